Source: an optimization exercise on an open RTL-to-GDS flow (aim: a short achievable clock period and few clock cycles). Production flows keep margins and buffers that such runs may drop. Where RTL was checked, it was by simulation tests only, not by an equivalence proof against the original. Order is by start time. A run may have started before the one above it ended, and the first run may already hold edits. Some runs may be left out. An edit can pass the tests and still lose a function that they never use. Function not checked in runs 4 and 5: the RTL went through the layout flow alone. Power and IR drop assume default switching activity.

File: flow/config.mk
export PLATFORM = sky130hd
export DESIGN_NAME = mini_mips_test_design
export DESIGN_NICKNAME = mini_mips_test_design
export VERILOG_FILES = /design/flow/design.v
export SDC_FILE = /design/flow/constraint.sdc
export NUM_CORES = 4
export LEC_CHECK = 0
export CAP_MARGIN = 20
export CORE_MARGIN = 2
export CORE_UTILIZATION = 40
export SLEW_MARGIN = 20
File: flow/constraint.sdc
create_clock -name core_clock -period 5.0 [get_ports {clk}]
set_input_delay 1.0000 -clock core_clock [delete_from_list [all_inputs] [get_ports {clk}]]
set_output_delay 1.0000 -clock core_clock [all_outputs]
set_load 0.01 [all_outputs]
File: flow/design.v
`timescale 1ns/10ps
module flop(
    input wire clk,
    input wire reset,
    input wire [7:0] d,
    output reg [7:0] q
);
    always @(posedge clk ) begin
        if (reset)
            q <= 8'b0;
        else
            q <= d;
    end
endmodule
`timescale 1ns/10ps
module flop_en(
    input wire clk,
    input wire reset,
    input wire en,
    input wire [7:0] d,
    output reg [7:0] q
);
    always @(posedge clk) begin
        if (reset) begin
            q <= 8'b0;
        end else begin
            if (en) begin
                q <= d;
            end
        end
    end
endmodule
`timescale 1ns/10ps
module mux2 #(parameter DATA_WIDTH=8) (
    input wire [DATA_WIDTH-1:0] a,
    input wire [DATA_WIDTH-1:0] b,
    input wire sel,
    output reg [DATA_WIDTH-1:0] y
);
    always @(*) begin
        case (sel)
            1'b0: y <= a;
            1'b1: y <= b;
        endcase
    end
endmodule
`timescale 1ns/10ps
module mux3(
    input wire [7:0] a,
    input wire [7:0] b,
    input wire [7:0] c,
    input wire [1:0] sel,
    output reg [7:0] y
);
    always @(*) begin
        case (sel)
            2'b00: y <= a;
            2'b01: y <= b;
            2'b10: y <= c;
            default: y <= a;
        endcase
    end
endmodule
`timescale 1ns/10ps
module mux4(
    input wire [7:0] a,
    input wire [7:0] b,
    input wire [7:0] c,
    input wire [7:0] d,
    input wire [1:0] sel,
    output reg [7:0] y
);
    always @(*) begin
        case (sel)
            2'b00: y <= a;
            2'b01: y <= b;
            2'b10: y <= c;
            2'b11: y <= d;
        endcase
    end
endmodule
`timescale 1ns/10ps
module alu(
    input wire [7:0] a,
    input wire [7:0] b,
    input wire [2:0] alucont,        
    output reg [7:0] aluout,         
    output reg zero                  
);
    reg [7:0] b2;
    reg [7:0] sum;
    reg [7:0] slt;
    always @(*) begin
        b2 = alucont[2] ? ~b : b;
        sum = a + b2 + alucont[2];
        slt = (sum[7]) ? 8'b1 : 8'b0;
        case (alucont[1:0])
            2'b00: aluout = a & b;        
            2'b01: aluout = a | b;        
            2'b10: aluout = sum;          
            2'b11: aluout = slt;          
        endcase
        zero = (aluout == 8'b0);
    end
endmodule
`timescale 1ns/10ps
module alucontrol(
    input wire [1:0] aluop,
    input wire [5:0] funct,
    output reg [2:0] alucont
);
    always @(*) begin
        case (aluop)
            2'b00: alucont <= 3'b010;  
            2'b01: alucont <= 3'b110;  
            default: begin
                case (funct)
                    6'b100000: alucont <= 3'b010;  
                    6'b100010: alucont <= 3'b110;  
                    6'b100100: alucont <= 3'b000;  
                    6'b100101: alucont <= 3'b001;  
                    6'b101010: alucont <= 3'b111;  
                    default:   alucont <= 3'b010;  
                endcase
            end
        endcase
    end
endmodule
`timescale 1ns/10ps
module register_file(
    input wire clk,
    input wire reset,               
    input wire regwrite,            
    input wire [4:0] ra1,           
    input wire [4:0] ra2,           
    input wire [4:0] wa,            
    input wire [7:0] wd,            
    output reg [7:0] rd1,          
    output reg [7:0] rd2           
);
    reg [7:0] REGS [7:0];           
    always @ (*) begin
        rd1 = (ra1[2:0] == 3'b0) ? 8'b0 : REGS[ra1[2:0]];
        rd2 = (ra2[2:0] == 3'b0) ? 8'b0 : REGS[ra2[2:0]];
    end
    always @(posedge clk) begin
        if (reset) begin
            REGS[0] <= 8'b0;
            REGS[1] <= 8'b0;
            REGS[2] <= 8'b0;
            REGS[3] <= 8'b0;
            REGS[4] <= 8'b0;
            REGS[5] <= 8'b0;
            REGS[6] <= 8'b0;
            REGS[7] <= 8'b0;
        end else begin
            if (regwrite && wa[2:0] != 3'b0) begin
                REGS[wa[2:0]] <= wd;
            end
        end
    end
endmodule
`timescale 1ns/10ps
module controller(
    input clk, reset,
    input [5:0] op,
    input [5:0] funct,
    output reg alusrca, 
    output reg [1:0] alusrcb,
    output reg branch,
    output reg iord,
    output reg [3:0] irwrite,
    output reg memwrite,
    output reg memtoreg,
    output reg pcwrite,
    output reg [1:0] pcsource,
    output reg regwrite,
    output reg regdst,
    output wire [2:0] alucont
);
parameter FETCH1 = 4'b0001;       
parameter FETCH2 = 4'b0010;       
parameter FETCH3 = 4'b0011;       
parameter FETCH4 = 4'b0100;       
parameter DECODE = 4'b0101;       
parameter MEMADR = 4'b0110;       
parameter LBRD = 4'b0111;         
parameter LBWR = 4'b1000;         
parameter SBWR = 4'b1001;         
parameter RTYPEEX = 4'b1010;      
parameter RTYPEWR = 4'b1011;      
parameter BEQEX = 4'b1100;        
parameter JEX = 4'b1101;          
parameter LB = 6'b100000;         
parameter SB = 6'b101000;         
parameter RTYPE = 6'b000000;      
parameter BEQ = 6'b000010;        
parameter J = 6'b001000;          
reg [3:0] state, nextstate;
reg [1:0] aluop;
alucontrol alucontt(
    .aluop(aluop),
    .funct(funct),
    .alucont(alucont)
);
always @(posedge clk) begin
    if (reset) begin
        state <= FETCH1;
    end 
    else begin
        state <= nextstate;
    end
end
always @(*) begin
    nextstate = state;
    case (state)
        FETCH1: nextstate = FETCH2;
        FETCH2: nextstate = FETCH3;
        FETCH3: nextstate = FETCH4;
        FETCH4: nextstate = DECODE;
        DECODE: begin
            case (op)
                LB: nextstate = MEMADR;
                SB: nextstate = MEMADR;
                RTYPE: nextstate = RTYPEEX;
                BEQ: nextstate = BEQEX;
                J: nextstate = JEX;
                default: nextstate = FETCH1;  
            endcase
        end
        MEMADR: begin
            case (op)
                LB: nextstate = LBRD;
                SB: nextstate = SBWR;
                default: nextstate = FETCH1;  
            endcase
        end
        LBRD: nextstate = LBWR;
        LBWR: nextstate = FETCH1;
        SBWR: nextstate = FETCH1;
        RTYPEEX: nextstate = RTYPEWR;
        RTYPEWR: nextstate = FETCH1;
        BEQEX: nextstate = FETCH1;
        JEX: nextstate = FETCH1;
        default: nextstate = FETCH1;  
    endcase
end
always @(*) begin
    irwrite = 4'b0000;
    pcwrite = 1'b0;
    regwrite = 1'b0;
    regdst = 1'b0;
    memwrite = 1'b0;
    alusrca = 1'b0;
    alusrcb = 2'b00;
    aluop = 2'b00;
    pcsource = 2'b00;
    iord = 1'b0;
    memtoreg = 1'b0;
    branch = 1'b0;
    case (state)
        FETCH1: begin
            alusrca = 1'b0;
            iord = 1'b0;
            irwrite = 4'b0001;  
            alusrcb = 2'b01;
            aluop = 2'b00;
            pcwrite = 1'b1;
            pcsource = 2'b00;
        end
        FETCH2: begin
            alusrca = 1'b0;
            iord = 1'b0;
            irwrite = 4'b0010;  
            alusrcb = 2'b01;
            aluop = 2'b00;
            pcwrite = 1'b1;
            pcsource = 2'b00;
        end
        FETCH3: begin
            alusrca = 1'b0;
            iord = 1'b0;
            irwrite = 4'b0100;  
            alusrcb = 2'b01;
            aluop = 2'b00;
            pcwrite = 1'b1;
            pcsource = 2'b00;
        end
        FETCH4: begin
            alusrca = 1'b0;
            iord = 1'b0;
            irwrite = 4'b1000;  
            alusrcb = 2'b01;
            aluop = 2'b00;
            pcwrite = 1'b1;
            pcsource = 2'b00;
        end
        DECODE: begin
            alusrca = 1'b0;
            alusrcb = 2'b11;
            aluop = 2'b00;
        end
        MEMADR: begin
            alusrca = 1'b1;
            alusrcb = 2'b10;
            aluop = 2'b00;
        end
        LBRD: begin
            iord = 1'b1;
        end
        LBWR: begin
            regdst = 1'b0;
            regwrite = 1'b1;
            memtoreg = 1'b1;
        end
        SBWR: begin
            memwrite = 1'b1;
            iord = 1'b1;
        end
        RTYPEEX: begin
            alusrca = 1'b1;
            alusrcb = 2'b00;
            aluop = 2'b10;
        end
        RTYPEWR: begin
            regdst = 1'b1;
            regwrite = 1'b1;
            memtoreg = 1'b0;
        end
        BEQEX: begin
            alusrca = 1'b1;
            alusrcb = 2'b00;
            aluop = 2'b01;
            branch = 1'b1;
            pcsource = 2'b01;
        end
        JEX: begin
            pcwrite = 1'b1;
            pcsource = 2'b10;
        end
    endcase
end
endmodule
`timescale 1ns/10ps
module datapath_test_design(
    input wire clk,
    input wire reset,
    input wire pcen,
    input wire iord,
    input wire [3:0] irwrite,
    input wire regdst,
    input wire memtoreg,
    input wire regwrite,
    input wire alusrca,
    input wire [1:0] alusrcb,
    input wire [2:0] alucont,
    input wire [1:0] pcsource,
    input wire [7:0] memdata,
    output reg [5:0] op,
    output reg [5:0] funct,
    output wire zero,
    output wire [7:0] addr,
    output wire [7:0] wdata
);
    wire [7:0] pc, pcnext, data, a;
    wire [7:0] aluout, aluout_flop, aluin1, aluin2, wd, rd1, rd2;
    wire [4:0] wa;
    reg  [31:0] instr;
    wire [7:0] imm = instr[7:0];
    wire [7:0] immx4 = {instr[5:0], 2'b00};
    flop_en pc_flop(.clk(clk), .reset(reset), .en(pcen), .d(pcnext), .q(pc));
    mux2 mux2_pc(.a(pc), .b(aluout_flop), .sel(iord), .y(addr));
    always @(posedge clk) begin
        if (irwrite[0]) instr[7:0]   <= memdata;
        if (irwrite[1]) instr[15:8]  <= memdata;
        if (irwrite[2]) instr[23:16] <= memdata;
        if (irwrite[3]) instr[31:24] <= memdata;
    end
    flop memdata_flop(.clk(clk), .reset(reset), .d(memdata), .q(data));
    mux2 #(.DATA_WIDTH(5)) mux2_a3(
        .a(instr[20:16]), 
        .b(instr[15:11]), 
        .sel(regdst), 
        .y(wa)
    );
    mux2 mux2_w3(.a(aluout_flop), .b(data), .sel(memtoreg), .y(wd));
    register_file regfile(
        .clk(clk),
        .reset(reset),
        .regwrite(regwrite),
        .ra1(instr[25:21]),
        .ra2(instr[20:16]),
        .wa(wa),
        .wd(wd),
        .rd1(rd1),
        .rd2(rd2)
    );
    flop rdata1_flop(.clk(clk), .reset(reset), .d(rd1), .q(a));
    flop rdata2_flop(.clk(clk), .reset(reset), .d(rd2), .q(wdata));
    mux2 mux2_a(.a(pc), .b(a), .sel(alusrca), .y(aluin1));
    mux4 mux4_b(
        .a(wdata), 
        .b(8'b00000001), 
        .c(imm), 
        .d(immx4[7:0]), 
        .sel(alusrcb), 
        .y(aluin2)
    );
    alu alu(.alucont(alucont), .a(aluin1), .b(aluin2), .aluout(aluout), .zero(zero));
    flop aluout_ff(.clk(clk), .reset(reset), .d(aluout), .q(aluout_flop));
    mux3 mux3_pc(.a(aluout), .b(aluout_flop), .c(immx4), .sel(pcsource), .y(pcnext));
    always @(*) begin
        op    = instr[31:26];
        funct = instr[5:0];
    end
endmodule
module mini_mips_test_design(
    input clk,
    input reset,
    input [7:0] memdata,
    output memwrite,
    output [7:0] adr,
    output [7:0] writedata
);
    wire zero, branch, pcwrite, alusrca, iord, regdst, memtoreg, regwrite;
    wire [1:0] alusrcb, pcsource;
    wire [2:0] alucont;
    wire [3:0] irwrite;
    wire [5:0] op, funct;
    datapath_test_design dp (
        .clk(clk),
        .reset(reset),
        .pcen((zero & branch) | pcwrite),
        .iord(iord),
        .irwrite(irwrite),
        .regdst(regdst),
        .memtoreg(memtoreg),
        .regwrite(regwrite),
        .alusrca(alusrca),
        .alusrcb(alusrcb),
        .alucont(alucont),
        .pcsource(pcsource),
        .memdata(memdata),
        .op(op),
        .funct(funct),
        .zero(zero),
        .addr(adr),
        .wdata(writedata)
    );
    controller cont (
        .clk(clk),
        .reset(reset),
        .op(op),
        .funct(funct),
        .alusrca(alusrca),
        .alusrcb(alusrcb),
        .branch(branch),
        .iord(iord),
        .irwrite(irwrite),
        .memwrite(memwrite),
        .memtoreg(memtoreg),
        .pcwrite(pcwrite),
        .pcsource(pcsource),
        .regwrite(regwrite),
        .regdst(regdst),
        .alucont(alucont)
    );
endmodule
File: flow/run.sh
#!/bin/bash
# synth_recipe.tcl (not shown) runs the flow's synth.tcl, then flattens the netlist and writes it again
# the make line also repeats each setting of config.mk as NAME=value (left out here)
make -C /OpenROAD-flow-scripts/flow DESIGN_CONFIG=/design/flow/config.mk WORK_HOME=/design/flow/orfs CLKGATE_MAP_FILE= SYNTH_SCRIPT=/design/flow/synth_recipe.tcl finish
==> parameters.txt, run 1 <==
Parameter                              Value

Drt
  Final routed DRC violation total ... 0
  Routed length per placed instance ... 21.0 um
  Post-detailed-routing wire length ... 18.5 mm
  Routed vias ... 5085
  First-pass detailed-route iteration total ... 5
  Number of DRC markers after the initial detailed-route iteration ... around 420
  Routed vias/inst ... 5.76
  Detail Route Antenna Nets ... 0

Timing
  Number of endpoints failing setup at the final stage ... 0
  Hold Vio Cnt, Final ... 0
  Worst-margin pin slew ... 979 ps
  Max transition margin ... 0.347
  Number of pins exceeding their max-slew limit in the final report ... 0
  Setup TNS ... 0 ps
  Post-route fraction of the period consumed by the critical path ... 0.821
  Fin Clk Skew ... between 9 and 10 ps
  Unrepaired setup endpoints after global routing ... no
  Post-layout minimum cycle time ... 4100 ps
  Peak clock frequency supported by timing ... 244 MHz
  Min setup slack post-route ... 896 ps

Setup path
  Startpoint type of the worst setup path ... flip-flop
  Critical-path maximum fanout ... 10
  Slowest stage cell, crit path ... sky130_fd_sc_hd__edfxtp_1
  Type of the worst setup path ... flip-flop to flip-flop
  Launch point of the critical path ... dp.instr[5]
  CP Capture Type ... flip-flop
  Maximum single-stage delay on the critical path ... 480 ps
  Series of cell instances along the critical path ... and3b_4, a32oi_4, xnor2_1, inv_1, fa_1, nor2b_1, o21ai_0, a311oi_1, nand2_1, a31o_2, nor3b_1, a41oi_4, mux2_4
  Data required, critical path ... 5310 ps
  Critical path arrival ... about 4400 ps
  FF-to-FF Start ... dp.instr[5]

Logic synthesis
  Most used flip-flop cell after synthesis ... sky130_fd_sc_hd__edfxtp_1
  Synth area leaders ... sky130_fd_sc_hd__edfxtp_1 (35%), sky130_fd_sc_hd__dfxtp_1 (16%), sky130_fd_sc_hd__mux4_2 (9.8%), sky130_fd_sc_hd__mux2i_1 (5.0%), sky130_fd_sc_hd__nor2_1 (5.0%)
  Cell type with the largest total area after synthesis ... sky130_fd_sc_hd__edfxtp_1
  Yosys top cell area share ... 0.354
  Seq/Total Area, Yosys ... 0.517
  Leading cell types by count after synthesis ... sky130_fd_sc_hd__nor2_1 (98), sky130_fd_sc_hd__edfxtp_1 (87), sky130_fd_sc_hd__dfxtp_1 (60)
  Yosys warns ... 11
  Most common cell in the netlist ... sky130_fd_sc_hd__nor2_1
  Count of different cell masters after synthesis ... 68
  Post-Syn Instances ... roughly 620
  Async set-reset flop share out of synthesis ... 0
  Summed instance area of the synthesized netlist ... 0.00737 sq mm
  Post-synthesis area per instance ... 12.0 sq um
  Synth Register Bits ... 147
  Number of flops mapped to enable cells by yosys ... 87

Clocking
  Setup fix buffers added after clock tree synthesis ... 0
  Maximum root-to-sink buffer count ... 2
  Post-CTS Resized ... 0
  Reg clk slew, reported paths ... 60 ps
  Num Clock Sinks ... 147
  Number of H-tree levels ... 4
  Clk Tree Root Cell ... sky130_fd_sc_hd__clkbuf_16
  CTS tree ... built
  Cts bufs inserted ... 17
  Later-pin clock latency in the skew report ... 430 ps
  Count of hold-fix buffers inserted at cts ... 0

Global routing
  Remaining global-route overflow ... 0
  Wire length of the first global-routing pass ... 29.3 mm
  Antenna violations before repair ... 0
  Via count of the first global-routing pass ... 5063
  Maximum number of pins on one net before global-route repair ... 55
  Global-route total usage across every layer ... 0.197

Layout
  Final nets ... approximately 670
  Final cell area excluding filler cells ... 0.00848 sq mm
  Ratio of cells with drive above 1 in the final layout ... 0.142
  Layout area overhead ... 15.0%
  Antenna cell count ... 0

Place
  Setup WS pre-CTS ... 956 ps
  Half-perimeter wire length after detailed placement ... 13.4 mm
  Global placer's final weighted congestion ... 0.871
  Quantity of I/O buffers inserted on ports ... 26
  Placed cell area ... a little under 0.008 sq mm

Die
  Total core area ... roughly 0.018 sq mm
  Number of rows in the core area ... 49
  Area of the die ... 0.0195 sq mm
  # IOs ... 27
  Overall die width ... 140 um
  Die Y-Extent ... around 140 um
  Initial cell density of the core ... 0.409

Run status
  Status ... no timing/DRC/antenna violations

Run
  Max-cap violations ... 0

Pwr
  Worst IR drop on VDD ... 0.256 mV
  Power Dens Cells ... 408 mW/mm^2
  Static power due to leakage ... between 3 and 4 nW

Worst hold path
  Type of the tightest min-delay check ... flip-flop to flip-flop
  Hold Path Origin ... dp.pc_flop.q[2]
worst paths after layout:
kind              slack (ps)  cells after the start               to
setup reg to reg         900                     13  dp.pc_flop.q[6]
setup / recovery         900                     13  dp.pc_flop.q[6]
hold reg to reg          500                      2  dp.pc_flop.q[2]
hold / removal           500                      2  dp.pc_flop.q[2]
area by class of cell:
cell class                 count  area [sq um]
clock inverter                 9           124
multi-input combinational    427          3400
timing repair buffer          29           285
sequential                   147          3810
clock buffer                  23           500
inverter                      19          71.3
fill                        1631          9540
tap                          229           287
metrics by stage:
stage	hold WS, ps	total power [mW]	cells	utilization
floorplan	460	1.91	623	-
global placement	480	2.13	850	0.435
detailed placement	484	2.14	850	0.435
CTS	499	3.48	882	0.470
global route	518	3.61	883	0.471
finish	500	3.46	883	0.471
registers in the layout, summed over array words and instances, names as in the netlist, 2 cells and up:
signal	count
dp.pc_flop.q	8
dp.rdata2_flop.q	8
cont.alucontt.aluop	2
dp.instr	23
dp.mux4_b.sel	2
dp.rdata1_flop.q	8
cont.state	4
dp.aluout_ff.q	8
dp.regfile.REGS	64
cont.irwrite	4
dp.memdata_flop.q	8
layer usage:
metal / vias to the layer above / track usage / wire length, um / share of wire
met5: - / 0 / 0 / 0
met4: 0 / 0.0632 / 330 / 0.018
met3: 23 / 0.0475 / 1250 / 0.067
met2: 154 / 0.315 / 8980 / 0.48
met1: 2578 / 0.267 / 7980 / 0.43
li1: 2330 / - / - / -
critical path: cells and delay by family, from the launching register on:
kind | cells | cell delay (ps)
muxes | 1 | 380
and+or+nand+nor | 4 | 900
adders and majority gates | 1 | 430
xor gates and xnor gates | 1 | 200
DFF | 1 | 480
AOI/OAI and AO/OA | 5 | 1530
buffers and inverters | 1 | 90
placed cells by master (no fill, tap or decap), types with 8 or more instances in the layout:
cell type                         instances
sky130_fd_sc_hd__nor2_1                  98
sky130_fd_sc_hd__edfxtp_1                87
sky130_fd_sc_hd__dfxtp_1                 60
sky130_fd_sc_hd__mux2i_1                 37
sky130_fd_sc_hd__mux4_2                  32
sky130_fd_sc_hd__clkdlybuf4s50_1         25
sky130_fd_sc_hd__nand2_1                 24
sky130_fd_sc_hd__nand2b_1                21
sky130_fd_sc_hd__inv_1                   19
sky130_fd_sc_hd__clkbuf_16               19
sky130_fd_sc_hd__mux2_2                  16
sky130_fd_sc_hd__a21oi_1                 16
sky130_fd_sc_hd__nor2b_1                 15
sky130_fd_sc_hd__ha_1                    13
sky130_fd_sc_hd__nand3_1                 12
sky130_fd_sc_hd__o21ai_0                 11
sky130_fd_sc_hd__nor3_1                   9
sky130_fd_sc_hd__conb_1                   8
cells by family (layout without fill, tap and decap cells):
family / Yosys count / count (layout) / synth area share
compound gates: 85 / 85 / 0.0889
xor+xnor: 9 / 9 / 0.0127
fa+ha+maj: 17 / 17 / 0.0288
buf+inv: 49 / 80 / 0.0251
flops: 147 / 147 / 0.517
mux: 88 / 88 / 0.178
other cells: 1 / 8 / 0.000509
simple gates: 220 / 220 / 0.148
report_power, final:
part / switching [mW] / internal [mW]
sequential: 0.117 / 1.38
clock: 0.483 / 0.855
combinational: 0.331 / 0.295
total: 0.931 / 2.53
Testbench counts, summed over its fixed seeds: cycles 77,306.
==> run 2, diff against run 1 <==
--- a/flow/design.v
+++ b/flow/design.v
@@ -423,46 +423,196 @@
     output [7:0] writedata
 );
-    wire zero, branch, pcwrite, alusrca, iord, regdst, memtoreg, regwrite;
-    wire [1:0] alusrcb, pcsource;
-    wire [2:0] alucont;
-    wire [3:0] irwrite;
-    wire [5:0] op, funct;
-    datapath_test_design dp (
-        .clk(clk),
-        .reset(reset),
-        .pcen((zero & branch) | pcwrite),
-        .iord(iord),
-        .irwrite(irwrite),
-        .regdst(regdst),
-        .memtoreg(memtoreg),
-        .regwrite(regwrite),
-        .alusrca(alusrca),
-        .alusrcb(alusrcb),
-        .alucont(alucont),
-        .pcsource(pcsource),
-        .memdata(memdata),
-        .op(op),
-        .funct(funct),
-        .zero(zero),
-        .addr(adr),
-        .wdata(writedata)
-    );
-    controller cont (
-        .clk(clk),
-        .reset(reset),
-        .op(op),
-        .funct(funct),
-        .alusrca(alusrca),
-        .alusrcb(alusrcb),
-        .branch(branch),
-        .iord(iord),
-        .irwrite(irwrite),
-        .memwrite(memwrite),
-        .memtoreg(memtoreg),
-        .pcwrite(pcwrite),
-        .pcsource(pcsource),
-        .regwrite(regwrite),
-        .regdst(regdst),
-        .alucont(alucont)
-    );
+    localparam E_R = 0, E_LB = 1, E_SB = 2, E_BEQ = 3, E_J = 4;
+    localparam EW = 26;
+    localparam S_ST = 0, S_B2 = 1, S_B1 = 2, S_B0 = 3, S_MEM = 4;
+    reg  [4:0]    st;
+    reg  [5:0]    pcw;           
+    reg           la_ok;         
+    reg           hit_q;
+    reg  [EW-1:0] cur;           
+    reg  [4:0]    mk;            
+    reg  [7:0]    adr_q, wdata_q;
+    reg           mw_q;
+    reg           mem_lb;
+    reg  [2:0]    mem_dest;
+    assign adr = adr_q;
+    assign writedata = wdata_q;
+    assign memwrite = mw_q;
+    wire       c_isR   = cur[0];
+    wire       c_isLB  = cur[1];
+    wire       c_isSB  = cur[2];
+    wire       c_isBEQ = cur[3];
+    wire       c_isJ   = cur[4];
+    wire [2:0] c_rs    = cur[7:5];
+    wire [2:0] c_rt    = cur[10:8];
+    wire [2:0] c_dest  = cur[13:11];
+    wire [2:0] c_aluop = cur[16:14];
+    wire [7:0] c_imm   = cur[24:17];
+    wire [5:0] c_tgt   = cur[22:17];
+    wire       c_we    = cur[25];
+    reg [7:0] rf [1:7];
+    wire [7:0] ra = (c_rs == 3'd0) ? 8'd0 : rf[c_rs];
+    wire [7:0] rb = (c_rt == 3'd0) ? 8'd0 : rf[c_rt];
+    reg [EW-1:0] cdata [0:31];
+    reg [31:0]   cvalid;
+    reg [31:0]   ctag;
+    wire [5:0]    pcw1 = pcw + 6'd1;
+    wire [5:0]    addrB = la_ok ? c_tgt : pcw;
+    wire [EW-1:0] entA = cdata[pcw1[4:0]];
+    wire          hitA = cvalid[pcw1[4:0]] & (ctag[pcw1[4:0]] == pcw1[5]);
+    wire [EW-1:0] entB = cdata[addrB[4:0]];
+    wire          hitB = cvalid[addrB[4:0]] & (ctag[addrB[4:0]] == addrB[5]);
+    function [2:0] dec_funct(input [5:0] f);
+        case (f)
+            6'b100010: dec_funct = 3'd1;   
+            6'b100100: dec_funct = 3'd2;   
+            6'b100101: dec_funct = 3'd3;   
+            6'b101010: dec_funct = 3'd4;   
+            default:   dec_funct = 3'd0;   
+        endcase
+    endfunction
+    wire [2:0] aluop = st[S_B0] ? dec_funct(memdata[5:0]) : c_aluop;
+    wire [7:0] sum  = ra + rb;
+    wire [7:0] diff = ra - rb;
+    reg  [7:0] alu;
+    always @(*) begin
+        case (aluop)
+            3'd1:    alu = diff;
+            3'd2:    alu = ra & rb;
+            3'd3:    alu = ra | rb;
+            3'd4:    alu = {7'd0, diff[7]};
+            default: alu = sum;
+        endcase
+    end
+    wire eq = (ra == rb);
+    wire X   = st[S_ST] & la_ok & hit_q;           
+    wire LK  = st[S_ST] & ~la_ok & hitB;           
+    wire DEC = st[S_ST] & ~(la_ok & hit_q) & ~LK;  
+    wire [5:0] op = memdata[7:2];
+    wire op_R   = (op == 6'b000000);
+    wire op_LB  = (op == 6'b100000);
+    wire op_SB  = (op == 6'b101000);
+    wire op_BEQ = (op == 6'b000010);
+    wire op_J   = (op == 6'b001000);
+    wire wr_alu = (X & c_isR & c_we) | (st[S_B0] & mk[E_R] & (c_dest != 3'd0));
+    wire wr_mem = st[S_MEM] & mem_lb & (mem_dest != 3'd0);
+    wire [7:0] b0_imm = mk[E_BEQ] ? {2'b00, pcw1 + memdata[5:0]} :
+                        mk[E_J]   ? {2'b00, memdata[5:0]} : memdata;
+    wire       b0_we  = (mk[E_R] | mk[E_LB]) & (c_dest != 3'd0);
+    wire [EW-1:0] b0_ent = {b0_we, b0_imm, dec_funct(memdata[5:0]), c_dest, c_rt, c_rs, mk};
+    integer i;
+    always @(posedge clk) begin
+        if (reset) begin
+            for (i = 1; i < 8; i = i + 1) rf[i] <= 8'd0;
+        end else if (wr_mem) begin
+            rf[mem_dest] <= memdata;
+        end else if (wr_alu) begin
+            rf[c_dest] <= alu;
+        end
+    end
+    always @(posedge clk) begin
+        if (reset) begin
+            cvalid <= 32'd0;
+        end else if (st[S_B0]) begin
+            cvalid[pcw[4:0]] <= 1'b1;
+            ctag[pcw[4:0]]   <= pcw[5];
+            cdata[pcw[4:0]]  <= b0_ent;
+        end
+    end
+    reg       take;
+    reg [5:0] npc;
+    always @(posedge clk) begin
+        if (reset) begin
+            st     <= 5'b00001;
+            pcw    <= 6'd0;
+            la_ok  <= 1'b0;
+            hit_q  <= 1'b0;
+            adr_q  <= 8'h03;
+            mw_q   <= 1'b0;
+            mem_lb <= 1'b0;
+        end else begin
+            mw_q <= 1'b0;
+            if (X) begin
+                if (c_isLB | c_isSB) begin
+                    adr_q    <= ra + c_imm;
+                    wdata_q  <= rb;
+                    mw_q     <= c_isSB;
+                    mem_lb   <= c_isLB;
+                    mem_dest <= c_dest;
+                    st       <= 5'b10000;
+                    pcw      <= pcw1;
+                    cur      <= entA;
+                    hit_q    <= hitA;
+                    la_ok    <= 1'b1;
+                end else begin
+                    take = c_isJ | (c_isBEQ & eq);
+                    npc  = take ? c_tgt : pcw1;
+                    pcw   <= npc;
+                    adr_q <= {npc, 2'b11};
+                    cur   <= take ? entB : entA;
+                    hit_q <= take ? hitB : hitA;
+                    la_ok <= 1'b1;
+                end
+            end else if (LK) begin
+                cur   <= entB;
+                hit_q <= 1'b1;
+                la_ok <= 1'b1;
+            end else if (DEC) begin
+                mk <= {op_J, op_BEQ, op_SB, op_LB, op_R};
+                if (op_J) begin
+                    st    <= 5'b01000;
+                    adr_q <= {pcw, 2'b00};
+                end else if (op_R | op_LB | op_SB | op_BEQ) begin
+                    st    <= 5'b00010;
+                    adr_q <= {pcw, 2'b10};
+                end else begin
+                    pcw   <= pcw1;
+                    adr_q <= {pcw1, 2'b11};
+                    cur   <= entA;
+                    hit_q <= hitA;
+                    la_ok <= 1'b1;
+                end
+            end else if (st[S_B2]) begin
+                cur[7:5]   <= memdata[7:5];
+                cur[10:8]  <= memdata[2:0];
+                cur[13:11] <= memdata[2:0];
+                if (mk[E_R]) begin
+                    st    <= 5'b00100;
+                    adr_q <= {pcw, 2'b01};
+                end else begin
+                    st    <= 5'b01000;
+                    adr_q <= {pcw, 2'b00};
+                end
+            end else if (st[S_B1]) begin
+                cur[13:11] <= memdata[5:3];
+                st    <= 5'b01000;
+                adr_q <= {pcw, 2'b00};
+            end else if (st[S_B0]) begin
+                if (mk[E_LB] | mk[E_SB]) begin
+                    adr_q    <= ra + memdata;
+                    wdata_q  <= rb;
+                    mw_q     <= mk[E_SB];
+                    mem_lb   <= mk[E_LB];
+                    mem_dest <= c_dest;
+                    st       <= 5'b10000;
+                    pcw      <= pcw1;
+                    cur      <= entA;
+                    hit_q    <= hitA;
+                    la_ok    <= 1'b1;
+                end else begin
+                    take = mk[E_J] | (mk[E_BEQ] & eq);
+                    npc  = mk[E_J] ? memdata[5:0] : (take ? b0_imm[5:0] : pcw1);
+                    st    <= 5'b00001;
+                    pcw   <= npc;
+                    adr_q <= {npc, 2'b11};
+                    cur   <= entA;
+                    hit_q <= hitA;
+                    la_ok <= ~take;
+                end
+            end else begin  
+                st    <= 5'b00001;
+                adr_q <= {pcw, 2'b11};
+            end
+        end
+    end
 endmodule
==> run 2 against run 1 <==
Against the previous run: power grew to 11 times the previous value; first-iteration DRC count grew to 11 times the previous value; sequential power grew to 7.5 times the previous value; still clean; synthesized area grew to 7.2 times the previous value; highest routed layer is now met5; wire length grew to 9.5 times the previous value; largest cell class unchanged; worst hold slack worse by 7.3 ps; global-route usage is 5.8 points higher; combinational power grew to 29 times the previous value; sequential share of layout area is 5.4 points higher.
==> parameters.txt, run 2 <==
Parameter                              Value

Setup path
  Crit path buf inv count ... 2 (+1)
  Slowest stage cell, crit path ... sky130_fd_sc_hd__mux4_2
  Series of cell instances along the critical path ... buf_4, mux4_2, nand2_1, a21o_1, ha_1, or4_1, nor2_1, buf_4, nand2_1, nor2_1, a21oi_1, mux2i_1, a2111oi_0, a2111oi_0, a221oi_1
  Maximum single-stage delay on the critical path ... 550 ps (+70 ps)
  Data required, critical path ... 5600 ps (+290 ps)
  Type of the worst setup path ... flip-flop to flip-flop
  Reg-to-reg endpoint ... adr_q[2]
  Critical-path maximum fanout ... 18 (+8)
  Depth of the most critical reg-to-reg path ... 15 (+2)
  End point of the critical path ... adr_q[2]
  CP Capture Type ... flip-flop
  Startpoint type of the worst setup path ... flip-flop
  Critical path arrival ... 5210 ps (+790 ps)
  Slack of the worst reg-to-reg path ... 390 ps (-510 ps)
  Depth of the critical timing path with buffers and inverters included ... 15 (+2)
  Kind of cell with the highest combined delay on the critical path ... simple AND/OR/NAND/NOR gates

Clocking
  Number of H-tree levels ... 3 (-1)
  Reg clk slew, reported paths ... 80 ps (+20 ps)
  Count of hold-fix buffers inserted at cts ... 0 (unchanged)
  Post-CTS Resized ... 0 (unchanged)
  Clk Tree Root Cell ... sky130_fd_sc_hd__clkbuf_16
  Later-pin clock latency in the skew report ... 730 ps (+300 ps)
  Cts bufs inserted ... 111 (+94)
  Maximum root-to-sink buffer count ... 3 (+1)
  CTS tree ... built
  Num Clock Sinks ... 1031 (+600%)
  Setup fix buffers added after clock tree synthesis ... 0 (unchanged)

Logic synthesis
  Seq/Total Area, Yosys ... 0.570 (+0.0524)
  Most used flip-flop cell after synthesis ... sky130_fd_sc_hd__edfxtp_1
  Count of different cell masters after synthesis ... 80 (+18%)
  Post-synthesis area per instance ... 12.2 sq um (+1.6%)
  Async set-reset flop share out of synthesis ... 0 (unchanged)
  Cell type with the largest total area after synthesis ... sky130_fd_sc_hd__edfxtp_1
  Leading cell types by count after synthesis ... sky130_fd_sc_hd__nand2_1 (1013), sky130_fd_sc_hd__edfxtp_1 (970), sky130_fd_sc_hd__nand3_1 (423)
  Yosys top cell area share ... 0.547 (+0.192)
  Yosys warns ... 1 (-10)
  Synth Register Bits ... 1031 (+600%)
  Post-Syn Instances ... 4381 (+610%)
  Summed instance area of the synthesized netlist ... 0.0533 sq mm (+620%)
  Most common cell in the netlist ... sky130_fd_sc_hd__nand2_1
  Synth area leaders ... sky130_fd_sc_hd__edfxtp_1 (55%), sky130_fd_sc_hd__mux4_2 (12%), sky130_fd_sc_hd__nand2_1 (7.1%), sky130_fd_sc_hd__nand3_1 (4.0%), sky130_fd_sc_hd__a311oi_1 (2.6%)
  Number of flops mapped to enable cells by yosys ... 970 (+1000%)

Layout
  Leading cell types in the layout, fill and taps excluded ... sky130_fd_sc_hd__nand2_1 (1013), sky130_fd_sc_hd__edfxtp_1 (970), sky130_fd_sc_hd__nand3_1 (423)
  Reg area ... 0.0304 sq mm (+700%)
  Area of the multi-input gates ... 0.0217 sq mm (+540%)
  Filler cells ... 11729 (+620%)
  Layout area overhead ... 13.1%
  Most common cell after layout, fill and taps aside ... sky130_fd_sc_hd__nand2_1
  Ratio of cells with drive above 1 in the final layout ... 0.166 (+0.0241)
  Number of flip-flops under the largest register name ... 832 (+1200%)
  Final nets ... 4437 (+570%)

Run
  Max-cap violations ... 0 (unchanged)

Die
  Overall die width ... 369 um (+160%)
  Area of the die ... 0.136 sq mm (+600%)
  Initial cell density of the core ... 0.404 (-0.00484)
  Total core area ... 0.132 sq mm (+630%)
  # IOs ... 27 (unchanged)
  Number of rows in the core area ... 133 (+170%)
  Die Y-Extent ... 369 um (+160%)

Drt
  Number of DRC markers after the initial detailed-route iteration ... 4691 (+1000%)
  Routed vias ... 38742 (+660%)
  Routed length per placed instance ... 28.3 um (+35%)
  Detail Route Antenna Nets ... 0 (unchanged)
  Post-detailed-routing wire length ... 176 mm (+850%)
  Final routed DRC violation total ... 0 (unchanged)
  First-pass detailed-route iteration total ... 6 (+1)
  Routed vias/inst ... 6.22 (+7.9%)

Pwr
  Power Dens Cells ... 625 mW/mm^2 (+53%)
  Worst IR drop on VDD ... 0.557 mV (+120%)
  Static power due to leakage ... 20.4 nW (+560%)

Global routing
  Via count of the first global-routing pass ... 37443 (+640%)
  Wire length of the first global-routing pass ... 256 mm (+780%)
  Antenna violations before repair ... 3 (+3)
  Global-route total usage across every layer ... 0.255 (+0.0579)
  Maximum number of pins on one net before global-route repair ... 146 (+170%)
  Remaining global-route overflow ... 0 (unchanged)

Worst hold path
  Hold Path Origin ... cvalid[21]
  Type of the tightest min-delay check ... flip-flop to flip-flop

Timing
  Worst-margin pin slew ... 1190 ps (+212 ps)
  Final worst hold slack ... 493 ps (-7.29 ps)
  Max transition margin ... 0.200 (-0.147)
  Unrepaired setup endpoints after global routing ... no
  Setup TNS ... 0 ps (unchanged)
  Hold Vio Cnt, Final ... 0 (unchanged)
  Post-route fraction of the period consumed by the critical path ... 0.923 (+0.102)
  Fin Clk Skew ... 33.5 ps (+23.9 ps)
  Number of endpoints failing setup at the final stage ... 0 (unchanged)
  Number of pins exceeding their max-slew limit in the final report ... 0 (unchanged)
  Post-layout minimum cycle time ... 4610 ps (+510 ps)
  Peak clock frequency supported by timing ... 217 MHz (-11%)

Place
  Quantity of I/O buffers inserted on ports ... 26 (unchanged)
  Global placer's final weighted congestion ... 0.947 (+8.7%)
  Half-perimeter wire length after detailed placement ... 104 mm (+680%)

Run status
  Status ... no timing/DRC/antenna violations
[run 2: cell count changes in the layout (fill, tap and decap cells not counted), sizes merged, moves of 62 or more]
cell,before,now
nand2,24,1013
edfxtp,87,970
nand3,12,424
mux4,32,280
buf,4,198
a311oi,2,156
clkbuf,23,135
mux2i,37,135
nor2,98,195
a21oi,16,95
and3,7,69
[run 2: worst min-delay path by stage]
| stage | endpoint | slack (ps) | cells after the start |
|---|---|---|---|
| after CTS | cvalid[21] | 490 | 1 |
| after floorplan | mem_lb | 430 | 2 |
| final | cvalid[21] | 490 | 1 |
| after global routing | cvalid[21] | 500 | 1 |
| after global placement | cvalid[29] | 480 | 1 |
| after detailed placement | cvalid[21] | 480 | 1 |
[run 2: final cells by class]
cell class,count,area share
antenna,4,0.000166
clock buffer,135,0.0493
clock inverter,76,0.0132
inverter,58,0.00374
multi-input combinational,2950,0.360
sequential,1031,0.504
tap,1755,0.0364
timing repair buffer,224,0.0336
[run 2: where the power goes]
group / switching, mW / internal (mW) / leakage [nW] / total, mW
combinational: 11.3 / 6.58 / 9.22 / 17.9
clock: 3.61 / 4.92 / 1.82 / 8.53
sequential: 0.569 / 10.6 / 9.34 / 11.2
total: 15.5 / 22.1 / 20.4 / 37.6
[run 2: metal layers]
layer,share of wire,track usage,vias to the layer above,wire (um)
met5,0.000074,0,-,13
met4,0.047,0.115,2,8250
met3,0.093,0.0462,457,16300
met2,0.46,0.403,2146,81800
met1,0.40,0.344,19426,69900
li1,-,-,16711,-
[run 2: cells by family (layout without fill, tap and decap cells)]
kind of cell,count (synthesis),in the layout,share of synthesized area
and+or+nand+nor,1841,1841,0.149
DFF,1031,1031,0.570
AOI/OAI and AO/OA,579,579,0.0808
muxes,432,432,0.148
buffers and inverters,400,493,0.0321
adders and majority gates,55,55,0.0134
xor gates and xnor gates,43,43,0.00707
other,0,4,0
[run 2: metrics by stage]
stage	std cells	util	setup WS (ps)	instance area [sq um]	power, mW
floorplan	4381	-	136	53300	23.3
global placement	6018	0.428	402	56500	28.9
detailed placement	6018	0.428	447	56500	29.0
CTS	6229	0.457	408	60200	37.4
global route	6231	0.457	123	60200	39.3
finish	6233	0.457	385	60300	37.6
Testbench counts for the RTL of run 2, summed over its fixed seeds: cycles 26,275.
==> run 3, diff against run 2 <==
--- a/flow/config.mk
+++ b/flow/config.mk
@@ -6,6 +6,8 @@
 export NUM_CORES = 4
 export LEC_CHECK = 0
+export ABC_CLOCK_PERIOD_IN_PS = 2500
 export CAP_MARGIN = 20
 export CORE_MARGIN = 2
 export CORE_UTILIZATION = 40
+export SETUP_SLACK_MARGIN = 2.2
 export SLEW_MARGIN = 20
==> run 3 against run 2 <==
Against the previous run: flip-flop and latch count stayed put; critical path depth rose by 1; sequential power about the same; cell area up 7.3%; setup slack gained 750 ps; largest power group unchanged.
==> parameters.txt, run 3 <==
Parameter                              Value

Run status
  Status ... no timing/DRC/antenna violations

Setup path
  Critical-path maximum fanout ... 8 (-10)
  Startpoint type of the worst setup path ... flip-flop
  Series of cell instances along the critical path ... buf_12, mux4_2, nand2_1, a21o_1, ha_4, or4_4, nor2_4, buf_12, a21oi_4, nand2b_4, nor2_4, nor2_4, buf_12, nor3_4, a21oi_4, buf_4
  Reg-to-reg endpoint ... cur[24]
  Data required, critical path ... 5460 ps (-140 ps)
  Slowest stage cell, crit path ... sky130_fd_sc_hd__or4_4
  Type of the worst setup path ... flip-flop to flip-flop
  Maximum single-stage delay on the critical path ... 560 ps (about the same)
  Slack of the worst reg-to-reg path ... 1130 ps (+750 ps)
  Critical path arrival ... 4330 ps (-880 ps)
  Depth of the most critical reg-to-reg path ... 16 (+1)
  CP Capture Type ... flip-flop

Drt
  First-pass detailed-route iteration total ... 6 (unchanged)
  Detail Route Antenna Nets ... 0 (unchanged)
  Final routed DRC violation total ... 0 (unchanged)
  Number of DRC markers after the initial detailed-route iteration ... 5652 (+20%)
  Routed vias ... 40213 (+3.8%)
  Routed length per placed instance ... 28.8 um (+1.8%)
  Routed vias/inst ... 6.28 (+0.98%)
  Post-detailed-routing wire length ... 184 mm (+4.6%)

Run
  Max-cap violations ... 0 (unchanged)

Logic synthesis
  Synth area leaders ... sky130_fd_sc_hd__edfxtp_1 (55%), sky130_fd_sc_hd__mux4_2 (12%), sky130_fd_sc_hd__nand2_1 (7.1%), sky130_fd_sc_hd__nand3_1 (4.0%), sky130_fd_sc_hd__a311oi_1 (2.6%)
  Yosys top cell area share ... 0.547 (unchanged)
  Leading cell types by count after synthesis ... sky130_fd_sc_hd__nand2_1 (1013), sky130_fd_sc_hd__edfxtp_1 (970), sky130_fd_sc_hd__nand3_1 (423)
  Synth Register Bits ... 1031 (unchanged)
  Cell type with the largest total area after synthesis ... sky130_fd_sc_hd__edfxtp_1
  Async set-reset flop share out of synthesis ... 0 (unchanged)
  Yosys warns ... 1 (unchanged)
  Post-synthesis area per instance ... 12.2 sq um (unchanged)
  Seq/Total Area, Yosys ... 0.570 (unchanged)
  Summed instance area of the synthesized netlist ... 0.0533 sq mm (unchanged)
  Most used flip-flop cell after synthesis ... sky130_fd_sc_hd__edfxtp_1
  Number of flops mapped to enable cells by yosys ... 970 (unchanged)
  Count of different cell masters after synthesis ... 80 (unchanged)
  Most common cell in the netlist ... sky130_fd_sc_hd__nand2_1
  Post-Syn Instances ... 4381 (unchanged)

Clocking
  CTS tree ... built
  Num Clock Sinks ... 1031 (unchanged)
  Maximum root-to-sink buffer count ... 3 (unchanged)
  Cts bufs inserted ... 110 (-0.90%)
  Number of H-tree levels ... 3 (unchanged)
  Clk Tree Root Cell ... sky130_fd_sc_hd__clkbuf_16
  Reg clk slew, reported paths ... 60 ps (-20 ps)
  Count of hold-fix buffers inserted at cts ... 0 (unchanged)
  Later-pin clock latency in the skew report ... 730 ps (about the same)

Timing
  Final worst hold slack ... 461 ps (-31.0 ps)
  Number of endpoints failing setup at the final stage ... 0 (unchanged)
  Post-route fraction of the period consumed by the critical path ... 0.774 (-0.149)
  Setup TNS ... 0 ps (unchanged)
  Max transition margin ... 0.292 (+0.0916)
  Unrepaired setup endpoints after global routing ... yes
  Min setup slack post-route ... 1130 ps (+746 ps)
  Post-layout minimum cycle time ... 3870 ps (-746 ps)
  Fin Clk Skew ... 43.9 ps (+10.4 ps)
  Hold Vio Cnt, Final ... 0 (unchanged)
  Worst-margin pin slew ... 1060 ps (-129 ps)
  Number of pins exceeding their max-slew limit in the final report ... 0 (unchanged)
  Peak clock frequency supported by timing ... 258 MHz (+19%)

Die
  Initial cell density of the core ... 0.404 (unchanged)
  Area of the die ... 0.136 sq mm (unchanged)
  # IOs ... 27 (unchanged)
  Number of rows in the core area ... 133 (unchanged)
  Overall die width ... 369 um (unchanged)
  Die Y-Extent ... 369 um (unchanged)
  Total core area ... 0.132 sq mm (unchanged)

Worst hold path
  Hold Path Origin ... adr_q[6]
  Worst hold path stage count ... 2 (+1)
  Type of the tightest min-delay check ... flip-flop to flip-flop
  Capture endpoint of the worst hold path ... adr_q[6]

Layout
  Final nets ... 4619 (+4.1%)
  Layout area overhead ... 21.3%
  Final instance count without filler cells ... 6407 (+2.8%)
  Leading cell types in the layout, fill and taps excluded ... sky130_fd_sc_hd__nand2_1 (989), sky130_fd_sc_hd__edfxtp_1 (970), sky130_fd_sc_hd__nand3_1 (419)
  Ratio of cells with drive above 1 in the final layout ... 0.257 (+0.0904)
  End-of-flow core utilization ... 0.491 (+0.0333)
  Most common cell after layout, fill and taps aside ... sky130_fd_sc_hd__nand2_1
  Number of flip-flops under the largest register name ... 832 (unchanged)

Global routing
  Global-route total usage across every layer ... 0.264 (+0.00917)
  Remaining global-route overflow ... 0 (unchanged)
  Maximum number of pins on one net before global-route repair ... 147 (+0.68%)
  Wire length of the first global-routing pass ... 265 mm (+3.4%)
  Antenna violations before repair ... 4 (+1)
  Via count of the first global-routing pass ... 38686 (+3.3%)

Place
  Half-perimeter wire length after detailed placement ... 99.5 mm (-4.8%)
  Setup WS pre-CTS ... 574 ps (+127 ps)
  Quantity of I/O buffers inserted on ports ... 26 (unchanged)
  Number of placed cells counting well taps ... 5987 (-0.52%)
  Global placer's final weighted congestion ... 0.912 (-3.6%)

Pwr
  Worst IR drop on VDD ... 0.507 mV (-9.0%)
  Static power due to leakage ... 21.9 nW (+7.2%)
  Power Dens Cells ... 644 mW/mm^2 (+3.2%)
[run 3: cell counts after synthesis]
Identical to the previous run, type by type.
[run 3: worst max-delay path by stage]
stage | slack (ps) | from | to
2_1_floorplan | 1430 | flip-flop | rf[2][7]
3_3_place_gp | 580 | flip-flop | cur[24]
3_5_place_dp | 570 | flip-flop | cur[24]
4_1_cts | 1240 | flip-flop | cur[24]
5_1_grt | 1060 | flip-flop | rf[4][7]
6_report | 1130 | flip-flop | cur[24]
[run 3: cells by family (layout without fill, tap and decap cells)]
logic type / count (synthesis) / after routing / share of synthesized area
XOR/XNOR: 43 / 44 / 0.00707
adder cells (fa/ha/maj): 55 / 55 / 0.0134
AND/OR/NAND/NOR: 1841 / 1841 / 0.149
flip-flops: 1031 / 1031 / 0.570
AO/OA/AOI/OAI: 579 / 582 / 0.0808
buffers and inverters: 400 / 663 / 0.0321
multiplexers: 432 / 435 / 0.148
other: 0 / 1 / 0
[run 3: layout make-up]
class	instances	area, sq um
fill	11341	67100
sequential	1031	30400
multi-input combinational	2957	23800
timing repair buffer	400	4480
clock buffer	140	2970
tap	1755	2200
clock inverter	65	569
inverter	58	253
antenna	1	2.50
[run 3: layer usage]
layer  vias up  track usage  share of wire
met5         -            0        0.00015
met4         4        0.121          0.047
met3       505       0.0562           0.11
met2      2398        0.416           0.46
met1     20175        0.351           0.38
li1      17131            -              -
[run 3: timing repair]
action | CTS | global route
gates cloned | 18 | 2
pin swaps | 120 | 67
buffers inserted | 160 | 34
endpoints found under the setup margin | 1140 | 425
gates resized for setup | 294 | 161
[run 3: worst max-delay path, delay by kind of cell (launching register included)]
kind / cells / cell delay [ps]
AO/OA/AOI/OAI: 3 / 390
AND/OR/NAND/NOR: 7 / 1440
adder cells (fa/ha/maj): 1 / 250
multiplexers: 1 / 510
flip-flops: 1 / 390
buffers and inverters: 4 / 610
[run 3: power breakdown]
part	switching, mW	internal, mW	leakage, nW
registers	0.450	10.6	9.34
clock network	3.56	4.61	1.73
logic	13.3	9.13	10.8
[run 3: metrics by stage]
step / cell area [sq um] / power, mW
after floorplan: 54000 / 23.8
after global placement: 56900 / 29.2
after detailed placement: 56900 / 29.3
after CTS: 63600 / 40.3
after global routing: 64600 / 43.3
final: 64600 / 41.7
==> run 4, diff against run 3 <==
--- a/flow/design.v
+++ b/flow/design.v
@@ -423,9 +423,13 @@
     output [7:0] writedata
 );
+    localparam IB = 4;               
+    localparam NE = 1 << IB;         
+    localparam TB = 6 - IB;          
     localparam E_R = 0, E_LB = 1, E_SB = 2, E_BEQ = 3, E_J = 4;
-    localparam EW = 26;
+    localparam EW = 30;
     localparam S_ST = 0, S_B2 = 1, S_B1 = 2, S_B0 = 3, S_MEM = 4;
     reg  [4:0]    st;
     reg  [5:0]    pcw;           
+    reg  [5:0]    pcw1;          
     reg           la_ok;         
     reg           hit_q;
@@ -436,4 +440,8 @@
     reg           mem_lb;
     reg  [2:0]    mem_dest;
+    reg           mis_q;         
+    reg  [EW-1:0] alt_ent;       
+    reg           alt_hit;
+    reg  [5:0]    alt_pc, alt_pc1;
     assign adr = adr_q;
     assign writedata = wdata_q;
@@ -447,46 +455,56 @@
     wire [2:0] c_rt    = cur[10:8];
     wire [2:0] c_dest  = cur[13:11];
-    wire [2:0] c_aluop = cur[16:14];
-    wire [7:0] c_imm   = cur[24:17];
-    wire [5:0] c_tgt   = cur[22:17];
-    wire       c_we    = cur[25];
+    wire [4:0] c_aluop = cur[18:14];     
+    wire [7:0] c_imm   = cur[26:19];
+    wire [5:0] c_tgt   = cur[24:19];
+    wire       c_we    = cur[27];
+    wire       c_ptk   = cur[28];        
+    wire       c_mem   = cur[29];        
     reg [7:0] rf [1:7];
     wire [7:0] ra = (c_rs == 3'd0) ? 8'd0 : rf[c_rs];
     wire [7:0] rb = (c_rt == 3'd0) ? 8'd0 : rf[c_rt];
-    reg [EW-1:0] cdata [0:31];
-    reg [31:0]   cvalid;
-    reg [31:0]   ctag;
-    wire [5:0]    pcw1 = pcw + 6'd1;
-    wire [5:0]    addrB = la_ok ? c_tgt : pcw;
-    wire [EW-1:0] entA = cdata[pcw1[4:0]];
-    wire          hitA = cvalid[pcw1[4:0]] & (ctag[pcw1[4:0]] == pcw1[5]);
-    wire [EW-1:0] entB = cdata[addrB[4:0]];
-    wire          hitB = cvalid[addrB[4:0]] & (ctag[addrB[4:0]] == addrB[5]);
-    function [2:0] dec_funct(input [5:0] f);
+    reg [EW-1:0] cdata [0:NE-1];
+    reg [NE-1:0] cvalid;
+    reg [TB-1:0] ctag [0:NE-1];
+    wire [5:0] pcw2 = pcw1 + 6'd1;
+    wire [5:0] tgt1 = c_tgt + 6'd1;
+    wire [5:0] addrB = c_tgt;            
+    reg  [EW-1:0] entA, entB;
+    reg           hitA, hitB;
+    integer k;
+    always @(*) begin
+        entA = {EW{1'b0}};
+        entB = {EW{1'b0}};
+        hitA = 1'b0;
+        hitB = 1'b0;
+        for (k = 0; k < NE; k = k + 1) begin
+            entA = entA | (cdata[k] & {EW{pcw1[IB-1:0] == k}});
+            entB = entB | (cdata[k] & {EW{addrB[IB-1:0] == k}});
+            hitA = hitA | (cvalid[k] & (ctag[k] == pcw1[5:IB]) & (pcw1[IB-1:0] == k));
+            hitB = hitB | (cvalid[k] & (ctag[k] == addrB[5:IB]) & (addrB[IB-1:0] == k));
+        end
+    end
+    function [4:0] dec_funct(input [5:0] f);
         case (f)
-            6'b100010: dec_funct = 3'd1;   
-            6'b100100: dec_funct = 3'd2;   
-            6'b100101: dec_funct = 3'd3;   
-            6'b101010: dec_funct = 3'd4;   
-            default:   dec_funct = 3'd0;   
+            6'b100010: dec_funct = 5'b00010;   
+            6'b100100: dec_funct = 5'b00100;   
+            6'b100101: dec_funct = 5'b01000;   
+            6'b101010: dec_funct = 5'b10000;   
+            default:   dec_funct = 5'b00001;   
         endcase
     endfunction
-    wire [2:0] aluop = st[S_B0] ? dec_funct(memdata[5:0]) : c_aluop;
+    wire [4:0] aluop = st[S_B0] ? dec_funct(memdata[5:0]) : c_aluop;
     wire [7:0] sum  = ra + rb;
     wire [7:0] diff = ra - rb;
-    reg  [7:0] alu;
-    always @(*) begin
-        case (aluop)
-            3'd1:    alu = diff;
-            3'd2:    alu = ra & rb;
-            3'd3:    alu = ra | rb;
-            3'd4:    alu = {7'd0, diff[7]};
-            default: alu = sum;
-        endcase
-    end
+    wire [7:0] alu  = ({8{aluop[0]}} & sum)
+                    | ({8{aluop[1]}} & diff)
+                    | ({8{aluop[2]}} & (ra & rb))
+                    | ({8{aluop[3]}} & (ra | rb))
+                    | ({8{aluop[4]}} & {7'd0, diff[7]});
     wire eq = (ra == rb);
-    wire X   = st[S_ST] & la_ok & hit_q;           
-    wire LK  = st[S_ST] & ~la_ok & hitB;           
-    wire DEC = st[S_ST] & ~(la_ok & hit_q) & ~LK;  
+    wire ST  = st[S_ST] & ~mis_q;
+    wire X   = ST & la_ok & hit_q;               
+    wire LK  = ST & ~la_ok & hitB;               
+    wire DEC = ST & ~(la_ok & hit_q) & ~LK;      
     wire [5:0] op = memdata[7:2];
     wire op_R   = (op == 6'b000000);
@@ -497,8 +515,13 @@
     wire wr_alu = (X & c_isR & c_we) | (st[S_B0] & mk[E_R] & (c_dest != 3'd0));
     wire wr_mem = st[S_MEM] & mem_lb & (mem_dest != 3'd0);
-    wire [7:0] b0_imm = mk[E_BEQ] ? {2'b00, pcw1 + memdata[5:0]} :
+    wire [5:0] b0_bt  = pcw1 + memdata[5:0];
+    wire [5:0] b0_bt1 = pcw2 + memdata[5:0];
+    wire [5:0] b0_jt1 = memdata[5:0] + 6'd1;
+    wire [7:0] b0_imm = mk[E_BEQ] ? {2'b00, b0_bt} :
                         mk[E_J]   ? {2'b00, memdata[5:0]} : memdata;
     wire       b0_we  = (mk[E_R] | mk[E_LB]) & (c_dest != 3'd0);
-    wire [EW-1:0] b0_ent = {b0_we, b0_imm, dec_funct(memdata[5:0]), c_dest, c_rt, c_rs, mk};
+    wire       b0_ptk = mk[E_J] | (mk[E_BEQ] & (c_rs == c_rt));
+    wire [EW-1:0] b0_ent = {mk[E_LB] | mk[E_SB], b0_ptk, b0_we, b0_imm,
+                            dec_funct(memdata[5:0]), c_dest, c_rt, c_rs, mk};
     integer i;
     always @(posedge clk) begin
@@ -513,11 +536,17 @@
     always @(posedge clk) begin
         if (reset) begin
-            cvalid <= 32'd0;
+            cvalid <= {NE{1'b0}};
         end else if (st[S_B0]) begin
-            cvalid[pcw[4:0]] <= 1'b1;
-            ctag[pcw[4:0]]   <= pcw[5];
-            cdata[pcw[4:0]]  <= b0_ent;
+            cvalid[pcw[IB-1:0]] <= 1'b1;
+            ctag[pcw[IB-1:0]]   <= pcw[5:IB];
+            cdata[pcw[IB-1:0]]  <= b0_ent;
         end
     end
+    always @(posedge clk) begin
+        alt_ent <= entB;
+        alt_hit <= hitB;
+        alt_pc  <= c_tgt;
+        alt_pc1 <= tgt1;
+    end
     reg       take;
     reg [5:0] npc;
@@ -526,4 +555,6 @@
             st     <= 5'b00001;
             pcw    <= 6'd0;
+            pcw1   <= 6'd1;
+            cur[24:19] <= 6'd0;
             la_ok  <= 1'b0;
             hit_q  <= 1'b0;
@@ -531,8 +562,17 @@
             mw_q   <= 1'b0;
             mem_lb <= 1'b0;
+            mis_q  <= 1'b0;
         end else begin
-            mw_q <= 1'b0;
-            if (X) begin
-                if (c_isLB | c_isSB) begin
+            mw_q  <= 1'b0;
+            mis_q <= 1'b0;
+            if (mis_q) begin
+                pcw   <= alt_pc;
+                pcw1  <= alt_pc1;
+                adr_q <= {alt_pc, 2'b11};
+                cur   <= alt_ent;
+                hit_q <= alt_hit;
+                la_ok <= 1'b1;
+            end else if (X) begin
+                if (c_mem) begin
                     adr_q    <= ra + c_imm;
                     wdata_q  <= rb;
@@ -542,14 +582,16 @@
                     st       <= 5'b10000;
                     pcw      <= pcw1;
+                    pcw1     <= pcw2;
                     cur      <= entA;
                     hit_q    <= hitA;
                     la_ok    <= 1'b1;
                 end else begin
-                    take = c_isJ | (c_isBEQ & eq);
-                    npc  = take ? c_tgt : pcw1;
+                    mis_q <= c_isBEQ & ~c_ptk & eq;
+                    npc   = c_ptk ? c_tgt : pcw1;
                     pcw   <= npc;
+                    pcw1  <= c_ptk ? tgt1 : pcw2;
                     adr_q <= {npc, 2'b11};
-                    cur   <= take ? entB : entA;
-                    hit_q <= take ? hitB : hitA;
+                    cur   <= c_ptk ? entB : entA;
+                    hit_q <= c_ptk ? hitB : hitA;
                     la_ok <= 1'b1;
                 end
@@ -568,4 +610,5 @@
                 end else begin
                     pcw   <= pcw1;
+                    pcw1  <= pcw2;
                     adr_q <= {pcw1, 2'b11};
                     cur   <= entA;
@@ -597,4 +640,5 @@
                     st       <= 5'b10000;
                     pcw      <= pcw1;
+                    pcw1     <= pcw2;
                     cur      <= entA;
                     hit_q    <= hitA;
@@ -602,13 +646,18 @@
                 end else begin
                     take = mk[E_J] | (mk[E_BEQ] & eq);
-                    npc  = mk[E_J] ? memdata[5:0] : (take ? b0_imm[5:0] : pcw1);
+                    npc  = mk[E_J] ? memdata[5:0] : (take ? b0_bt : pcw1);
                     st    <= 5'b00001;
                     pcw   <= npc;
+                    pcw1  <= mk[E_J] ? b0_jt1 : (take ? b0_bt1 : pcw2);
                     adr_q <= {npc, 2'b11};
-                    cur   <= entA;
-                    hit_q <= hitA;
+                    if (take) begin
+                        cur[24:19] <= npc;
+                    end else begin
+                        cur   <= entA;
+                        hit_q <= hitA;
+                    end
                     la_ok <= ~take;
                 end
-            end else begin  
+            end else if (st[S_MEM]) begin
                 st    <= 5'b00001;
                 adr_q <= {pcw, 2'b11};
--- a/flow/config.mk
+++ b/flow/config.mk
@@ -6,8 +6,8 @@
 export NUM_CORES = 4
 export LEC_CHECK = 0
-export ABC_CLOCK_PERIOD_IN_PS = 2500
+export ABC_CLOCK_PERIOD_IN_PS = 2000
 export CAP_MARGIN = 20
 export CORE_MARGIN = 2
-export CORE_UTILIZATION = 40
-export SETUP_SLACK_MARGIN = 2.2
+export CORE_UTILIZATION = 50
+export SETUP_SLACK_MARGIN = 2.6
 export SLEW_MARGIN = 20
==> run 4 against run 3 <==
Against the previous run: synthesized area is 36% lower; fmax is 7.1% higher; combinational power is 44% lower; clock skew is 9.8 ps lower; wire length is 17% lower; highest routed layer unchanged; non-clock buffer count is 48 higher; worst hold slack better by 52 ps; largest cell class unchanged; final cell count is 38% lower; sequential power is about 30% lower; core utilization is 17 points higher; power is 38% lower; clock-buffer cell count is 32 lower.
==> parameters.txt, run 4 <==
Parameter                              Value

Logic synthesis
  Leading cell types by count after synthesis ... sky130_fd_sc_hd__edfxtp_1 (599), sky130_fd_sc_hd__nor2_1 (182), sky130_fd_sc_hd__a221oi_1 (168)
  Count of different cell masters after synthesis ... 88 (+10%)
  Yosys top cell area share ... 0.530 (-0.0170)
  Most common cell in the netlist ... sky130_fd_sc_hd__edfxtp_1
  Synth area leaders ... sky130_fd_sc_hd__edfxtp_1 (53%), sky130_fd_sc_hd__dfxtp_1 (5.9%), sky130_fd_sc_hd__a221oi_1 (4.3%), sky130_fd_sc_hd__a22o_1 (4.1%), sky130_fd_sc_hd__xnor2_1 (2.5%)
  Synth Register Bits ... 699 (-32%)
  Number of flops mapped to enable cells by yosys ... 599 (-38%)
  Async set-reset flop share out of synthesis ... 0 (unchanged)
  Yosys warns ... 1 (unchanged)
  Post-synthesis area per instance ... 12.5 sq um (+3.0%)
  Cell type with the largest total area after synthesis ... sky130_fd_sc_hd__edfxtp_1
  Seq/Total Area, Yosys ... 0.589 (+0.0190)
  Post-Syn Instances ... 2711 (-38%)
  Most used flip-flop cell after synthesis ... sky130_fd_sc_hd__edfxtp_1
  Summed instance area of the synthesized netlist ... 0.0340 sq mm (-36%)

Drt
  Post-detailed-routing wire length ... 154 mm (-17%)
  Number of DRC markers after the initial detailed-route iteration ... 5318 (-5.9%)
  Routed vias ... 29850 (-26%)
  Detail Route Antenna Nets ... 0 (unchanged)
  Routed length per placed instance ... 38.4 um (+34%)
  Final routed DRC violation total ... 0 (unchanged)
  Routed vias/inst ... 7.46 (+19%)
  First-pass detailed-route iteration total ... 11 (+5)

Clocking
  Number of H-tree levels ... 3 (unchanged)
  CTS tree ... built
  Num Clock Sinks ... 699 (-32%)
  Later-pin clock latency in the skew report ... 650 ps (-80 ps)
  Maximum root-to-sink buffer count ... 3 (unchanged)
  Clk Tree Root Cell ... sky130_fd_sc_hd__clkbuf_16
  Cts bufs inserted ... 76 (-31%)
  Reg clk slew, reported paths ... 60 ps (about the same)

Place
  Half-perimeter wire length after detailed placement ... 80.8 mm (-19%)
  Setup WS pre-CTS ... 886 ps (+312 ps)
  Placed cell area ... 0.0359 sq mm (-37%)
  Global placer's final weighted congestion ... 0.977 (+7.1%)
  Quantity of I/O buffers inserted on ports ... 26 (unchanged)

Timing
  Number of pins exceeding their max-slew limit in the final report ... 0 (unchanged)
  Peak clock frequency supported by timing ... 277 MHz (+7.1%)
  Fin Clk Skew ... 34.2 ps (-9.76 ps)
  Setup TNS ... 0 ps (unchanged)
  Number of endpoints failing setup at the final stage ... 0 (unchanged)
  Max transition margin ... 0.0750 (-0.217)
  Post-route fraction of the period consumed by the critical path ... 0.723 (-0.0512)
  Hold Vio Cnt, Final ... 0 (unchanged)
  Worst-margin pin slew ... 1380 ps (+320 ps)
  Post-layout minimum cycle time ... 3610 ps (-256 ps)
  Final worst hold slack ... 513 ps (+52.0 ps)
  Unrepaired setup endpoints after global routing ... yes
  Min setup slack post-route ... 1390 ps (+256 ps)

Die
  # IOs ... 27 (unchanged)
  Number of rows in the core area ... 95 (-29%)
  Overall die width ... 265 um (-28%)
  Area of the die ... 0.0700 sq mm (-49%)
  Initial cell density of the core ... 0.506 (+0.101)
  Total core area ... 0.0672 sq mm (-49%)
  Die Y-Extent ... 265 um (-28%)

Setup path
  CP Capture Type ... flip-flop
  Depth of the most critical reg-to-reg path ... 13 (-3)
  Critical path arrival ... 4110 ps (-220 ps)
  Data required, critical path ... 5500 ps (+40 ps)
  Reg-to-reg endpoint ... pcw1[0]
  Critical-path maximum fanout ... 8 (unchanged)
  Type of the worst setup path ... flip-flop to flip-flop
  Startpoint type of the worst setup path ... flip-flop
  Slack of the worst reg-to-reg path ... 1390 ps (+260 ps)

Layout
  Final nets ... 3139 (-32%)
  Ratio of cells with drive above 1 in the final layout ... 0.318 (+0.0617)
  Layout area overhead ... 30.4%
  Filler cells ... 4869 (-57%)
  Most common cell after layout, fill and taps aside ... sky130_fd_sc_hd__edfxtp_1
  Number of flip-flops under the largest register name ... 464 (-44%)
  Final cell area excluding filler cells ... 0.0443 sq mm (-31%)
  Leading cell types in the layout, fill and taps excluded ... sky130_fd_sc_hd__edfxtp_1 (599), sky130_fd_sc_hd__buf_4 (269), sky130_fd_sc_hd__a22o_1 (160)
  End-of-flow core utilization ... 0.659 (+0.169)

Pwr
  Worst IR drop on VDD ... 0.337 mV (-33%)
  Power Dens Cells ... 587 mW/mm^2 (-9.0%)
  Static power due to leakage ... 15.5 nW (-29%)

Worst hold path
  Capture endpoint of the worst hold path ... cvalid[11]
  Type of the tightest min-delay check ... flip-flop to flip-flop
  Hold Path Origin ... cvalid[11]
  Worst hold path stage count ... 2 (unchanged)

Run status
  Status ... no timing/DRC/antenna violations

Run
  Max-cap violations ... 0 (unchanged)

Global routing
  Maximum number of pins on one net before global-route repair ... 52 (-65%)
  Antenna violations before repair ... 7 (+3)
  Via count of the first global-routing pass ... 28317 (-27%)
  Remaining global-route overflow ... 0 (unchanged)
  Global-route total usage across every layer ... 0.428 (+0.164)
  Wire length of the first global-routing pass ... 211 mm (-20%)
[run 4: cell types whose count changed in the layout (fill, tap and decap cells not counted), moves of 39 or more]
cell and change:
sky130_fd_sc_hd__nand2_1 -863, sky130_fd_sc_hd__nand3_1 -381, sky130_fd_sc_hd__edfxtp_1 -371, sky130_fd_sc_hd__mux4_2 -247, sky130_fd_sc_hd__a311oi_1 -155, sky130_fd_sc_hd__a22o_1 +134
sky130_fd_sc_hd__a221oi_1 +128, sky130_fd_sc_hd__nand4_1 +93, sky130_fd_sc_hd__a22oi_1 +91, sky130_fd_sc_hd__mux2i_1 -89, sky130_fd_sc_hd__xnor2_1 +67, sky130_fd_sc_hd__and3_1 -52
sky130_fd_sc_hd__nor2_4 -44, sky130_fd_sc_hd__nor2_1 +39
[run 4: per-stage QoR]
step / cells / total power [mW]
6_report: 4000 / 26.0
5_1_grt: 3995 / 26.6
4_1_cts: 3907 / 24.2
3_5_place_dp: 3522 / 16.5
3_3_place_gp: 3522 / 16.4
2_1_floorplan: 2711 / 13.4
[run 4: repair_timing]
action                                  CTS  global route
pin swaps                               132           185
hold buffers                              0             0
endpoints found under the setup margin  892           698
endpoints found under the hold margin     0             0
setup buffers                           218            87
cloned                                   27             1
gates resized for setup                 453           230
[run 4: area by class of cell]
type / instances / area (sq um) / share of cell area
Clock buffer: 108 / 2150 / 0.0485
Antenna cell: 5 / 12.5 / 0.000283
Multi-Input combinational cell: 1771 / 15500 / 0.351
Tap cell: 873 / 1090 / 0.0247
Inverter: 63 / 274 / 0.00619
Sequential cell: 699 / 20100 / 0.453
Clock inverter: 32 / 327 / 0.00737
Timing Repair Buffer: 448 / 4840 / 0.109
Timing Repair inverter: 1 / 5.00 / 0.000113
[run 4: power breakdown]
group          switching [mW]  internal, mW
registers               0.537          7.21
logic                    7.31          5.25
clock network            2.44          3.23
total                    10.3          15.7
[run 4: critical path, cell delays in order, from the launching register on]
cell and delay [ps]:
sky130_fd_sc_hd__dfxtp_4 390, sky130_fd_sc_hd__buf_12 150, sky130_fd_sc_hd__mux4_2 510, sky130_fd_sc_hd__nand2_2 80, sky130_fd_sc_hd__a21o_1 210, sky130_fd_sc_hd__buf_6 120
sky130_fd_sc_hd__ha_4 200, sky130_fd_sc_hd__nor4_4 340, sky130_fd_sc_hd__and3_4 320, sky130_fd_sc_hd__mux2i_1 230, sky130_fd_sc_hd__mux2_4 270, sky130_fd_sc_hd__a21bo_1 220
sky130_fd_sc_hd__a311o_1 290, sky130_fd_sc_hd__a21boi_1 140
[run 4: cell families (layout without fill, tap and decap cells)]
| kind of cell | Yosys count | in the layout | synth area share |
|---|---|---|---|
| AND/OR/NAND/NOR | 673 | 684 | 0.101 |
| multiplexers | 91 | 92 | 0.0394 |
| flip-flops | 699 | 699 | 0.589 |
| XOR/XNOR | 106 | 106 | 0.0273 |
| buffers and inverters | 253 | 652 | 0.0316 |
| AO/OA/AOI/OAI | 820 | 820 | 0.186 |
| adder cells (fa/ha/maj) | 69 | 69 | 0.0267 |
| other | 0 | 5 | 0 |
[run 4: how the worst max path moves through the flow]
stage | start | to | slack, ps
global route | flip-flop | adr_q[6] | 1270
detailed placement | memdata[1] | rf[6][3] | 890
floorplan | flip-flop | flip-flop | 1750
CTS | flip-flop | rf[6][7] | 1470
finish | flip-flop | pcw1[0] | 1390
global placement | memdata[0] | adr_q[6] | 960
[run 4: routing by layer]
| metal | up-vias | part of all wire | wire [um] | GRT usage |
|---|---|---|---|---|
| met5 | - | 0.00079 | 121 | 0.00832 |
| met4 | 8 | 0.081 | 12500 | 0.262 |
| met3 | 822 | 0.15 | 22500 | 0.145 |
| met2 | 2759 | 0.42 | 65200 | 0.628 |
| met1 | 14635 | 0.35 | 53500 | 0.549 |
| li1 | 11626 | - | - | - |
==> run 5, diff against run 4 <==
--- a/flow/design.v
+++ b/flow/design.v
@@ -423,9 +423,9 @@
     output [7:0] writedata
 );
-    localparam IB = 4;               
+    localparam IB = 5;               
     localparam NE = 1 << IB;         
     localparam TB = 6 - IB;          
     localparam E_R = 0, E_LB = 1, E_SB = 2, E_BEQ = 3, E_J = 4;
-    localparam EW = 30;
+    localparam EW = 41;
     localparam S_ST = 0, S_B2 = 1, S_B1 = 2, S_B0 = 3, S_MEM = 4;
     reg  [4:0]    st;
@@ -439,9 +439,15 @@
     reg           mw_q;
     reg           mem_lb;
-    reg  [2:0]    mem_dest;
+    reg  [7:1]    mem_dest;
     reg           mis_q;         
     reg  [EW-1:0] alt_ent;       
     reg           alt_hit;
     reg  [5:0]    alt_pc, alt_pc1;
+    reg  [5:0]    pf;            
+    reg  [3:0]    pf_st;         
+    reg  [4:0]    pf_mk;
+    reg  [7:1]    pf_rs, pf_rt, pf_dest;
+    reg  [4:0]    pf_alu;
+    reg           pf_own;        
     assign adr = adr_q;
     assign writedata = wdata_q;
@@ -452,16 +458,36 @@
     wire       c_isBEQ = cur[3];
     wire       c_isJ   = cur[4];
-    wire [2:0] c_rs    = cur[7:5];
-    wire [2:0] c_rt    = cur[10:8];
-    wire [2:0] c_dest  = cur[13:11];
-    wire [4:0] c_aluop = cur[18:14];     
-    wire [7:0] c_imm   = cur[26:19];
-    wire [5:0] c_tgt   = cur[24:19];
-    wire       c_we    = cur[27];
-    wire       c_ptk   = cur[28];        
-    wire       c_mem   = cur[29];        
+    wire [7:1] c_rs    = cur[11:5];
+    wire [7:1] c_rt    = cur[18:12];
+    wire [7:1] c_dest  = cur[25:19];
+    wire [4:0] c_aluop = cur[30:26];     
+    wire [7:0] c_imm   = cur[38:31];
+    wire [5:0] c_tgt   = cur[36:31];
+    wire       c_ptk   = cur[39];        
+    wire       c_mem   = cur[40];        
+    function [7:1] dec_reg(input [2:0] r);
+        integer j;
+        for (j = 1; j < 8; j = j + 1) dec_reg[j] = (r == j);
+    endfunction
+    function [4:0] dec_funct(input [5:0] f);
+        case (f)
+            6'b100010: dec_funct = 5'b00010;   
+            6'b100100: dec_funct = 5'b00100;   
+            6'b100101: dec_funct = 5'b01000;   
+            6'b101010: dec_funct = 5'b10000;   
+            default:   dec_funct = 5'b00001;   
+        endcase
+    endfunction
     reg [7:0] rf [1:7];
-    wire [7:0] ra = (c_rs == 3'd0) ? 8'd0 : rf[c_rs];
-    wire [7:0] rb = (c_rt == 3'd0) ? 8'd0 : rf[c_rt];
+    reg [7:0] ra, rb;
+    integer m;
+    always @(*) begin
+        ra = 8'd0;
+        rb = 8'd0;
+        for (m = 1; m < 8; m = m + 1) begin
+            ra = ra | (rf[m] & {8{c_rs[m]}});
+            rb = rb | (rf[m] & {8{c_rt[m]}});
+        end
+    end
     reg [EW-1:0] cdata [0:NE-1];
     reg [NE-1:0] cvalid;
@@ -485,14 +511,6 @@
         end
     end
-    function [4:0] dec_funct(input [5:0] f);
-        case (f)
-            6'b100010: dec_funct = 5'b00010;   
-            6'b100100: dec_funct = 5'b00100;   
-            6'b100101: dec_funct = 5'b01000;   
-            6'b101010: dec_funct = 5'b10000;   
-            default:   dec_funct = 5'b00001;   
-        endcase
-    endfunction
-    wire [4:0] aluop = st[S_B0] ? dec_funct(memdata[5:0]) : c_aluop;
+    wire pf_busy = cvalid[pf[IB-1:0]];    
+    wire [4:0] aluop = c_aluop;
     wire [7:0] sum  = ra + rb;
     wire [7:0] diff = ra - rb;
@@ -513,6 +531,8 @@
     wire op_BEQ = (op == 6'b000010);
     wire op_J   = (op == 6'b001000);
-    wire wr_alu = (X & c_isR & c_we) | (st[S_B0] & mk[E_R] & (c_dest != 3'd0));
-    wire wr_mem = st[S_MEM] & mem_lb & (mem_dest != 3'd0);
+    wire op_4   = op_R | op_LB | op_SB | op_BEQ;    
+    wire [7:1] md_dest = dec_reg(memdata[5:3]);    
+    wire [7:1] wr_alu = ({7{X & c_isR}} & c_dest) | ({7{st[S_B1]}} & md_dest);
+    wire wr_mem = st[S_MEM] & mem_lb;
     wire [5:0] b0_bt  = pcw1 + memdata[5:0];
     wire [5:0] b0_bt1 = pcw2 + memdata[5:0];
@@ -520,16 +540,92 @@
     wire [7:0] b0_imm = mk[E_BEQ] ? {2'b00, b0_bt} :
                         mk[E_J]   ? {2'b00, memdata[5:0]} : memdata;
-    wire       b0_we  = (mk[E_R] | mk[E_LB]) & (c_dest != 3'd0);
     wire       b0_ptk = mk[E_J] | (mk[E_BEQ] & (c_rs == c_rt));
-    wire [EW-1:0] b0_ent = {mk[E_LB] | mk[E_SB], b0_ptk, b0_we, b0_imm,
-                            dec_funct(memdata[5:0]), c_dest, c_rt, c_rs, mk};
-    integer i;
+    wire [EW-1:0] b0_ent = {mk[E_LB] | mk[E_SB], b0_ptk, b0_imm, c_aluop,
+                            st[S_B1] ? md_dest : (c_dest & {7{mk[E_LB]}}), c_rt, c_rs, mk};
+    wire b0_wr = (st[S_B0] & ~mk[E_R]) | st[S_B1];
+    wire [5:0] pf1   = pf + 6'd1;
+    wire [5:0] pf_bt = pf1 + memdata[5:0];
+    wire [7:0] pf_imm = pf_mk[E_BEQ] ? {2'b00, pf_bt} :
+                        pf_mk[E_J]   ? {2'b00, memdata[5:0]} : memdata;
+    wire [4:0] pf_k   = pf_mk;
+    wire       pf_ptk = pf_k[E_J] | (pf_k[E_BEQ] & (pf_rs == pf_rt));
+    wire [EW-1:0] pf_ent = {pf_k[E_LB] | pf_k[E_SB], pf_ptk, pf_imm, pf_alu,
+                            pf_st[2] ? md_dest : (pf_dest & {7{pf_k[E_LB]}}), pf_rt, pf_rs, pf_k};
+    wire pf_wr = pf_own & ((pf_st[3] & ~pf_mk[E_R]) | pf_st[2]);
+    reg next_free, main_done;
+    always @(*) begin
+        next_free = 1'b0;
+        main_done = 1'b0;
+        if (mis_q)          next_free = alt_hit;
+        else if (X)         next_free = ~c_mem & (c_ptk ? hitB : hitA);
+        else if (LK)        next_free = 1'b1;
+        else if (DEC) begin
+            next_free = ~(op_4 | op_J) & hitA;
+            main_done = ~(op_4 | op_J);
+        end else if (st[S_B0]) begin
+            next_free = ~(mk[E_LB] | mk[E_SB] | mk[E_R]) & ~(mk[E_J] | (mk[E_BEQ] & eq)) & hitA;
+            main_done = ~mk[E_R];
+        end else if (st[S_B1]) begin
+            next_free = hitA;
+            main_done = 1'b1;
+        end else if (st[S_MEM]) next_free = la_ok & hit_q;
+    end
+    reg [5:0] pf_n;
+    reg [3:0] pf_st_n;
+    reg [4:0] pf_mk_n;
+    reg [1:0] pf_b_n;
+    always @(*) begin
+        pf_n    = pf;
+        pf_st_n = pf_st;
+        pf_mk_n = pf_mk;
+        if (main_done) begin
+            pf_n    = pcw1;
+            pf_st_n = 4'b0001;
+        end else if (pf_st[0] & pf_busy) begin
+            pf_n    = pf1;
+        end else if (pf_own) begin
+            if (pf_st[0]) begin
+                pf_mk_n = {op_J, op_BEQ, op_SB, op_LB, op_R};
+                if (op_J)      pf_st_n = 4'b1000;
+                else if (op_4) pf_st_n = 4'b0010;
+                else           pf_n    = pf1;
+            end else if (pf_st[1]) begin
+                pf_st_n = 4'b1000;
+            end else if (pf_st[3] & pf_mk[E_R]) begin
+                pf_st_n = 4'b0100;
+            end else begin
+                pf_n    = pf1;
+                pf_st_n = 4'b0001;
+            end
+        end
+        pf_b_n = pf_st_n[0] ? 2'b11 : pf_st_n[1] ? 2'b10 : pf_st_n[2] ? 2'b01 : 2'b00;
+    end
     always @(posedge clk) begin
         if (reset) begin
-            for (i = 1; i < 8; i = i + 1) rf[i] <= 8'd0;
-        end else if (wr_mem) begin
-            rf[mem_dest] <= memdata;
-        end else if (wr_alu) begin
-            rf[c_dest] <= alu;
+            pf     <= 6'd1;
+            pf_st  <= 4'b0001;
+            pf_own <= 1'b0;
+        end else begin
+            pf     <= pf_n;
+            pf_st  <= pf_st_n;
+            pf_mk  <= pf_mk_n;
+            pf_own <= next_free;
+            if (pf_own & pf_st[1]) begin
+                pf_rs   <= dec_reg(memdata[7:5]);
+                pf_rt   <= dec_reg(memdata[2:0]);
+                pf_dest <= dec_reg(memdata[2:0]);
+            end
+            if (pf_own & pf_st[3]) pf_alu <= dec_funct(memdata[5:0]);
+        end
+    end
+    integer i;
+    always @(posedge clk) begin
+        for (i = 1; i < 8; i = i + 1) begin
+            if (reset)
+                rf[i] <= 8'd0;
+            else if (wr_mem & mem_dest[i])
+                rf[i] <= memdata;
+            else if (wr_alu[i])
+                rf[i] <= alu;
         end
     end
@@ -537,8 +633,12 @@
         if (reset) begin
             cvalid <= {NE{1'b0}};
-        end else if (st[S_B0]) begin
+        end else if (b0_wr) begin
             cvalid[pcw[IB-1:0]] <= 1'b1;
             ctag[pcw[IB-1:0]]   <= pcw[5:IB];
             cdata[pcw[IB-1:0]]  <= b0_ent;
+        end else if (pf_wr) begin
+            cvalid[pf[IB-1:0]] <= 1'b1;
+            ctag[pf[IB-1:0]]   <= pf[5:IB];
+            cdata[pf[IB-1:0]]  <= pf_ent;
         end
     end
@@ -556,5 +656,5 @@
             pcw    <= 6'd0;
             pcw1   <= 6'd1;
-            cur[24:19] <= 6'd0;
+            cur[36:31] <= 6'd0;
             la_ok  <= 1'b0;
             hit_q  <= 1'b0;
@@ -605,5 +705,5 @@
                     st    <= 5'b01000;
                     adr_q <= {pcw, 2'b00};
-                end else if (op_R | op_LB | op_SB | op_BEQ) begin
+                end else if (op_4) begin
                     st    <= 5'b00010;
                     adr_q <= {pcw, 2'b10};
@@ -617,18 +717,23 @@
                 end
             end else if (st[S_B2]) begin
-                cur[7:5]   <= memdata[7:5];
-                cur[10:8]  <= memdata[2:0];
-                cur[13:11] <= memdata[2:0];
-                if (mk[E_R]) begin
+                cur[11:5]  <= dec_reg(memdata[7:5]);
+                cur[18:12] <= dec_reg(memdata[2:0]);
+                cur[25:19] <= dec_reg(memdata[2:0]);
+                st    <= 5'b01000;
+                adr_q <= {pcw, 2'b00};
+            end else if (st[S_B1] | (st[S_B0] & mk[E_R])) begin
+                if (st[S_B0]) begin
+                    cur[30:26] <= dec_funct(memdata[5:0]);
                     st    <= 5'b00100;
                     adr_q <= {pcw, 2'b01};
                 end else begin
-                    st    <= 5'b01000;
-                    adr_q <= {pcw, 2'b00};
+                    st    <= 5'b00001;
+                    pcw   <= pcw1;
+                    pcw1  <= pcw2;
+                    adr_q <= {pcw1, 2'b11};
+                    cur   <= entA;
+                    hit_q <= hitA;
+                    la_ok <= 1'b1;
                 end
-            end else if (st[S_B1]) begin
-                cur[13:11] <= memdata[5:3];
-                st    <= 5'b01000;
-                adr_q <= {pcw, 2'b00};
             end else if (st[S_B0]) begin
                 if (mk[E_LB] | mk[E_SB]) begin
@@ -652,5 +757,5 @@
                     adr_q <= {npc, 2'b11};
                     if (take) begin
-                        cur[24:19] <= npc;
+                        cur[36:31] <= npc;
                     end else begin
                         cur   <= entA;
@@ -663,4 +768,5 @@
                 adr_q <= {pcw, 2'b11};
             end
+            if (next_free) adr_q <= {pf_n, pf_b_n};
         end
     end
==> run 5 against run 4 <==
Against the previous run: the run now fails in global routing (5_1_grt); synthesized cell count is 100% higher; synthesized area grew 110%.
==> parameters.txt, run 5 <==
Parameter                              Value

Global routing
  Remaining global-route overflow ... 1
  Global-route total usage across every layer ... 0.720
  Maximum number of pins on one net before global-route repair ... around 70

Die
  Die Y-Extent ... 382 um (+44%)
  # IOs ... 27 (unchanged)
  Overall die width ... 382 um (+44%)
  Initial cell density of the core ... 0.503 (-0.00234)
  Number of rows in the core area ... 138 (+45%)

Place
  Quantity of I/O buffers inserted on ports ... 26 (unchanged)
  Half-perimeter wire length after detailed placement ... 188 mm (+130%)
  Placed cell area ... 0.0766 sq mm (+110%)
  Global placer's final weighted congestion ... 0.983 (+0.62%)
  Number of placed cells counting well taps ... 7162 (+100%)

Run status
  Error message ... [ERROR GRT-0232] Routing congestion too high. Check the congestion heatmap in the GUI.
  Exit stage ... global routing (5_1_grt)
  Status ... aborted with a tool error

Logic synthesis
  Multiplexer area fraction after synthesis ... 0.00964 (-0.0297)
  Async set-reset flop share out of synthesis ... 0 (unchanged)
  Most used flip-flop cell after synthesis ... sky130_fd_sc_hd__edfxtp_1
  Post-synthesis area per instance ... 13.0 sq um (+3.9%)
  Summed instance area of the synthesized netlist ... 0.0713 sq mm (+110%)
  Xor-xnor portion of the synthesized cell area ... 0.0157 (-0.0116)
  Yosys top cell area share ... 0.586 (+0.0560)
  Cell type with the largest total area after synthesis ... sky130_fd_sc_hd__edfxtp_1
  Count of different cell masters after synthesis ... 94 (+6.8%)
  Seq/Total Area, Yosys ... 0.638 (+0.0499)
  Post-synthesis share of cell area spent on full adders, half adders and majority gates ... 0.0158 (-0.0109)
  Yosys warns ... 2 (+1)
  Largest family of logic cells by synthesized area ... compound AO/OA/AOI/OAI gates
  Synth area leaders ... sky130_fd_sc_hd__edfxtp_1 (59%), sky130_fd_sc_hd__a22oi_1 (9.2%), sky130_fd_sc_hd__dfxtp_1 (5.3%), sky130_fd_sc_hd__a222oi_1 (2.3%), sky130_fd_sc_hd__nand4_1 (2.2%)
  Post-Syn Instances ... 5475 (+100%)
  Leading cell types by count after synthesis ... sky130_fd_sc_hd__edfxtp_1 (1390), sky130_fd_sc_hd__a22oi_1 (877), sky130_fd_sc_hd__clkbuf_1 (360)
  Area fraction in and, or, nand and nor cells after synthesis ... 0.0914 (-0.00918)
  Synth Area in Compound Gates ... 0.199 (+0.0128)
  Number of flops mapped to enable cells by yosys ... 1390 (+130%)
  Synth Register Bits ... 1578 (+130%)
  Most common cell in the netlist ... sky130_fd_sc_hd__edfxtp_1

Clocking
  Cts bufs inserted ... 164 (+120%)
  Count of hold-fix buffers inserted at cts ... 0 (unchanged)
  Maximum root-to-sink buffer count ... 3 (unchanged)
  Clk Tree Root Cell ... sky130_fd_sc_hd__clkbuf_16
  Num Clock Sinks ... 1578 (+130%)
  Number of H-tree levels ... 4 (+1)
run 5: cell types whose count changed after synthesis, moves of 44 or more:
cell,change
sky130_fd_sc_hd__edfxtp_1,+791
sky130_fd_sc_hd__a22oi_1,+770
sky130_fd_sc_hd__clkbuf_1,+253
sky130_fd_sc_hd__nand4_1,+155
sky130_fd_sc_hd__a222oi_1,+149
sky130_fd_sc_hd__a21oi_1,+108
sky130_fd_sc_hd__dfxtp_1,+88
sky130_fd_sc_hd__nor2_1,+75
sky130_fd_sc_hd__nand3_1,+71
sky130_fd_sc_hd__nand2_1,+70
sky130_fd_sc_hd__a22o_1,-44
sky130_fd_sc_hd__a31oi_1,+44
run 5: repair_timing:
| action | 4_1_cts |
|---|---|
| pin swaps | 311 |
| gates resized for setup | 1320 |
| setup endpoints to repair | 2907 |
| buffers inserted | 612 |
| cloned | 297 |
run 5: metal layers:
| layer | overflow | GRT usage |
|---|---|---|
| met1 | 1 | 0.718 |
| met2 | 0 | 0.824 |
| met3 | 0 | 0.635 |
| met4 | 0 | 0.687 |
| met5 | 0 | 0.500 |
run 5: power groups by stage:
stage	Sequential [mW]	Clock, mW	Combinational [mW]
after floorplan	16.9	0	7.82
after global placement	17.9	0	12.5
after CTS	17.3	13.2	18.1
after detailed placement	17.9	0	12.5
run 5: cells by family after synthesis:
logic type / after synthesis
multiplexers: 60
flip-flops: 1578
adder cells (fa/ha/maj): 86
AND/OR/NAND/NOR: 1216
AO/OA/AOI/OAI: 1869
buffers and inverters: 538
XOR/XNOR: 128
run 5: how the worst max path moves through the flow:
stage | endpoint | depth (start not counted) | start
after floorplan | pcw1[5] | 14 | cur[5]
after global placement | adr_q[5] | 11 | cur[17]
after detailed placement | adr_q[5] | 11 | cur[17]
after CTS | adr_q[7] | 12 | cur[16]
run 5: per-stage QoR:
stage	hold slack [ps]	setup WS, ps	util
3_3_place_gp	460	402	0.541
2_1_floorplan	355	1620	-
4_1_cts	473	1270	0.714
3_5_place_dp	460	370	0.541
==> run 6, diff against run 5 <==
--- a/flow/design.v
+++ b/flow/design.v
@@ -427,26 +427,29 @@
     localparam TB = 6 - IB;          
     localparam E_R = 0, E_LB = 1, E_SB = 2, E_BEQ = 3, E_J = 4;
-    localparam EW = 41;
+    localparam EW = 40;
     localparam S_ST = 0, S_B2 = 1, S_B1 = 2, S_B0 = 3, S_MEM = 4;
+    localparam M_X = 0, M_DEC = 3, M_R = 4;
     reg  [4:0]    st;
+    reg  [4:0]    mode;
     reg  [5:0]    pcw;           
     reg  [5:0]    pcw1;          
-    reg           la_ok;         
-    reg           hit_q;
     reg  [EW-1:0] cur;           
+    reg  [7:0]    opa, opb;      
+    reg  [EW-1:0] nxt;           
+    reg           nxt_hit;
+    reg  [5:0]    nxt_pc, nxt_pc1;
+    reg  [5:0]    la_q;          
     reg  [4:0]    mk;            
     reg  [7:0]    adr_q, wdata_q;
     reg           mw_q;
-    reg           mem_lb;
+    reg           ldw;           
     reg  [7:1]    mem_dest;
-    reg           mis_q;         
-    reg  [EW-1:0] alt_ent;       
-    reg           alt_hit;
-    reg  [5:0]    alt_pc, alt_pc1;
     reg  [5:0]    pf;            
+    reg  [5:0]    pf1;           
     reg  [3:0]    pf_st;         
     reg  [4:0]    pf_mk;
-    reg  [7:1]    pf_rs, pf_rt, pf_dest;
-    reg  [4:0]    pf_alu;
+    reg  [7:1]    pf_rs, pf_rt;
+    reg  [2:0]    pf_dest;
+    reg  [2:0]    pf_alu;
     reg           pf_own;        
     assign adr = adr_q;
@@ -460,34 +463,55 @@
     wire [7:1] c_rs    = cur[11:5];
     wire [7:1] c_rt    = cur[18:12];
-    wire [7:1] c_dest  = cur[25:19];
-    wire [4:0] c_aluop = cur[30:26];     
-    wire [7:0] c_imm   = cur[38:31];
-    wire [5:0] c_tgt   = cur[36:31];
-    wire       c_ptk   = cur[39];        
-    wire       c_mem   = cur[40];        
+    wire [2:0] c_destb = cur[21:19];     
+    wire [2:0] c_alub  = cur[24:22];     
+    wire [7:0] c_imm   = cur[32:25];
+    wire [5:0] c_tgt   = cur[30:25];
+    wire       c_ptk   = cur[33];        
+    wire       c_mem   = c_isLB | c_isSB;
+    wire [7:1] n_rs    = nxt[11:5];
+    wire [7:1] n_rt    = nxt[18:12];
     function [7:1] dec_reg(input [2:0] r);
         integer j;
         for (j = 1; j < 8; j = j + 1) dec_reg[j] = (r == j);
     endfunction
-    function [4:0] dec_funct(input [5:0] f);
+    function [2:0] dec_funct(input [5:0] f);
         case (f)
-            6'b100010: dec_funct = 5'b00010;   
-            6'b100100: dec_funct = 5'b00100;   
-            6'b100101: dec_funct = 5'b01000;   
-            6'b101010: dec_funct = 5'b10000;   
-            default:   dec_funct = 5'b00001;   
+            6'b100010: dec_funct = 3'd1;   
+            6'b100100: dec_funct = 3'd2;   
+            6'b100101: dec_funct = 3'd3;   
+            6'b101010: dec_funct = 3'd4;   
+            default:   dec_funct = 3'd0;   
         endcase
     endfunction
+    function [7:0] ks_add(input [7:0] a, input [7:0] b, input cin);
+        reg [7:0] p, g, gg, pp, gn, pn;
+        integer d, j;
+        begin
+            p  = a ^ b;
+            g  = a & b;
+            gg = g;
+            gg[0] = g[0] | (p[0] & cin);
+            pp = p;
+            for (d = 1; d < 8; d = d * 2) begin
+                gn = gg;
+                pn = pp;
+                for (j = d; j < 8; j = j + 1) begin
+                    gn[j] = gg[j] | (pp[j] & gg[j-d]);
+                    pn[j] = pp[j] & pp[j-d];
+                end
+                gg = gn;
+                pp = pn;
+            end
+            ks_add = p ^ {gg[6:0], cin};
+        end
+    endfunction
     reg [7:0] rf [1:7];
-    reg [7:0] ra, rb;
-    integer m;
-    always @(*) begin
-        ra = 8'd0;
-        rb = 8'd0;
-        for (m = 1; m < 8; m = m + 1) begin
-            ra = ra | (rf[m] & {8{c_rs[m]}});
-            rb = rb | (rf[m] & {8{c_rt[m]}});
+    function [7:0] rd_reg(input [7:1] sel);
+        integer j;
+        begin
+            rd_reg = 8'd0;
+            for (j = 1; j < 8; j = j + 1) rd_reg = rd_reg | (rf[j] & {8{sel[j]}});
         end
-    end
+    endfunction
     reg [EW-1:0] cdata [0:NE-1];
     reg [NE-1:0] cvalid;
@@ -495,34 +519,33 @@
     wire [5:0] pcw2 = pcw1 + 6'd1;
     wire [5:0] tgt1 = c_tgt + 6'd1;
-    wire [5:0] addrB = c_tgt;            
-    reg  [EW-1:0] entA, entB;
-    reg           hitA, hitB;
+    wire [5:0] addrA  = la_q;
+    wire [5:0] addrA1 = addrA + 6'd1;
+    reg  [EW-1:0] entA;
+    reg           hitA;
     integer k;
     always @(*) begin
         entA = {EW{1'b0}};
-        entB = {EW{1'b0}};
         hitA = 1'b0;
-        hitB = 1'b0;
         for (k = 0; k < NE; k = k + 1) begin
-            entA = entA | (cdata[k] & {EW{pcw1[IB-1:0] == k}});
-            entB = entB | (cdata[k] & {EW{addrB[IB-1:0] == k}});
-            hitA = hitA | (cvalid[k] & (ctag[k] == pcw1[5:IB]) & (pcw1[IB-1:0] == k));
-            hitB = hitB | (cvalid[k] & (ctag[k] == addrB[5:IB]) & (addrB[IB-1:0] == k));
+            entA = entA | (cdata[k] & {EW{addrA[IB-1:0] == k}});
+            hitA = hitA | (cvalid[k] & (ctag[k] == addrA[5:IB]) & (addrA[IB-1:0] == k));
         end
     end
+    wire [5:0] a_pn  = entA[39:34];
     wire pf_busy = cvalid[pf[IB-1:0]];    
-    wire [4:0] aluop = c_aluop;
-    wire [7:0] sum  = ra + rb;
-    wire [7:0] diff = ra - rb;
-    wire [7:0] alu  = ({8{aluop[0]}} & sum)
-                    | ({8{aluop[1]}} & diff)
-                    | ({8{aluop[2]}} & (ra & rb))
-                    | ({8{aluop[3]}} & (ra | rb))
-                    | ({8{aluop[4]}} & {7'd0, diff[7]});
-    wire eq = (ra == rb);
-    wire ST  = st[S_ST] & ~mis_q;
-    wire X   = ST & la_ok & hit_q;               
-    wire LK  = ST & ~la_ok & hitB;               
-    wire DEC = ST & ~(la_ok & hit_q) & ~LK;      
+    wire [7:0] sum  = ks_add(opa, opb, 1'b0);
+    wire [7:0] diff = ks_add(opa, ~opb, 1'b1);
+    wire [7:1] c_dest  = dec_reg(c_destb);
+    wire [4:0] c_aluop = {c_alub == 3'd4, c_alub == 3'd3, c_alub == 3'd2, c_alub == 3'd1, c_alub == 3'd0};
+    wire [7:0] alu  = ({8{c_aluop[0]}} & sum)
+                    | ({8{c_aluop[1]}} & diff)
+                    | ({8{c_aluop[2]}} & (opa & opb))
+                    | ({8{c_aluop[3]}} & (opa | opb))
+                    | ({8{c_aluop[4]}} & {7'd0, diff[7]});
+    wire eq = (opa == opb);
+    wire X   = st[S_ST] & mode[M_X];
+    wire DEC = st[S_ST] & mode[M_DEC];                   
+    wire RD  = st[S_ST] & mode[M_R];                     
+    wire mis = c_isBEQ & ~c_ptk & eq;                    
     wire [5:0] op = memdata[7:2];
     wire op_R   = (op == 6'b000000);
@@ -533,6 +556,6 @@
     wire op_4   = op_R | op_LB | op_SB | op_BEQ;    
     wire [7:1] md_dest = dec_reg(memdata[5:3]);    
-    wire [7:1] wr_alu = ({7{X & c_isR}} & c_dest) | ({7{st[S_B1]}} & md_dest);
-    wire wr_mem = st[S_MEM] & mem_lb;
+    wire [7:1] wr_alu  = ({7{X & c_isR}} & c_dest) | ({7{st[S_B1]}} & md_dest);
+    wire       wr_mem  = ldw;
     wire [5:0] b0_bt  = pcw1 + memdata[5:0];
     wire [5:0] b0_bt1 = pcw2 + memdata[5:0];
@@ -541,15 +564,17 @@
                         mk[E_J]   ? {2'b00, memdata[5:0]} : memdata;
     wire       b0_ptk = mk[E_J] | (mk[E_BEQ] & (c_rs == c_rt));
-    wire [EW-1:0] b0_ent = {mk[E_LB] | mk[E_SB], b0_ptk, b0_imm, c_aluop,
-                            st[S_B1] ? md_dest : (c_dest & {7{mk[E_LB]}}), c_rt, c_rs, mk};
+    wire [5:0] b0_pn  = b0_ptk ? b0_imm[5:0] : pcw1;
+    wire [EW-1:0] b0_ent = {b0_pn, b0_ptk, b0_imm, c_alub,
+                            st[S_B1] ? memdata[5:3] : (c_destb & {3{mk[E_LB]}}), c_rt, c_rs, mk};
     wire b0_wr = (st[S_B0] & ~mk[E_R]) | st[S_B1];
-    wire [5:0] pf1   = pf + 6'd1;
+    wire b0_take = mk[E_J] | (mk[E_BEQ] & eq);
+    wire [5:0] pf2   = pf1 + 6'd1;
     wire [5:0] pf_bt = pf1 + memdata[5:0];
     wire [7:0] pf_imm = pf_mk[E_BEQ] ? {2'b00, pf_bt} :
                         pf_mk[E_J]   ? {2'b00, memdata[5:0]} : memdata;
-    wire [4:0] pf_k   = pf_mk;
-    wire       pf_ptk = pf_k[E_J] | (pf_k[E_BEQ] & (pf_rs == pf_rt));
-    wire [EW-1:0] pf_ent = {pf_k[E_LB] | pf_k[E_SB], pf_ptk, pf_imm, pf_alu,
-                            pf_st[2] ? md_dest : (pf_dest & {7{pf_k[E_LB]}}), pf_rt, pf_rs, pf_k};
+    wire       pf_ptk = pf_mk[E_J] | (pf_mk[E_BEQ] & (pf_rs == pf_rt));
+    wire [5:0] pf_pn  = pf_ptk ? pf_imm[5:0] : pf1;
+    wire [EW-1:0] pf_ent = {pf_pn, pf_ptk, pf_imm, pf_alu,
+                            pf_st[2] ? memdata[5:3] : (pf_dest & {3{pf_mk[E_LB]}}), pf_rt, pf_rs, pf_mk};
     wire pf_wr = pf_own & ((pf_st[3] & ~pf_mk[E_R]) | pf_st[2]);
     reg next_free, main_done;
@@ -557,19 +582,11 @@
         next_free = 1'b0;
         main_done = 1'b0;
-        if (mis_q)          next_free = alt_hit;
-        else if (X)         next_free = ~c_mem & (c_ptk ? hitB : hitA);
-        else if (LK)        next_free = 1'b1;
-        else if (DEC) begin
-            next_free = ~(op_4 | op_J) & hitA;
-            main_done = ~(op_4 | op_J);
-        end else if (st[S_B0]) begin
-            next_free = ~(mk[E_LB] | mk[E_SB] | mk[E_R]) & ~(mk[E_J] | (mk[E_BEQ] & eq)) & hitA;
-            main_done = ~mk[E_R];
-        end else if (st[S_B1]) begin
-            next_free = hitA;
-            main_done = 1'b1;
-        end else if (st[S_MEM]) next_free = la_ok & hit_q;
+        if (X)              next_free = ~c_mem & ~mis & nxt_hit;
+        else if (DEC)       main_done = ~(op_4 | op_J);
+        else if (st[S_B0])  main_done = ~mk[E_R];
+        else if (st[S_B1])  main_done = 1'b1;
+        else if (st[S_MEM]) next_free = ~mode[M_DEC];
     end
-    reg [5:0] pf_n;
+    reg [5:0] pf_n, pf_n1;
     reg [3:0] pf_st_n;
     reg [4:0] pf_mk_n;
@@ -577,17 +594,18 @@
     always @(*) begin
         pf_n    = pf;
+        pf_n1   = pf1;
         pf_st_n = pf_st;
         pf_mk_n = pf_mk;
         if (main_done) begin
             pf_n    = pcw1;
+            pf_n1   = pcw2;
             pf_st_n = 4'b0001;
         end else if (pf_st[0] & pf_busy) begin
             pf_n    = pf1;
+            pf_n1   = pf2;
         end else if (pf_own) begin
             if (pf_st[0]) begin
                 pf_mk_n = {op_J, op_BEQ, op_SB, op_LB, op_R};
-                if (op_J)      pf_st_n = 4'b1000;
-                else if (op_4) pf_st_n = 4'b0010;
-                else           pf_n    = pf1;
+                pf_st_n = 4'b0010;
             end else if (pf_st[1]) begin
                 pf_st_n = 4'b1000;
@@ -596,4 +614,5 @@
             end else begin
                 pf_n    = pf1;
+                pf_n1   = pf2;
                 pf_st_n = 4'b0001;
             end
@@ -604,8 +623,10 @@
         if (reset) begin
             pf     <= 6'd1;
+            pf1    <= 6'd2;
             pf_st  <= 4'b0001;
             pf_own <= 1'b0;
         end else begin
             pf     <= pf_n;
+            pf1    <= pf_n1;
             pf_st  <= pf_st_n;
             pf_mk  <= pf_mk_n;
@@ -614,5 +635,5 @@
                 pf_rs   <= dec_reg(memdata[7:5]);
                 pf_rt   <= dec_reg(memdata[2:0]);
-                pf_dest <= dec_reg(memdata[2:0]);
+                pf_dest <= memdata[2:0];
             end
             if (pf_own & pf_st[3]) pf_alu <= dec_funct(memdata[5:0]);
@@ -624,82 +645,105 @@
             if (reset)
                 rf[i] <= 8'd0;
+            else if (wr_alu[i])          
+                rf[i] <= alu;
             else if (wr_mem & mem_dest[i])
                 rf[i] <= memdata;
-            else if (wr_alu[i])
-                rf[i] <= alu;
         end
     end
+    reg          wq_v;
+    reg [5:0]    wq_pc;
+    reg [EW-1:0] wq_ent;
     always @(posedge clk) begin
-        if (reset) begin
+        wq_v   <= ~reset & (b0_wr | pf_wr);
+        wq_pc  <= b0_wr ? pcw : pf;
+        wq_ent <= b0_wr ? b0_ent : pf_ent;
+    end
+    always @(posedge clk) begin
+        if (reset)
             cvalid <= {NE{1'b0}};
-        end else if (b0_wr) begin
-            cvalid[pcw[IB-1:0]] <= 1'b1;
-            ctag[pcw[IB-1:0]]   <= pcw[5:IB];
-            cdata[pcw[IB-1:0]]  <= b0_ent;
-        end else if (pf_wr) begin
-            cvalid[pf[IB-1:0]] <= 1'b1;
-            ctag[pf[IB-1:0]]   <= pf[5:IB];
-            cdata[pf[IB-1:0]]  <= pf_ent;
-        end
+        else if (wq_v)
+            cvalid[wq_pc[IB-1:0]] <= 1'b1;
     end
     always @(posedge clk) begin
-        alt_ent <= entB;
-        alt_hit <= hitB;
-        alt_pc  <= c_tgt;
-        alt_pc1 <= tgt1;
+        if (wq_v) begin
+            ctag[wq_pc[IB-1:0]]  <= wq_pc[5:IB];
+            cdata[wq_pc[IB-1:0]] <= wq_ent;
+        end
     end
-    reg       take;
-    reg [5:0] npc;
+    wire fwd_a = c_isR & |(c_dest & n_rs);
+    wire fwd_b = c_isR & |(c_dest & n_rt);
+    wire [7:0] nxt_a = fwd_a ? alu : (ldw & |(mem_dest & n_rs)) ? memdata : rd_reg(n_rs);
+    wire [7:0] nxt_b = fwd_b ? alu : (ldw & |(mem_dest & n_rt)) ? memdata : rd_reg(n_rt);
+    wire ovl = nxt_hit & ~(c_isLB & |(c_dest & (n_rs | n_rt)));
+    task seq_next(input set_adr);
+        begin
+            pcw     <= pcw1;
+            pcw1    <= pcw2;
+            cur[4:0] <= 5'd0;
+            nxt     <= entA;
+            nxt_hit <= hitA;
+            nxt_pc  <= pcw1;
+            nxt_pc1 <= pcw2;
+            mode    <= hitA ? 5'b00001 : 5'b01000;   
+            la_q    <= hitA ? a_pn : pcw2;
+            if (set_adr) adr_q <= {pcw1, 2'b11};
+        end
+    endtask
     always @(posedge clk) begin
         if (reset) begin
             st     <= 5'b00001;
+            mode   <= 5'b01000;              
             pcw    <= 6'd0;
             pcw1   <= 6'd1;
-            cur[36:31] <= 6'd0;
-            la_ok  <= 1'b0;
-            hit_q  <= 1'b0;
+            la_q   <= 6'd1;
             adr_q  <= 8'h03;
             mw_q   <= 1'b0;
-            mem_lb <= 1'b0;
-            mis_q  <= 1'b0;
+            ldw    <= 1'b0;
         end else begin
-            mw_q  <= 1'b0;
-            mis_q <= 1'b0;
-            if (mis_q) begin
-                pcw   <= alt_pc;
-                pcw1  <= alt_pc1;
-                adr_q <= {alt_pc, 2'b11};
-                cur   <= alt_ent;
-                hit_q <= alt_hit;
-                la_ok <= 1'b1;
-            end else if (X) begin
+            mw_q <= 1'b0;
+            ldw  <= 1'b0;
+            if (X) begin
                 if (c_mem) begin
-                    adr_q    <= ra + c_imm;
-                    wdata_q  <= rb;
+                    adr_q    <= ks_add(opa, c_imm, 1'b0);
+                    wdata_q  <= opb;
                     mw_q     <= c_isSB;
-                    mem_lb   <= c_isLB;
+                    ldw      <= c_isLB;
                     mem_dest <= c_dest;
-                    st       <= 5'b10000;
-                    pcw      <= pcw1;
-                    pcw1     <= pcw2;
-                    cur      <= entA;
-                    hit_q    <= hitA;
-                    la_ok    <= 1'b1;
+                    if (~ovl) st <= 5'b10000;
+                end
+                if (mis) begin
+                    pcw  <= c_tgt;
+                    pcw1 <= tgt1;
+                    mode  <= 5'b10000;   
+                    la_q  <= c_tgt;
+                    adr_q <= {c_tgt, 2'b11};
                 end else begin
-                    mis_q <= c_isBEQ & ~c_ptk & eq;
-                    npc   = c_ptk ? c_tgt : pcw1;
-                    pcw   <= npc;
-                    pcw1  <= c_ptk ? tgt1 : pcw2;
-                    adr_q <= {npc, 2'b11};
-                    cur   <= c_ptk ? entB : entA;
-                    hit_q <= c_ptk ? hitB : hitA;
-                    la_ok <= 1'b1;
+                    pcw  <= nxt_pc;
+                    pcw1 <= nxt_pc1;
+                    if (nxt_hit) begin
+                        cur     <= nxt;
+                        opa     <= nxt_a;
+                        opb     <= nxt_b;
+                        nxt     <= entA;
+                        nxt_hit <= hitA;
+                        nxt_pc  <= addrA;
+                        nxt_pc1 <= addrA1;
+                        la_q    <= a_pn;
+                    end else begin
+                        mode <= 5'b01000;    
+                        la_q <= nxt_pc1;
+                        if (~c_mem) adr_q <= {nxt_pc, 2'b11};
+                    end
                 end
-            end else if (LK) begin
-                cur   <= entB;
-                hit_q <= 1'b1;
-                la_ok <= 1'b1;
+            end else if (RD) begin
+                cur[4:0] <= 5'd0;
+                    nxt     <= entA;
+                nxt_hit <= hitA;
+                nxt_pc  <= pcw;
+                nxt_pc1 <= pcw1;
+                la_q    <= hitA ? a_pn : pcw1;
+                mode    <= hitA ? 5'b00001 : 5'b01000;   
             end else if (DEC) begin
-                mk <= {op_J, op_BEQ, op_SB, op_LB, op_R};
+                mk   <= {op_J, op_BEQ, op_SB, op_LB, op_R};
                 if (op_J) begin
                     st    <= 5'b01000;
@@ -709,62 +753,47 @@
                     adr_q <= {pcw, 2'b10};
                 end else begin
-                    pcw   <= pcw1;
-                    pcw1  <= pcw2;
-                    adr_q <= {pcw1, 2'b11};
-                    cur   <= entA;
-                    hit_q <= hitA;
-                    la_ok <= 1'b1;
+                    seq_next(1'b1);
                 end
             end else if (st[S_B2]) begin
                 cur[11:5]  <= dec_reg(memdata[7:5]);
                 cur[18:12] <= dec_reg(memdata[2:0]);
-                cur[25:19] <= dec_reg(memdata[2:0]);
+                cur[21:19] <= memdata[2:0];
+                opa   <= rd_reg(dec_reg(memdata[7:5]));
+                opb   <= rd_reg(dec_reg(memdata[2:0]));
                 st    <= 5'b01000;
                 adr_q <= {pcw, 2'b00};
-            end else if (st[S_B1] | (st[S_B0] & mk[E_R])) begin
-                if (st[S_B0]) begin
-                    cur[30:26] <= dec_funct(memdata[5:0]);
-                    st    <= 5'b00100;
-                    adr_q <= {pcw, 2'b01};
-                end else begin
-                    st    <= 5'b00001;
-                    pcw   <= pcw1;
-                    pcw1  <= pcw2;
-                    adr_q <= {pcw1, 2'b11};
-                    cur   <= entA;
-                    hit_q <= hitA;
-                    la_ok <= 1'b1;
-                end
+            end else if (st[S_B0] & mk[E_R]) begin
+                cur[24:22] <= dec_funct(memdata[5:0]);
+                st    <= 5'b00100;
+                adr_q <= {pcw, 2'b01};
+            end else if (st[S_B1]) begin
+                st <= 5'b00001;
+                seq_next(1'b1);
             end else if (st[S_B0]) begin
                 if (mk[E_LB] | mk[E_SB]) begin
-                    adr_q    <= ra + memdata;
-                    wdata_q  <= rb;
+                    adr_q    <= ks_add(opa, memdata, 1'b0);
+                    wdata_q  <= opb;
                     mw_q     <= mk[E_SB];
-                    mem_lb   <= mk[E_LB];
+                    ldw      <= mk[E_LB];
                     mem_dest <= c_dest;
                     st       <= 5'b10000;
-                    pcw      <= pcw1;
-                    pcw1     <= pcw2;
-                    cur      <= entA;
-                    hit_q    <= hitA;
-                    la_ok    <= 1'b1;
+                    seq_next(1'b0);
                 end else begin
-                    take = mk[E_J] | (mk[E_BEQ] & eq);
-                    npc  = mk[E_J] ? memdata[5:0] : (take ? b0_bt : pcw1);
-                    st    <= 5'b00001;
-                    pcw   <= npc;
-                    pcw1  <= mk[E_J] ? b0_jt1 : (take ? b0_bt1 : pcw2);
-                    adr_q <= {npc, 2'b11};
-                    if (take) begin
-                        cur[36:31] <= npc;
+                    st <= 5'b00001;
+                    if (b0_take) begin
+                        pcw  <= mk[E_J] ? memdata[5:0] : b0_bt;
+                        pcw1 <= mk[E_J] ? b0_jt1 : b0_bt1;
+                        la_q <= mk[E_J] ? memdata[5:0] : b0_bt;
+                        mode  <= 5'b10000;   
+                        adr_q <= {mk[E_J] ? memdata[5:0] : b0_bt, 2'b11};
                     end else begin
-                        cur   <= entA;
-                        hit_q <= hitA;
+                        seq_next(1'b1);
                     end
-                    la_ok <= ~take;
                 end
             end else if (st[S_MEM]) begin
-                st    <= 5'b00001;
-                adr_q <= {pcw, 2'b11};
+                st <= 5'b00001;
+                if (mode[M_DEC]) adr_q <= {pcw, 2'b11};
+                if (mode[M_X] & ldw & |(mem_dest & c_rs)) opa <= memdata;
+                if (mode[M_X] & ldw & |(mem_dest & c_rt)) opb <= memdata;
             end
             if (next_free) adr_q <= {pf_n, pf_b_n};
--- a/flow/config.mk
+++ b/flow/config.mk
@@ -8,6 +8,9 @@
 export ABC_CLOCK_PERIOD_IN_PS = 2000
 export CAP_MARGIN = 20
+export CELL_PAD_IN_SITES_DETAIL_PLACEMENT = 1
+export CELL_PAD_IN_SITES_GLOBAL_PLACEMENT = 1
 export CORE_MARGIN = 2
-export CORE_UTILIZATION = 50
+export CORE_UTILIZATION = 33
+export PLACE_DENSITY = 0.45
 export SETUP_SLACK_MARGIN = 2.6
 export SLEW_MARGIN = 20
==> run 6 against run 5 <==
Against the previous run: now clean on timing, DRC and antenna; synthesized area fell by 7.6%; synthesized cell count decreased by 16%.
==> parameters.txt, run 6 <==
Parameter                              Value

Logic synthesis
  Summed instance area of the synthesized netlist ... 0.0659 sq mm (-7.6%)
  Count of different cell masters after synthesis ... 91 (-3.2%)
  Cell type with the largest total area after synthesis ... sky130_fd_sc_hd__edfxtp_1
  Yosys warns ... 2 (unchanged)
  Synth area leaders ... sky130_fd_sc_hd__edfxtp_1 (65%), sky130_fd_sc_hd__dfxtp_1 (5.7%), sky130_fd_sc_hd__a22oi_1 (4.3%), sky130_fd_sc_hd__nand2_1 (1.5%), sky130_fd_sc_hd__clkbuf_1 (1.5%)
  Post-Syn Instances ... 4596 (-16%)
  Yosys top cell area share ... 0.647 (+0.0616)
  Leading cell types by count after synthesis ... sky130_fd_sc_hd__edfxtp_1 (1420), sky130_fd_sc_hd__a22oi_1 (381), sky130_fd_sc_hd__nand2_1 (271)
  Most used flip-flop cell after synthesis ... sky130_fd_sc_hd__edfxtp_1
  Async set-reset flop share out of synthesis ... 0 (unchanged)
  Number of flops mapped to enable cells by yosys ... 1420 (+2.2%)
  Post-synthesis area per instance ... 14.3 sq um (+10%)
  Seq/Total Area, Yosys ... 0.704 (+0.0656)
  Most common cell in the netlist ... sky130_fd_sc_hd__edfxtp_1
  Synth Register Bits ... 1607 (+1.8%)

Setup path
  Series of cell instances along the critical path ... ha_4, and3_4, ha_4, buf_12, a222oi_1, nand4b_1, or4_4, mux2_4, a221oi_2, a311oi_1
  Critical path arrival ... approximately 3700 ps
  Slowest stage cell, crit path ... sky130_fd_sc_hd__or4_4
  Critical-path maximum fanout ... 8
  Reg-to-reg endpoint ... la_q[1]
  Depth of the most critical reg-to-reg path ... 10
  Cell type with the highest occurrence count on the critical path ... sky130_fd_sc_hd__ha_4
  Maximum single-stage delay on the critical path ... 630 ps
  Startpoint type of the worst setup path ... flip-flop
  FF-to-FF Start ... la_q[1]
  Kind of cell with the highest combined delay on the critical path ... simple AND/OR/NAND/NOR gates
  Type of the worst setup path ... flip-flop to flip-flop
  Data required, critical path ... roughly 5700 ps
  Depth of the critical timing path with buffers and inverters included ... 10
  Crit path buf inv count ... 1
  End point of the critical path ... la_q[1]
  CP Capture Type ... flip-flop
  Launch point of the critical path ... la_q[1]
  Slack of the worst reg-to-reg path ... 1980 ps

Run
  Max-cap violations ... 0

Drt
  Final routed DRC violation total ... 0
  Routed vias ... 48811
  Routed vias/inst ... 6.09
  First-pass detailed-route iteration total ... 6
  Number of DRC markers after the initial detailed-route iteration ... roughly 6300
  Routed length per placed instance ... 40.7 um
  Detail Route Antenna Nets ... 0
  Post-detailed-routing wire length ... 326 mm

Pwr
  Post-layout power ... 41.6 mW
  Static power due to leakage ... about 29 nW
  Worst IR drop on VDD ... 0.377 mV
  Power Dens Cells ... 483 mW/mm^2

Layout
  Layout area overhead ... 30.8%
  End-of-flow core utilization ... 0.436
  Filler cells ... 19511
  Leading cell types in the layout, fill and taps excluded ... sky130_fd_sc_hd__edfxtp_1 (1420), sky130_fd_sc_hd__buf_4 (395), sky130_fd_sc_hd__a22oi_1 (352)
  Final nets ... 5294
  Ratio of cells with drive above 1 in the final layout ... 0.310
  Number of flip-flops under the largest register name ... 1248
  Most common cell after layout, fill and taps aside ... sky130_fd_sc_hd__edfxtp_1

Die
  Overall die width ... 451 um (+18%)
  # IOs ... 27 (unchanged)
  Number of rows in the core area ... 163 (+18%)
  Initial cell density of the core ... 0.333 (-0.170)
  Die Y-Extent ... 451 um (+18%)
  Area of the die ... 0.203 sq mm
  Total core area ... 0.198 sq mm

Place
  Global placer's final weighted congestion ... 0.845 (-14%)
  Half-perimeter wire length after detailed placement ... 170 mm (-9.7%)
  Quantity of I/O buffers inserted on ports ... 26 (unchanged)

Timing
  Final worst hold slack ... 418 ps
  Unrepaired setup endpoints after global routing ... yes
  Setup TNS ... 0 ps
  Peak clock frequency supported by timing ... 331 MHz
  Hold Vio Cnt, Final ... 0
  Post-route fraction of the period consumed by the critical path ... 0.605
  Post-layout minimum cycle time ... 3020 ps
  Fin Clk Skew ... around 40 ps
  Max transition margin ... 0.184
  Worst-margin pin slew ... 1220 ps
  Number of endpoints failing setup at the final stage ... 0
  Number of pins exceeding their max-slew limit in the final report ... 0

Clocking
  CTS tree ... built
  Number of H-tree levels ... 4 (unchanged)
  Cts bufs inserted ... 182 (+11%)
  Maximum root-to-sink buffer count ... 3 (unchanged)
  Clk Tree Root Cell ... sky130_fd_sc_hd__clkbuf_16
  Num Clock Sinks ... 1607 (+1.8%)
  Later-pin clock latency in the skew report ... 860 ps
  Reg clk slew, reported paths ... 60 ps

Global routing
  Antenna violations before repair ... 19
  Wire length of the first global-routing pass ... 437 mm
  Remaining global-route overflow ... 0
  Maximum number of pins on one net before global-route repair ... 64
  Via count of the first global-routing pass ... 48266
  Global-route total usage across every layer ... 0.314

Run status
  Status ... no timing/DRC/antenna violations

Worst hold path
  Type of the tightest min-delay check ... flip-flop to flip-flop
## run 6: changes by cell type after synthesis, moves of 33 or more
cell,before,now
sky130_fd_sc_hd__a222oi_1,166,97
sky130_fd_sc_hd__nand4_1,252,119
sky130_fd_sc_hd__nand2_1,222,271
sky130_fd_sc_hd__nand3_1,116,83
sky130_fd_sc_hd__a22oi_1,877,381
sky130_fd_sc_hd__clkbuf_1,360,260
sky130_fd_sc_hd__a211oi_1,40,103
## run 6: per-stage QoR
stage,std cells,worst slack (ps),area [sq um]
finish,8009,1980,86200
global route,8005,1900,86200
CTS,7917,2010,84300
detailed placement,7133,669,70800
global placement,7131,731,70700
floorplan,4596,1240,66400
## run 6: timing repair
action,4_1_cts,5_1_grt
endpoints found under the hold margin,0,0
gates cloned,43,5
hold buffers,0,0
gates resized for setup,764,246
endpoints found under the setup margin,1516,610
pin swaps,259,173
buffers inserted,404,82
## run 6: cell type report
cell class / instances / area (sq um) / area share
Tap cell: 2640 / 3300 / 0.0383
Clock buffer: 249 / 5070 / 0.0589
Multi-Input combinational cell: 2614 / 21300 / 0.248
Timing Repair Buffer: 742 / 8800 / 0.102
Antenna cell: 4 / 10.0 / 0.000116
Clock inverter: 88 / 917 / 0.0106
Sequential cell: 1607 / 46500 / 0.539
Inverter: 65 / 265 / 0.00308
## run 6: metal layers
metal  vias up  GRT usage  share of wire
li1      19866          -              -
met1     26336      0.414           0.41
met2      2062      0.523           0.48
met3       539     0.0455          0.065
met4         8      0.118          0.046
met5         -          0        0.00015
## run 6: logic make-up (layout without fill, tap and decap cells)
group	after synthesis	after routing	synth area share
compound gates	1277	1277	0.144
xor+xnor	96	96	0.0128
fa+ha+maj	72	72	0.0145
buf+inv	390	1144	0.0241
flops	1607	1607	0.704
mux	125	125	0.0224
other cells	0	4	0
simple gates	1029	1044	0.0782
## run 6: worst min path at each step
stage               startpoint        to  slack [ps]  cells after the start
floorplan              nxt[25]  c_imm[0]         400                      0
global placement       nxt[32]  c_imm[7]         400                      0
detailed placement     nxt[32]  c_imm[7]         410                      0
CTS                    nxt[32]  c_imm[7]         410                      0
global route           nxt[28]  c_imm[3]         420                      0
finish                 nxt[28]  c_imm[3]         420                      0
## run 6: power breakdown
part | internal (mW) | switching (mW)
Combinational | 4.51 | 7.02
Clock | 7.74 | 5.82
Sequential | 15.5 | 0.958
Total | 27.8 | 13.8
Testbench counts for the RTL of run 6, summed over its fixed seeds: cycles 24,133.
==> run 7, diff against run 6 <==
--- a/flow/config.mk
+++ b/flow/config.mk
@@ -8,9 +8,9 @@
 export ABC_CLOCK_PERIOD_IN_PS = 2000
 export CAP_MARGIN = 20
-export CELL_PAD_IN_SITES_DETAIL_PLACEMENT = 1
-export CELL_PAD_IN_SITES_GLOBAL_PLACEMENT = 1
+export CELL_PAD_IN_SITES_DETAIL_PLACEMENT = 2
+export CELL_PAD_IN_SITES_GLOBAL_PLACEMENT = 2
 export CORE_MARGIN = 2
-export CORE_UTILIZATION = 33
-export PLACE_DENSITY = 0.45
+export CORE_UTILIZATION = 30
+export PLACE_DENSITY = 0.4
 export SETUP_SLACK_MARGIN = 2.6
 export SLEW_MARGIN = 20
==> run 7 against run 6 <==
Against the previous run: critical path depth did not move; synthesized area unchanged; largest power group unchanged; fmax decreased by 0.36%; first-iteration DRC count fell by 17%; clock skew increased by 36 ps.
==> parameters.txt, run 7 <==
Parameter                              Value

Layout
  Number of flip-flops under the largest register name ... 1248 (unchanged)
  Final nets ... 5271 (-0.43%)
  Filler cells ... 21436 (+9.9%)
  Final instance count without filler cells ... 8229 (+2.7%)
  Layout area overhead ... 30.5%
  Most common cell after layout, fill and taps aside ... sky130_fd_sc_hd__edfxtp_1
  Ratio of cells with drive above 1 in the final layout ... 0.307 (-0.00285)
  Area of the multi-input gates ... 0.0214 sq mm (+0.43%)
  Leading cell types in the layout, fill and taps excluded ... sky130_fd_sc_hd__edfxtp_1 (1420), sky130_fd_sc_hd__buf_4 (417), sky130_fd_sc_hd__a22oi_1 (369)
  Reg area ... 0.0465 sq mm (about the same)

Logic synthesis
  Yosys warns ... 2 (unchanged)
  Synth area leaders ... sky130_fd_sc_hd__edfxtp_1 (65%), sky130_fd_sc_hd__dfxtp_1 (5.7%), sky130_fd_sc_hd__a22oi_1 (4.3%), sky130_fd_sc_hd__nand2_1 (1.5%), sky130_fd_sc_hd__clkbuf_1 (1.5%)
  Post-Syn Instances ... 4596 (unchanged)
  Seq/Total Area, Yosys ... 0.704 (unchanged)
  Most used flip-flop cell after synthesis ... sky130_fd_sc_hd__edfxtp_1
  Count of different cell masters after synthesis ... 91 (unchanged)
  Async set-reset flop share out of synthesis ... 0 (unchanged)
  Most common cell in the netlist ... sky130_fd_sc_hd__edfxtp_1
  Yosys top cell area share ... 0.647 (unchanged)
  Number of flops mapped to enable cells by yosys ... 1420 (unchanged)
  Post-synthesis area per instance ... 14.3 sq um (unchanged)
  Synth Register Bits ... 1607 (unchanged)
  Leading cell types by count after synthesis ... sky130_fd_sc_hd__edfxtp_1 (1420), sky130_fd_sc_hd__a22oi_1 (381), sky130_fd_sc_hd__nand2_1 (271)
  Summed instance area of the synthesized netlist ... 0.0659 sq mm (unchanged)
  Cell type with the largest total area after synthesis ... sky130_fd_sc_hd__edfxtp_1

Die
  Die Y-Extent ... 473 um (+4.8%)
  Initial cell density of the core ... 0.301 (-0.0323)
  # IOs ... 27 (unchanged)
  Number of rows in the core area ... 172 (+5.5%)
  Overall die width ... 473 um (+4.8%)
  Total core area ... 0.219 sq mm (+11%)
  Area of the die ... 0.223 sq mm (+9.9%)

Timing
  Number of pins exceeding their max-slew limit in the final report ... 0 (unchanged)
  Unrepaired setup endpoints after global routing ... yes
  Setup TNS ... 0 ps (unchanged)
  Number of endpoints failing setup at the final stage ... 0 (unchanged)
  Fin Clk Skew ... 76.7 ps (+36.3 ps)
  Worst-margin pin slew ... 1120 ps (-102 ps)
  Hold Vio Cnt, Final ... 0 (unchanged)
  Post-layout minimum cycle time ... 3030 ps (+10.8 ps)
  Post-route fraction of the period consumed by the critical path ... 0.607 (+0.00216)
  Max transition margin ... 0.252 (+0.0679)
  Peak clock frequency supported by timing ... 330 MHz (-0.36%)

Clocking
  Maximum root-to-sink buffer count ... 3 (unchanged)
  CTS tree ... built
  Clk Tree Root Cell ... sky130_fd_sc_hd__clkbuf_16
  Count of hold-fix buffers inserted at cts ... 0 (unchanged)
  Later-pin clock latency in the skew report ... 860 ps (about the same)
  Reg clk slew, reported paths ... 50 ps (about the same)
  Cts bufs inserted ... 189 (+3.8%)
  Number of H-tree levels ... 4 (unchanged)
  Num Clock Sinks ... 1607 (unchanged)

Setup path
  Depth of the most critical reg-to-reg path ... 10 (unchanged)
  Slack of the worst reg-to-reg path ... 1970 ps (about the same)
  Maximum single-stage delay on the critical path ... 550 ps (-80 ps)
  Slowest stage cell, crit path ... sky130_fd_sc_hd__or4_4
  Startpoint type of the worst setup path ... flip-flop
  Critical-path maximum fanout ... 7 (-1)
  Critical path arrival ... 3680 ps (-40 ps)
  Series of cell instances along the critical path ... buf_16, and3_4, ha_4, buf_12, a222oi_1, nand4b_1, or4_4, mux2_4, a221oi_2, a311oi_2
  Data required, critical path ... 5640 ps (-50 ps)
  Type of the worst setup path ... flip-flop to flip-flop
  CP Capture Type ... flip-flop

Global routing
  Via count of the first global-routing pass ... 49609 (+2.8%)
  Remaining global-route overflow ... 0 (unchanged)
  Maximum number of pins on one net before global-route repair ... 76 (+19%)
  Wire length of the first global-routing pass ... 461 mm (+5.4%)
  Antenna violations before repair ... 23 (+4)
  Global-route total usage across every layer ... 0.304 (-0.0102)

Pwr
  Static power due to leakage ... 28.6 nW (-1.0%)
  Worst IR drop on VDD ... 0.326 mV (-14%)
  Power Dens Cells ... 482 mW/mm^2 (about the same)
  Post-layout power ... 41.5 mW (-0.29%)

Place
  Global placer's final weighted congestion ... 0.806 (-4.7%)
  Number of placed cells counting well taps ... 7380 (+3.5%)
  Quantity of I/O buffers inserted on ports ... 26 (unchanged)
  Half-perimeter wire length after detailed placement ... 187 mm (+10%)

Drt
  Routed vias/inst ... 5.88 (-3.6%)
  First-pass detailed-route iteration total ... 9 (+3)
  Post-detailed-routing wire length ... 348 mm (+6.7%)
  Final routed DRC violation total ... 0 (unchanged)
  Routed vias ... 48368 (-0.91%)
  Number of DRC markers after the initial detailed-route iteration ... 5249 (-17%)
  Routed length per placed instance ... 42.3 um (+3.9%)
  Detail Route Antenna Nets ... 0 (unchanged)

Run status
  Status ... no timing/DRC/antenna violations

Worst hold path
  Type of the tightest min-delay check ... flip-flop to flip-flop
  Worst hold path stage count ... 0 (unchanged)

Run
  Max-cap violations ... 0 (unchanged)
==> run 7: worst paths after layout <==
kind / startpoint / to
max: la_q[2] / la_q[1]
max reg2reg: la_q[2] / la_q[1]
min: nxt[31] / c_imm[6]
min reg2reg: nxt[31] / c_imm[6]
==> run 7: per-stage QoR <==
stage	cell area, sq um	worst slack [ps]	hold slack, ps	util
3_3_place_gp	71200	605	404	0.325
4_1_cts	83800	1990	432	0.382
3_5_place_dp	71200	601	406	0.325
6_report	86000	1970	430	0.392
2_1_floorplan	66400	1240	400	-
5_1_grt	86000	1930	438	0.392
==> run 7: layout make-up <==
class | instances | area share
sequential | 1607 | 0.541
multi-input combinational | 2611 | 0.249
timing repair buffer | 715 | 0.0937
clock buffer | 268 | 0.0615
tap | 2871 | 0.0418
clock inverter | 87 | 0.00923
inverter | 65 | 0.00319
antenna | 5 | 0.000146
==> run 7: kinds of logic (layout without fill, tap and decap cells) <==
family | after synthesis | count (layout) | share of synthesized area
AND/OR/NAND/NOR | 1029 | 1041 | 0.0782
XOR/XNOR | 96 | 96 | 0.0128
adder cells (fa/ha/maj) | 72 | 72 | 0.0145
other | 0 | 5 | 0
multiplexers | 125 | 125 | 0.0224
flip-flops | 1607 | 1607 | 0.704
buffers and inverters | 390 | 1135 | 0.0241
AO/OA/AOI/OAI | 1277 | 1277 | 0.144
==> run 7: power by group <==
group | leakage [nW] | internal, mW | switching, mW
Clock | 2.95 | 7.71 | 6.06
Sequential | 14.4 | 15.5 | 1.01
Combinational | 11.3 | 4.13 | 7.03
Total | 28.6 | 27.4 | 14.1
==> run 7: critical path: cells and delay by family (launching register included) <==
family                     cells  cell delay (ps)
muxes                          1              290
adders and majority gates      1              210
buffers and inverters          2              320
DFF                            1              390
and+or+nand+nor                3              890
AOI/OAI and AO/OA              3              770
==> run 7: per-layer routing <==
layer	GRT usage	up-vias	wire length, um
met5	0	-	36
met4	0.0820	6	10600
met3	0.0320	431	16000
met2	0.515	1444	169000
met1	0.412	26689	152000
li1	-	19798	-
==> run 7: timing repair <==
item                                    in CTS  in global routing
resized for setup                          698                252
endpoints found under the hold margin        0                  0
gates cloned                                30                  9
pin swaps                                  235                202
endpoints found under the setup margin    1447                315
buffers inserted                           365                 85
==> run 8, diff against run 7 <==
--- a/flow/design.v
+++ b/flow/design.v
@@ -440,4 +440,5 @@
     reg  [5:0]    nxt_pc, nxt_pc1;
     reg  [5:0]    la_q;          
+    reg  [NE-1:0] la_oh;         
     reg  [4:0]    mk;            
     reg  [7:0]    adr_q, wdata_q;
@@ -528,8 +529,12 @@
         hitA = 1'b0;
         for (k = 0; k < NE; k = k + 1) begin
-            entA = entA | (cdata[k] & {EW{addrA[IB-1:0] == k}});
-            hitA = hitA | (cvalid[k] & (ctag[k] == addrA[5:IB]) & (addrA[IB-1:0] == k));
+            entA = entA | (cdata[k] & {EW{la_oh[k]}});
+            hitA = hitA | (cvalid[k] & (ctag[k] == addrA[5:IB]) & la_oh[k]);
         end
     end
+    function [NE-1:0] dec_idx(input [IB-1:0] a);
+        integer j;
+        for (j = 0; j < NE; j = j + 1) dec_idx[j] = (a == j);
+    endfunction
     wire [5:0] a_pn  = entA[39:34];
     wire pf_busy = cvalid[pf[IB-1:0]];    
@@ -676,4 +681,10 @@
     wire [7:0] nxt_b = fwd_b ? alu : (ldw & |(mem_dest & n_rt)) ? memdata : rd_reg(n_rt);
     wire ovl = nxt_hit & ~(c_isLB & |(c_dest & (n_rs | n_rt)));
+    task set_la(input [5:0] v);
+        begin
+            la_q  <= v;
+            la_oh <= dec_idx(v[IB-1:0]);
+        end
+    endtask
     task seq_next(input set_adr);
         begin
@@ -686,5 +697,5 @@
             nxt_pc1 <= pcw2;
             mode    <= hitA ? 5'b00001 : 5'b01000;   
-            la_q    <= hitA ? a_pn : pcw2;
+            set_la(hitA ? a_pn : pcw2);
             if (set_adr) adr_q <= {pcw1, 2'b11};
         end
@@ -696,5 +707,5 @@
             pcw    <= 6'd0;
             pcw1   <= 6'd1;
-            la_q   <= 6'd1;
+            set_la(6'd1);
             adr_q  <= 8'h03;
             mw_q   <= 1'b0;
@@ -716,5 +727,5 @@
                     pcw1 <= tgt1;
                     mode  <= 5'b10000;   
-                    la_q  <= c_tgt;
+                    set_la(c_tgt);
                     adr_q <= {c_tgt, 2'b11};
                 end else begin
@@ -729,8 +740,8 @@
                         nxt_pc  <= addrA;
                         nxt_pc1 <= addrA1;
-                        la_q    <= a_pn;
+                        set_la(a_pn);
                     end else begin
                         mode <= 5'b01000;    
-                        la_q <= nxt_pc1;
+                        set_la(nxt_pc1);
                         if (~c_mem) adr_q <= {nxt_pc, 2'b11};
                     end
@@ -742,5 +753,5 @@
                 nxt_pc  <= pcw;
                 nxt_pc1 <= pcw1;
-                la_q    <= hitA ? a_pn : pcw1;
+                set_la(hitA ? a_pn : pcw1);
                 mode    <= hitA ? 5'b00001 : 5'b01000;   
             end else if (DEC) begin
@@ -784,5 +795,5 @@
                         pcw  <= mk[E_J] ? memdata[5:0] : b0_bt;
                         pcw1 <= mk[E_J] ? b0_jt1 : b0_bt1;
-                        la_q <= mk[E_J] ? memdata[5:0] : b0_bt;
+                        set_la(mk[E_J] ? memdata[5:0] : b0_bt);
                         mode  <= 5'b10000;   
                         adr_q <= {mk[E_J] ? memdata[5:0] : b0_bt, 2'b11};
--- a/flow/config.mk
+++ b/flow/config.mk
@@ -8,9 +8,9 @@
 export ABC_CLOCK_PERIOD_IN_PS = 2000
 export CAP_MARGIN = 20
-export CELL_PAD_IN_SITES_DETAIL_PLACEMENT = 2
-export CELL_PAD_IN_SITES_GLOBAL_PLACEMENT = 2
+export CELL_PAD_IN_SITES_DETAIL_PLACEMENT = 1
+export CELL_PAD_IN_SITES_GLOBAL_PLACEMENT = 1
 export CORE_MARGIN = 2
-export CORE_UTILIZATION = 30
-export PLACE_DENSITY = 0.4
+export CORE_UTILIZATION = 33
+export PLACE_DENSITY = 0.45
 export SETUP_SLACK_MARGIN = 2.6
 export SLEW_MARGIN = 20
==> run 8 against run 7 <==
Against the previous run: still clean on timing, DRC and antenna; via count grew 3.9%; setup slack got worse by 51 ps; sequential power up 12%; core utilization grew 3.0 points; wire length is 6.6% lower; cell area grew 0.24%; critical endpoint is now nxt[28]; largest power group unchanged.
==> parameters.txt, run 8 <==
Parameter                              Value

Run status
  Status ... no timing/DRC/antenna violations

Timing
  Post-route fraction of the period consumed by the critical path ... 0.617 (+0.0103)
  Setup TNS ... 0 ps (unchanged)
  Post-layout minimum cycle time ... 3090 ps (+51.3 ps)
  Number of endpoints failing setup at the final stage ... 0 (unchanged)
  Unrepaired setup endpoints after global routing ... yes
  Hold Vio Cnt, Final ... 0 (unchanged)
  Peak clock frequency supported by timing ... 324 MHz (-1.7%)
  Fin Clk Skew ... 54.2 ps (-22.5 ps)
  Number of pins exceeding their max-slew limit in the final report ... 0 (unchanged)
  Worst-margin pin slew ... 1200 ps (+76.8 ps)
  Max transition margin ... 0.201 (-0.0513)

Logic synthesis
  Most used flip-flop cell after synthesis ... sky130_fd_sc_hd__edfxtp_1
  Count of different cell masters after synthesis ... 92 (+1.1%)
  Post-Syn Instances ... 4897 (+6.5%)
  Xor-xnor portion of the synthesized cell area ... 0.0122 (-0.000580)
  Async set-reset flop share out of synthesis ... 0 (unchanged)
  Leading cell types by count after synthesis ... sky130_fd_sc_hd__edfxtp_1 (1420), sky130_fd_sc_hd__a22oi_1 (562), sky130_fd_sc_hd__nand2_1 (374)
  Most common cell in the netlist ... sky130_fd_sc_hd__edfxtp_1
  Cell type with the largest total area after synthesis ... sky130_fd_sc_hd__edfxtp_1
  Area fraction in and, or, nand and nor cells after synthesis ... 0.0857 (+0.00747)
  Summed instance area of the synthesized netlist ... 0.0676 sq mm (+2.6%)
  Synth Register Bits ... 1639 (+2.0%)
  Multiplexer area fraction after synthesis ... 0.0200 (-0.00240)
  Yosys warns ... 2 (unchanged)
  Post-synthesis area per instance ... 13.8 sq um (-3.7%)
  Synth Area in Compound Gates ... 0.150 (+0.00643)
  Synth area leaders ... sky130_fd_sc_hd__edfxtp_1 (63%), sky130_fd_sc_hd__dfxtp_1 (6.5%), sky130_fd_sc_hd__a22oi_1 (6.2%), sky130_fd_sc_hd__nand2_1 (2.1%), sky130_fd_sc_hd__clkbuf_1 (1.6%)
  Number of flops mapped to enable cells by yosys ... 1420 (unchanged)
  Seq/Total Area, Yosys ... 0.696 (-0.00824)
  Largest family of logic cells by synthesized area ... compound AO/OA/AOI/OAI gates
  Yosys top cell area share ... 0.631 (-0.0163)
  Post-synthesis share of cell area spent on full adders, half adders and majority gates ... 0.0134 (-0.00110)

Pwr
  Post-layout power ... 48.0 mW (+16%)
  Worst IR drop on VDD ... 0.370 mV (+13%)
  Power Dens Cells ... 557 mW/mm^2 (+15%)
  Static power due to leakage ... 28.7 nW (about the same)

Global routing
  Wire length of the first global-routing pass ... 438 mm (-5.0%)
  Maximum number of pins on one net before global-route repair ... 71 (-6.6%)
  Via count of the first global-routing pass ... 49384 (-0.45%)
  Global-route total usage across every layer ... 0.304 (about the same)
  Antenna violations before repair ... 24 (+4.3%)
  Remaining global-route overflow ... 0 (unchanged)

Clocking
  Later-pin clock latency in the skew report ... 870 ps (about the same)
  Maximum root-to-sink buffer count ... 3 (unchanged)
  Cts bufs inserted ... 187 (-1.1%)
  Clk Tree Root Cell ... sky130_fd_sc_hd__clkbuf_16
  Reg clk slew, reported paths ... 60 ps (about the same)
  Number of H-tree levels ... 4 (unchanged)
  Num Clock Sinks ... 1639 (+2.0%)
  CTS tree ... built

Drt
  Routed vias/inst ... 6.10 (+3.7%)
  Final routed DRC violation total ... 0 (unchanged)
  Number of DRC markers after the initial detailed-route iteration ... 5959 (+14%)
  Post-detailed-routing wire length ... 325 mm (-6.6%)
  Routed vias ... 50278 (+3.9%)
  First-pass detailed-route iteration total ... 6 (-3)
  Routed length per placed instance ... 39.4 um (-6.8%)
  Detail Route Antenna Nets ... 0 (unchanged)

Setup path
  Critical-path maximum fanout ... 9 (+2)
  Data required, critical path ... 5590 ps (-50 ps)
  Critical path arrival ... 3670 ps (about the same)
  Reg-to-reg endpoint ... nxt[28]
  Startpoint type of the worst setup path ... flip-flop
  Type of the worst setup path ... flip-flop to flip-flop
  FF-to-FF Start ... opa[0]
  Depth of the most critical reg-to-reg path ... 13 (+3)
  Slack of the worst reg-to-reg path ... 1910 ps (-50 ps)
  CP Capture Type ... flip-flop

Die
  Number of rows in the core area ... 166 (-3.5%)
  # IOs ... 27 (unchanged)
  Area of the die ... 0.208 sq mm (-6.7%)
  Total core area ... 0.204 sq mm (-6.8%)
  Die Y-Extent ... 457 um (-3.4%)
  Initial cell density of the core ... 0.331 (+0.0303)
  Overall die width ... 457 um (-3.4%)

Layout
  Filler cells ... 20529 (-4.2%)
  Leading cell types in the layout, fill and taps excluded ... sky130_fd_sc_hd__edfxtp_1 (1420), sky130_fd_sc_hd__a22oi_1 (556), sky130_fd_sc_hd__buf_4 (344)
  Final cell area excluding filler cells ... 0.0862 sq mm (+0.24%)
  End-of-flow core utilization ... 0.422 (+0.0297)
  Most common cell after layout, fill and taps aside ... sky130_fd_sc_hd__edfxtp_1
  Number of flip-flops under the largest register name ... 1248 (unchanged)
  Layout area overhead ... 27.5%
  Ratio of cells with drive above 1 in the final layout ... 0.276 (-0.0308)
  Final instance count without filler cells ... 8245 (+0.19%)
  Final nets ... 5470 (+3.8%)

Place
  Half-perimeter wire length after detailed placement ... 181 mm (-3.2%)
  Global placer's final weighted congestion ... 0.858 (+6.5%)
  Number of placed cells counting well taps ... 7493 (+1.5%)
  Placed cell area ... 0.0722 sq mm (+1.4%)
  Quantity of I/O buffers inserted on ports ... 26 (unchanged)

Worst hold path
  Capture endpoint of the worst hold path ... c_imm[4]
  Worst hold path stage count ... 0 (unchanged)
  Hold Path Origin ... nxt[29]
  Type of the tightest min-delay check ... flip-flop to flip-flop

Run
  Max-cap violations ... 0 (unchanged)
[run 8: worst max-delay path, cell delays in order, from the launching register on]
cell	delay, ps
sky130_fd_sc_hd__edfxtp_1	420
sky130_fd_sc_hd__inv_2	110
sky130_fd_sc_hd__ha_4	210
sky130_fd_sc_hd__nor4_4	290
sky130_fd_sc_hd__buf_6	170
sky130_fd_sc_hd__a31oi_4	160
sky130_fd_sc_hd__nor4b_4	310
sky130_fd_sc_hd__buf_6	140
sky130_fd_sc_hd__buf_4	140
sky130_fd_sc_hd__a21oi_4	70
sky130_fd_sc_hd__and2_4	170
sky130_fd_sc_hd__a21boi_4	140
sky130_fd_sc_hd__buf_12	170
sky130_fd_sc_hd__bufbuf_16	300
[run 8: what timing repair did]
| action | CTS | global route |
|---|---|---|
| hold buffers | 0 | 0 |
| endpoints found under the setup margin | 1579 | 492 |
| cloned | 13 | 7 |
| pin swaps | 189 | 153 |
| gates resized for setup | 751 | 261 |
| hold endpoints to repair | 0 | 0 |
| setup buffers | 309 | 69 |
[run 8: worst max path at each step]
stage | startpoint | to | depth (start not counted)
final | opa[0] | nxt[28] | 13
after global routing | opa[0] | la_oh[11] | 13
after CTS | la_q[5] | la_oh[0] | 11
after detailed placement | memdata[0] | la_oh[28] | 9
after global placement | memdata[3] | nxt[17] | 10
after floorplan | memdata[5] | c_isBEQ | 9
[run 8: cell families (layout without fill, tap and decap cells)]
| family | Yosys count | in the layout |
|---|---|---|
| AOI/OAI and AO/OA | 1399 | 1399 |
| xor gates and xnor gates | 94 | 94 |
| adders and majority gates | 68 | 68 |
| buffers and inverters | 395 | 1049 |
| DFF | 1639 | 1639 |
| muxes | 109 | 109 |
| other | 0 | 6 |
| and+or+nand+nor | 1193 | 1193 |
[run 8: layer usage]
metal / track usage / vias to the layer above / wire length (um)
met5: 0 / - / 13
met4: 0.0829 / 2 / 9930
met3: 0.0407 / 463 / 19500
met2: 0.494 / 2008 / 153000
met1: 0.426 / 27228 / 143000
li1: - / 20577 / -
[run 8: stage by stage]
stage	setup slack, ps	hold slack (ps)
after floorplan	1780	400
after global routing	1870	428
after detailed placement	919	410
final	1910	420
after CTS	2080	423
after global placement	1000	409
[run 8: cell type report]
class | instances | area [sq um] | share of cell area
clock buffers | 250 | 5020 | 0.0583
clock inverters | 98 | 998 | 0.0116
repair buffers | 633 | 7080 | 0.0821
multi-input cells | 2863 | 22200 | 0.258
inverters | 68 | 270 | 0.00314
diodes | 6 | 15.0 | 0.000174
well taps | 2688 | 3360 | 0.0390
flip-flops and latches | 1639 | 47200 | 0.548
[run 8: power by group]
group          internal, mW  switching, mW
Sequential             16.3           2.18
Combinational          5.63           10.2
Clock                  7.72           6.01
Total                  29.6           18.4
Testbench counts for the RTL of run 8, summed over its fixed seeds: cycles 24,133.
==> run 9, diff against run 8 <==
--- a/flow/design.v
+++ b/flow/design.v
@@ -440,5 +440,4 @@
     reg  [5:0]    nxt_pc, nxt_pc1;
     reg  [5:0]    la_q;          
-    reg  [NE-1:0] la_oh;         
     reg  [4:0]    mk;            
     reg  [7:0]    adr_q, wdata_q;
@@ -508,9 +507,10 @@
     endfunction
     reg [7:0] rf [1:7];
-    function [7:0] rd_reg(input [7:1] sel);
+    wire [63:8] rfv = {rf[7], rf[6], rf[5], rf[4], rf[3], rf[2], rf[1]};
+    function [7:0] rd_reg(input [7:1] sel, input [63:8] regs);
         integer j;
         begin
             rd_reg = 8'd0;
-            for (j = 1; j < 8; j = j + 1) rd_reg = rd_reg | (rf[j] & {8{sel[j]}});
+            for (j = 1; j < 8; j = j + 1) rd_reg = rd_reg | (regs[8*j +: 8] & {8{sel[j]}});
         end
     endfunction
@@ -529,12 +529,8 @@
         hitA = 1'b0;
         for (k = 0; k < NE; k = k + 1) begin
-            entA = entA | (cdata[k] & {EW{la_oh[k]}});
-            hitA = hitA | (cvalid[k] & (ctag[k] == addrA[5:IB]) & la_oh[k]);
+            entA = entA | (cdata[k] & {EW{addrA[IB-1:0] == k}});
+            hitA = hitA | (cvalid[k] & (ctag[k] == addrA[5:IB]) & (addrA[IB-1:0] == k));
         end
     end
-    function [NE-1:0] dec_idx(input [IB-1:0] a);
-        integer j;
-        for (j = 0; j < NE; j = j + 1) dec_idx[j] = (a == j);
-    endfunction
     wire [5:0] a_pn  = entA[39:34];
     wire pf_busy = cvalid[pf[IB-1:0]];    
@@ -678,13 +674,7 @@
     wire fwd_a = c_isR & |(c_dest & n_rs);
     wire fwd_b = c_isR & |(c_dest & n_rt);
-    wire [7:0] nxt_a = fwd_a ? alu : (ldw & |(mem_dest & n_rs)) ? memdata : rd_reg(n_rs);
-    wire [7:0] nxt_b = fwd_b ? alu : (ldw & |(mem_dest & n_rt)) ? memdata : rd_reg(n_rt);
+    wire [7:0] nxt_a = fwd_a ? alu : (ldw & |(mem_dest & n_rs)) ? memdata : rd_reg(n_rs, rfv);
+    wire [7:0] nxt_b = fwd_b ? alu : (ldw & |(mem_dest & n_rt)) ? memdata : rd_reg(n_rt, rfv);
     wire ovl = nxt_hit & ~(c_isLB & |(c_dest & (n_rs | n_rt)));
-    task set_la(input [5:0] v);
-        begin
-            la_q  <= v;
-            la_oh <= dec_idx(v[IB-1:0]);
-        end
-    endtask
     task seq_next(input set_adr);
         begin
@@ -697,5 +687,5 @@
             nxt_pc1 <= pcw2;
             mode    <= hitA ? 5'b00001 : 5'b01000;   
-            set_la(hitA ? a_pn : pcw2);
+            la_q    <= hitA ? a_pn : pcw2;
             if (set_adr) adr_q <= {pcw1, 2'b11};
         end
@@ -707,5 +697,5 @@
             pcw    <= 6'd0;
             pcw1   <= 6'd1;
-            set_la(6'd1);
+            la_q   <= 6'd1;
             adr_q  <= 8'h03;
             mw_q   <= 1'b0;
@@ -727,5 +717,5 @@
                     pcw1 <= tgt1;
                     mode  <= 5'b10000;   
-                    set_la(c_tgt);
+                    la_q  <= c_tgt;
                     adr_q <= {c_tgt, 2'b11};
                 end else begin
@@ -740,8 +730,8 @@
                         nxt_pc  <= addrA;
                         nxt_pc1 <= addrA1;
-                        set_la(a_pn);
+                        la_q    <= a_pn;
                     end else begin
                         mode <= 5'b01000;    
-                        set_la(nxt_pc1);
+                        la_q <= nxt_pc1;
                         if (~c_mem) adr_q <= {nxt_pc, 2'b11};
                     end
@@ -753,5 +743,5 @@
                 nxt_pc  <= pcw;
                 nxt_pc1 <= pcw1;
-                set_la(hitA ? a_pn : pcw1);
+                la_q    <= hitA ? a_pn : pcw1;
                 mode    <= hitA ? 5'b00001 : 5'b01000;   
             end else if (DEC) begin
@@ -770,6 +760,6 @@
                 cur[18:12] <= dec_reg(memdata[2:0]);
                 cur[21:19] <= memdata[2:0];
-                opa   <= rd_reg(dec_reg(memdata[7:5]));
-                opb   <= rd_reg(dec_reg(memdata[2:0]));
+                opa   <= rd_reg(dec_reg(memdata[7:5]), rfv);
+                opb   <= rd_reg(dec_reg(memdata[2:0]), rfv);
                 st    <= 5'b01000;
                 adr_q <= {pcw, 2'b00};
@@ -795,5 +785,5 @@
                         pcw  <= mk[E_J] ? memdata[5:0] : b0_bt;
                         pcw1 <= mk[E_J] ? b0_jt1 : b0_bt1;
-                        set_la(mk[E_J] ? memdata[5:0] : b0_bt);
+                        la_q <= mk[E_J] ? memdata[5:0] : b0_bt;
                         mode  <= 5'b10000;   
                         adr_q <= {mk[E_J] ? memdata[5:0] : b0_bt, 2'b11};
--- a/flow/config.mk
+++ b/flow/config.mk
@@ -8,9 +8,9 @@
 export ABC_CLOCK_PERIOD_IN_PS = 2000
 export CAP_MARGIN = 20
-export CELL_PAD_IN_SITES_DETAIL_PLACEMENT = 1
-export CELL_PAD_IN_SITES_GLOBAL_PLACEMENT = 1
+export CELL_PAD_IN_SITES_DETAIL_PLACEMENT = 2
+export CELL_PAD_IN_SITES_GLOBAL_PLACEMENT = 2
 export CORE_MARGIN = 2
-export CORE_UTILIZATION = 33
-export PLACE_DENSITY = 0.45
+export CORE_UTILIZATION = 30
+export PLACE_DENSITY = 0.4
 export SETUP_SLACK_MARGIN = 2.6
 export SLEW_MARGIN = 20
==> run 9 against run 8 <==
Against the previous run: still clean; cell area is 0.24% lower; flip-flop and latch count is 32 lower; sequential power is about 10% lower; combinational power is 29% lower; power is 14% lower; clock-buffer cell count is 18 higher; critical endpoint is now la_q[1]; largest cell class unchanged.
==> parameters.txt, run 9 <==
Parameter                              Value

Pwr
  Post-layout power ... 41.5 mW (-14%)
  Share of power burned in combinational logic ... 0.269 (-0.061)
  Switching share of total power ... 0.340 (-0.0432)
  Static power due to leakage ... 28.6 nW (about the same)
  Net switching power figure ... 14.1 mW (-23%)
  Worst IR drop on VDD ... 0.326 mV (-12%)
  Internal power contribution ... 27.4 mW (-7.5%)
  Share of total power in sequential cells ... 0.399 (+0.015)
  Clock network power share ... 0.332 (+0.046)
  Power Dens Cells ... 482 mW/mm^2 (-13%)

Die
  Number of rows in the core area ... 172 (+3.6%)
  Initial cell density of the core ... 0.301 (-0.0303)
  Area of the die ... 0.223 sq mm (+7.2%)
  Total core area ... 0.219 sq mm (+7.3%)
  # IOs ... 27 (unchanged)
  Die Y-Extent ... 473 um (+3.5%)
  Overall die width ... 473 um (+3.5%)

Place
  Quantity of I/O buffers inserted on ports ... 26 (unchanged)
  Global placer's final weighted congestion ... 0.806 (-6.1%)
  Half-perimeter wire length after detailed placement ... 187 mm (+3.4%)

Clocking
  Count of hold-fix buffers inserted at cts ... 0 (unchanged)
  Number of H-tree levels ... 4 (unchanged)
  Reg clk slew, reported paths ... 50 ps (about the same)
  Later-pin clock latency in the skew report ... 860 ps (about the same)
  CTS tree ... built
  Clk Tree Root Cell ... sky130_fd_sc_hd__clkbuf_16
  Maximum root-to-sink buffer count ... 3 (unchanged)
  Cts bufs inserted ... 189 (+1.1%)
  Num Clock Sinks ... 1607 (-2.0%)

Worst hold path
  Capture endpoint of the worst hold path ... c_imm[6]
  Type of the tightest min-delay check ... flip-flop to flip-flop
  Hold Path Origin ... nxt[31]
  Worst hold path stage count ... 0 (unchanged)

Global routing
  Via count of the first global-routing pass ... 49609 (+0.46%)
  Global-route total usage across every layer ... 0.304 (about the same)
  Wire length of the first global-routing pass ... 461 mm (+5.3%)
  Antenna violations before repair ... 23 (-4.2%)
  Remaining global-route overflow ... 0 (unchanged)
  Maximum number of pins on one net before global-route repair ... 76 (+7.0%)

Drt
  Detail Route Antenna Nets ... 0 (unchanged)
  First-pass detailed-route iteration total ... 9 (+3)
  Final routed DRC violation total ... 0 (unchanged)
  Routed length per placed instance ... 42.3 um (+7.3%)
  Post-detailed-routing wire length ... 348 mm (+7.1%)
  Routed vias ... 48368 (-3.8%)
  Number of DRC markers after the initial detailed-route iteration ... 5249 (-12%)
  Routed vias/inst ... 5.88 (-3.6%)

Setup path
  Depth of the most critical reg-to-reg path ... 10 (-3)
  Critical-path maximum fanout ... 7 (-2)
  Type of the worst setup path ... flip-flop to flip-flop
  Reg-to-reg endpoint ... la_q[1]
  FF-to-FF Start ... la_q[2]
  Data required, critical path ... 5640 ps (+50 ps)
  Slack of the worst reg-to-reg path ... 1970 ps (+50 ps)
  Critical path arrival ... 3680 ps (about the same)
  Startpoint type of the worst setup path ... flip-flop
  CP Capture Type ... flip-flop

Logic synthesis
  Summed instance area of the synthesized netlist ... 0.0659 sq mm (-2.5%)
  Count of different cell masters after synthesis ... 91 (-1.1%)
  Seq/Total Area, Yosys ... 0.704 (+0.00824)
  Post-synthesis area per instance ... 14.3 sq um (+3.9%)
  Cell type with the largest total area after synthesis ... sky130_fd_sc_hd__edfxtp_1
  Yosys warns ... 2 (unchanged)
  Most used flip-flop cell after synthesis ... sky130_fd_sc_hd__edfxtp_1
  Yosys top cell area share ... 0.647 (+0.0163)
  Leading cell types by count after synthesis ... sky130_fd_sc_hd__edfxtp_1 (1420), sky130_fd_sc_hd__a22oi_1 (381), sky130_fd_sc_hd__nand2_1 (271)
  Async set-reset flop share out of synthesis ... 0 (unchanged)
  Post-Syn Instances ... 4596 (-6.1%)
  Number of flops mapped to enable cells by yosys ... 1420 (unchanged)
  Synth area leaders ... sky130_fd_sc_hd__edfxtp_1 (65%), sky130_fd_sc_hd__dfxtp_1 (5.7%), sky130_fd_sc_hd__a22oi_1 (4.3%), sky130_fd_sc_hd__nand2_1 (1.5%), sky130_fd_sc_hd__clkbuf_1 (1.5%)
  Most common cell in the netlist ... sky130_fd_sc_hd__edfxtp_1
  Synth Register Bits ... 1607 (-2.0%)

Layout
  Layout area overhead ... 30.5%
  Final nets ... 5271 (-3.6%)
  Leading cell types in the layout, fill and taps excluded ... sky130_fd_sc_hd__edfxtp_1 (1420), sky130_fd_sc_hd__buf_4 (417), sky130_fd_sc_hd__a22oi_1 (369)
  Number of flip-flops under the largest register name ... 1248 (unchanged)
  Most common cell after layout, fill and taps aside ... sky130_fd_sc_hd__edfxtp_1
  Ratio of cells with drive above 1 in the final layout ... 0.307 (+0.0308)

Timing
  Worst-margin pin slew ... 1120 ps (-76.8 ps)
  Unrepaired setup endpoints after global routing ... yes
  Peak clock frequency supported by timing ... 330 MHz (+1.7%)
  Post-route fraction of the period consumed by the critical path ... 0.607 (-0.0103)
  Hold Vio Cnt, Final ... 0 (unchanged)
  Fin Clk Skew ... 76.7 ps (+22.5 ps)
  Number of pins exceeding their max-slew limit in the final report ... 0 (unchanged)
  Max transition margin ... 0.252 (+0.0513)
  Setup TNS ... 0 ps (unchanged)
  Final worst hold slack ... 430 ps (+10.1 ps)
  Number of endpoints failing setup at the final stage ... 0 (unchanged)
  Post-layout minimum cycle time ... 3030 ps (-51.3 ps)

Run
  Max-cap violations ... 0 (unchanged)

Run status
  Status ... no timing/DRC/antenna violations
==> run 9: final cells by class <==
class,instances,area [sq um]
inverter,65,274
clock inverter,87,793
timing repair buffer,715,8060
antenna,5,12.5
tap,2871,3590
clock buffer,268,5290
sequential,1607,46500
multi-input combinational,2611,21400
fill,21436,133000
==> run 9: timing repair <==
item	CTS	global route
gates resized for setup	698	252
pin swaps	235	202
endpoints found under the hold margin	0	0
endpoints found under the setup margin	1447	315
buffers inserted	365	85
cloned	30	9
==> run 9: cell families after synthesis <==
logic type / synth area share
buf+inv: 0.0241
fa+ha+maj: 0.0145
xor+xnor: 0.0128
simple gates: 0.0782
mux: 0.0224
compound gates: 0.144
flops: 0.704
==> run 9: layer usage <==
metal  routed length, um  share of wire  global-route usage  vias up
met5                  36        0.00010                   0        -
met4               10600          0.031              0.0820        6
met3               16000          0.046              0.0320      431
met2              169000           0.49               0.515     1444
met1              152000           0.44               0.412    26689
li1                    -              -                   -    19798
==> run 9: worst max path at each step <==
| stage | from | end | slack (ps) | depth (start not counted) |
|---|---|---|---|---|
| final | la_q[2] | la_q[1] | 1970 | 10 |
| after global routing | la_q[1] | la_q[1] | 1930 | 10 |
| after CTS | la_q[1] | la_q[1] | 1990 | 10 |
| after detailed placement | memdata[4] | pf_mk[2] | 600 | 9 |
| after global placement | memdata[4] | pf_mk[2] | 610 | 9 |
| after floorplan | memdata[7] | c_isBEQ | 1240 | 6 |
==> run 9: worst max-delay path, stage by stage (launching register included) <==
cell and delay (ps):
sky130_fd_sc_hd__dfxtp_4 390, sky130_fd_sc_hd__buf_16 160, sky130_fd_sc_hd__and3_4 190, sky130_fd_sc_hd__ha_4 210
sky130_fd_sc_hd__buf_12 160, sky130_fd_sc_hd__a222oi_1 380, sky130_fd_sc_hd__nand4b_1 150, sky130_fd_sc_hd__or4_4 550
sky130_fd_sc_hd__mux2_4 290, sky130_fd_sc_hd__a221oi_2 260, sky130_fd_sc_hd__a311oi_2 130
==> run 9: per-stage QoR <==
step | setup WS, ps | util | area [sq um] | cells
after global placement | 605 | 0.325 | 71200 | 7380
after global routing | 1930 | 0.392 | 86000 | 8226
after CTS | 1990 | 0.382 | 83800 | 8130
after detailed placement | 601 | 0.325 | 71200 | 7380
final | 1970 | 0.392 | 86000 | 8229
after floorplan | 1240 | - | 66400 | 4596
==> run 9: power groups by stage <==
stage | combinational [mW] | sequential (mW) | clock (mW)
2_1_floorplan | 4.08 | 16.2 | 0
3_3_place_gp | 7.91 | 16.9 | 0
3_5_place_dp | 7.92 | 16.9 | 0
4_1_cts | 10.4 | 16.5 | 14.0
5_1_grt | 11.5 | 16.6 | 14.5
6_report | 11.2 | 16.5 | 13.8
Testbench counts for the RTL of run 9, summed over its fixed seeds: cycles 24,133.

## static timing again, ports no longer ideal
Ports are ideal in the flow. The routed layouts listed here were re-timed in OpenROAD. Step 1, drivers: a clkbuf_16 drives clk and a buf_2 each remaining input, both assumed. Step 2 times the ports against the registers' clock, not the clock port: input delays grow and output delays shrink by t, the midpoint of the rising clock arrivals with the driver on. a / b / c = ideal / step 1 / step 2; a / b = the first two.
run	t (ns)	setup slack, ns	hold WS [ns]	clock arrival spread, ns	worst slew at a driven data input, ns
run 1	0.462	0.896 / 0.896 / 0.896	0.500 / 0.500 / 0.500	0.010 / 0.010	0.03
run 2	0.792	0.385 / 0.385 / 0.385	0.493 / 0.493 / 0.493	0.034 / 0.034	0.11
run 3	0.794	1.131 / 1.131 / 0.774	0.461 / 0.461 / 0.461	0.054 / 0.055	0.04
run 4	0.700	1.387 / 1.387 / 1.193	0.513 / 0.513 / 0.513	0.035 / 0.036	0.07
run 6	0.916	1.976 / 1.976 / 1.441	0.418 / 0.418 / 0.418	0.061 / 0.062	0.04
run 7	0.911	1.965 / 1.965 / 1.399	0.430 / 0.430 / 0.430	0.078 / 0.077	0.04
run 8	0.923	1.914 / 1.914 / 1.219	0.420 / 0.420 / 0.420	0.055 / 0.055	0.04
run 9	0.911	1.965 / 1.965 / 1.399	0.430 / 0.430 / 0.430	0.078 / 0.077	0.04
After both steps every run listed still meets setup and hold. For run 8, which loses most, drivers alone change the setup slack by 0.000 ns; drivers and shift together by -0.695 ns.
